Context: an optimization exercise on an open-source flow, tuned for small area and few clock cycles. The choices shown serve that exercise and are no tape-out recipe.
In this exercise RTL edits were held to simulation tests only and were not proved equivalent to the original.
Runs are listed by start time; runs that overlapped did not see each other's results, and the first one shown may already differ from the original design.
Some runs may be left out. An edit can pass the tests and still lose a function that they never use.
Power figures rest on the tool's default switching activity, not on a simulated workload.

==> flow/design.v <==
module IOTDF( clk, rst, in_en, iot_in, fn_sel, busy, valid, iot_out);
input          clk;
input          rst;
input          in_en;
input  [7:0]   iot_in;
input  [2:0]   fn_sel;
output         busy;
output         valid;
output [127:0] iot_out;
localparam      INIT = 3'd0;
localparam      IDLE = 3'd1;
localparam READ_DATA = 3'd2;
localparam MOVE_DATA = 3'd3;
localparam  WAIT_OUT = 3'd4;
reg [2 : 0] current_state;
reg [2 : 0] next_state;
reg [5 : 0] data_index_w;
reg [5 : 0] data_index_r;
reg [5 : 0] valid_index_w;
reg [5 : 0] valid_index_r;
reg [3 : 0] data_byte_w;
reg [3 : 0] data_byte_r;
reg [7 : 0] iot_data_w [15 : 0];
reg [7 : 0] iot_data_r [15 : 0];
reg busy_w;
reg busy_r;
reg valid_w;
reg valid_r;
reg [127 : 0] iot_out_w;
reg [127 : 0] iot_out_r;
wire DES_valid;
wire [127 : 0] DES_iot_out;
wire DES_clk;
reg DES_enable;
wire MAXMIN_valid;
wire [127 : 0] MAXMIN_iot_out;
wire MAXMIN_clk;
reg MAXMIN_enable;
reg MAXMIN_new_data;
wire CRC_valid;
wire [2 : 0] CRC_iot_out;
reg CRC_enable;
reg [3 : 0] index;
integer i;
assign busy = busy_r;
assign valid = valid_w;
assign iot_out = iot_out_w;
always @ (*)
begin
	data_index_w = data_index_r;
	if (current_state == MOVE_DATA)
	begin
		if (data_index_r < 6'd63)
		begin
			data_index_w = data_index_r + 1;
		end
	end
end
always @ (*)
begin
	valid_index_w = valid_index_r;
	case (fn_sel)
		3'd1, 3'd2:
		begin
			if (DES_valid)
			begin
				valid_index_w = valid_index_r + 1;
			end
		end
		3'd3:
		begin
			if (CRC_valid)
			begin
				valid_index_w = valid_index_r + 1;
			end
		end
		3'd4, 3'd5:
		begin
			if (MAXMIN_valid)
			begin
				valid_index_w = valid_index_r + 1;
			end
		end
	endcase
end
always @ (*)
begin
	MAXMIN_enable = 0;
    MAXMIN_new_data = 0;
	if (fn_sel == 3'd4 || fn_sel == 3'd5)
	begin
		case (current_state)
            READ_DATA:
            begin
                if (data_index_r[2 : 0] != 3'd0)
                begin
                    MAXMIN_enable = 1;
                end
                else if (data_byte_r == 4'd15)
                begin
                    MAXMIN_enable = 1;
                end
            end
			MOVE_DATA:
			begin
                MAXMIN_enable = 1;
				MAXMIN_new_data = 1;
			end
		endcase
	end
end
always @ (*)
begin
	CRC_enable = 0;
	if (fn_sel == 3'd3)
	begin
		case (current_state)
			READ_DATA:
			begin
				CRC_enable = in_en;
			end
		endcase
	end
end
always @ (*)
begin
	DES_enable = 0;
	if (fn_sel == 3'd1 || fn_sel == 3'd2)
	begin
		case (current_state)
			READ_DATA:
			begin
				if (data_index_r != 6'd0)
				begin
					DES_enable = 1;
				end
			end
			MOVE_DATA:
			begin
				DES_enable = 1;
			end
			WAIT_OUT:
			begin
				DES_enable = 1;
			end
		endcase
	end
end
always @ (*)
begin
	data_byte_w = data_byte_r;
	case (current_state)
		READ_DATA:
		begin
			if (in_en)
			begin
				data_byte_w = data_byte_r + 1;
			end
		end
		WAIT_OUT, MOVE_DATA:
		begin
			data_byte_w = 0;
		end
	endcase
end
always @ (*)
begin
	busy_w = 1;
	case (current_state)
		IDLE:
		begin
			busy_w = 0;
		end
		READ_DATA:
		begin
			if (data_byte_r > 5'd13)
			begin
				busy_w = 1;
			end
			else
			begin
				busy_w = 0;
			end
		end
		MOVE_DATA:
		begin
			busy_w = 0;
		end
		WAIT_OUT:
		begin
			if (fn_sel > 5'd2)
			begin
				busy_w = 0;
			end
		end
	endcase
end
always @ (*)
begin
	for (i = 0; i < 16; i = i + 1)
	begin
		iot_data_w[i] = iot_data_r[i];
	end
	index = 0;
	case (current_state)
		IDLE:
		begin
			for (i = 0; i < 16; i = i + 1)
			begin
				iot_data_w[i] = 0;
			end
		end
		READ_DATA:
		begin
			iot_data_w[data_byte_r] = iot_in;
		end
		MOVE_DATA:
		begin
			for (i = 0; i < 16; i = i + 1)
			begin
				iot_data_w[i] = 0;
			end
		end
	endcase
end
always @ (posedge clk or posedge rst)
begin
	if (rst)
	begin
		for (i = 0; i < 16; i = i + 1)
		begin
			iot_data_r[i] <= 0;
		end
	end
	else
	begin
		for (i = 0; i < 16; i = i + 1)
		begin
			iot_data_r[i] <= iot_data_w[i];
		end
	end
end
always @ (posedge clk or posedge rst)
begin
	if (rst)
	begin
		data_byte_r <= 0;
	end
	else
	begin
		data_byte_r <= data_byte_w;
	end
end
always @ (posedge clk or posedge rst)
begin
	if (rst)
	begin
		data_index_r <= 0;
	end
	else
	begin
		data_index_r <= data_index_w;
	end
end
always @ (posedge clk or posedge rst)
begin
	if (rst)
	begin
		valid_index_r <= 0;
	end
	else
	begin
		valid_index_r <= valid_index_w;
	end
end
always @ (posedge clk or posedge rst)
begin
	if (rst)
	begin
		busy_r <= 1;
	end
	else
	begin
		busy_r <= busy_w;
	end
end
always @ (posedge clk or posedge rst)
begin
	if (rst)
	begin
		iot_out_r <= 0;
	end
	else
	begin
		iot_out_r <= iot_out_w;
	end
end
always @ (posedge clk or posedge rst)
begin
	if (rst)
	begin
		valid_r <= 0;
	end
	else
	begin
		valid_r <= valid_w;
	end
end
always @ (posedge clk or posedge rst)
begin
	if (rst)
	begin
		current_state <= INIT;
	end
	else
	begin
		current_state <= next_state;
	end
end
always @ (*)
begin
	case (current_state)
		INIT: next_state = IDLE;
		IDLE:
		begin
			if (data_index_r == 6'd63)
			begin
				next_state = IDLE;
			end
			else
			begin
				next_state = READ_DATA;
			end
		end
		READ_DATA:
		begin
			if (data_byte_r == 4'd15)
			begin
				case (fn_sel)
					3'd1, 3'd2:
					begin
						next_state = MOVE_DATA;
					end
					3'd3:
					begin
						next_state = WAIT_OUT;
					end
					3'd4, 3'd5:
					begin
						next_state = MOVE_DATA;
					end
					default: next_state = INIT;
				endcase
			end
			else
			begin
				next_state = READ_DATA;
			end
		end
		MOVE_DATA:
		begin
			if (data_index_r == 6'd63)
			begin
				next_state = WAIT_OUT;
			end
			else
			begin
				next_state = READ_DATA;
			end
		end
		WAIT_OUT:
		begin
			if (valid_w)
			begin
				case (fn_sel)
					3'd1, 3'd2:
					begin
						if (valid_index_r == 6'd63)
						begin
							next_state = IDLE;
						end
						else
						begin
							next_state = MOVE_DATA;
						end
					end
					3'd3:
					begin
						if (valid_index_r == 6'd63)
						begin
							next_state = IDLE;
						end
						else
						begin
							next_state = READ_DATA;
						end
					end
					3'd4, 3'd5:
					begin
						if (!valid_index_r[0])
						begin
							next_state = WAIT_OUT;
						end
						else
						begin
							next_state = IDLE;
						end
					end
					default next_state = IDLE;
				endcase
			end
			else
			begin
				next_state = WAIT_OUT;
			end
		end
		default: next_state = INIT;
	endcase
end
always @ (*)
begin
	iot_out_w = 0;
	valid_w = 0;
	case (fn_sel)
		3'd1, 3'd2:
		begin
			iot_out_w = DES_iot_out;
			valid_w = DES_valid;
		end
		3'd3:
		begin
			iot_out_w = {{125{1'b0}}, CRC_iot_out};
			valid_w = CRC_valid;
		end
		3'd4, 3'd5:
		begin
			iot_out_w = MAXMIN_iot_out;
			valid_w = MAXMIN_valid;
		end
	endcase
end
DES u_DES
(
	.clk     (clk),
	.rst     (rst),
	.enable  (DES_enable),
	.mode    (fn_sel[0]),
	.valid   (DES_valid),
	.iot_out (DES_iot_out),
	.iot_in
	({
		iot_data_r[15], iot_data_r[14], iot_data_r[13], iot_data_r[12], iot_data_r[11], iot_data_r[10], iot_data_r[ 9], iot_data_r[ 8],
		iot_data_r[ 7], iot_data_r[ 6], iot_data_r[ 5], iot_data_r[ 4], iot_data_r[ 3], iot_data_r[ 2], iot_data_r[ 1], iot_data_r[ 0]
	})
);
MAXMIN u_MAXMIN
(
	.clk      (clk),
	.rst      (rst),
	.enable   (MAXMIN_enable),
    .new_data (MAXMIN_new_data),
	.mode     (fn_sel[0]),
	.valid    (MAXMIN_valid),
	.iot_out  (MAXMIN_iot_out),
	.iot_in
	({
		iot_data_r[15], iot_data_r[14], iot_data_r[13], iot_data_r[12], iot_data_r[11], iot_data_r[10], iot_data_r[ 9], iot_data_r[ 8],
		iot_data_r[ 7], iot_data_r[ 6], iot_data_r[ 5], iot_data_r[ 4], iot_data_r[ 3], iot_data_r[ 2], iot_data_r[ 1], iot_data_r[ 0]
	})
);
CRC u_CRC
(
	.clk     (clk),
	.rst     (rst),
	.enable  (CRC_enable),
	.iot_in  (iot_in),
	.valid   (CRC_valid),
	.iot_out (CRC_iot_out)
);
endmodule
module DES
(
	input clk,
	input rst,
	input enable,
	input mode,
	output valid,
	input  [127 : 0] iot_in,
	output [127 : 0] iot_out
);
localparam        IDLE = 2'd0;
localparam     ENCRYPT = 2'd1;
localparam     DECRYPT = 2'd2;
localparam      OUTPUT = 2'd3;
reg [1 : 0] current_state;
reg [1 : 0] next_state;
reg [127 : 0] iot_data_w;
reg [127 : 0] iot_data_r;
reg [3 : 0] counter_w;
reg [3 : 0] counter_r;
reg [47 : 0] key;
reg [31 : 0] F_out;
reg valid_w;
reg [127 : 0] iot_out_w;
assign valid = valid_w;
assign iot_out = iot_out_w;
always @ (*)
begin
	counter_w = counter_r;
	case (current_state)
		IDLE:
		begin
			if (mode)
			begin
				counter_w = 0;
			end
			else
			begin
				counter_w = 15;
			end
		end
		ENCRYPT:
		begin
			counter_w = counter_r + 1;
		end
		DECRYPT:
		begin
			counter_w = counter_r - 1;
		end
	endcase
end
always @ (*)
begin
	iot_data_w = iot_data_r;
	key = 0;
	F_out = 0;
	case (current_state)
		IDLE:
		begin
			if (enable)
			begin
				iot_data_w = {{iot_in[120], iot_in[112], iot_in[104], iot_in[96], iot_in[88], iot_in[80], iot_in[72], iot_in[64], init_mainkey(iot_in[127 : 64])}, init_plaintext(iot_in[63 : 0])};
			end
			else
			begin
				iot_data_w = 0;
			end
		end
		ENCRYPT:
		begin
			if (counter_r == 4'd0 || counter_r == 4'd1 || counter_r == 4'd8 || counter_r == 4'd15)
			begin
				iot_data_w[119 : 64] = {iot_data_r[118 : 92], iot_data_r[119], iot_data_r[90 : 64], iot_data_r[91]};
			end
			else
			begin
				iot_data_w[119 : 64] = {iot_data_r[117 : 92], iot_data_r[119 : 118], iot_data_r[89 : 64], iot_data_r[91 : 90]};
			end
			key = PC2(iot_data_w[119 : 64]);
			F_out = F(iot_data_r[31 : 0], key);
			if (counter_r == 4'd15)
			begin
				iot_data_w[31 :  0] = iot_data_r[31 : 0];
				iot_data_w[63 : 32] = F_out ^ iot_data_r[63 : 32];
			end
			else
			begin
				iot_data_w[31 :  0] = F_out ^ iot_data_r[63 : 32];
				iot_data_w[63 : 32] = iot_data_r[31 : 0];
			end
		end
		DECRYPT:
		begin
			if (counter_r == 4'd0 || counter_r == 4'd1 || counter_r == 4'd8 || counter_r == 4'd15)
			begin
				iot_data_w[119 : 64] = {iot_data_r[92], iot_data_r[119 : 93], iot_data_r[64], iot_data_r[91 : 65]};
			end
			else
			begin
				iot_data_w[119 : 64] = {iot_data_r[93 : 92], iot_data_r[119 : 94], iot_data_r[65 : 64], iot_data_r[91 : 66]};
			end
			key = PC2(iot_data_r[119 : 64]);
			F_out = F(iot_data_r[31 : 0], key);
			if (counter_r == 4'd0)
			begin
				iot_data_w[31 :  0] = iot_data_r[31 : 0];
				iot_data_w[63 : 32] = F_out ^ iot_data_r[63 : 32];
			end
			else
			begin
				iot_data_w[31 :  0] = F_out ^ iot_data_r[63 : 32];
				iot_data_w[63 : 32] = iot_data_r[31 : 0];
			end
		end
	endcase
end
always @ (posedge clk or posedge rst)
begin
	if (rst)
	begin
		counter_r <= 0;
	end
	else
	begin
		counter_r <= counter_w;
	end
end
always @ (posedge clk or posedge rst)
begin
	if (rst)
	begin
		iot_data_r <= 0;
	end
	else
	begin
		iot_data_r <= iot_data_w;
	end
end
always @ (posedge clk or posedge rst)
begin
	if (rst)
	begin
		current_state <= IDLE;
	end
	else
	begin
		current_state <= next_state;
	end
end
always @ (*)
begin
	next_state = IDLE;
	case (current_state)
		IDLE:
		begin
			if (enable)
			begin
				if (mode)
				begin
					next_state = ENCRYPT;
				end
				else
				begin
					next_state = DECRYPT;
				end
			end
		end
		ENCRYPT:
		begin
			if (counter_r == 4'd15)
			begin
				next_state = OUTPUT;
			end
			else
			begin
				next_state = ENCRYPT;
			end
		end
		DECRYPT:
		begin
			if (counter_r == 4'd0)
			begin
				next_state = OUTPUT;
			end
			else
			begin
				next_state = DECRYPT;
			end
		end
		OUTPUT: next_state = IDLE;
	endcase
end
always @ (*)
begin
	iot_out_w = 0;
	valid_w = 0;
	if (current_state == OUTPUT)
	begin
		iot_out_w = {inv_key(iot_data_r[127 : 64]), final_ciphertext(iot_data_r[63 : 0])};
		valid_w = 1;
	end
end
function automatic [63 : 0] init_plaintext;
	input [63 : 0] plaintext;
	begin
		init_plaintext = 
		{
			plaintext[ 6], plaintext[14], plaintext[22], plaintext[30], plaintext[38], plaintext[46], plaintext[54], plaintext[62],
			plaintext[ 4], plaintext[12], plaintext[20], plaintext[28], plaintext[36], plaintext[44], plaintext[52], plaintext[60],
			plaintext[ 2], plaintext[10], plaintext[18], plaintext[26], plaintext[34], plaintext[42], plaintext[50], plaintext[58],
			plaintext[ 0], plaintext[ 8], plaintext[16], plaintext[24], plaintext[32], plaintext[40], plaintext[48], plaintext[56],
			plaintext[ 7], plaintext[15], plaintext[23], plaintext[31], plaintext[39], plaintext[47], plaintext[55], plaintext[63],
			plaintext[ 5], plaintext[13], plaintext[21], plaintext[29], plaintext[37], plaintext[45], plaintext[53], plaintext[61],
			plaintext[ 3], plaintext[11], plaintext[19], plaintext[27], plaintext[35], plaintext[43], plaintext[51], plaintext[59],
			plaintext[ 1], plaintext[ 9], plaintext[17], plaintext[25], plaintext[33], plaintext[41], plaintext[49], plaintext[57]
		};
	end
endfunction
function automatic [55 : 0] init_mainkey;
	input [63 : 0] mainkey;
	begin
		init_mainkey = 
		{
			mainkey[ 7], mainkey[15], mainkey[23], mainkey[31], mainkey[39], mainkey[47], mainkey[55],
			mainkey[63], mainkey[ 6], mainkey[14], mainkey[22], mainkey[30], mainkey[38], mainkey[46],
			mainkey[54], mainkey[62], mainkey[ 5], mainkey[13], mainkey[21], mainkey[29], mainkey[37],
			mainkey[45], mainkey[53], mainkey[61], mainkey[ 4], mainkey[12], mainkey[20], mainkey[28],
			mainkey[ 1], mainkey[ 9], mainkey[17], mainkey[25], mainkey[33], mainkey[41], mainkey[49],
			mainkey[57], mainkey[ 2], mainkey[10], mainkey[18], mainkey[26], mainkey[34], mainkey[42],
			mainkey[50], mainkey[58], mainkey[ 3], mainkey[11], mainkey[19], mainkey[27], mainkey[35],
			mainkey[43], mainkey[51], mainkey[59], mainkey[36], mainkey[44], mainkey[52], mainkey[60]
		};
	end
endfunction
function automatic [63 : 0] inv_key;
	input [63 : 0] cipher_key;
	begin
		inv_key = 
		{
			cipher_key[48], cipher_key[40], cipher_key[32], cipher_key[ 0], cipher_key[ 4], cipher_key[12], cipher_key[20], cipher_key[63],
			cipher_key[49], cipher_key[41], cipher_key[33], cipher_key[ 1], cipher_key[ 5], cipher_key[13], cipher_key[21], cipher_key[62],
			cipher_key[50], cipher_key[42], cipher_key[34], cipher_key[ 2], cipher_key[ 6], cipher_key[14], cipher_key[22], cipher_key[61],
			cipher_key[51], cipher_key[43], cipher_key[35], cipher_key[ 3], cipher_key[ 7], cipher_key[15], cipher_key[23], cipher_key[60],
			cipher_key[52], cipher_key[44], cipher_key[36], cipher_key[28], cipher_key[ 8], cipher_key[16], cipher_key[24], cipher_key[59],
			cipher_key[53], cipher_key[45], cipher_key[37], cipher_key[29], cipher_key[ 9], cipher_key[17], cipher_key[25], cipher_key[58],
			cipher_key[54], cipher_key[46], cipher_key[38], cipher_key[30], cipher_key[10], cipher_key[18], cipher_key[26], cipher_key[57],
			cipher_key[55], cipher_key[47], cipher_key[39], cipher_key[31], cipher_key[11], cipher_key[19], cipher_key[27], cipher_key[56]
		};
	end
endfunction
function automatic [63 : 0] final_ciphertext;
	input [63 : 0] ciphertext;
	begin
		final_ciphertext = 
		{
			ciphertext[24], ciphertext[56], ciphertext[16], ciphertext[48], ciphertext[ 8], ciphertext[40], ciphertext[ 0], ciphertext[32],
			ciphertext[25], ciphertext[57], ciphertext[17], ciphertext[49], ciphertext[ 9], ciphertext[41], ciphertext[ 1], ciphertext[33],
			ciphertext[26], ciphertext[58], ciphertext[18], ciphertext[50], ciphertext[10], ciphertext[42], ciphertext[ 2], ciphertext[34],
			ciphertext[27], ciphertext[59], ciphertext[19], ciphertext[51], ciphertext[11], ciphertext[43], ciphertext[ 3], ciphertext[35],
			ciphertext[28], ciphertext[60], ciphertext[20], ciphertext[52], ciphertext[12], ciphertext[44], ciphertext[ 4], ciphertext[36],
			ciphertext[29], ciphertext[61], ciphertext[21], ciphertext[53], ciphertext[13], ciphertext[45], ciphertext[ 5], ciphertext[37],
			ciphertext[30], ciphertext[62], ciphertext[22], ciphertext[54], ciphertext[14], ciphertext[46], ciphertext[ 6], ciphertext[38],
			ciphertext[31], ciphertext[63], ciphertext[23], ciphertext[55], ciphertext[15], ciphertext[47], ciphertext[ 7], ciphertext[39]
		};
	end
endfunction
function automatic [47 : 0] PC2;
	input [55 : 0] cipher_key;
	begin
		PC2 = 
		{
			cipher_key[42], cipher_key[39], cipher_key[45], cipher_key[32], cipher_key[55], cipher_key[51], cipher_key[53], cipher_key[28],
			cipher_key[41], cipher_key[50], cipher_key[35], cipher_key[46], cipher_key[33], cipher_key[37], cipher_key[44], cipher_key[52],
			cipher_key[30], cipher_key[48], cipher_key[40], cipher_key[49], cipher_key[29], cipher_key[36], cipher_key[43], cipher_key[54],
			cipher_key[15], cipher_key[ 4], cipher_key[25], cipher_key[19], cipher_key[ 9], cipher_key[ 1], cipher_key[26], cipher_key[16],
			cipher_key[ 5], cipher_key[11], cipher_key[23], cipher_key[ 8], cipher_key[12], cipher_key[ 7], cipher_key[17], cipher_key[ 0],
			cipher_key[22], cipher_key[ 3], cipher_key[10], cipher_key[14], cipher_key[ 6], cipher_key[20], cipher_key[27], cipher_key[24]
		};
	end
endfunction
function automatic [31 : 0] P;
	input [31 : 0] box_text;
	begin
		P =
		{
			box_text[16], box_text[25], box_text[12], box_text[11], box_text[ 3], box_text[20], box_text[ 4], box_text[15],
			box_text[31], box_text[17], box_text[ 9], box_text[ 6], box_text[27], box_text[14], box_text[ 1], box_text[22],
			box_text[30], box_text[24], box_text[ 8], box_text[18], box_text[ 0], box_text[ 5], box_text[29], box_text[23],
			box_text[13], box_text[19], box_text[ 2], box_text[26], box_text[10], box_text[21], box_text[28], box_text[ 7]
		};
	end
endfunction
function automatic [31 : 0] F;
	input [31 : 0] R;
	input [47 : 0] K;
	reg [47 : 0] F_0;
	begin
		F_0 = expansion(R) ^ K;
		F = P
		({
			S_BOX_1(F_0[47 : 42]), S_BOX_2(F_0[41 : 36]), S_BOX_3(F_0[35 : 30]), S_BOX_4(F_0[29 : 24]),
			S_BOX_5(F_0[23 : 18]), S_BOX_6(F_0[17 : 12]), S_BOX_7(F_0[11 :  6]) ,S_BOX_8(F_0[ 5 :  0])
		});
	end
endfunction
function automatic [47 : 0] expansion;
	input [31 : 0] text;
	begin
		expansion =
		{
			text[ 0], text[31], text[30], text[29], text[28], text[27], text[28], text[27],
			text[26], text[25], text[24], text[23], text[24], text[23], text[22], text[21],
			text[20], text[19], text[20], text[19], text[18], text[17], text[16], text[15],
			text[16], text[15], text[14], text[13], text[12], text[11], text[12], text[11],
			text[10], text[ 9], text[ 8], text[ 7], text[ 8], text[ 7], text[ 6], text[ 5],
			text[ 4], text[ 3], text[ 4], text[ 3], text[ 2], text[ 1], text[ 0], text[31]
		};
	end
endfunction
function automatic [3 : 0] S_BOX_8;
	input [5 : 0] i_data;
	begin
		case ({i_data[5], i_data[0]})
			2'b00:  
			begin
				case (i_data[4 : 1])
					4'd0: S_BOX_8 = 4'd13;
					4'd1: S_BOX_8 = 4'd2;
					4'd2: S_BOX_8 = 4'd8;
					4'd3: S_BOX_8 = 4'd4;
					4'd4: S_BOX_8 = 4'd6;
					4'd5: S_BOX_8 = 4'd15;
					4'd6: S_BOX_8 = 4'd11;
					4'd7: S_BOX_8 = 4'd1;
					4'd8: S_BOX_8 = 4'd10;
					4'd9: S_BOX_8 = 4'd9;
					4'd10: S_BOX_8 = 4'd3;
					4'd11: S_BOX_8 = 4'd14;
					4'd12: S_BOX_8 = 4'd5;
					4'd13: S_BOX_8 = 4'd0;
					4'd14: S_BOX_8 = 4'd12;
					4'd15: S_BOX_8 = 4'd7;
				endcase
			end
			2'b01:  
			begin
				case (i_data[4 : 1])
					4'd0: S_BOX_8 = 4'd1;
					4'd1: S_BOX_8 = 4'd15;
					4'd2: S_BOX_8 = 4'd13;
					4'd3: S_BOX_8 = 4'd8;
					4'd4: S_BOX_8 = 4'd10;
					4'd5: S_BOX_8 = 4'd3;
					4'd6: S_BOX_8 = 4'd7;
					4'd7: S_BOX_8 = 4'd4;
					4'd8: S_BOX_8 = 4'd12;
					4'd9: S_BOX_8 = 4'd5;
					4'd10: S_BOX_8 = 4'd6;
					4'd11: S_BOX_8 = 4'd11;
					4'd12: S_BOX_8 = 4'd0;
					4'd13: S_BOX_8 = 4'd14;
					4'd14: S_BOX_8 = 4'd9;
					4'd15: S_BOX_8 = 4'd2;
				endcase
			end
			2'b10:
			begin
				case (i_data[4 : 1])
					4'd0: S_BOX_8 = 4'd7;
					4'd1: S_BOX_8 = 4'd11;
					4'd2: S_BOX_8 = 4'd4;
					4'd3: S_BOX_8 = 4'd1;
					4'd4: S_BOX_8 = 4'd9;
					4'd5: S_BOX_8 = 4'd12;
					4'd6: S_BOX_8 = 4'd14;
					4'd7: S_BOX_8 = 4'd2;
					4'd8: S_BOX_8 = 4'd0;
					4'd9: S_BOX_8 = 4'd6;
					4'd10: S_BOX_8 = 4'd10;
					4'd11: S_BOX_8 = 4'd13;
					4'd12: S_BOX_8 = 4'd15;
					4'd13: S_BOX_8 = 4'd3;
					4'd14: S_BOX_8 = 4'd5;
					4'd15: S_BOX_8 = 4'd8;
				endcase
			end
			2'b11:  
			begin
				case (i_data[4 : 1])
					4'd0: S_BOX_8 = 4'd2;
					4'd1: S_BOX_8 = 4'd1;
					4'd2: S_BOX_8 = 4'd14;
					4'd3: S_BOX_8 = 4'd7;
					4'd4: S_BOX_8 = 4'd4;
					4'd5: S_BOX_8 = 4'd10;
					4'd6: S_BOX_8 = 4'd8;
					4'd7: S_BOX_8 = 4'd13;
					4'd8: S_BOX_8 = 4'd15;
					4'd9: S_BOX_8 = 4'd12;
					4'd10: S_BOX_8 = 4'd9;
					4'd11: S_BOX_8 = 4'd0;
					4'd12: S_BOX_8 = 4'd3;
					4'd13: S_BOX_8 = 4'd5;
					4'd14: S_BOX_8 = 4'd6;
					4'd15: S_BOX_8 = 4'd11;
				endcase
			end
		endcase
	end
endfunction
function automatic [3 : 0] S_BOX_7;
	input [5 : 0] i_data;
	begin
		case ({i_data[5], i_data[0]})
			2'b00:  
			begin
				case (i_data[4 : 1])
					4'd0: S_BOX_7 = 4'd4;
					4'd1: S_BOX_7 = 4'd11;
					4'd2: S_BOX_7 = 4'd2;
					4'd3: S_BOX_7 = 4'd14;
					4'd4: S_BOX_7 = 4'd15;
					4'd5: S_BOX_7 = 4'd0;
					4'd6: S_BOX_7 = 4'd8;
					4'd7: S_BOX_7 = 4'd13;
					4'd8: S_BOX_7 = 4'd3;
					4'd9: S_BOX_7 = 4'd12;
					4'd10: S_BOX_7 = 4'd9;
					4'd11: S_BOX_7 = 4'd7;
					4'd12: S_BOX_7 = 4'd5;
					4'd13: S_BOX_7 = 4'd10;
					4'd14: S_BOX_7 = 4'd6;
					4'd15: S_BOX_7 = 4'd1;
				endcase
			end
			2'b01:  
			begin
				case (i_data[4 : 1])
					4'd0: S_BOX_7 = 4'd13;
					4'd1: S_BOX_7 = 4'd0;
					4'd2: S_BOX_7 = 4'd11;
					4'd3: S_BOX_7 = 4'd7;
					4'd4: S_BOX_7 = 4'd4;
					4'd5: S_BOX_7 = 4'd9;
					4'd6: S_BOX_7 = 4'd1;
					4'd7: S_BOX_7 = 4'd10;
					4'd8: S_BOX_7 = 4'd14;
					4'd9: S_BOX_7 = 4'd3;
					4'd10: S_BOX_7 = 4'd5;
					4'd11: S_BOX_7 = 4'd12;
					4'd12: S_BOX_7 = 4'd2;
					4'd13: S_BOX_7 = 4'd15;
					4'd14: S_BOX_7 = 4'd8;
					4'd15: S_BOX_7 = 4'd6;
				endcase
			end
			2'b10:  
			begin
				case (i_data[4 : 1])
					4'd0: S_BOX_7 = 4'd1;
					4'd1: S_BOX_7 = 4'd4;
					4'd2: S_BOX_7 = 4'd11;
					4'd3: S_BOX_7 = 4'd13;
					4'd4: S_BOX_7 = 4'd12;
					4'd5: S_BOX_7 = 4'd3;
					4'd6: S_BOX_7 = 4'd7;
					4'd7: S_BOX_7 = 4'd14;
					4'd8: S_BOX_7 = 4'd10;
					4'd9: S_BOX_7 = 4'd15;
					4'd10: S_BOX_7 = 4'd6;
					4'd11: S_BOX_7 = 4'd8;
					4'd12: S_BOX_7 = 4'd0;
					4'd13: S_BOX_7 = 4'd5;
					4'd14: S_BOX_7 = 4'd9;
					4'd15: S_BOX_7 = 4'd2;
				endcase
			end
			2'b11:  
			begin
				case (i_data[4 : 1])
					4'd0: S_BOX_7 = 4'd6;
					4'd1: S_BOX_7 = 4'd11;
					4'd2: S_BOX_7 = 4'd13;
					4'd3: S_BOX_7 = 4'd8;
					4'd4: S_BOX_7 = 4'd1;
					4'd5: S_BOX_7 = 4'd4;
					4'd6: S_BOX_7 = 4'd10;
					4'd7: S_BOX_7 = 4'd7;
					4'd8: S_BOX_7 = 4'd9;
					4'd9: S_BOX_7 = 4'd5;
					4'd10: S_BOX_7 = 4'd0;
					4'd11: S_BOX_7 = 4'd15;
					4'd12: S_BOX_7 = 4'd14;
					4'd13: S_BOX_7 = 4'd2;
					4'd14: S_BOX_7 = 4'd3;
					4'd15: S_BOX_7 = 4'd12;
				endcase
			end
		endcase
	end
endfunction
function automatic [3 : 0] S_BOX_6;
	input [5 : 0] i_data;
	begin
		case ({i_data[5], i_data[0]})
			2'b00:  
			begin
				case (i_data[4 : 1])
					4'd0: S_BOX_6 = 4'd12;
					4'd1: S_BOX_6 = 4'd1;
					4'd2: S_BOX_6 = 4'd10;
					4'd3: S_BOX_6 = 4'd15;
					4'd4: S_BOX_6 = 4'd9;
					4'd5: S_BOX_6 = 4'd2;
					4'd6: S_BOX_6 = 4'd6;
					4'd7: S_BOX_6 = 4'd8;
					4'd8: S_BOX_6 = 4'd0;
					4'd9: S_BOX_6 = 4'd13;
					4'd10: S_BOX_6 = 4'd3;
					4'd11: S_BOX_6 = 4'd4;
					4'd12: S_BOX_6 = 4'd14;
					4'd13: S_BOX_6 = 4'd7;
					4'd14: S_BOX_6 = 4'd5;
					4'd15: S_BOX_6 = 4'd11;
				endcase
			end
			2'b01:  
			begin
				case (i_data[4 : 1])
					4'd0: S_BOX_6 = 4'd10;
					4'd1: S_BOX_6 = 4'd15;
					4'd2: S_BOX_6 = 4'd4;
					4'd3: S_BOX_6 = 4'd2;
					4'd4: S_BOX_6 = 4'd7;
					4'd5: S_BOX_6 = 4'd12;
					4'd6: S_BOX_6 = 4'd9;
					4'd7: S_BOX_6 = 4'd5;
					4'd8: S_BOX_6 = 4'd6;
					4'd9: S_BOX_6 = 4'd1;
					4'd10: S_BOX_6 = 4'd13;
					4'd11: S_BOX_6 = 4'd14;
					4'd12: S_BOX_6 = 4'd0;
					4'd13: S_BOX_6 = 4'd11;
					4'd14: S_BOX_6 = 4'd3;
					4'd15: S_BOX_6 = 4'd8;
				endcase
			end
			2'b10:  
			begin
				case (i_data[4 : 1])
					4'd0: S_BOX_6 = 4'd9;
					4'd1: S_BOX_6 = 4'd14;
					4'd2: S_BOX_6 = 4'd15;
					4'd3: S_BOX_6 = 4'd5;
					4'd4: S_BOX_6 = 4'd2;
					4'd5: S_BOX_6 = 4'd8;
					4'd6: S_BOX_6 = 4'd12;
					4'd7: S_BOX_6 = 4'd3;
					4'd8: S_BOX_6 = 4'd7;
					4'd9: S_BOX_6 = 4'd0;
					4'd10: S_BOX_6 = 4'd4;
					4'd11: S_BOX_6 = 4'd10;
					4'd12: S_BOX_6 = 4'd1;
					4'd13: S_BOX_6 = 4'd13;
					4'd14: S_BOX_6 = 4'd11;
					4'd15: S_BOX_6 = 4'd6;
				endcase
			end
			2'b11:  
			begin
				case (i_data[4 : 1])
					4'd0: S_BOX_6 = 4'd4;
					4'd1: S_BOX_6 = 4'd3;
					4'd2: S_BOX_6 = 4'd2;
					4'd3: S_BOX_6 = 4'd12;
					4'd4: S_BOX_6 = 4'd9;
					4'd5: S_BOX_6 = 4'd5;
					4'd6: S_BOX_6 = 4'd15;
					4'd7: S_BOX_6 = 4'd10;
					4'd8: S_BOX_6 = 4'd11;
					4'd9: S_BOX_6 = 4'd14;
					4'd10: S_BOX_6 = 4'd1;
					4'd11: S_BOX_6 = 4'd7;
					4'd12: S_BOX_6 = 4'd6;
					4'd13: S_BOX_6 = 4'd0;
					4'd14: S_BOX_6 = 4'd8;
					4'd15: S_BOX_6 = 4'd13;
				endcase
			end
		endcase
	end
endfunction
function automatic [3 : 0] S_BOX_5;
	input [5 : 0] i_data;
	begin
		case ({i_data[5], i_data[0]})
			2'b00:  
			begin
				case (i_data[4 : 1])
					4'd0: S_BOX_5 = 4'd2;
					4'd1: S_BOX_5 = 4'd12;
					4'd2: S_BOX_5 = 4'd4;
					4'd3: S_BOX_5 = 4'd1;
					4'd4: S_BOX_5 = 4'd7;
					4'd5: S_BOX_5 = 4'd10;
					4'd6: S_BOX_5 = 4'd11;
					4'd7: S_BOX_5 = 4'd6;
					4'd8: S_BOX_5 = 4'd8;
					4'd9: S_BOX_5 = 4'd5;
					4'd10: S_BOX_5 = 4'd3;
					4'd11: S_BOX_5 = 4'd15;
					4'd12: S_BOX_5 = 4'd13;
					4'd13: S_BOX_5 = 4'd0;
					4'd14: S_BOX_5 = 4'd14;
					4'd15: S_BOX_5 = 4'd9;
				endcase
			end
			2'b01:  
			begin
				case (i_data[4 : 1])
					4'd0: S_BOX_5 = 4'd14;
					4'd1: S_BOX_5 = 4'd11;
					4'd2: S_BOX_5 = 4'd2;
					4'd3: S_BOX_5 = 4'd12;
					4'd4: S_BOX_5 = 4'd4;
					4'd5: S_BOX_5 = 4'd7;
					4'd6: S_BOX_5 = 4'd13;
					4'd7: S_BOX_5 = 4'd1;
					4'd8: S_BOX_5 = 4'd5;
					4'd9: S_BOX_5 = 4'd0;
					4'd10: S_BOX_5 = 4'd15;
					4'd11: S_BOX_5 = 4'd10;
					4'd12: S_BOX_5 = 4'd3;
					4'd13: S_BOX_5 = 4'd9;
					4'd14: S_BOX_5 = 4'd8;
					4'd15: S_BOX_5 = 4'd6;
				endcase
			end
			2'b10:  
			begin
				case (i_data[4 : 1])
					4'd0: S_BOX_5 = 4'd4;
					4'd1: S_BOX_5 = 4'd2;
					4'd2: S_BOX_5 = 4'd1;
					4'd3: S_BOX_5 = 4'd11;
					4'd4: S_BOX_5 = 4'd10;
					4'd5: S_BOX_5 = 4'd13;
					4'd6: S_BOX_5 = 4'd7;
					4'd7: S_BOX_5 = 4'd8;
					4'd8: S_BOX_5 = 4'd15;
					4'd9: S_BOX_5 = 4'd9;
					4'd10: S_BOX_5 = 4'd12;
					4'd11: S_BOX_5 = 4'd5;
					4'd12: S_BOX_5 = 4'd6;
					4'd13: S_BOX_5 = 4'd3;
					4'd14: S_BOX_5 = 4'd0;
					4'd15: S_BOX_5 = 4'd14;
				endcase
			end
			2'b11:  
			begin
				case (i_data[4 : 1])
					4'd0: S_BOX_5 = 4'd11;
					4'd1: S_BOX_5 = 4'd8;
					4'd2: S_BOX_5 = 4'd12;
					4'd3: S_BOX_5 = 4'd7;
					4'd4: S_BOX_5 = 4'd1;
					4'd5: S_BOX_5 = 4'd14;
					4'd6: S_BOX_5 = 4'd2;
					4'd7: S_BOX_5 = 4'd13;
					4'd8: S_BOX_5 = 4'd6;
					4'd9: S_BOX_5 = 4'd15;
					4'd10: S_BOX_5 = 4'd0;
					4'd11: S_BOX_5 = 4'd9;
					4'd12: S_BOX_5 = 4'd10;
					4'd13: S_BOX_5 = 4'd4;
					4'd14: S_BOX_5 = 4'd5;
					4'd15: S_BOX_5 = 4'd3;
				endcase
			end
		endcase
	end
endfunction
function automatic [3 : 0] S_BOX_4;
	input [5 : 0] i_data;
	begin
		case ({i_data[5], i_data[0]})
			2'b00:  
			begin
				case (i_data[4 : 1])
					4'd0: S_BOX_4 = 4'd7;
					4'd1: S_BOX_4 = 4'd13;
					4'd2: S_BOX_4 = 4'd14;
					4'd3: S_BOX_4 = 4'd3;
					4'd4: S_BOX_4 = 4'd0;
					4'd5: S_BOX_4 = 4'd6;
					4'd6: S_BOX_4 = 4'd9;
					4'd7: S_BOX_4 = 4'd10;
					4'd8: S_BOX_4 = 4'd1;
					4'd9: S_BOX_4 = 4'd2;
					4'd10: S_BOX_4 = 4'd8;
					4'd11: S_BOX_4 = 4'd5;
					4'd12: S_BOX_4 = 4'd11;
					4'd13: S_BOX_4 = 4'd12;
					4'd14: S_BOX_4 = 4'd4;
					4'd15: S_BOX_4 = 4'd15;
				endcase
			end
			2'b01:  
			begin
				case (i_data[4 : 1])
					4'd0: S_BOX_4 = 4'd13;
					4'd1: S_BOX_4 = 4'd8;
					4'd2: S_BOX_4 = 4'd11;
					4'd3: S_BOX_4 = 4'd5;
					4'd4: S_BOX_4 = 4'd6;
					4'd5: S_BOX_4 = 4'd15;
					4'd6: S_BOX_4 = 4'd0;
					4'd7: S_BOX_4 = 4'd3;
					4'd8: S_BOX_4 = 4'd4;
					4'd9: S_BOX_4 = 4'd7;
					4'd10: S_BOX_4 = 4'd2;
					4'd11: S_BOX_4 = 4'd12;
					4'd12: S_BOX_4 = 4'd1;
					4'd13: S_BOX_4 = 4'd10;
					4'd14: S_BOX_4 = 4'd14;
					4'd15: S_BOX_4 = 4'd9;
				endcase
			end
			2'b10:  
			begin
				case (i_data[4 : 1])
					4'd0: S_BOX_4 = 4'd10;
					4'd1: S_BOX_4 = 4'd6;
					4'd2: S_BOX_4 = 4'd9;
					4'd3: S_BOX_4 = 4'd0;
					4'd4: S_BOX_4 = 4'd12;
					4'd5: S_BOX_4 = 4'd11;
					4'd6: S_BOX_4 = 4'd7;
					4'd7: S_BOX_4 = 4'd13;
					4'd8: S_BOX_4 = 4'd15;
					4'd9: S_BOX_4 = 4'd1;
					4'd10: S_BOX_4 = 4'd3;
					4'd11: S_BOX_4 = 4'd14;
					4'd12: S_BOX_4 = 4'd5;
					4'd13: S_BOX_4 = 4'd2;
					4'd14: S_BOX_4 = 4'd8;
					4'd15: S_BOX_4 = 4'd4;
				endcase
			end
			2'b11:  
			begin
				case (i_data[4 : 1])
					4'd0: S_BOX_4 = 4'd3;
					4'd1: S_BOX_4 = 4'd15;
					4'd2: S_BOX_4 = 4'd0;
					4'd3: S_BOX_4 = 4'd6;
					4'd4: S_BOX_4 = 4'd10;
					4'd5: S_BOX_4 = 4'd1;
					4'd6: S_BOX_4 = 4'd13;
					4'd7: S_BOX_4 = 4'd8;
					4'd8: S_BOX_4 = 4'd9;
					4'd9: S_BOX_4 = 4'd4;
					4'd10: S_BOX_4 = 4'd5;
					4'd11: S_BOX_4 = 4'd11;
					4'd12: S_BOX_4 = 4'd12;
					4'd13: S_BOX_4 = 4'd7;
					4'd14: S_BOX_4 = 4'd2;
					4'd15: S_BOX_4 = 4'd14;
				endcase
			end
		endcase
	end
endfunction
function automatic [3 : 0] S_BOX_3;
	input [5 : 0] i_data;
	begin
		case ({i_data[5], i_data[0]})
			2'b00:  
			begin
				case (i_data[4 : 1])
					4'd0: S_BOX_3 = 4'd10;
					4'd1: S_BOX_3 = 4'd0;
					4'd2: S_BOX_3 = 4'd9;
					4'd3: S_BOX_3 = 4'd14;
					4'd4: S_BOX_3 = 4'd6;
					4'd5: S_BOX_3 = 4'd3;
					4'd6: S_BOX_3 = 4'd15;
					4'd7: S_BOX_3 = 4'd5;
					4'd8: S_BOX_3 = 4'd1;
					4'd9: S_BOX_3 = 4'd13;
					4'd10: S_BOX_3 = 4'd12;
					4'd11: S_BOX_3 = 4'd7;
					4'd12: S_BOX_3 = 4'd11;
					4'd13: S_BOX_3 = 4'd4;
					4'd14: S_BOX_3 = 4'd2;
					4'd15: S_BOX_3 = 4'd8;
				endcase
			end
			2'b01:  
			begin
				case (i_data[4 : 1])
					4'd0: S_BOX_3 = 4'd13;
					4'd1: S_BOX_3 = 4'd7;
					4'd2: S_BOX_3 = 4'd0;
					4'd3: S_BOX_3 = 4'd9;
					4'd4: S_BOX_3 = 4'd3;
					4'd5: S_BOX_3 = 4'd4;
					4'd6: S_BOX_3 = 4'd6;
					4'd7: S_BOX_3 = 4'd10;
					4'd8: S_BOX_3 = 4'd2;
					4'd9: S_BOX_3 = 4'd8;
					4'd10: S_BOX_3 = 4'd5;
					4'd11: S_BOX_3 = 4'd14;
					4'd12: S_BOX_3 = 4'd12;
					4'd13: S_BOX_3 = 4'd11;
					4'd14: S_BOX_3 = 4'd15;
					4'd15: S_BOX_3 = 4'd1;
				endcase
			end
			2'b10:  
			begin
				case (i_data[4 : 1])
					4'd0: S_BOX_3 = 4'd13;
					4'd1: S_BOX_3 = 4'd6;
					4'd2: S_BOX_3 = 4'd4;
					4'd3: S_BOX_3 = 4'd9;
					4'd4: S_BOX_3 = 4'd8;
					4'd5: S_BOX_3 = 4'd15;
					4'd6: S_BOX_3 = 4'd3;
					4'd7: S_BOX_3 = 4'd0;
					4'd8: S_BOX_3 = 4'd11;
					4'd9: S_BOX_3 = 4'd1;
					4'd10: S_BOX_3 = 4'd2;
					4'd11: S_BOX_3 = 4'd12;
					4'd12: S_BOX_3 = 4'd5;
					4'd13: S_BOX_3 = 4'd10;
					4'd14: S_BOX_3 = 4'd14;
					4'd15: S_BOX_3 = 4'd7;
				endcase
			end
			2'b11:  
			begin
				case (i_data[4 : 1])
					4'd0: S_BOX_3 = 4'd1;
					4'd1: S_BOX_3 = 4'd10;
					4'd2: S_BOX_3 = 4'd13;
					4'd3: S_BOX_3 = 4'd0;
					4'd4: S_BOX_3 = 4'd6;
					4'd5: S_BOX_3 = 4'd9;
					4'd6: S_BOX_3 = 4'd8;
					4'd7: S_BOX_3 = 4'd7;
					4'd8: S_BOX_3 = 4'd4;
					4'd9: S_BOX_3 = 4'd15;
					4'd10: S_BOX_3 = 4'd14;
					4'd11: S_BOX_3 = 4'd3;
					4'd12: S_BOX_3 = 4'd11;
					4'd13: S_BOX_3 = 4'd5;
					4'd14: S_BOX_3 = 4'd2;
					4'd15: S_BOX_3 = 4'd12;
				endcase
			end
		endcase
	end
endfunction
function automatic [3 : 0] S_BOX_2;
	input [5 : 0] i_data;
	begin
		case ({i_data[5], i_data[0]})
			2'b00:  
			begin
				case (i_data[4 : 1])
					4'd0: S_BOX_2 = 4'd15;
					4'd1: S_BOX_2 = 4'd1;
					4'd2: S_BOX_2 = 4'd8;
					4'd3: S_BOX_2 = 4'd14;
					4'd4: S_BOX_2 = 4'd6;
					4'd5: S_BOX_2 = 4'd11;
					4'd6: S_BOX_2 = 4'd3;
					4'd7: S_BOX_2 = 4'd4;
					4'd8: S_BOX_2 = 4'd9;
					4'd9: S_BOX_2 = 4'd7;
					4'd10: S_BOX_2 = 4'd2;
					4'd11: S_BOX_2 = 4'd13;
					4'd12: S_BOX_2 = 4'd12;
					4'd13: S_BOX_2 = 4'd0;
					4'd14: S_BOX_2 = 4'd5;
					4'd15: S_BOX_2 = 4'd10;
				endcase
			end
			2'b01:  
			begin
				case (i_data[4 : 1])
					4'd0: S_BOX_2 = 4'd3;
					4'd1: S_BOX_2 = 4'd13;
					4'd2: S_BOX_2 = 4'd4;
					4'd3: S_BOX_2 = 4'd7;
					4'd4: S_BOX_2 = 4'd15;
					4'd5: S_BOX_2 = 4'd2;
					4'd6: S_BOX_2 = 4'd8;
					4'd7: S_BOX_2 = 4'd14;
					4'd8: S_BOX_2 = 4'd12;
					4'd9: S_BOX_2 = 4'd0;
					4'd10: S_BOX_2 = 4'd1;
					4'd11: S_BOX_2 = 4'd10;
					4'd12: S_BOX_2 = 4'd6;
					4'd13: S_BOX_2 = 4'd9;
					4'd14: S_BOX_2 = 4'd11;
					4'd15: S_BOX_2 = 4'd5;
				endcase
			end
			2'b10:  
			begin
				case (i_data[4 : 1])
					4'd0: S_BOX_2 = 4'd0;
					4'd1: S_BOX_2 = 4'd14;
					4'd2: S_BOX_2 = 4'd7;
					4'd3: S_BOX_2 = 4'd11;
					4'd4: S_BOX_2 = 4'd10;
					4'd5: S_BOX_2 = 4'd4;
					4'd6: S_BOX_2 = 4'd13;
					4'd7: S_BOX_2 = 4'd1;
					4'd8: S_BOX_2 = 4'd5;
					4'd9: S_BOX_2 = 4'd8;
					4'd10: S_BOX_2 = 4'd12;
					4'd11: S_BOX_2 = 4'd6;
					4'd12: S_BOX_2 = 4'd9;
					4'd13: S_BOX_2 = 4'd3;
					4'd14: S_BOX_2 = 4'd2;
					4'd15: S_BOX_2 = 4'd15;
				endcase
			end
			2'b11:  
			begin
				case (i_data[4 : 1])
					4'd0: S_BOX_2 = 4'd13;
					4'd1: S_BOX_2 = 4'd8;
					4'd2: S_BOX_2 = 4'd10;
					4'd3: S_BOX_2 = 4'd1;
					4'd4: S_BOX_2 = 4'd3;
					4'd5: S_BOX_2 = 4'd15;
					4'd6: S_BOX_2 = 4'd4;
					4'd7: S_BOX_2 = 4'd2;
					4'd8: S_BOX_2 = 4'd11;
					4'd9: S_BOX_2 = 4'd6;
					4'd10: S_BOX_2 = 4'd7;
					4'd11: S_BOX_2 = 4'd12;
					4'd12: S_BOX_2 = 4'd0;
					4'd13: S_BOX_2 = 4'd5;
					4'd14: S_BOX_2 = 4'd14;
					4'd15: S_BOX_2 = 4'd9;
				endcase
			end
		endcase
	end
endfunction
function automatic [3 : 0] S_BOX_1;
	input [5 : 0] i_data;
	begin
		case ({i_data[5], i_data[0]})
			2'b00:  
			begin
				case (i_data[4 : 1])
					4'd0: S_BOX_1 = 4'd14;
					4'd1: S_BOX_1 = 4'd4;
					4'd2: S_BOX_1 = 4'd13;
					4'd3: S_BOX_1 = 4'd1;
					4'd4: S_BOX_1 = 4'd2;
					4'd5: S_BOX_1 = 4'd15;
					4'd6: S_BOX_1 = 4'd11;
					4'd7: S_BOX_1 = 4'd8;
					4'd8: S_BOX_1 = 4'd3;
					4'd9: S_BOX_1 = 4'd10;
					4'd10: S_BOX_1 = 4'd6;
					4'd11: S_BOX_1 = 4'd12;
					4'd12: S_BOX_1 = 4'd5;
					4'd13: S_BOX_1 = 4'd9;
					4'd14: S_BOX_1 = 4'd0;
					4'd15: S_BOX_1 = 4'd7;
				endcase
			end
			2'b01:  
			begin
				case (i_data[4 : 1])
					4'd0: S_BOX_1 = 4'd0;
					4'd1: S_BOX_1 = 4'd15;
					4'd2: S_BOX_1 = 4'd7;
					4'd3: S_BOX_1 = 4'd4;
					4'd4: S_BOX_1 = 4'd14;
					4'd5: S_BOX_1 = 4'd2;
					4'd6: S_BOX_1 = 4'd13;
					4'd7: S_BOX_1 = 4'd1;
					4'd8: S_BOX_1 = 4'd10;
					4'd9: S_BOX_1 = 4'd6;
					4'd10: S_BOX_1 = 4'd12;
					4'd11: S_BOX_1 = 4'd11;
					4'd12: S_BOX_1 = 4'd9;
					4'd13: S_BOX_1 = 4'd5;
					4'd14: S_BOX_1 = 4'd3;
					4'd15: S_BOX_1 = 4'd8;
				endcase
			end
			2'b10:  
			begin
				case (i_data[4 : 1])
					4'd0: S_BOX_1 = 4'd4;
					4'd1: S_BOX_1 = 4'd1;
					4'd2: S_BOX_1 = 4'd14;
					4'd3: S_BOX_1 = 4'd8;
					4'd4: S_BOX_1 = 4'd13;
					4'd5: S_BOX_1 = 4'd6;
					4'd6: S_BOX_1 = 4'd2;
					4'd7: S_BOX_1 = 4'd11;
					4'd8: S_BOX_1 = 4'd15;
					4'd9: S_BOX_1 = 4'd12;
					4'd10: S_BOX_1 = 4'd9;
					4'd11: S_BOX_1 = 4'd7;
					4'd12: S_BOX_1 = 4'd3;
					4'd13: S_BOX_1 = 4'd10;
					4'd14: S_BOX_1 = 4'd5;
					4'd15: S_BOX_1 = 4'd0;
				endcase
			end
			2'b11:  
			begin
				case (i_data[4 : 1])
					4'd0: S_BOX_1 = 4'd15;
					4'd1: S_BOX_1 = 4'd12;
					4'd2: S_BOX_1 = 4'd8;
					4'd3: S_BOX_1 = 4'd2;
					4'd4: S_BOX_1 = 4'd4;
					4'd5: S_BOX_1 = 4'd9;
					4'd6: S_BOX_1 = 4'd1;
					4'd7: S_BOX_1 = 4'd7;
					4'd8: S_BOX_1 = 4'd5;
					4'd9: S_BOX_1 = 4'd11;
					4'd10: S_BOX_1 = 4'd3;
					4'd11: S_BOX_1 = 4'd14;
					4'd12: S_BOX_1 = 4'd10;
					4'd13: S_BOX_1 = 4'd0;
					4'd14: S_BOX_1 = 4'd6;
					4'd15: S_BOX_1 = 4'd13;
				endcase
			end
		endcase
	end
endfunction
endmodule
module MAXMIN
(
	input clk,
	input rst,
	input enable,
	input new_data,
	input mode,
	output valid,
	input  [127 : 0] iot_in,
	output [127 : 0] iot_out
);
localparam      IDLE = 3'd0;
localparam      CMP1 = 3'd1;
localparam      CMP2 = 3'd2;
localparam WAIT_DATA = 3'd3;
localparam    OUTPUT = 3'd4;
reg valid_w;
reg [127 : 0] iot_out_w;
reg [2 : 0] current_state;
reg [2 : 0] next_state;
reg [2 : 0] counter_w;
reg [2 : 0] counter_r;
reg [127 : 0] iot_data_w [1 : 0];
reg [127 : 0] iot_data_r [1 : 0];
reg [127 : 0] iot_in_w;
reg [127 : 0] iot_in_r;
reg is_need_CMP2;
integer i;
assign valid = valid_w;
assign iot_out = iot_out_w;
always @ (*)
begin
	for (i = 0; i < 2; i = i + 1)
	begin
		iot_data_w[i] = iot_data_r[i];
	end
	is_need_CMP2 = 1;
	case (current_state)
		IDLE:
		begin
			for (i = 0; i < 2; i = i + 1)
			begin
				iot_data_w[i] = {128{mode}};
			end
		end
		CMP1:
		begin
			if (mode)
			begin
				if (iot_in_r < iot_data_r[0])
				begin
					is_need_CMP2 = 0;
					begin iot_data_w[1] = iot_data_r[0]; iot_data_w[0] = iot_in_r; end
				end
			end
			else
			begin
				if (iot_in_r > iot_data_r[0])
				begin
					is_need_CMP2 = 0;
					begin iot_data_w[1] = iot_data_r[0]; iot_data_w[0] = iot_in_r; end
				end
			end
		end
		CMP2:
		begin
			if (mode)
			begin
				if (iot_in_r < iot_data_r[1])
				begin
					iot_data_w[1] = iot_in_r;
				end
			end
			else
			begin
				if (iot_in_r >  iot_data_r[1])
				begin
					iot_data_w[1] = iot_in_r;
				end
			end
		end
	endcase
end
always @ (*)
begin
	counter_w = counter_r;
	case (current_state)
		CMP1:
		begin
			if (!is_need_CMP2)
			begin
				counter_w = counter_r + 1;
			end
		end
		CMP2:
		begin
			counter_w = counter_r + 1;
		end
		OUTPUT:
		begin
			if (counter_r == 3'd1)
			begin
				counter_w = 0;
			end
			else
			begin
				counter_w = counter_r + 1;
			end
		end
	endcase
end
always @ (*)
begin
	iot_in_w = iot_in_r;
	if (current_state == WAIT_DATA)
	begin
		if (new_data)
		begin
			iot_in_w = iot_in;
		end
	end
end
always @ (posedge clk or posedge rst)
begin
	if (rst)
	begin
		counter_r <= 0;
	end
	else
	begin
		counter_r <= counter_w;
	end
end
always @ (posedge clk or posedge rst)
begin
	if (rst)
	begin
		for (i = 0; i < 2; i = i + 1)
		begin
			iot_data_r[i] <= 0;
		end
	end
	else
	begin
		for (i = 0; i < 2; i = i + 1)
		begin
			iot_data_r[i] <= iot_data_w[i];
		end
	end
end
always @ (posedge clk or posedge rst)
begin
	if (rst)
	begin
		iot_in_r <= 0;
	end
	else
	begin
		iot_in_r <= iot_in_w;
	end
end
always @ (posedge clk or posedge rst)
begin
	if (rst)
	begin
		current_state <= IDLE;
	end
	else
	begin
		current_state <= next_state;
	end
end
always @ (*)
begin
	case (current_state)
		IDLE:
		begin
			if (enable)
			begin
				next_state = WAIT_DATA;
			end
			else
			begin
				next_state = IDLE;
			end
		end
		WAIT_DATA:
		begin
			if (new_data)
			begin
				next_state = CMP1;
			end
			else
			begin
				next_state = WAIT_DATA;
			end
		end
		CMP1:
		begin
			if (is_need_CMP2)
			begin
				next_state = CMP2;
			end
			else
			begin
				if (counter_r == 3'd7)
				begin
					next_state = OUTPUT;
				end
				else
				begin
					next_state = WAIT_DATA;
				end
			end
		end
		CMP2:
		begin
			if (counter_r == 3'd7)
			begin
				next_state = OUTPUT;
			end
			else
			begin
				next_state = WAIT_DATA;
			end
		end
		OUTPUT:
		begin
			if (counter_r == 3'd1)
			begin
				next_state = IDLE;
			end
			else
			begin
				next_state = OUTPUT;
			end
		end
		default: next_state = IDLE;
	endcase
end
always @ (*)
begin
	valid_w = 0;
	iot_out_w = 0;
	if (current_state == OUTPUT)
	begin
		iot_out_w = iot_data_r[counter_r[0]];
		valid_w = 1;
	end
end
endmodule
module CRC
(
	input clk,
	input rst,
	input enable,
	output valid,
	input  [7 : 0] iot_in,
	output [2 : 0] iot_out
);
reg valid_w;
reg [2 : 0] iot_out_w;
reg [2 : 0] crc_w;
reg [2 : 0] crc_r;
reg [4 : 0] counter_w;
reg [4 : 0] counter_r;
integer i;
assign iot_out = iot_out_w;
assign valid = valid_w;
always @ (*)
begin
	crc_w = crc_r;
	if (enable)
	begin
		case (counter_r)
			5'd0, 5'd3, 5'd6, 5'd09, 5'd12, 5'd15:
			begin
				crc_w[1] = crc_r[1] ^ iot_in[7] ^ iot_in[6] ^ iot_in[4] ^ iot_in[3] ^ iot_in[1] ^ iot_in[0];
				crc_w[2] = crc_r[2] ^ iot_in[6] ^ iot_in[5] ^ iot_in[3] ^ iot_in[2] ^ iot_in[0];
			end
			5'd1, 5'd4, 5'd7, 5'd10, 5'd13:
			begin
				crc_w[1] = crc_r[1] ^ iot_in[7] ^ iot_in[5] ^ iot_in[4] ^ iot_in[2] ^ iot_in[1];
				crc_w[2] = crc_r[2] ^ iot_in[7] ^ iot_in[6] ^ iot_in[4] ^ iot_in[3] ^ iot_in[1] ^ iot_in[0];
			end
			5'd2, 5'd5, 5'd8, 5'd11, 5'd14:
			begin
				crc_w[1] = crc_r[1] ^ iot_in[6] ^ iot_in[5] ^ iot_in[3] ^ iot_in[2] ^ iot_in[0];
				crc_w[2] = crc_r[2] ^ iot_in[7] ^ iot_in[5] ^ iot_in[4] ^ iot_in[2] ^ iot_in[1];
			end
		endcase
	end
	else
	begin
		crc_w = 0;
	end
end
always @ (*)
begin
	counter_w = counter_r;
	if (enable)
	begin
		counter_w = counter_r + 1;
	end
	else
	begin
		counter_w = 0;
	end
end
always @ (posedge clk or posedge rst)
begin
	if (rst)
	begin
		crc_r <= 0;
	end
	else
	begin
		crc_r <= crc_w;
	end
end
always @ (posedge clk or posedge rst)
begin
	if (rst)
	begin
		counter_r <= 0;
	end
	else
	begin
		counter_r <= counter_w;
	end
end
always @ (*)
begin
	iot_out_w = 0;
	valid_w = 0;
	if (counter_r == 5'd16)
	begin
		iot_out_w = crc_r;
		valid_w = 1;
	end
end
endmodule
==> flow/run.sh <==
#!/bin/bash
# synth_recipe.tcl (not shown) runs the flow's synth.tcl, then flattens the netlist and writes it again
# the make line also repeats each setting of config.mk as NAME=value (left out here)
make -C /OpenROAD-flow-scripts/flow DESIGN_CONFIG=/design/flow/config.mk WORK_HOME=/design/flow/orfs CLKGATE_MAP_FILE= SYNTH_SCRIPT=/design/flow/synth_recipe.tcl finish
==> flow/config.mk <==
export PLATFORM = sky130hd
export DESIGN_NAME = IOTDF
export DESIGN_NICKNAME = IOTDF
export VERILOG_FILES = /design/flow/design.v
export SDC_FILE = /design/flow/constraint.sdc
export NUM_CORES = 4
export LEC_CHECK = 0
export CAP_MARGIN = 20
export CORE_MARGIN = 2
export CORE_UTILIZATION = 40
export SLEW_MARGIN = 20
==> flow/constraint.sdc <==
create_clock -name core_clock -period 8.0 [get_ports {clk}]
set_input_delay 1.6000 -clock core_clock [delete_from_list [all_inputs] [get_ports {clk}]]
set_output_delay 1.6000 -clock core_clock [all_outputs]
set_load 0.01 [all_outputs]
==> run notes, run 1 <==
CP Launch Type input port; Worst Max-Slew Pin Slew 1.21 ns; detailed placement HPWL 146 mm; # setup viols final 0; combinational family with the most area after synthesis compound AO/OA/AOI/OAI gates; post-synthesis simple-gate area fraction 0.120; Post-CTS Repair Setup Buffers 0; antenna violations before repair 3; worst reg2reg path depth 13; DIE HEIGHT 367 microns; Num CTS Buffers 78; nets@finish 6,339; Tcrit/Tclk final 0.808; Mapped Cells 6,075; Via-to-Cell Ratio 6.19; total grt overflow 0; synth warn 8; sequential element share of the synthesized area 0.323; CTS tree done; Tot GR Track Use 0.291; initial drt markers 5,605; core area 131,000 sq um; share of layout cells above drive strength 1 0.0971; PortBufs 143; Synth-to-Final Area Change 10.6%; Hold Vio Cnt, Final 0; drt drc 0; leading register cell type out of synthesis dfrtp_1; placer congestion estimate 0.979; Area contributors post-synth dfrtp_1 (32%), ha_1 (9.5%), a21oi_1 (5.6%), mux2i_1 (5.4%), nand2_1 (4.3%); top-area cell type share of the netlist area 0.322; crit path DAT 4.87 ns; Compound-Gate Fraction of Synth Area 0.242; XOR/XNOR share of the synthesized area 0.0528; Post-synth EDFFs 0; Max clock buf depth 3; Max Freq 155 MHz; die area 135,000 sq um; status timing/DRC/antenna clean; # diodes 0; post-synthesis cell area 52,600 sq um; clk_skew 0.0282 ns; Worst-path clk slew 0.06 ns; minimum clock period 6.47 ns; most area-hungry cell type in the Yosys netlist dfrtp_1; H-Tree Depth 3; RSZ-0062 raised after global routing no; Ports 144; Netlist cell types 109; Final Max Tran Viols 0; adder-cell share of the synthesized area 0.0946; first-pass GRT wire length 300 mm; Root Buffer clkbuf_16; Worst slew margin 0.188; Avg WL per Cell 26.1 microns; syn nets 6,487; starting density of the core 0.402; Final ANT Viol Nets 0; placed insts 7,602; CTS sink cnt 679; synthesized flop and latch total 679; Hold WC Path Type reg -> reg; row cnt 133; largest net degree at the start of global routing 190; worst-path fanout max 84; Avg Cell Area, Syn 8.67 sq um; fraction of synthesized area in multiplexers 0.104; Required @ worst endpoint 6.40 ns; die width 367 microns; crit end category output pin; Total Wirelength 202 mm; Clk Latency, worst-skew pair 0.68 ns; Hold Crit Depth 1; Max-Cap Viols 0; via count 47,900; post_cts resized 0; Setup Crit Path Kind in -> out; hold_buf cts 0; post-route non-filler standard cell count 7,741; first-pass detailed-route iteration total 6; vias in the first global route 44,500; ys async rst share 1.00
==> final timing paths <==
path	from	end	slack (ns)
worst max-delay path	fn_sel[0]	iot_out[75]	1.53
min in group asynchronous	rst	u_MAXMIN.iot_data_r[0][101]	1.42
worst min-delay path	valid_index_r[5]	valid_index_r[5]	0.49
worst min register to register	valid_index_r[5]	valid_index_r[5]	0.49
max in group asynchronous	rst	iot_data_r[4][6]	4.88
worst max register to register	u_MAXMIN.iot_in_r[86]	u_MAXMIN.iot_data_r[1][93]	2.10
==> synth_stat cells (130+ instances only) <==
master	instances
nor2_1	433
a22oi_1	182
mux2i_1	284
nand2_1	606
clkbuf_1	346
xnor2_1	130
a21oi_1	585
mux2_2	156
inv_1	342
o21ai_0	447
ha_1	398
dfrtp_1	678
==> registers in the layout, indices dropped and copies added (netlist names) <==
name,cells
iot_data_r,128
valid_index_r,6
u_DES.current_state,2
u_MAXMIN.iot_data_r,256
u_MAXMIN.iot_in_r,128
busy_r,1
u_CRC.counter_r,5
u_CRC.crc_r,2
u_MAXMIN.counter_r,3
u_MAXMIN.current_state,3
u_DES.counter_r,4
data_index_r,6
current_state,3
u_DES.iot_data_r,128
data_byte_r,4
==> layer usage <==
metal  vias to the layer above  global-route usage  part of all wire
li1                      21700                   -                 -
met4                         4               0.130             0.049
met2                      2066               0.449              0.44
met3                       370              0.0493             0.078
met1                     23700               0.400              0.43
met5                         -                   0           0.00014
==> layout make-up <==
cell class                 instances  area (sq um)
tap                             1755          2200
clock buffer                      97          2190
timing repair buffer             248          2350
sequential                       679         17000
fill                           12700         72800
multi-input combinational       4565         32500
clock inverter                    42           608
inverter                         355          1340
==> through the flow <==
stage / setup TNS, ns / hold slack [ns] / worst slack (ns) / area [sq um] / util
floorplan: -1957.93 / 0.438 / -2.89 / 52600 / -
global placement: 0 / 0.462 / 1.62 / 55300 / 0.423
detailed placement: 0 / 0.478 / 1.54 / 55400 / 0.423
CTS: 0 / 0.491 / 1.54 / 58200 / 0.444
global route: 0 / 0.499 / 1.26 / 58200 / 0.444
finish: 0 / 0.486 / 1.53 / 58200 / 0.444
==> cell usage in the layout, fill, tap and decap left out, drive strengths merged, types with 45 or more instances in the layout <==
cell / n
a21oi: 586
a221oi: 45
nand3: 109
o211ai: 73
xor2: 103
o21ai: 461
dfrtp: 678
mux2: 157
nor3: 104
xnor2: 161
clkbuf: 97
a211oi: 105
inv: 356
ha: 398
a22oi: 184
buf: 105
a2bb2oi: 131
o22ai: 69
mux2i: 309
nor2: 434
nand2: 608
clkdlybuf4s50: 143
nand4: 54
==> critical path, cell delays in order <==
cell and delay (ns):
clkdlybuf4s50_1 0.81, xor2_1 0.23, nor2b_1 0.20, and2_4 0.80, buf_4 0.39, nand2_1 0.07, o21ai_0 0.10, clkdlybuf4s50_1 0.58
==> cells by family (layout without fill, tap and decap cells) <==
| family | count (synthesis) | after routing |
|---|---|---|
| adder cells (fa/ha/maj) | 398 | 398 |
| flip-flops | 679 | 679 |
| multiplexers | 482 | 482 |
| AND/OR/NAND/NOR | 1455 | 1455 |
| XOR/XNOR | 264 | 264 |
| AO/OA/AOI/OAI | 1966 | 1966 |
| buffers and inverters | 831 | 742 |
Testbench counts, summed over its fixed seeds: cycles 92,990.
Power of run 1 is not shown: the default activity estimate is doubtful for this run.
==> run 2: changes to the inputs <==
--- a/flow/design.v
+++ b/flow/design.v
@@ -7,711 +7,178 @@
 output         busy;
 output         valid;
 output [127:0] iot_out;
-localparam      INIT = 3'd0;
-localparam      IDLE = 3'd1;
-localparam READ_DATA = 3'd2;
-localparam MOVE_DATA = 3'd3;
-localparam  WAIT_OUT = 3'd4;
-reg [2 : 0] current_state;
-reg [2 : 0] next_state;
-reg [5 : 0] data_index_w;
-reg [5 : 0] data_index_r;
-reg [5 : 0] valid_index_w;
-reg [5 : 0] valid_index_r;
-reg [3 : 0] data_byte_w;
-reg [3 : 0] data_byte_r;
-reg [7 : 0] iot_data_w [15 : 0];
-reg [7 : 0] iot_data_r [15 : 0];
-reg busy_w;
-reg busy_r;
-reg valid_w;
-reg valid_r;
-reg [127 : 0] iot_out_w;
-reg [127 : 0] iot_out_r;
-wire DES_valid;
-wire [127 : 0] DES_iot_out;
-wire DES_clk;
-reg DES_enable;
-wire MAXMIN_valid;
-wire [127 : 0] MAXMIN_iot_out;
-wire MAXMIN_clk;
-reg MAXMIN_enable;
-reg MAXMIN_new_data;
-wire CRC_valid;
-wire [2 : 0] CRC_iot_out;
-reg CRC_enable;
-reg [3 : 0] index;
-integer i;
-assign busy = busy_r;
-assign valid = valid_w;
-assign iot_out = iot_out_w;
-always @ (*)
-begin
-	data_index_w = data_index_r;
-	if (current_state == MOVE_DATA)
-	begin
-		if (data_index_r < 6'd63)
-		begin
-			data_index_w = data_index_r + 1;
-		end
-	end
-end
-always @ (*)
-begin
-	valid_index_w = valid_index_r;
-	case (fn_sel)
-		3'd1, 3'd2:
-		begin
-			if (DES_valid)
-			begin
-				valid_index_w = valid_index_r + 1;
-			end
-		end
-		3'd3:
-		begin
-			if (CRC_valid)
-			begin
-				valid_index_w = valid_index_r + 1;
-			end
-		end
-		3'd4, 3'd5:
-		begin
-			if (MAXMIN_valid)
-			begin
-				valid_index_w = valid_index_r + 1;
-			end
-		end
-	endcase
-end
-always @ (*)
-begin
-	MAXMIN_enable = 0;
-    MAXMIN_new_data = 0;
-	if (fn_sel == 3'd4 || fn_sel == 3'd5)
-	begin
-		case (current_state)
-            READ_DATA:
-            begin
-                if (data_index_r[2 : 0] != 3'd0)
-                begin
-                    MAXMIN_enable = 1;
-                end
-                else if (data_byte_r == 4'd15)
-                begin
-                    MAXMIN_enable = 1;
-                end
-            end
-			MOVE_DATA:
-			begin
-                MAXMIN_enable = 1;
-				MAXMIN_new_data = 1;
-			end
-		endcase
-	end
-end
-always @ (*)
-begin
-	CRC_enable = 0;
-	if (fn_sel == 3'd3)
-	begin
-		case (current_state)
-			READ_DATA:
-			begin
-				CRC_enable = in_en;
-			end
-		endcase
-	end
-end
-always @ (*)
-begin
-	DES_enable = 0;
-	if (fn_sel == 3'd1 || fn_sel == 3'd2)
-	begin
-		case (current_state)
-			READ_DATA:
-			begin
-				if (data_index_r != 6'd0)
-				begin
-					DES_enable = 1;
-				end
-			end
-			MOVE_DATA:
-			begin
-				DES_enable = 1;
-			end
-			WAIT_OUT:
-			begin
-				DES_enable = 1;
-			end
+reg [10 : 0] cnt;        
+wire [3 : 0] k   = cnt[3 : 0];
+wire [6 : 0] blk = cnt[10 : 4];
+wire m_enc = (fn_sel == 3'd1);
+wire m_dec = (fn_sel == 3'd2);
+wire m_des = m_enc | m_dec;
+wire m_crc = (fn_sel == 3'd3);
+wire m_mm  = (fn_sel == 3'd4) | (fn_sel == 3'd5);
+wire m_min = fn_sel[0];
+reg [127 : 0] A, X, Y;
+reg           stl;      
+reg           s_x;      
+reg           a_hi;     
+reg           q_x;      
+reg           sh_px;    
+reg           sh_qa;    
+reg           f_a, f_c;
+reg [1 : 0]   crc;
+wire last  = (k == 4'd15);
+wire [2 : 0] bi = blk[2 : 0];
+wire g_first = (bi == 3'd0) & !stl;   
+wire g_last  = (bi == 3'd7);          
+wire a_ok  = (bi[2 : 1] != 2'd0);     
+wire c_ok  = (bi != 3'd0);            
+wire [7 : 0] a_b;
+wire [7 : 0] x_o = X[7 : 0];
+wire [7 : 0] y_o = Y[7 : 0];
+reg [7 : 0] x_in, y_in;
+always @ (*)
+begin
+	x_in = 8'd0;
+	y_in = iot_in;
+	if (m_des)
+		x_in = iot_in;
+	else if (m_mm)
+	begin
+		if (stl)
+		begin
+			x_in = sh_px ? x_o : y_o;
+			y_in = sh_qa ? a_b : x_o;
+		end
+		else if (g_first)
+			x_in = q_x ? x_o : y_o;
+		else if (g_last)
+			x_in = s_x ? y_o : x_o;
+		else
+		begin
+			x_in = s_x ? iot_in : x_o;
+			y_in = s_x ? y_o : iot_in;
+		end
+	end
+end
+wire [127 : 0] x_nx = {x_in, X[127 : 8]};
+always @ (posedge clk)
+begin
+	X <= x_nx;
+	Y <= {y_in, Y[127 : 8]};
+end
+MAXMIN_BYTE u_abyte (.st(A), .k(k), .b(a_b));
+wire [7 : 0] c_b = s_x ? y_o : x_o;
+wire b_a, b_c;
+MAXMIN u_cmp_a (.nb(iot_in), .sb(a_b), .first(k == 4'd0), .better(f_a), .min(m_min), .better_nx(b_a));
+MAXMIN u_cmp_c (.nb(iot_in), .sb(c_b), .first(k == 4'd0), .better(f_c), .min(m_min), .better_nx(b_c));
+wire worse_a = !a_ok | !a_hi;
+wire r_a = worse_a & (!a_ok | b_a);
+wire r_c = !worse_a & (!c_ok | b_c);
+wire p_a = a_hi & !b_a;
+wire p_c = !a_hi & !b_c;
+wire p_n = !p_a & !p_c;
+wire stall = p_n | (p_c & !b_a);
+always @ (posedge clk)
+begin
+	f_a <= b_a;
+	f_c <= b_c;
+	if (last)
+	begin
+		if (g_first | r_a)
+			s_x <= 1'b1;
+		else if (r_c)
+			s_x <= !s_x;
+		if (!g_first & !g_last & r_a)
+			a_hi <= s_x ? b_c : !b_c;
+		else if (!g_first & !g_last & r_c)
+			a_hi <= !b_a;
+		if (g_last)
+		begin
+			q_x   <= p_a & !b_c;
+			sh_px <= p_c;
+			sh_qa <= p_c | a_hi;
+		end
+	end
+end
+reg [1 : 0] rot;
+always @ (*)
+begin
+	if (m_enc)
+		rot = (k == 4'd0 || k == 4'd1 || k == 4'd8 || k == 4'd15) ? 2'd0 : 2'd1;
+	else if (m_dec)
+		rot = (k == 4'd0 || k == 4'd7 || k == 4'd14 || k == 4'd15) ? 2'd2 : 2'd3;
+	else
+		case (k)
+			4'd0, 4'd1, 4'd6, 4'd8, 4'd10, 4'd12, 4'd14: rot = 2'd0;
+			4'd2: rot = 2'd3;
+			4'd3: rot = 2'd1;
+			default: rot = 2'd2;
 		endcase
-	end
-end
-always @ (*)
-begin
-	data_byte_w = data_byte_r;
-	case (current_state)
-		READ_DATA:
-		begin
-			if (in_en)
-			begin
-				data_byte_w = data_byte_r + 1;
-			end
-		end
-		WAIT_OUT, MOVE_DATA:
-		begin
-			data_byte_w = 0;
-		end
-	endcase
-end
-always @ (*)
-begin
-	busy_w = 1;
-	case (current_state)
-		IDLE:
-		begin
-			busy_w = 0;
-		end
-		READ_DATA:
-		begin
-			if (data_byte_r > 5'd13)
-			begin
-				busy_w = 1;
-			end
-			else
-			begin
-				busy_w = 0;
-			end
-		end
-		MOVE_DATA:
-		begin
-			busy_w = 0;
-		end
-		WAIT_OUT:
-		begin
-			if (fn_sel > 5'd2)
-			begin
-				busy_w = 0;
-			end
-		end
-	endcase
 end
-always @ (*)
+wire [127 : 0] a_nx, a_view, a_ld;
+DES_ROUND u_round (.st(A), .rot(rot), .enc(m_enc), .f_on(m_des), .nx(a_nx), .view(a_view));
+DES_LOAD  u_load  (.blk(x_nx), .st(a_ld));
+wire load = last & (m_des | m_crc | (m_mm & (stl | g_first | (g_last ? (p_c & b_a) : r_a))));
+always @ (posedge clk)
+begin
+	A <= load ? a_ld : a_nx;
+end
+wire [1 : 0] crc_nx;
+CRC u_crc (.k(k), .iot_in(iot_in), .crc((k == 4'd0) ? 2'd0 : crc), .crc_nx(crc_nx));
+always @ (posedge clk)
 begin
-	for (i = 0; i < 16; i = i + 1)
-	begin
-		iot_data_w[i] = iot_data_r[i];
-	end
-	index = 0;
-	case (current_state)
-		IDLE:
-		begin
-			for (i = 0; i < 16; i = i + 1)
-			begin
-				iot_data_w[i] = 0;
-			end
-		end
-		READ_DATA:
-		begin
-			iot_data_w[data_byte_r] = iot_in;
-		end
-		MOVE_DATA:
-		begin
-			for (i = 0; i < 16; i = i + 1)
-			begin
-				iot_data_w[i] = 0;
-			end
-		end
-	endcase
+	crc <= crc_nx;
 end
 always @ (posedge clk or posedge rst)
 begin
 	if (rst)
 	begin
-		for (i = 0; i < 16; i = i + 1)
-		begin
-			iot_data_r[i] <= 0;
-		end
+		cnt <= 11'd0;
+		stl <= 1'b0;
 	end
-	else
+	else if (in_en | (cnt != 11'd0))
 	begin
-		for (i = 0; i < 16; i = i + 1)
+		cnt[3 : 0] <= cnt[3 : 0] + 4'd1;
+		if (last)
 		begin
-			iot_data_r[i] <= iot_data_w[i];
+			if (!stl)
+				cnt[10 : 4] <= cnt[10 : 4] + 7'd1;
+			stl <= m_mm & g_last & !stl & stall;
 		end
 	end
 end
-always @ (posedge clk or posedge rst)
-begin
-	if (rst)
-	begin
-		data_byte_r <= 0;
-	end
-	else
-	begin
-		data_byte_r <= data_byte_w;
-	end
-end
-always @ (posedge clk or posedge rst)
-begin
-	if (rst)
-	begin
-		data_index_r <= 0;
-	end
-	else
-	begin
-		data_index_r <= data_index_w;
-	end
-end
-always @ (posedge clk or posedge rst)
-begin
-	if (rst)
-	begin
-		valid_index_r <= 0;
-	end
-	else
-	begin
-		valid_index_r <= valid_index_w;
-	end
-end
-always @ (posedge clk or posedge rst)
-begin
-	if (rst)
-	begin
-		busy_r <= 1;
-	end
-	else
-	begin
-		busy_r <= busy_w;
-	end
-end
-always @ (posedge clk or posedge rst)
-begin
-	if (rst)
-	begin
-		iot_out_r <= 0;
-	end
-	else
-	begin
-		iot_out_r <= iot_out_w;
-	end
-end
-always @ (posedge clk or posedge rst)
-begin
-	if (rst)
-	begin
-		valid_r <= 0;
-	end
-	else
-	begin
-		valid_r <= valid_w;
-	end
-end
-always @ (posedge clk or posedge rst)
-begin
-	if (rst)
-	begin
-		current_state <= INIT;
-	end
-	else
-	begin
-		current_state <= next_state;
-	end
-end
-always @ (*)
-begin
-	case (current_state)
-		INIT: next_state = IDLE;
-		IDLE:
-		begin
-			if (data_index_r == 6'd63)
-			begin
-				next_state = IDLE;
-			end
-			else
-			begin
-				next_state = READ_DATA;
-			end
-		end
-		READ_DATA:
-		begin
-			if (data_byte_r == 4'd15)
-			begin
-				case (fn_sel)
-					3'd1, 3'd2:
-					begin
-						next_state = MOVE_DATA;
-					end
-					3'd3:
-					begin
-						next_state = WAIT_OUT;
-					end
-					3'd4, 3'd5:
-					begin
-						next_state = MOVE_DATA;
-					end
-					default: next_state = INIT;
-				endcase
-			end
-			else
-			begin
-				next_state = READ_DATA;
-			end
-		end
-		MOVE_DATA:
-		begin
-			if (data_index_r == 6'd63)
-			begin
-				next_state = WAIT_OUT;
-			end
-			else
-			begin
-				next_state = READ_DATA;
-			end
-		end
-		WAIT_OUT:
-		begin
-			if (valid_w)
-			begin
-				case (fn_sel)
-					3'd1, 3'd2:
-					begin
-						if (valid_index_r == 6'd63)
-						begin
-							next_state = IDLE;
-						end
-						else
-						begin
-							next_state = MOVE_DATA;
-						end
-					end
-					3'd3:
-					begin
-						if (valid_index_r == 6'd63)
-						begin
-							next_state = IDLE;
-						end
-						else
-						begin
-							next_state = READ_DATA;
-						end
-					end
-					3'd4, 3'd5:
-					begin
-						if (!valid_index_r[0])
-						begin
-							next_state = WAIT_OUT;
-						end
-						else
-						begin
-							next_state = IDLE;
-						end
-					end
-					default next_state = IDLE;
-				endcase
-			end
-			else
-			begin
-				next_state = WAIT_OUT;
-			end
-		end
-		default: next_state = INIT;
-	endcase
-end
-always @ (*)
-begin
-	iot_out_w = 0;
-	valid_w = 0;
-	case (fn_sel)
-		3'd1, 3'd2:
-		begin
-			iot_out_w = DES_iot_out;
-			valid_w = DES_valid;
-		end
-		3'd3:
-		begin
-			iot_out_w = {{125{1'b0}}, CRC_iot_out};
-			valid_w = CRC_valid;
-		end
-		3'd4, 3'd5:
-		begin
-			iot_out_w = MAXMIN_iot_out;
-			valid_w = MAXMIN_valid;
-		end
-	endcase
-end
-DES u_DES
-(
-	.clk     (clk),
-	.rst     (rst),
-	.enable  (DES_enable),
-	.mode    (fn_sel[0]),
-	.valid   (DES_valid),
-	.iot_out (DES_iot_out),
-	.iot_in
-	({
-		iot_data_r[15], iot_data_r[14], iot_data_r[13], iot_data_r[12], iot_data_r[11], iot_data_r[10], iot_data_r[ 9], iot_data_r[ 8],
-		iot_data_r[ 7], iot_data_r[ 6], iot_data_r[ 5], iot_data_r[ 4], iot_data_r[ 3], iot_data_r[ 2], iot_data_r[ 1], iot_data_r[ 0]
-	})
-);
-MAXMIN u_MAXMIN
-(
-	.clk      (clk),
-	.rst      (rst),
-	.enable   (MAXMIN_enable),
-    .new_data (MAXMIN_new_data),
-	.mode     (fn_sel[0]),
-	.valid    (MAXMIN_valid),
-	.iot_out  (MAXMIN_iot_out),
-	.iot_in
-	({
-		iot_data_r[15], iot_data_r[14], iot_data_r[13], iot_data_r[12], iot_data_r[11], iot_data_r[10], iot_data_r[ 9], iot_data_r[ 8],
-		iot_data_r[ 7], iot_data_r[ 6], iot_data_r[ 5], iot_data_r[ 4], iot_data_r[ 3], iot_data_r[ 2], iot_data_r[ 1], iot_data_r[ 0]
-	})
-);
-CRC u_CRC
-(
-	.clk     (clk),
-	.rst     (rst),
-	.enable  (CRC_enable),
-	.iot_in  (iot_in),
-	.valid   (CRC_valid),
-	.iot_out (CRC_iot_out)
-);
+wire in_1_64 = (blk != 7'd0) & (!blk[6] | (blk[5 : 0] == 6'd0));
+assign valid = (m_des & last & in_1_64)
+             | (m_crc & (k == 4'd0) & in_1_64)
+             | (m_mm & (k == 4'd2) & !stl & (bi[2 : 1] == 2'd0) & (blk >= 7'd8) & (blk <= 7'd65));
+assign iot_out = {a_view[127 : 3], m_crc ? {crc, 1'b0} : a_view[2 : 0]};
+assign busy = m_mm & ((stl & !last) | (last & g_last & !stl & stall));
 endmodule
-module DES
+module DES_ROUND
 (
-	input clk,
-	input rst,
-	input enable,
-	input mode,
-	output valid,
-	input  [127 : 0] iot_in,
-	output [127 : 0] iot_out
+	input  [127 : 0] st,       
+	input  [1 : 0]   rot,      
+	input            enc,      
+	input            f_on,     
+	output [127 : 0] nx,       
+	output [127 : 0] view      
 );
-localparam        IDLE = 2'd0;
-localparam     ENCRYPT = 2'd1;
-localparam     DECRYPT = 2'd2;
-localparam      OUTPUT = 2'd3;
-reg [1 : 0] current_state;
-reg [1 : 0] next_state;
-reg [127 : 0] iot_data_w;
-reg [127 : 0] iot_data_r;
-reg [3 : 0] counter_w;
-reg [3 : 0] counter_r;
-reg [47 : 0] key;
-reg [31 : 0] F_out;
-reg valid_w;
-reg [127 : 0] iot_out_w;
-assign valid = valid_w;
-assign iot_out = iot_out_w;
-always @ (*)
-begin
-	counter_w = counter_r;
-	case (current_state)
-		IDLE:
-		begin
-			if (mode)
-			begin
-				counter_w = 0;
-			end
-			else
-			begin
-				counter_w = 15;
-			end
-		end
-		ENCRYPT:
-		begin
-			counter_w = counter_r + 1;
-		end
-		DECRYPT:
-		begin
-			counter_w = counter_r - 1;
-		end
-	endcase
-end
+wire [27 : 0] c = st[119 : 92];
+wire [27 : 0] d = st[91 : 64];
+reg  [27 : 0] cn, dn;
 always @ (*)
 begin
-	iot_data_w = iot_data_r;
-	key = 0;
-	F_out = 0;
-	case (current_state)
-		IDLE:
-		begin
-			if (enable)
-			begin
-				iot_data_w = {{iot_in[120], iot_in[112], iot_in[104], iot_in[96], iot_in[88], iot_in[80], iot_in[72], iot_in[64], init_mainkey(iot_in[127 : 64])}, init_plaintext(iot_in[63 : 0])};
-			end
-			else
-			begin
-				iot_data_w = 0;
-			end
-		end
-		ENCRYPT:
-		begin
-			if (counter_r == 4'd0 || counter_r == 4'd1 || counter_r == 4'd8 || counter_r == 4'd15)
-			begin
-				iot_data_w[119 : 64] = {iot_data_r[118 : 92], iot_data_r[119], iot_data_r[90 : 64], iot_data_r[91]};
-			end
-			else
-			begin
-				iot_data_w[119 : 64] = {iot_data_r[117 : 92], iot_data_r[119 : 118], iot_data_r[89 : 64], iot_data_r[91 : 90]};
-			end
-			key = PC2(iot_data_w[119 : 64]);
-			F_out = F(iot_data_r[31 : 0], key);
-			if (counter_r == 4'd15)
-			begin
-				iot_data_w[31 :  0] = iot_data_r[31 : 0];
-				iot_data_w[63 : 32] = F_out ^ iot_data_r[63 : 32];
-			end
-			else
-			begin
-				iot_data_w[31 :  0] = F_out ^ iot_data_r[63 : 32];
-				iot_data_w[63 : 32] = iot_data_r[31 : 0];
-			end
-		end
-		DECRYPT:
-		begin
-			if (counter_r == 4'd0 || counter_r == 4'd1 || counter_r == 4'd8 || counter_r == 4'd15)
-			begin
-				iot_data_w[119 : 64] = {iot_data_r[92], iot_data_r[119 : 93], iot_data_r[64], iot_data_r[91 : 65]};
-			end
-			else
-			begin
-				iot_data_w[119 : 64] = {iot_data_r[93 : 92], iot_data_r[119 : 94], iot_data_r[65 : 64], iot_data_r[91 : 66]};
-			end
-			key = PC2(iot_data_r[119 : 64]);
-			F_out = F(iot_data_r[31 : 0], key);
-			if (counter_r == 4'd0)
-			begin
-				iot_data_w[31 :  0] = iot_data_r[31 : 0];
-				iot_data_w[63 : 32] = F_out ^ iot_data_r[63 : 32];
-			end
-			else
-			begin
-				iot_data_w[31 :  0] = F_out ^ iot_data_r[63 : 32];
-				iot_data_w[63 : 32] = iot_data_r[31 : 0];
-			end
-		end
+	case (rot)
+		2'd0: begin cn = {c[26 : 0], c[27]};      dn = {d[26 : 0], d[27]};      end
+		2'd1: begin cn = {c[25 : 0], c[27 : 26]}; dn = {d[25 : 0], d[27 : 26]}; end
+		2'd2: begin cn = {c[0], c[27 : 1]};       dn = {d[0], d[27 : 1]};       end
+		default: begin cn = {c[1 : 0], c[27 : 2]}; dn = {d[1 : 0], d[27 : 2]}; end
 	endcase
 end
-always @ (posedge clk or posedge rst)
-begin
-	if (rst)
-	begin
-		counter_r <= 0;
-	end
-	else
-	begin
-		counter_r <= counter_w;
-	end
-end
-always @ (posedge clk or posedge rst)
-begin
-	if (rst)
-	begin
-		iot_data_r <= 0;
-	end
-	else
-	begin
-		iot_data_r <= iot_data_w;
-	end
-end
-always @ (posedge clk or posedge rst)
-begin
-	if (rst)
-	begin
-		current_state <= IDLE;
-	end
-	else
-	begin
-		current_state <= next_state;
-	end
-end
-always @ (*)
-begin
-	next_state = IDLE;
-	case (current_state)
-		IDLE:
-		begin
-			if (enable)
-			begin
-				if (mode)
-				begin
-					next_state = ENCRYPT;
-				end
-				else
-				begin
-					next_state = DECRYPT;
-				end
-			end
-		end
-		ENCRYPT:
-		begin
-			if (counter_r == 4'd15)
-			begin
-				next_state = OUTPUT;
-			end
-			else
-			begin
-				next_state = ENCRYPT;
-			end
-		end
-		DECRYPT:
-		begin
-			if (counter_r == 4'd0)
-			begin
-				next_state = OUTPUT;
-			end
-			else
-			begin
-				next_state = DECRYPT;
-			end
-		end
-		OUTPUT: next_state = IDLE;
-	endcase
-end
-always @ (*)
-begin
-	iot_out_w = 0;
-	valid_w = 0;
-	if (current_state == OUTPUT)
-	begin
-		iot_out_w = {inv_key(iot_data_r[127 : 64]), final_ciphertext(iot_data_r[63 : 0])};
-		valid_w = 1;
-	end
-end
-function automatic [63 : 0] init_plaintext;
-	input [63 : 0] plaintext;
-	begin
-		init_plaintext = 
-		{
-			plaintext[ 6], plaintext[14], plaintext[22], plaintext[30], plaintext[38], plaintext[46], plaintext[54], plaintext[62],
-			plaintext[ 4], plaintext[12], plaintext[20], plaintext[28], plaintext[36], plaintext[44], plaintext[52], plaintext[60],
-			plaintext[ 2], plaintext[10], plaintext[18], plaintext[26], plaintext[34], plaintext[42], plaintext[50], plaintext[58],
-			plaintext[ 0], plaintext[ 8], plaintext[16], plaintext[24], plaintext[32], plaintext[40], plaintext[48], plaintext[56],
-			plaintext[ 7], plaintext[15], plaintext[23], plaintext[31], plaintext[39], plaintext[47], plaintext[55], plaintext[63],
-			plaintext[ 5], plaintext[13], plaintext[21], plaintext[29], plaintext[37], plaintext[45], plaintext[53], plaintext[61],
-			plaintext[ 3], plaintext[11], plaintext[19], plaintext[27], plaintext[35], plaintext[43], plaintext[51], plaintext[59],
-			plaintext[ 1], plaintext[ 9], plaintext[17], plaintext[25], plaintext[33], plaintext[41], plaintext[49], plaintext[57]
-		};
-	end
-endfunction
-function automatic [55 : 0] init_mainkey;
-	input [63 : 0] mainkey;
-	begin
-		init_mainkey = 
-		{
-			mainkey[ 7], mainkey[15], mainkey[23], mainkey[31], mainkey[39], mainkey[47], mainkey[55],
-			mainkey[63], mainkey[ 6], mainkey[14], mainkey[22], mainkey[30], mainkey[38], mainkey[46],
-			mainkey[54], mainkey[62], mainkey[ 5], mainkey[13], mainkey[21], mainkey[29], mainkey[37],
-			mainkey[45], mainkey[53], mainkey[61], mainkey[ 4], mainkey[12], mainkey[20], mainkey[28],
-			mainkey[ 1], mainkey[ 9], mainkey[17], mainkey[25], mainkey[33], mainkey[41], mainkey[49],
-			mainkey[57], mainkey[ 2], mainkey[10], mainkey[18], mainkey[26], mainkey[34], mainkey[42],
-			mainkey[50], mainkey[58], mainkey[ 3], mainkey[11], mainkey[19], mainkey[27], mainkey[35],
-			mainkey[43], mainkey[51], mainkey[59], mainkey[36], mainkey[44], mainkey[52], mainkey[60]
-		};
-	end
-endfunction
+wire [47 : 0] k  = PC2(enc ? {cn, dn} : {c, d});
+wire [31 : 0] fo = F(st[31 : 0], k) & {32{f_on}};
+wire [63 : 0] lr = {st[31 : 0], st[63 : 32] ^ fo};
+assign nx   = {st[127 : 120], cn, dn, lr};
+assign view = {inv_key({st[127 : 120], cn, dn}), final_ciphertext({lr[31 : 0], lr[63 : 32]})};
 function automatic [63 : 0] inv_key;
 	input [63 : 0] cipher_key;
 	begin
@@ -1526,345 +993,137 @@
 	end
 endfunction
 endmodule
-module MAXMIN
+module DES_LOAD
 (
-	input clk,
-	input rst,
-	input enable,
-	input new_data,
-	input mode,
-	output valid,
-	input  [127 : 0] iot_in,
-	output [127 : 0] iot_out
+	input  [127 : 0] blk,
+	output [127 : 0] st
 );
-localparam      IDLE = 3'd0;
-localparam      CMP1 = 3'd1;
-localparam      CMP2 = 3'd2;
-localparam WAIT_DATA = 3'd3;
-localparam    OUTPUT = 3'd4;
-reg valid_w;
-reg [127 : 0] iot_out_w;
-reg [2 : 0] current_state;
-reg [2 : 0] next_state;
-reg [2 : 0] counter_w;
-reg [2 : 0] counter_r;
-reg [127 : 0] iot_data_w [1 : 0];
-reg [127 : 0] iot_data_r [1 : 0];
-reg [127 : 0] iot_in_w;
-reg [127 : 0] iot_in_r;
-reg is_need_CMP2;
-integer i;
-assign valid = valid_w;
-assign iot_out = iot_out_w;
-always @ (*)
-begin
-	for (i = 0; i < 2; i = i + 1)
-	begin
-		iot_data_w[i] = iot_data_r[i];
-	end
-	is_need_CMP2 = 1;
-	case (current_state)
-		IDLE:
-		begin
-			for (i = 0; i < 2; i = i + 1)
-			begin
-				iot_data_w[i] = {128{mode}};
-			end
-		end
-		CMP1:
-		begin
-			if (mode)
-			begin
-				if (iot_in_r < iot_data_r[0])
-				begin
-					is_need_CMP2 = 0;
-					begin iot_data_w[1] = iot_data_r[0]; iot_data_w[0] = iot_in_r; end
-				end
-			end
-			else
-			begin
-				if (iot_in_r > iot_data_r[0])
-				begin
-					is_need_CMP2 = 0;
-					begin iot_data_w[1] = iot_data_r[0]; iot_data_w[0] = iot_in_r; end
-				end
-			end
-		end
-		CMP2:
-		begin
-			if (mode)
-			begin
-				if (iot_in_r < iot_data_r[1])
-				begin
-					iot_data_w[1] = iot_in_r;
-				end
-			end
-			else
-			begin
-				if (iot_in_r >  iot_data_r[1])
-				begin
-					iot_data_w[1] = iot_in_r;
-				end
-			end
-		end
-	endcase
-end
-always @ (*)
-begin
-	counter_w = counter_r;
-	case (current_state)
-		CMP1:
-		begin
-			if (!is_need_CMP2)
-			begin
-				counter_w = counter_r + 1;
-			end
-		end
-		CMP2:
-		begin
-			counter_w = counter_r + 1;
-		end
-		OUTPUT:
-		begin
-			if (counter_r == 3'd1)
-			begin
-				counter_w = 0;
-			end
-			else
-			begin
-				counter_w = counter_r + 1;
-			end
-		end
-	endcase
-end
-always @ (*)
-begin
-	iot_in_w = iot_in_r;
-	if (current_state == WAIT_DATA)
-	begin
-		if (new_data)
-		begin
-			iot_in_w = iot_in;
-		end
-	end
-end
-always @ (posedge clk or posedge rst)
-begin
-	if (rst)
-	begin
-		counter_r <= 0;
-	end
-	else
-	begin
-		counter_r <= counter_w;
-	end
-end
-always @ (posedge clk or posedge rst)
-begin
-	if (rst)
-	begin
-		for (i = 0; i < 2; i = i + 1)
-		begin
-			iot_data_r[i] <= 0;
-		end
-	end
-	else
-	begin
-		for (i = 0; i < 2; i = i + 1)
-		begin
-			iot_data_r[i] <= iot_data_w[i];
-		end
-	end
-end
-always @ (posedge clk or posedge rst)
-begin
-	if (rst)
+assign st = {blk[120], blk[112], blk[104], blk[96], blk[88], blk[80], blk[72], blk[64],
+             init_mainkey(blk[127 : 64]), init_plaintext(blk[63 : 0])};
+function automatic [63 : 0] init_plaintext;
+	input [63 : 0] plaintext;
 	begin
-		iot_in_r <= 0;
+		init_plaintext = 
+		{
+			plaintext[ 6], plaintext[14], plaintext[22], plaintext[30], plaintext[38], plaintext[46], plaintext[54], plaintext[62],
+			plaintext[ 4], plaintext[12], plaintext[20], plaintext[28], plaintext[36], plaintext[44], plaintext[52], plaintext[60],
+			plaintext[ 2], plaintext[10], plaintext[18], plaintext[26], plaintext[34], plaintext[42], plaintext[50], plaintext[58],
+			plaintext[ 0], plaintext[ 8], plaintext[16], plaintext[24], plaintext[32], plaintext[40], plaintext[48], plaintext[56],
+			plaintext[ 7], plaintext[15], plaintext[23], plaintext[31], plaintext[39], plaintext[47], plaintext[55], plaintext[63],
+			plaintext[ 5], plaintext[13], plaintext[21], plaintext[29], plaintext[37], plaintext[45], plaintext[53], plaintext[61],
+			plaintext[ 3], plaintext[11], plaintext[19], plaintext[27], plaintext[35], plaintext[43], plaintext[51], plaintext[59],
+			plaintext[ 1], plaintext[ 9], plaintext[17], plaintext[25], plaintext[33], plaintext[41], plaintext[49], plaintext[57]
+		};
 	end
-	else
+endfunction
+function automatic [55 : 0] init_mainkey;
+	input [63 : 0] mainkey;
 	begin
-		iot_in_r <= iot_in_w;
+		init_mainkey = 
+		{
+			mainkey[ 7], mainkey[15], mainkey[23], mainkey[31], mainkey[39], mainkey[47], mainkey[55],
+			mainkey[63], mainkey[ 6], mainkey[14], mainkey[22], mainkey[30], mainkey[38], mainkey[46],
+			mainkey[54], mainkey[62], mainkey[ 5], mainkey[13], mainkey[21], mainkey[29], mainkey[37],
+			mainkey[45], mainkey[53], mainkey[61], mainkey[ 4], mainkey[12], mainkey[20], mainkey[28],
+			mainkey[ 1], mainkey[ 9], mainkey[17], mainkey[25], mainkey[33], mainkey[41], mainkey[49],
+			mainkey[57], mainkey[ 2], mainkey[10], mainkey[18], mainkey[26], mainkey[34], mainkey[42],
+			mainkey[50], mainkey[58], mainkey[ 3], mainkey[11], mainkey[19], mainkey[27], mainkey[35],
+			mainkey[43], mainkey[51], mainkey[59], mainkey[36], mainkey[44], mainkey[52], mainkey[60]
+		};
 	end
-end
-always @ (posedge clk or posedge rst)
-begin
-	if (rst)
+endfunction
+endmodule
+module DES_UNLOAD
+(
+	input  [127 : 0] st,
+	output [127 : 0] blk
+);
+assign blk = {inv_key(st[127 : 64]), final_ciphertext(st[63 : 0])};
+function automatic [63 : 0] inv_key;
+	input [63 : 0] cipher_key;
 	begin
-		current_state <= IDLE;
+		inv_key = 
+		{
+			cipher_key[48], cipher_key[40], cipher_key[32], cipher_key[ 0], cipher_key[ 4], cipher_key[12], cipher_key[20], cipher_key[63],
+			cipher_key[49], cipher_key[41], cipher_key[33], cipher_key[ 1], cipher_key[ 5], cipher_key[13], cipher_key[21], cipher_key[62],
+			cipher_key[50], cipher_key[42], cipher_key[34], cipher_key[ 2], cipher_key[ 6], cipher_key[14], cipher_key[22], cipher_key[61],
+			cipher_key[51], cipher_key[43], cipher_key[35], cipher_key[ 3], cipher_key[ 7], cipher_key[15], cipher_key[23], cipher_key[60],
+			cipher_key[52], cipher_key[44], cipher_key[36], cipher_key[28], cipher_key[ 8], cipher_key[16], cipher_key[24], cipher_key[59],
+			cipher_key[53], cipher_key[45], cipher_key[37], cipher_key[29], cipher_key[ 9], cipher_key[17], cipher_key[25], cipher_key[58],
+			cipher_key[54], cipher_key[46], cipher_key[38], cipher_key[30], cipher_key[10], cipher_key[18], cipher_key[26], cipher_key[57],
+			cipher_key[55], cipher_key[47], cipher_key[39], cipher_key[31], cipher_key[11], cipher_key[19], cipher_key[27], cipher_key[56]
+		};
 	end
-	else
+endfunction
+function automatic [63 : 0] final_ciphertext;
+	input [63 : 0] ciphertext;
 	begin
-		current_state <= next_state;
+		final_ciphertext = 
+		{
+			ciphertext[24], ciphertext[56], ciphertext[16], ciphertext[48], ciphertext[ 8], ciphertext[40], ciphertext[ 0], ciphertext[32],
+			ciphertext[25], ciphertext[57], ciphertext[17], ciphertext[49], ciphertext[ 9], ciphertext[41], ciphertext[ 1], ciphertext[33],
+			ciphertext[26], ciphertext[58], ciphertext[18], ciphertext[50], ciphertext[10], ciphertext[42], ciphertext[ 2], ciphertext[34],
+			ciphertext[27], ciphertext[59], ciphertext[19], ciphertext[51], ciphertext[11], ciphertext[43], ciphertext[ 3], ciphertext[35],
+			ciphertext[28], ciphertext[60], ciphertext[20], ciphertext[52], ciphertext[12], ciphertext[44], ciphertext[ 4], ciphertext[36],
+			ciphertext[29], ciphertext[61], ciphertext[21], ciphertext[53], ciphertext[13], ciphertext[45], ciphertext[ 5], ciphertext[37],
+			ciphertext[30], ciphertext[62], ciphertext[22], ciphertext[54], ciphertext[14], ciphertext[46], ciphertext[ 6], ciphertext[38],
+			ciphertext[31], ciphertext[63], ciphertext[23], ciphertext[55], ciphertext[15], ciphertext[47], ciphertext[ 7], ciphertext[39]
+		};
 	end
-end
-always @ (*)
-begin
-	case (current_state)
-		IDLE:
-		begin
-			if (enable)
-			begin
-				next_state = WAIT_DATA;
-			end
-			else
-			begin
-				next_state = IDLE;
-			end
-		end
-		WAIT_DATA:
-		begin
-			if (new_data)
-			begin
-				next_state = CMP1;
-			end
-			else
-			begin
-				next_state = WAIT_DATA;
-			end
-		end
-		CMP1:
-		begin
-			if (is_need_CMP2)
-			begin
-				next_state = CMP2;
-			end
-			else
-			begin
-				if (counter_r == 3'd7)
-				begin
-					next_state = OUTPUT;
-				end
-				else
-				begin
-					next_state = WAIT_DATA;
-				end
-			end
-		end
-		CMP2:
-		begin
-			if (counter_r == 3'd7)
-			begin
-				next_state = OUTPUT;
-			end
-			else
-			begin
-				next_state = WAIT_DATA;
-			end
-		end
-		OUTPUT:
-		begin
-			if (counter_r == 3'd1)
-			begin
-				next_state = IDLE;
-			end
-			else
-			begin
-				next_state = OUTPUT;
-			end
-		end
-		default: next_state = IDLE;
-	endcase
-end
-always @ (*)
-begin
-	valid_w = 0;
-	iot_out_w = 0;
-	if (current_state == OUTPUT)
-	begin
-		iot_out_w = iot_data_r[counter_r[0]];
-		valid_w = 1;
+endfunction
+endmodule
+module MAXMIN
+(
+	input  [7 : 0] nb,      
+	input  [7 : 0] sb,      
+	input          first,   
+	input          better,  
+	input          min,
+	output         better_nx
+);
+assign better_nx = (nb != sb) ? ((nb > sb) ^ min) : (better & !first);
+endmodule
+module MAXMIN_BYTE
+(
+	input  [127 : 0] st,
+	input  [3 : 0]   k,
+	output [7 : 0]   b
+);
+localparam [31 : 0] ROT_AT = {2'd1, 2'd0, 2'd1, 2'd0, 2'd1, 2'd0, 2'd1, 2'd0,
+                              2'd1, 2'd0, 2'd1, 2'd2, 2'd0, 2'd2, 2'd1, 2'd0};
+wire [7 : 0] bk [15 : 0];
+genvar i;
+generate
+	for (i = 0; i < 16; i = i + 1)
+	begin : g_byte
+		localparam integer R = ROT_AT[2 * i +: 2];
+		wire [27 : 0] c = st[119 : 92];
+		wire [27 : 0] d = st[91 : 64];
+		wire [27 : 0] cu = (R == 0) ? c : (R == 1) ? {c[0], c[27 : 1]} : {c[1 : 0], c[27 : 2]};
+		wire [27 : 0] du = (R == 0) ? d : (R == 1) ? {d[0], d[27 : 1]} : {d[1 : 0], d[27 : 2]};
+		wire [63 : 0] lr = (i % 2) ? {st[31 : 0], st[63 : 32]} : st[63 : 0];
+		wire [127 : 0] blk;
+		DES_UNLOAD u_unload (.st({st[127 : 120], cu, du, lr}), .blk(blk));
+		assign bk[i] = blk[8 * i +: 8];
 	end
-end
+endgenerate
+assign b = bk[k];
 endmodule
 module CRC
 (
-	input clk,
-	input rst,
-	input enable,
-	output valid,
+	input  [3 : 0] k,       
 	input  [7 : 0] iot_in,
-	output [2 : 0] iot_out
+	input  [1 : 0] crc,     
+	output [1 : 0] crc_nx
 );
-reg valid_w;
-reg [2 : 0] iot_out_w;
-reg [2 : 0] crc_w;
-reg [2 : 0] crc_r;
-reg [4 : 0] counter_w;
-reg [4 : 0] counter_r;
-integer i;
-assign iot_out = iot_out_w;
-assign valid = valid_w;
-always @ (*)
-begin
-	crc_w = crc_r;
-	if (enable)
-	begin
-		case (counter_r)
-			5'd0, 5'd3, 5'd6, 5'd09, 5'd12, 5'd15:
-			begin
-				crc_w[1] = crc_r[1] ^ iot_in[7] ^ iot_in[6] ^ iot_in[4] ^ iot_in[3] ^ iot_in[1] ^ iot_in[0];
-				crc_w[2] = crc_r[2] ^ iot_in[6] ^ iot_in[5] ^ iot_in[3] ^ iot_in[2] ^ iot_in[0];
-			end
-			5'd1, 5'd4, 5'd7, 5'd10, 5'd13:
-			begin
-				crc_w[1] = crc_r[1] ^ iot_in[7] ^ iot_in[5] ^ iot_in[4] ^ iot_in[2] ^ iot_in[1];
-				crc_w[2] = crc_r[2] ^ iot_in[7] ^ iot_in[6] ^ iot_in[4] ^ iot_in[3] ^ iot_in[1] ^ iot_in[0];
-			end
-			5'd2, 5'd5, 5'd8, 5'd11, 5'd14:
-			begin
-				crc_w[1] = crc_r[1] ^ iot_in[6] ^ iot_in[5] ^ iot_in[3] ^ iot_in[2] ^ iot_in[0];
-				crc_w[2] = crc_r[2] ^ iot_in[7] ^ iot_in[5] ^ iot_in[4] ^ iot_in[2] ^ iot_in[1];
-			end
-		endcase
-	end
-	else
-	begin
-		crc_w = 0;
-	end
-end
-always @ (*)
-begin
-	counter_w = counter_r;
-	if (enable)
-	begin
-		counter_w = counter_r + 1;
-	end
-	else
-	begin
-		counter_w = 0;
-	end
-end
-always @ (posedge clk or posedge rst)
-begin
-	if (rst)
-	begin
-		crc_r <= 0;
-	end
-	else
-	begin
-		crc_r <= crc_w;
-	end
-end
-always @ (posedge clk or posedge rst)
-begin
-	if (rst)
-	begin
-		counter_r <= 0;
-	end
-	else
-	begin
-		counter_r <= counter_w;
-	end
-end
+reg [7 : 0] m1, m2;
 always @ (*)
 begin
-	iot_out_w = 0;
-	valid_w = 0;
-	if (counter_r == 5'd16)
-	begin
-		iot_out_w = crc_r;
-		valid_w = 1;
-	end
+	case (k)
+		4'd0, 4'd3, 4'd6, 4'd9, 4'd12, 4'd15: begin m1 = 8'hDB; m2 = 8'h6D; end
+		4'd1, 4'd4, 4'd7, 4'd10, 4'd13:       begin m1 = 8'hB6; m2 = 8'hDB; end
+		default:                              begin m1 = 8'h6D; m2 = 8'hB6; end
+	endcase
 end
+assign crc_nx = {crc[1] ^ (^(iot_in & m2)), crc[0] ^ (^(iot_in & m1))};
 endmodule
==> run 2 against run 1 <==
Flip-flop and latch count fell by 274. Clock skew is 0.0095 ns higher. Synthesized cell count fell by 56%. Critical path type unchanged. Routed wire length decreased by 57%. Area after synthesis fell by 58%. Hold slack lost 0.16 ns.
==> run notes, run 2 <==
row cnt 86; Required @ worst endpoint 6.40 ns; Avg Cell Area, Syn 8.31 sq um; RSZ-0062 raised after global routing no; CTS tree done; Hold Vio Cnt, Final 0; most common cell after layout, fill and taps aside nand2_1; Clk Latency, worst-skew pair 0.62 ns; Ports 144; clk_skew 0.0377 ns; worst-path fanout max 30; first-pass GRT wire length 126 mm; worst reg2reg path startpoint cnt[0]; synth cell count leaders nand2_1 (543), dfxtp_1 (380), nor2_1 (188); via count 21,300; Total Wirelength 86.7 mm; Worst slew margin 0.384; syn nets 2,785; synth warn 6; top-area cell type share of the netlist area 0.341; Num CTS Buffers 42; DIE HEIGHT 240 microns; crit path to iot_out[18]; Max Freq 127 MHz; ys async rst share 0.0296; Worst Max-Slew Pin Slew 0.916 ns; Setup WS pre-CTS -0.0841 ns; CTS sink cnt 405; die area 57,700 sq um; status timing/DRC/antenna clean; Post-synth EDFFs 13; crit path DAT 6.25 ns; critical path depth 16; Area contributors post-synth dfxtp_1 (34%), nand2_1 (9.1%), ha_1 (4.7%), mux2i_1 (3.7%), nor2_1 (3.2%); crit path cell chain clkdlybuf4s50_1 > or3b_2 > a221o_1 > o21ai_4 > buf_4 > buf_4 > buf_4 > a21boi_0 > buf_4 > o211ai_1 > buf_4 > nor4_1 > a2111oi_0 > nand4_1 > xnor2_1 > clkdlybuf4s50_1; H-Tree Depth 2; first-pass detailed-route iteration total 6; CP Buf/Inv Count 7; Top Registers A: 128 flops, X: 128 flops, Y: 128 flops; nets@finish 2,944; most area-hungry cell type in the Yosys netlist dfxtp_1; Hold WC Path Type reg -> reg; gate family responsible for the most delay along the worst path buffers and inverters; # setup viols final 0; post-route non-filler standard cell count 3,625; leading register cell type out of synthesis dfxtp_1; most common cell in the netlist nand2_1; vias in the first global route 19,500; detailed placement HPWL 64.8 mm; core area 55,200 sq um; antenna violations before repair 2; total grt overflow 0; most frequent CP cell buf_4; CP Launch Type input port; Final ANT Viol Nets 0; Netlist cell types 98; Setup Crit Path Kind in -> out; most frequent cells in the layout nand2_1 (543), dfxtp_1 (380), buf_4 (190); synthesized flop and latch total 405; crit end category output pin; starting density of the core 0.405; Max-Cap Viols 0; crit-path max cell delay 0.58 ns; drt drc 0; # diodes 0; Worst-path clk slew 0.06 ns; initial drt markers 2,441; Tcrit/Tclk final 0.981; placed insts 3,544; Mapped Cells 2,687; R2R setup slack 1.91 ns; Synth-to-Final Area Change 20.0%; Avg WL per Cell 23.9 microns; Crit. Startpoint fn_sel[0]; fill count 5,378; Critical-path top delay cell clkdlybuf4s50_1; sequential element share of the synthesized area 0.371; largest net degree at the start of global routing 119; Max clock buf depth 3; Via-to-Cell Ratio 5.87; die width 240 microns; PortBufs 143; share of layout cells above drive strength 1 0.143; Final Max Tran Viols 0; Setup WS post-layout 0.152 ns; minimum clock period 7.85 ns; Root Buffer clkbuf_16; worst reg2reg path depth 23; r2r endpoint A[65]; fin util 0.486; post-synthesis cell area 22,300 sq um; Tot GR Track Use 0.294; placer congestion estimate 0.975
[run 2: cell count changes after synthesis, sizes merged, moves of 64 or more]
cell	change
a2bb2oi	-124
o21ai	-345
nand2	-64
clkbuf	-242
dfxtp	+380
nor2	-243
inv	-275
mux2i	-227
a22oi	-174
a21oi	-480
mux2	-103
xnor2	-91
ha	-314
dfrtp	-666
[run 2: area by class of cell]
cell class | instances | area, sq um | share of cell area
Timing Repair Buffer | 339 | 2980 | 0.111
Tap cell | 748 | 936 | 0.0349
Clock inverter | 25 | 359 | 0.0134
Sequential cell | 405 | 8300 | 0.310
Inverter | 79 | 298 | 0.0111
Clock buffer | 50 | 1100 | 0.0411
Multi-Input combinational cell | 1979 | 12800 | 0.479
[run 2: cell families (layout without fill, tap and decap cells)]
family                     after synthesis  after routing  share of synthesized area
and+or+nand+nor                        986            986                      0.190
DFF                                    405            405                      0.371
buffers and inverters                  303            493                     0.0639
adders and majority gates               86             86                     0.0479
AOI/OAI and AO/OA                      655            655                      0.212
xor gates and xnor gates               111            111                     0.0449
muxes                                  141            141                     0.0690
[run 2: worst min path at each step]
stage	start	to	slack, ns	depth (start not counted)
4_1_cts	Y[40]	Y[32]	0.32	0
6_report	Y[40]	Y[32]	0.32	0
2_1_floorplan	Y[8]	Y[0]	0.31	0
3_3_place_gp	Y[15]	Y[7]	0.31	0
3_5_place_dp	Y[91]	Y[83]	0.31	0
5_1_grt	Y[40]	Y[32]	0.33	0
[run 2: worst register-to-register path, delay by kind of cell (launching register included)]
family	cells	cell delay (ns)
fa+ha+maj	2	0.85
buf+inv	4	0.86
compound gates	9	1.71
mux	3	1.20
flops	1	0.45
simple gates	5	0.93
[run 2: metrics by stage]
step                area (sq um)  hold slack [ns]  setup TNS, ns
floorplan                  22300            0.310              0
global placement           25100            0.310        -0.0642
detailed placement         25100            0.312         -0.224
CTS                        26600            0.324              0
global route               26800            0.328              0
finish                     26800            0.322              0
[run 2: per-layer routing]
metal  wire, microns  track usage
met3            8570       0.0786
met2           37600        0.448
met4            3280        0.109
met1           37300        0.395
met5               8            0
[run 2: timing repair]
action	in CTS	in global routing
pin swaps	0	4
resized for setup	4	37
cloned	0	0
setup buffers	0	6
endpoints found under the setup margin	7	19
hold buffers	0	0
Testbench counts for the RTL of run 2, summed over its fixed seeds: cycles 85,120.
Power of run 2 is not shown: default switching activity piles up to over one toggle a cycle in this logic, so the estimate is an artifact.
==> run 3: changes to the inputs <==
--- a/flow/design.v
+++ b/flow/design.v
@@ -10,12 +10,16 @@
 reg [10 : 0] cnt;        
 wire [3 : 0] k   = cnt[3 : 0];
 wire [6 : 0] blk = cnt[10 : 4];
-wire m_enc = (fn_sel == 3'd1);
-wire m_dec = (fn_sel == 3'd2);
-wire m_des = m_enc | m_dec;
-wire m_crc = (fn_sel == 3'd3);
-wire m_mm  = (fn_sel == 3'd4) | (fn_sel == 3'd5);
-wire m_min = fn_sel[0];
+reg m_enc, m_dec, m_des, m_crc, m_mm, m_min;
+always @ (posedge clk)
+begin
+	m_enc <= (fn_sel == 3'd1);
+	m_dec <= (fn_sel == 3'd2);
+	m_des <= (fn_sel == 3'd1) | (fn_sel == 3'd2);
+	m_crc <= (fn_sel == 3'd3);
+	m_mm  <= (fn_sel == 3'd4) | (fn_sel == 3'd5);
+	m_min <= fn_sel[0];
+end
 reg [127 : 0] A, X, Y;
 reg           stl;      
 reg           s_x;      
==> flow/flow/run.sh (new file) <==
#!/bin/bash
# Own layout flow: the standard flow (standard.sh) with
#  - synthesis: the standard synthesis script, but ABC maps for area
#    (flow/abc_area.script) instead of ORFS's speed script; registers are
#    mapped by the same dfflibmap step, so they keep their names and cells;
#    the half/full adder extraction step is skipped (ADDER_MAP_FILE empty);
#  - port buffers: sky130_fd_sc_hd__buf_1 on every input and output port;
#  - clock tree: no dummy loads, smaller clock buffers.
# Every tool's output goes to flow_*.log in this folder.
set -euo pipefail
here=$(pwd)
{
  echo 'proc abc {args} {'
  echo '  set i [lsearch -exact $args -script]'
  echo "  if {\$i >= 0} { set args [lreplace \$args [expr {\$i + 1}] [expr {\$i + 1}] {$here/flow/abc_area.script}] }"
  echo '  yosys abc {*}$args'
  echo '}'
  cat synth_recipe.tcl
} > own_synth.tcl
sed -e 's#synth_recipe\.tcl#own_synth.tcl#g' -e 's#CLKGATE_MAP_FILE= #CLKGATE_MAP_FILE= ADDER_MAP_FILE= #' standard.sh > own_standard.sh
grep -q own_synth.tcl own_standard.sh
grep -q 'ADDER_MAP_FILE= ' own_standard.sh
export BUFFER_PORTS_ARGS="-buffer_cell sky130_fd_sc_hd__buf_1"
export CTS_ARGS="-sink_clustering_enable -repair_clock_nets -dont_use_dummy_load -buf_list {sky130_fd_sc_hd__clkbuf_4 sky130_fd_sc_hd__clkbuf_8} -root_buf sky130_fd_sc_hd__clkbuf_8"
bash own_standard.sh > flow_orfs.log 2>&1
test -s out/final.def
==> flow/flow/abc_area.script (new file) <==
strash
dc2
dch -f
map -a
stime -p
==> flow/standard.sh (new file) <==
#!/bin/bash
# synth_recipe.tcl (not shown) runs the flow's synth.tcl, then flattens the netlist and writes it again
# the make line also repeats each setting of config.mk as NAME=value (left out here)
make -C /OpenROAD-flow-scripts/flow DESIGN_CONFIG=/design/flow/config.mk WORK_HOME=/design/flow/orfs CLKGATE_MAP_FILE= SYNTH_SCRIPT=/design/flow/synth_recipe.tcl "${@:-finish}"
--- a/flow/config.mk
+++ b/flow/config.mk
@@ -7,5 +7,5 @@
 export LEC_CHECK = 0
 export CAP_MARGIN = 20
 export CORE_MARGIN = 2
-export CORE_UTILIZATION = 40
+export CORE_UTILIZATION = 50
 export SLEW_MARGIN = 20
removed: flow/run.sh
==> run 3 against run 2 <==
Final area shrank 23%. Area after synthesis shrank 18%. Register-to-register slack lost 0.29 ns. Sequential share of layout area grew 10 points. Worst setup slack gained 0.15 ns. Global-route usage grew 4.2 points. Still clean on timing, DRC and antenna. Via count shrank 13%. Hold slack lost 0.0063 ns.
==> run notes, run 3 <==
most area-hungry cell type in the Yosys netlist dfxtp_1; antenna violations before repair 0; Ports 144; initial drt markers 2,118; vias in the first global route 16,800; Mapped Cells 2,461; Max Freq 130 MHz; detailed placement HPWL 48.8 mm; Tot GR Track Use 0.335; Via-to-Cell Ratio 5.88; placer congestion estimate 0.977; Hold Vio Cnt, Final 0; top-area cell type share of the netlist area 0.422; clk_skew 0.0407 ns; via count 18,500; ys async rst share 0.0292; hold_buf cts 0; nets@finish 2,686; sequential element share of the synthesized area 0.460; status timing/DRC/antenna clean; Avg Cell Area, Syn 7.43 sq um; synth cell count leaders nand2_1 (457), dfxtp_1 (386), nor2_1 (344); synth warn 6; Avg WL per Cell 20.8 microns; post-synthesis cell area 18,300 sq um; die area 38,100 sq um; Setup Crit Path Kind reg -> out; die width 195 microns; drt drc 0; CTS sink cnt 411; Critical-path top delay cell o21ai_1; first-pass detailed-route iteration total 6; Netlist cell types 38; worst-path fanout max 18; # diodes 0; Final ANT Viol Nets 0; leading register cell type out of synthesis dfxtp_1; Top Registers A: 128 flops, X: 128 flops, Y: 128 flops; H-Tree Depth 3; total grt overflow 0; Clk Latency, worst-skew pair 0.63 ns; Max-Cap Viols 0; row cnt 70; synthesized flop and latch total 411; CTS tree done; Hold WC Path Type reg -> reg; Num CTS Buffers 69; first-pass GRT wire length 98.2 mm; most frequent cells in the layout nand2_1 (455), dfxtp_1 (385), nor2_1 (330); Worst slew margin 0.322; crit end category output pin; syn nets 2,475; share of layout cells above drive strength 1 0.0712; PortBufs 143; crit-path max cell delay 0.50 ns; post-route setup TNS 0 ns; # setup viols final 0; DIE HEIGHT 195 microns; Tcrit/Tclk final 0.962; core area 36,300 sq um; Max clock buf depth 3; starting density of the core 0.503; Total Wirelength 65.3 mm; crit path DAT 6.10 ns; Worst-path clk slew 0.06 ns; Required @ worst endpoint 6.40 ns; Final Max Tran Viols 0; Post-Route Hold Slack 0.316 ns; CP Launch Type register; Area contributors post-synth dfxtp_1 (42%), nand2_1 (9.4%), a21oi_1 (7.7%), nor2_1 (7.1%), clkinv_1 (6.2%); Worst Max-Slew Pin Slew 1.02 ns; Root Buffer clkbuf_8; largest net degree at the start of global routing 190; most common cell in the netlist nand2_1; Post-synth EDFFs 13; Synth-to-Final Area Change 12.5%; minimum clock period 7.70 ns; most common cell after layout, fill and taps aside nand2_1
==> run 3: cell types whose count changed after synthesis, sizes merged, moves of 54 or more <==
| cell | before | now |
|---|---|---|
| clkinv | 1 | 302 |
| a21oi | 106 | 283 |
| nor2 | 191 | 344 |
| clkbuf | 104 | 0 |
| ha | 84 | 0 |
| nand2 | 544 | 457 |
| inv | 78 | 0 |
| a22oi | 10 | 67 |
| o21ai | 116 | 208 |
| mux2i | 82 | 0 |
| buf | 120 | 39 |
| mux2 | 54 | 0 |
==> run 3: cells by family (layout without fill, tap and decap cells) <==
kind of cell | count (synthesis) | after routing | share of synthesized area
simple gates | 932 | 932 | 0.204
compound gates | 711 | 711 | 0.226
flops | 411 | 411 | 0.460
buf+inv | 341 | 550 | 0.0780
xor+xnor | 66 | 66 | 0.0316
==> run 3: final timing paths <==
check / slack (ns) / to / cells after the start / start
worst max-delay path: 0.30 / iot_out[62] / 28 / cnt[0]
worst min-delay path: 0.32 / Y[105] / 0 / Y[113]
worst max register to register: 1.62 / A[120] / 24 / cnt[0]
worst min register to register: 0.32 / Y[105] / 0 / Y[113]
max in group asynchronous: 6.76 / cnt[2] / 2 / rst
min in group asynchronous: 0.92 / cnt[0] / 2 / rst
==> run 3: worst max-delay path: cells and delay by family, from the launching register on <==
family	cells	cell delay (ns)
compound gates	10	1.93
xor+xnor	1	0.22
buf+inv	6	1.11
flops	1	0.40
simple gates	11	1.78
==> run 3: layer usage <==
metal	up-vias	track usage	wire, microns
li1	8679	-	-
met1	8488	0.445	27100
met2	1085	0.534	29200
met3	198	0.0639	6170
met4	0	0.148	2730
met5	-	0	0
==> run 3: timing repair <==
| action | 4_1_cts | 5_1_grt |
|---|---|---|
| pin swaps | 0 | 3 |
| buffers inserted | 0 | 1 |
| resized for setup | 7 | 35 |
| endpoints found under the setup margin | 29 | 32 |
==> run 3: final cells by class <==
class | instances | area [sq um]
clock buffer | 69 | 950
multi-input combinational | 1709 | 8650
inverter | 302 | 1150
sequential | 411 | 8420
timing repair buffer | 179 | 823
tap | 468 | 586
fill | 3463 | 15800
==> run 3: metrics by stage <==
step / setup slack [ns] / utilization / cell area (sq um) / instances
finish: 0.302 / 0.566 / 20600 / 3138
global placement: 0.289 / 0.536 / 19500 / 3068
global route: -0.00334 / 0.566 / 20600 / 3138
detailed placement: 0.208 / 0.536 / 19500 / 3068
floorplan: 0.0110 / - / 18400 / 2461
CTS: 0.0180 / 0.562 / 20400 / 3137
Testbench counts for the RTL of run 3, summed over its fixed seeds: cycles 85,120.
Power of run 3 is not shown: the default activity estimate is doubtful for this run.
==> run 4: changes to the inputs <==
--- a/flow/design.v
+++ b/flow/design.v
@@ -1120,14 +1120,18 @@
 	input  [1 : 0] crc,     
 	output [1 : 0] crc_nx
 );
-reg [7 : 0] m1, m2;
+wire q0 = iot_in[0] ^ iot_in[3] ^ iot_in[6];
+wire q1 = iot_in[1] ^ iot_in[4] ^ iot_in[7];
+wire q2 = iot_in[2] ^ iot_in[5];
+wire qa = q0 ^ q1 ^ q2;
+reg  n1, n2;    
 always @ (*)
 begin
 	case (k)
-		4'd0, 4'd3, 4'd6, 4'd9, 4'd12, 4'd15: begin m1 = 8'hDB; m2 = 8'h6D; end
-		4'd1, 4'd4, 4'd7, 4'd10, 4'd13:       begin m1 = 8'hB6; m2 = 8'hDB; end
-		default:                              begin m1 = 8'h6D; m2 = 8'hB6; end
+		4'd0, 4'd3, 4'd6, 4'd9, 4'd12, 4'd15: begin n1 = q2; n2 = q1; end   
+		4'd2, 4'd5, 4'd8, 4'd11, 4'd14:       begin n1 = q1; n2 = q0; end   
+		default:                              begin n1 = q0; n2 = q2; end   
 	endcase
 end
-assign crc_nx = {crc[1] ^ (^(iot_in & m2)), crc[0] ^ (^(iot_in & m1))};
+assign crc_nx = {crc[1] ^ qa ^ n2, crc[0] ^ qa ^ n1};
 endmodule
--- a/flow/flow/run.sh
+++ b/flow/flow/run.sh
@@ -1,11 +1,11 @@
 #!/bin/bash
 # Own layout flow: the standard flow (standard.sh) with
 #  - synthesis: the standard synthesis script, but ABC maps for area
-#    (flow/abc_area.script) instead of ORFS's speed script; registers are
+#    (flow/abc_area.script: deepsyn restructuring, then amap) instead of ORFS's speed script; registers are
 #    mapped by the same dfflibmap step, so they keep their names and cells;
 #    the half/full adder extraction step is skipped (ADDER_MAP_FILE empty);
 #  - port buffers: sky130_fd_sc_hd__buf_1 on every input and output port;
-#  - clock tree: no dummy loads, smaller clock buffers.
+#  - clock tree: no dummy loads, fewer and larger leaf clusters.
 # Every tool's output goes to flow_*.log in this folder.
 set -euo pipefail
 here=$(pwd)
@@ -21,6 +21,6 @@
 grep -q own_synth.tcl own_standard.sh
 grep -q 'ADDER_MAP_FILE= ' own_standard.sh
 export BUFFER_PORTS_ARGS="-buffer_cell sky130_fd_sc_hd__buf_1"
-export CTS_ARGS="-sink_clustering_enable -repair_clock_nets -dont_use_dummy_load -buf_list {sky130_fd_sc_hd__clkbuf_4 sky130_fd_sc_hd__clkbuf_8} -root_buf sky130_fd_sc_hd__clkbuf_8"
+export CTS_ARGS="-sink_clustering_enable -repair_clock_nets -dont_use_dummy_load -buf_list {sky130_fd_sc_hd__clkbuf_16} -root_buf sky130_fd_sc_hd__clkbuf_16 -sink_clustering_size 25 -sink_clustering_max_diameter 70"
 bash own_standard.sh > flow_orfs.log 2>&1
 test -s out/final.def
==> flow/flow/abc_area.script (replaced) <==
strash
&get -n
&deepsyn -T 60
&put
dch -f
amap
stime -p
==> run 4 against run 3 <==
Worst setup slack better by 0.035 ns. Critical endpoint is now iot_out[44]. Final area fell by 3.5%. Area after synthesis fell by 5.7%. Core utilization is 1.3 points higher. Clock-buffer cell count fell by 42.
==> run notes, run 4 <==
antenna violations before repair 1; crit path DAT 6.06 ns; Top Registers A: 128 flops, X: 128 flops, Y: 128 flops; Hold Crit Start Y[118]; ys async rst share 0.0292; synthesized flop and latch total 411; placed insts 2,676; core area 34,300 sq um; Clk Latency, worst-skew pair 0.59 ns; first-pass detailed-route iteration total 6; combinational family with the most area after synthesis compound AO/OA/AOI/OAI gates; adder-cell share of the synthesized area 0; crit end category output pin; DIE HEIGHT 190 microns; row cnt 68; Sequential Area 8420 sq um; vias in the first global route 15,300; Total Wirelength 61.0 mm; clk_skew 0.0579 ns; Pleak 0.00712 uW; crit-path max cell delay 0.42 ns; Worst Hold Endpoint Y[110]; CTS tree done; WL met1 25.5 mm; share of layout cells above drive strength 1 0.102; # diodes 0; Root Buffer clkbuf_16; synth cell count leaders dfxtp_1 (386), nor2_1 (386), clkinv_1 (221); sequential element share of the synthesized area 0.488; Mapped Cells 2,076; first-pass GRT wire length 90.9 mm; routed wl met2 26.3 mm; Tot GR Track Use 0.329; post-route non-filler standard cell count 2,716; CP Launch Type register; status timing/DRC/antenna clean; Worst Max-Slew Pin Slew 1.02 ns; worst reg2reg path depth 27; leading register cell type out of synthesis dfxtp_1; gate family responsible for the most delay along the worst path compound AO/OA/AOI/OAI gates; post-synthesis cell area 17,200 sq um; placer congestion estimate 1.00; Avg Cell Area, Syn 8.31 sq um; drt drc 0; Worst-path clk slew 0.09 ns; worst-path fanout max 29; Ports 144; detailed placement HPWL 45.4 mm; synth warn 6; Max clock buf depth 3; Avg WL per Cell 22.5 microns; largest net degree at the start of global routing 78; Multi-input gate area 8340 sq um; minimum clock period 7.66 ns; post-synthesis simple-gate area fraction 0.142; worst vdd ir 226 uV; CTS sink cnt 411; nets@finish 2,277; Compound-Gate Fraction of Synth Area 0.304; Setup Crit Path Kind reg -> out; Worst slew margin 0.314; H-Tree Depth 1; Num CTS Buffers 27; Via-to-Cell Ratio 6.27; Netlist cell types 48; fin util 0.579; fraction of synthesized area in multiplexers 0; worst reg2reg path startpoint cnt[1]; starting density of the core 0.503; Max-Cap Viols 0; Post-synth EDFFs 13; Hold Crit Depth 0; R2R setup slack 1.79 ns; most area-hungry cell type in the Yosys netlist dfxtp_1; met3 routed WL 5.71 mm; most frequent cells in the layout dfxtp_1 (386), nor2_1 (361), clkinv_1 (189); Post-Place Cell Area 18,900 sq um; top-area cell type share of the netlist area 0.448; Max Freq 131 MHz; XOR/XNOR share of the synthesized area 0.00102; r2r endpoint A[89]; fill count 3,209; PortBufs 143; Hold Vio Cnt, Final 0; die area 36,000 sq um; initial drt markers 2,128; PwrDens 415 nW/um^2; Hold WC Path Type reg -> reg; Final Max Tran Viols 0; Final ANT Viol Nets 0; total grt overflow 0; top sig layer met5; Required @ worst endpoint 6.40 ns; Tcrit/Tclk final 0.958; via count 17,000; Synth-to-Final Area Change 15.2%; Area contributors post-synth dfxtp_1 (45%), nor2_1 (8.4%), clkinv_1 (4.8%), a21oi_1 (4.8%), o21ai_0 (4.7%); Final Instance Area 19,900 sq um; CP Buf/Inv Count 9; most frequent CP cell nor2_1; Critical-path top delay cell dfrtp_2; most common cell after layout, fill and taps aside dfxtp_1; # setup viols final 0; die width 190 microns; syn nets 2,090
[run 4: cell types whose count changed in the layout (fill, tap and decap cells not counted), sizes merged, moves of 42 or more]
cell	delta
a21oi	-118
clkbuf	-42
clkinv	-81
nand2	-325
nor2	+42
o21ai	-46
o22a	+50
o22ai	+100
[run 4: area by class of cell]
type | count | share of cell area
sequential | 411 | 0.424
multi-input combinational | 1406 | 0.420
tap | 455 | 0.0287
timing repair buffer | 196 | 0.0493
inverter | 221 | 0.0440
clock buffer | 27 | 0.0340
[run 4: power by group]
| part | switching, uW | total [uW] | internal (uW) | leakage [uW] |
|---|---|---|---|---|
| Clock | 668 | 1260 | 595 | 0.000333 |
| Sequential | 428 | 2840 | 2410 | 0.00349 |
| Combinational | 2740 | 4140 | 1400 | 0.00330 |
| Total | 3840 | 8250 | 4410 | 0.00712 |
[run 4: metrics by stage]
stage / setup TNS, ns / hold slack [ns] / power, uW / setup WS [ns]
after CTS: 0 / 0.301 / 8100 / 0.0287
after floorplan: -96.51 / 0.310 / 5640 / -2.24
after detailed placement: 0 / 0.312 / 6830 / 0.114
final: 0 / 0.304 / 8250 / 0.337
after global placement: 0 / 0.310 / 6850 / 0.258
after global routing: -0.00687 / 0.309 / 8760 / -0.00687
[run 4: cell families (layout without fill, tap and decap cells)]
logic type,Yosys count,after routing
compound gates,795,796
xor+xnor,2,2
buf+inv,260,444
flops,411,411
simple gates,608,608
[run 4: routing by layer]
layer,global-route usage,up-vias
met5,0,-
met4,0.165,2
met3,0.0533,166
met2,0.500,998
met1,0.455,7947
li1,-,7914
[run 4: timing repair]
item                       4_1_cts  5_1_grt
hold buffers                     0        0
buffers inserted                 7        5
cloned                           1        0
setup endpoints to repair       16       22
pin swaps                        1        2
gates resized for setup          4       44
[run 4: worst reg2reg max path, cell delays in order (launching register included)]
cell and delay [ns]:
dfrtp_2 0.42, clkinv_4 0.15, nor3_1 0.12, nand2_1 0.23, clkinv_1 0.32, a222oi_1 0.56
o2111ai_1 0.22, a2111oi_0 0.75, clkinv_1 0.21, o22ai_1 0.25, nor4_1 0.06, o21ai_0 0.10
o21a_1 0.18, o22ai_1 0.10, o21ai_0 0.10, o21ai_0 0.09, o21ai_0 0.18, clkinv_1 0.15
nor2_1 0.15, nor2_1 0.07, clkinv_1 0.06, nand2_1 0.08, nand3_1 0.13, nand2_1 0.13
a31oi_4 0.28, buf_4 0.72, nand2_1 0.22, o21ai_0 0.11
[run 4: worst max-delay path by stage]
stage / start / endpoint / slack (ns) / cells after the start
5_1_grt: cnt[1] / iot_out[30] / -0.007 / 29
2_1_floorplan: cnt[1] / iot_out[0] / -2.24 / 32
4_1_cts: cnt[1] / iot_out[30] / 0.03 / 29
3_5_place_dp: cnt[1] / iot_out[48] / 0.11 / 28
3_3_place_gp: cnt[1] / iot_out[48] / 0.26 / 28
6_report: cnt[1] / iot_out[44] / 0.34 / 31
Testbench counts for the RTL of run 4, summed over its fixed seeds: cycles 85,120.
==> run 5: changes to the inputs <==
--- a/flow/design.v
+++ b/flow/design.v
@@ -103,19 +103,21 @@
 		end
 	end
 end
-reg [1 : 0] rot;
-always @ (*)
+wire       run  = in_en | (cnt != 11'd0);
+wire [3 : 0] k_nx = run ? k + 4'd1 : k;
+reg  [3 : 0] rot;
+always @ (posedge clk)
 begin
 	if (m_enc)
-		rot = (k == 4'd0 || k == 4'd1 || k == 4'd8 || k == 4'd15) ? 2'd0 : 2'd1;
+		rot <= (k_nx == 4'd0 || k_nx == 4'd1 || k_nx == 4'd8 || k_nx == 4'd15) ? 4'b0001 : 4'b0010;
 	else if (m_dec)
-		rot = (k == 4'd0 || k == 4'd7 || k == 4'd14 || k == 4'd15) ? 2'd2 : 2'd3;
+		rot <= (k_nx == 4'd0 || k_nx == 4'd7 || k_nx == 4'd14 || k_nx == 4'd15) ? 4'b0100 : 4'b1000;
 	else
-		case (k)
-			4'd0, 4'd1, 4'd6, 4'd8, 4'd10, 4'd12, 4'd14: rot = 2'd0;
-			4'd2: rot = 2'd3;
-			4'd3: rot = 2'd1;
-			default: rot = 2'd2;
+		case (k_nx)
+			4'd0, 4'd1, 4'd6, 4'd8, 4'd10, 4'd12, 4'd14: rot <= 4'b0001;
+			4'd2: rot <= 4'b1000;
+			4'd3: rot <= 4'b0010;
+			default: rot <= 4'b0100;
 		endcase
 end
 wire [127 : 0] a_nx, a_view, a_ld;
@@ -139,7 +141,7 @@
 		cnt <= 11'd0;
 		stl <= 1'b0;
 	end
-	else if (in_en | (cnt != 11'd0))
+	else if (run)
 	begin
 		cnt[3 : 0] <= cnt[3 : 0] + 4'd1;
 		if (last)
@@ -160,7 +162,7 @@
 module DES_ROUND
 (
 	input  [127 : 0] st,       
-	input  [1 : 0]   rot,      
+	input  [3 : 0]   rot,      
 	input            enc,      
 	input            f_on,     
 	output [127 : 0] nx,       
@@ -168,16 +170,14 @@
 );
 wire [27 : 0] c = st[119 : 92];
 wire [27 : 0] d = st[91 : 64];
-reg  [27 : 0] cn, dn;
-always @ (*)
-begin
-	case (rot)
-		2'd0: begin cn = {c[26 : 0], c[27]};      dn = {d[26 : 0], d[27]};      end
-		2'd1: begin cn = {c[25 : 0], c[27 : 26]}; dn = {d[25 : 0], d[27 : 26]}; end
-		2'd2: begin cn = {c[0], c[27 : 1]};       dn = {d[0], d[27 : 1]};       end
-		default: begin cn = {c[1 : 0], c[27 : 2]}; dn = {d[1 : 0], d[27 : 2]}; end
-	endcase
-end
+wire [27 : 0] cn = ({28{rot[0]}} & {c[26 : 0], c[27]})
+                 | ({28{rot[1]}} & {c[25 : 0], c[27 : 26]})
+                 | ({28{rot[2]}} & {c[0], c[27 : 1]})
+                 | ({28{rot[3]}} & {c[1 : 0], c[27 : 2]});
+wire [27 : 0] dn = ({28{rot[0]}} & {d[26 : 0], d[27]})
+                 | ({28{rot[1]}} & {d[25 : 0], d[27 : 26]})
+                 | ({28{rot[2]}} & {d[0], d[27 : 1]})
+                 | ({28{rot[3]}} & {d[1 : 0], d[27 : 2]});
 wire [47 : 0] k  = PC2(enc ? {cn, dn} : {c, d});
 wire [31 : 0] fo = F(st[31 : 0], k) & {32{f_on}};
 wire [63 : 0] lr = {st[31 : 0], st[63 : 32] ^ fo};
==> run 5 against run 4 <==
Still clean on timing, DRC and antenna. Clock skew up 0.021 ns. Synthesized cell count down 0.39%. Global-route usage up 0.43 points. Core utilization down 1.4 points. Hold slack better by 0.014 ns. Clock-buffer cell count up 3. Routed wire length up 1.0%. Maximum frequency up 4.1%. Cell count down 1.4%. Flip-flop and latch count up 4. Highest routed layer unchanged.
==> run notes, run 5 <==
crit path DAT 5.76 ns; fin util 0.565; r2r endpoint A[28]; CP Launch Type register; vias in the first global route 15,200; die area 35,800 sq um; Max-Cap Viols 0; Synth-to-Final Area Change 10.9%; RSZ-0062 raised after global routing no; top-area cell type share of the netlist area 0.455; Area contributors post-synth dfxtp_1 (45%), nor2_1 (7.6%), clkinv_1 (6.0%), o21ai_0 (5.9%), o22ai_1 (5.1%); most common cell in the netlist dfxtp_1; clk_skew 0.0787 ns; Netlist cell types 50; placer congestion estimate 1.01; post-route setup TNS 0 ns; synth cell count leaders dfxtp_1 (390), nor2_1 (348), clkinv_1 (276); Max Freq 136 MHz; worst reg2reg path depth 25; most area-hungry cell type in the Yosys netlist dfxtp_1; Worst slew margin 0.222; most common cell after layout, fill and taps aside dfxtp_1; sequential element share of the synthesized area 0.495; Worst Hold Endpoint Y[29]; # setup viols final 0; CTS sink cnt 415; synth warn 6; Avg Cell Area, Syn 8.30 sq um; Post-synth EDFFs 13; core area 33,700 sq um; # diodes 0; DIE HEIGHT 189 microns; largest net degree at the start of global routing 73; post-synthesis cell area 17,200 sq um; status timing/DRC/antenna clean; Final ANT Viol Nets 0; Mapped Cells 2,068; most frequent cells in the layout dfxtp_1 (389), nor2_1 (346), clkinv_1 (273); Tcrit/Tclk final 0.920; detailed placement HPWL 47.1 mm; first-pass GRT wire length 91.5 mm; post-route non-filler standard cell count 2,677; minimum clock period 7.36 ns; Hold Vio Cnt, Final 0; ys async rst share 0.0289; Tot GR Track Use 0.333; share of layout cells above drive strength 1 0.0314; Setup WS pre-CTS 1.29 ns; synthesized flop and latch total 415; Worst Max-Slew Pin Slew 1.16 ns; row cnt 67; total grt overflow 0; leading register cell type out of synthesis dfxtp_1; Clk Latency, worst-skew pair 0.62 ns; first-pass detailed-route iteration total 8; Num CTS Buffers 30; hold_buf cts 0; CTS tree done; die width 189 microns; Worst-path clk slew 0.09 ns; initial drt markers 2,252; syn nets 2,082; Hold Crit Start Y[37]; antenna violations before repair 1; via count 16,700; Setup WS post-layout 0.641 ns; Final Max Tran Viols 0; Via-to-Cell Ratio 6.26; Avg WL per Cell 23.0 microns; placed insts 2,647; crit end category output pin; starting density of the core 0.509; worst reg2reg path startpoint cnt[1]; drt drc 0; Ports 144; Max clock buf depth 3; Total Wirelength 61.6 mm; R2R setup slack 1.23 ns; Hold WC Path Type reg -> reg; Root Buffer clkbuf_16; Top Registers A: 128 flops, X: 128 flops, Y: 128 flops; Setup Crit Path Kind reg -> out; H-Tree Depth 1; worst-path fanout max 7; Required @ worst endpoint 6.40 ns; PortBufs 143; nets@finish 2,245; Hold Crit Depth 0
[run 5: cell count changes after synthesis, sizes merged, moves of 7 or more]
cell / change
o22ai: +15
a221oi: +20
o221ai: -13
nor2: -38
nor3: +7
a22oi: -88
o32ai: -7
o22a: -33
o21ai: +39
clkinv: +55
a22o: +19
nand2: +25
a222oi: +30
a21oi: -54
[run 5: per-layer routing]
layer | up-vias | wire [microns] | global-route usage
met4 | 2 | 2210 | 0.108
met2 | 1067 | 25400 | 0.486
li1 | 7734 | - | -
met3 | 152 | 6700 | 0.0673
met5 | - | 13 | 0
met1 | 7791 | 27300 | 0.492
[run 5: cells by family after synthesis]
group | synth area share
AND/OR/NAND/NOR | 0.142
flip-flops | 0.495
buffers and inverters | 0.0774
AO/OA/AOI/OAI | 0.281
XOR/XNOR | 0.00408
[run 5: area by class of cell]
cell class | instances | area (sq um)
repair buffers | 170 | 752
flip-flops and latches | 415 | 8500
multi-input cells | 1338 | 7400
well taps | 448 | 561
fillers | 3223 | 14700
clock buffers | 30 | 751
inverters | 276 | 1080
[run 5: worst max path at each step]
| stage | from | end | slack [ns] | cells past startpoint |
|---|---|---|---|---|
| 3_5_place_dp | rot[1] | iot_out[48] | 1.29 | 16 |
| 4_1_cts | rot[1] | iot_out[48] | 0.60 | 16 |
| 3_3_place_gp | rot[1] | iot_out[48] | 1.32 | 16 |
| 5_1_grt | cnt[1] | busy | 0.18 | 21 |
| 6_report | cnt[1] | busy | 0.64 | 21 |
| 2_1_floorplan | iot_in[7] | A[84] | -0.07 | 15 |
[run 5: critical path, cell delays in order, from the launching register on]
cell	delay [ns]
dfrtp_1	0.50
clkinv_1	0.27
nor3_1	0.98
clkinv_1	0.62
o22ai_1	0.27
a221oi_1	0.10
o2111ai_1	0.28
clkinv_1	0.19
a22oi_1	0.25
nand2_1	0.15
nor2_1	0.11
a211oi_1	0.05
o22ai_1	0.24
nor2_1	0.07
a211oi_1	0.18
a31oi_1	0.11
nor2_1	0.16
nand2_1	0.09
nand4_1	0.11
o21ai_0	0.11
and2_0	0.20
buf_1	0.12
[run 5: stage by stage]
step | instance area [sq um] | hold WS (ns)
floorplan | 17300 | 0.310
global placement | 18300 | 0.310
detailed placement | 18300 | 0.312
CTS | 19000 | 0.317
global route | 19000 | 0.324
finish | 19000 | 0.318
[run 5: what timing repair did]
item                                   in CTS  in global routing
setup endpoints to repair                   0                  1
buffers inserted                            0                  0
endpoints found under the hold margin       0                  0
gates resized for setup                     0                  1
Testbench counts for the RTL of run 5, summed over its fixed seeds: cycles 85,120.
Power of run 5 is not shown: the default activity estimate is doubtful for this run.
==> run 6: changes to the inputs <==
--- a/flow/design.v
+++ b/flow/design.v
@@ -103,7 +103,7 @@
 		end
 	end
 end
-wire       run  = in_en | (cnt != 11'd0);
+wire       run  = (in_en | (cnt != 11'd0)) & (cnt != 11'h7FF);
 wire [3 : 0] k_nx = run ? k + 4'd1 : k;
 reg  [3 : 0] rot;
 always @ (posedge clk)
==> flow/flow/abc_area.script (replaced) <==
strash
&get -n
&deepsyn -T 150
&put
dch -f
amap
stime -p
--- a/flow/config.mk
+++ b/flow/config.mk
@@ -7,5 +7,5 @@
 export LEC_CHECK = 0
 export CAP_MARGIN = 20
 export CORE_MARGIN = 2
-export CORE_UTILIZATION = 50
+export CORE_UTILIZATION = 60
 export SLEW_MARGIN = 20
==> run 6 against run 5 <==
Critical path depth down 1. Core utilization up 9.5 points. Register-to-register slack worse by 0.08 ns. Cell count down 1.1%. Maximum frequency down 2.7%. First-iteration DRC count up 12%. Synthesized cell count up 2.0%. Sequential share of layout area up 0.49 points. Hold slack worse by 0.018 ns. Critical path type unchanged. Clock-buffer cell count down 7. Non-clock buffer count down 1. Area after synthesis up 0.69%.
==> run notes, run 6 <==
post-route setup TNS 0 ns; Num CTS Buffers 23; Top Registers A: 128 flops, X: 128 flops, Y: 128 flops; DIE HEIGHT 174 microns; Worst Max-Slew Pin Slew 1.30 ns; minimum clock period 7.56 ns; PortBufs 143; die area 30,200 sq um; Tcrit/Tclk final 0.945; crit path DAT 5.96 ns; CTS tree done; via count 17,200; worst-path fanout max 7; Max-Cap Viols 0; first-pass GRT wire length 90.1 mm; Max clock buf depth 3; status timing/DRC/antenna clean; vias in the first global route 15,600; Required @ worst endpoint 6.40 ns; CP Launch Type register; Avg Cell Area, Syn 8.20 sq um; Tot GR Track Use 0.384; crit end category output pin; most area-hungry cell type in the Yosys netlist dfxtp_1; share of layout cells above drive strength 1 0.0274; clk_skew 0.0496 ns; syn nets 2,123; CTS sink cnt 415; Final Max Tran Viols 0; Mapped Cells 2,109; Setup Crit Path Kind reg -> out; starting density of the core 0.605; placer congestion estimate 1.04; crit-path max cell delay 1.02 ns; post-synthesis cell area 17,300 sq um; Netlist cell types 54; Via-to-Cell Ratio 6.51; Clk Latency, worst-skew pair 0.55 ns; Hold WC Path Type reg -> reg; Critical-path top delay cell nor3_1; nets@finish 2,278; Post-CTS Repair Setup Buffers 0; synth cell count leaders dfxtp_1 (390), nor2_1 (386), clkinv_1 (282); H-Tree Depth 1; # setup viols final 0; Avg WL per Cell 22.8 microns; Post-synth EDFFs 13; drt drc 0; Hold Vio Cnt, Final 0; Worst-path clk slew 0.09 ns; hold_buf cts 0; most common cell after layout, fill and taps aside dfxtp_1; Ports 144; fin util 0.660; most frequent cells in the layout dfxtp_1 (389), nor2_1 (383), clkinv_1 (279); antenna violations before repair 0; Worst slew margin 0.127; row cnt 62; total grt overflow 0; Total Wirelength 60.2 mm; ys async rst share 0.0289; die width 174 microns; top-area cell type share of the netlist area 0.452; RSZ-0062 raised after global routing no; crit path cell chain clkinv_2 > nor3_1 > clkinv_1 > o22ai_1 > a2111o_1 > a2111oi_2 > a22o_1 > a2111oi_1 > o21ai_0 > nor2_1 > o2111a_1 > a211oi_1 > a31oi_1 > nor2_1 > nand2_1 > nand2_1 > a211oi_1 > a21oi_1 > nor2b_1 > buf_1; core area 28,500 sq um; Final ANT Viol Nets 0; Max Freq 132 MHz; Area contributors post-synth dfxtp_1 (45%), nor2_1 (8.4%), o21ai_0 (6.2%), clkinv_1 (6.1%), o22ai_1 (4.9%); largest net degree at the start of global routing 94; first-pass detailed-route iteration total 12; post_cts resized 0; sequential element share of the synthesized area 0.492; synth warn 6; most common cell in the netlist dfxtp_1; Synth-to-Final Area Change 9.00%; Root Buffer clkbuf_16; synthesized flop and latch total 415; leading register cell type out of synthesis dfxtp_1; detailed placement HPWL 45.5 mm; initial drt markers 2,524
==> run 6: changes by cell type after synthesis, sizes merged, moves of 4 or more <==
cell and change:
clkinv +6, a2111o +4, a22o -4, a31oi -4, o21ai +13, a211oi +7
o22ai -5, nor2 +38, a222oi -6, nand3 -6, o311a -4, a221oi +4
==> run 6: metrics by stage <==
stage,hold slack [ns],area (sq um),setup WS [ns],std cells
2_1_floorplan,0.310,17300,0.0308,2109
3_3_place_gp,0.311,18300,1.36,2623
3_5_place_dp,0.313,18300,1.36,2623
4_1_cts,0.306,18800,0.731,2646
5_1_grt,0.314,18800,0.180,2646
6_report,0.300,18800,0.437,2647
==> run 6: path summary, 6_finish.rpt <==
check	cells after the start	from	slack [ns]	endpoint
worst max-delay path	20	cnt[1]	0.44	busy
worst max register to register	22	cnt[1]	1.15	A[47]
min in group asynchronous	2	rst	0.97	cnt[6]
max in group asynchronous	2	rst	6.74	cnt[0]
worst min register to register	0	Y[120]	0.30	Y[112]
worst min-delay path	0	Y[120]	0.30	Y[112]
==> run 6: logic make-up after synthesis <==
group	after synthesis	synth area share
XOR/XNOR	9	0.00456
AND/OR/NAND/NOR	632	0.146
AO/OA/AOI/OAI	732	0.279
flip-flops	415	0.492
buffers and inverters	321	0.0782
==> run 6: per-layer routing <==
| layer | vias to the layer above | GRT usage | wire, microns |
|---|---|---|---|
| met5 | - | 0 | 0 |
| met4 | 0 | 0.174 | 3500 |
| met3 | 254 | 0.0765 | 7550 |
| met2 | 1330 | 0.597 | 25800 |
| met1 | 7796 | 0.520 | 23300 |
| li1 | 7839 | - | - |
==> run 6: area by class of cell <==
type | instances | area (sq um)
Inverter | 282 | 1060
Tap cell | 384 | 480
Antenna cell | 1 | 2.50
Timing Repair Buffer | 169 | 732
Clock buffer | 23 | 576
Sequential cell | 415 | 8500
Fill cell | 2448 | 9710
Multi-Input combinational cell | 1373 | 7490
==> run 6: worst max-delay path: cells and delay by family (launching register included) <==
kind            cells  cell delay [ns]
compound gates     11             2.22
simple gates        6             1.70
buf+inv             3             0.98
flops               1             0.53
Testbench counts for the RTL of run 6, summed over its fixed seeds: cycles 85,120.
Power of run 6 is not shown: the default activity estimate is doubtful for this run.
==> run 7: changes to the inputs <==
--- a/flow/flow/run.sh
+++ b/flow/flow/run.sh
@@ -21,6 +21,6 @@
 grep -q own_synth.tcl own_standard.sh
 grep -q 'ADDER_MAP_FILE= ' own_standard.sh
 export BUFFER_PORTS_ARGS="-buffer_cell sky130_fd_sc_hd__buf_1"
-export CTS_ARGS="-sink_clustering_enable -repair_clock_nets -dont_use_dummy_load -buf_list {sky130_fd_sc_hd__clkbuf_16} -root_buf sky130_fd_sc_hd__clkbuf_16 -sink_clustering_size 25 -sink_clustering_max_diameter 70"
+export CTS_ARGS="-sink_clustering_enable -repair_clock_nets -dont_use_dummy_load -buf_list {sky130_fd_sc_hd__clkbuf_16} -root_buf sky130_fd_sc_hd__clkbuf_16 -sink_clustering_size 30 -sink_clustering_max_diameter 80"
 bash own_standard.sh > flow_orfs.log 2>&1
 test -s out/final.def
==> run 7 against run 6 <==
Still clean on timing, DRC and antenna. Global-route usage down 0.18 points. Routed wire length decreased by 0.56%. Non-clock buffer count did not move. Clock skew is 0.0067 ns lower. Via count decreased by 0.71%. Area after synthesis did not move. Core utilization is 0.44 points lower. Worst setup slack improved by 0.033 ns. Cell count is 0.19% lower. Register-to-register slack about the same. Critical path type unchanged. Largest cell class unchanged.
==> run notes, run 7 <==
status timing/DRC/antenna clean; Ports 144; clk_skew 0.0429 ns; post-route setup TNS 0 ns; Post-Place Cell Area 18,300 sq um; die width 174 microns; most area-hungry cell type in the Yosys netlist dfxtp_1; PortBufs 143; DIE HEIGHT 174 microns; gate family responsible for the most delay along the worst path compound AO/OA/AOI/OAI gates; CP Buf/Inv Count 3; synth cell count leaders dfxtp_1 (390), nor2_1 (386), clkinv_1 (282); starting density of the core 0.605; Setup Crit Path Kind reg -> out; Tcrit/Tclk final 0.941; ys async rst share 0.0289; Max Freq 133 MHz; Avg WL per Cell 22.7 microns; most frequent cells in the layout dfxtp_1 (389), nor2_1 (383), clkinv_1 (279); Avg Cell Area, Syn 8.20 sq um; detailed placement HPWL 45.5 mm; Worst-path clk slew 0.11 ns; die area 30,200 sq um; crit path DAT 5.93 ns; leading register cell type out of synthesis dfxtp_1; nets@finish 2,273; Root Buffer clkbuf_16; antenna violations before repair 1; Clk Latency, worst-skew pair 0.54 ns; worst-path fanout max 7; vias in the first global route 15,600; crit path cell chain clkinv_2 > nor3_1 > clkinv_1 > o22ai_1 > a2111o_1 > a2111oi_2 > a22o_1 > a2111oi_1 > o21ai_0 > nor2_1 > o2111a_1 > a211oi_1 > a31oi_1 > nor2_1 > nand2_1 > nand2_1 > a211oi_1 > a21oi_1 > nor2b_1 > buf_1; Critical-path top delay cell nor3_1; post-synthesis cell area 17,300 sq um; Final ANT Viol Nets 0; first-pass detailed-route iteration total 13; Final Max Tran Viols 0; Mapped Cells 2,109; Post-Route Hold Slack 0.325 ns; CTS sink cnt 415; Num CTS Buffers 18; H-Tree Depth 1; Worst slew margin 0.138; Top Registers A: 128 flops, X: 128 flops, Y: 128 flops; Worst Max-Slew Pin Slew 1.28 ns; share of layout cells above drive strength 1 0.0253; syn nets 2,123; Area contributors post-synth dfxtp_1 (45%), nor2_1 (8.4%), o21ai_0 (6.2%), clkinv_1 (6.1%), o22ai_1 (4.9%); drt drc 0; post_cts resized 0; Max-Cap Viols 0; Netlist cell types 54; Setup WS pre-CTS 1.36 ns; row cnt 62; placer congestion estimate 1.04; Setup WS post-layout 0.471 ns; largest net degree at the start of global routing 94; initial drt markers 2,492; synth warn 6; CTS tree done; Max clock buf depth 3; Hold WC Path Type reg -> reg; minimum clock period 7.53 ns; Synth-to-Final Area Change 8.27%; Tot GR Track Use 0.382; core area 28,500 sq um; # setup viols final 0; synthesized flop and latch total 415; Via-to-Cell Ratio 6.47; Total Wirelength 59.9 mm; crit end category output pin; crit-path max cell delay 1.01 ns; via count 17,100; most common cell in the netlist dfxtp_1; CP Launch Type register; Final Instance Area 18,700 sq um; total grt overflow 0; hold_buf cts 0; top-area cell type share of the netlist area 0.452; fill count 2,454; first-pass GRT wire length 89.8 mm; Hold Vio Cnt, Final 0; RSZ-0062 raised after global routing no; Post-synth EDFFs 13; sequential element share of the synthesized area 0.492; most common cell after layout, fill and taps aside dfxtp_1; Required @ worst endpoint 6.40 ns; Post-CTS Repair Setup Buffers 0
-- run 7: cell types whose count changed in the layout (fill, tap and decap cells not counted), sizes merged --
cell / before / now
clkbuf: 23 / 18
-- run 7: final timing paths --
check / from / slack (ns) / endpoint / depth (start not counted)
min in group asynchronous: rst / 0.97 / cnt[3] / 2
max in group asynchronous: rst / 6.77 / cnt[0] / 2
worst min-delay path: Y[15] / 0.32 / Y[7] / 0
worst max-delay path: cnt[1] / 0.47 / busy / 20
worst max register to register: cnt[1] / 1.16 / A[79] / 21
worst min register to register: Y[15] / 0.32 / Y[7] / 0
-- run 7: layout make-up --
| cell class | instances | area, sq um | area share |
|---|---|---|---|
| Inverter | 282 | 1060 | 0.0568 |
| Tap cell | 384 | 480 | 0.0257 |
| Multi-Input combinational cell | 1373 | 7490 | 0.400 |
| Timing Repair Buffer | 169 | 732 | 0.0391 |
| Antenna cell | 1 | 2.50 | 0.000134 |
| Sequential cell | 415 | 8500 | 0.454 |
| Clock buffer | 18 | 450 | 0.0241 |
-- run 7: stage by stage --
stage,cells,util
global route,2641,0.655
CTS,2641,0.655
finish,2642,0.656
detailed placement,2623,0.640
global placement,2623,0.640
floorplan,2109,-
-- run 7: logic make-up (layout without fill, tap and decap cells) --
kind of cell | Yosys count | in the layout | synth area share
AOI/OAI and AO/OA | 732 | 732 | 0.279
xor gates and xnor gates | 9 | 9 | 0.00456
buffers and inverters | 321 | 469 | 0.0782
DFF | 415 | 415 | 0.492
other | 0 | 1 | 0
and+or+nand+nor | 632 | 632 | 0.146
-- run 7: routing by layer --
metal | up-vias | part of all wire | global-route usage
li1 | 7803 | - | -
met1 | 7781 | 0.39 | 0.516
met2 | 1268 | 0.43 | 0.590
met3 | 245 | 0.12 | 0.0757
met4 | 0 | 0.060 | 0.187
met5 | - | 0 | 0
Power of run 7 is not shown: the default activity estimate is doubtful for this run.

-- re-timing with driven ports --
The flow's constraints put no driver on any port. The routed layouts listed below were extracted and timed again, unchanged, in two steps. Step 1: set_driving_cell puts a clkbuf_16 on clk and a buf_2 on each other input, an assumption about the parent block. Step 2 moves the port delays by t, midway between the first and last clock arrival at a register: inputs arrive t later, outputs are due t later. That takes back most of the time a late clock gives input paths. Slacks: ideal ports / drivers / drivers and shift; pairs: ideal ports / drivers.
run | shift t [ns] | setup WS [ns] | worst setup path after step 2 | clock arrival spread, ns
run 1 | 0.745 | 1.532 / 1.510 / 1.510 | input to output | 0.028 / 0.028
run 2 | 0.654 | 0.152 / 0.069 / 0.069 | input to output | 0.038 / 0.038
run 3 | 0.658 | 0.302 / 0.249 / 0.907 | register to output | 0.041 / 0.040
run 4 | 0.619 | 0.337 / 0.281 / 0.900 | register to output | 0.058 / 0.058
run 5 | 0.633 | 0.641 / 0.585 / 1.217 | register to output | 0.079 / 0.079
run 6 | 0.578 | 0.437 / 0.385 / 0.963 | register to output | 0.050 / 0.050
run 7 | 0.574 | 0.471 / 0.420 / 0.993 | register to output | 0.043 / 0.043
After both steps every run listed still meets setup and hold. The setup slack of run 2, which loses most, moves by -0.083 ns with the drivers and by -0.083 ns with both steps.
